From an optimization exercise on the open Yosys and OpenROAD flow, aimed at small area; shortcuts taken in it are not production practice. The RTL was checked by simulation tests, not by an equivalence proof against the original design. The runs stand in the order in which they began. Some may have run side by side, so a run need not build on the results above it, and the first need not be the original design. Not every run is shown, and edits may drop behaviour that the tests do not exercise. Power is estimated from default activity; no workload was simulated.

[config.mk]
export PLATFORM = sky130hd
export DESIGN_NAME = action_processor
export DESIGN_NICKNAME = action_processor
export VERILOG_FILES = /design/flow/design.v
export SDC_FILE = /design/flow/constraint.sdc
export NUM_CORES = 4
export LEC_CHECK = 0
export CAP_MARGIN = 20
export CORE_MARGIN = 2
export CORE_UTILIZATION = 30
export PLACE_DENSITY = 0.5
export SLEW_MARGIN = 20
[design.v]
`timescale 1ns/1ps
  module small_fifo
    #(parameter WIDTH = 72,
      parameter MAX_DEPTH_BITS = 3,
      parameter PROG_FULL_THRESHOLD = 2**MAX_DEPTH_BITS - 1
      )
    (
     input [WIDTH-1:0] din,      
     input          wr_en,    
     input          rd_en,    
     output reg [WIDTH-1:0]  dout,     
     output         full,
     output         nearly_full,
     output         prog_full,
     output         empty,
     input          reset,
     input          clk
     );
parameter MAX_DEPTH        = 2 ** MAX_DEPTH_BITS;
reg [WIDTH-1:0] queue [MAX_DEPTH - 1 : 0];
reg [MAX_DEPTH_BITS - 1 : 0] rd_ptr;
reg [MAX_DEPTH_BITS - 1 : 0] wr_ptr;
reg [MAX_DEPTH_BITS : 0] depth;
always @(posedge clk)
begin
   if (wr_en)
      queue[wr_ptr] <= din;
   if (rd_en)
      dout <=
	      queue[rd_ptr];
end
always @(posedge clk)
begin
   if (reset) begin
      rd_ptr <= 'h0;
      wr_ptr <= 'h0;
      depth  <= 'h0;
   end
   else begin
      if (wr_en) wr_ptr <= wr_ptr + 'h1;
      if (rd_en) rd_ptr <= rd_ptr + 'h1;
      if (wr_en & ~rd_en) depth <=
				   depth + 'h1;
      else if (~wr_en & rd_en) depth <=
				   depth - 'h1;
   end
end
assign full = depth == MAX_DEPTH;
assign prog_full = (depth >= PROG_FULL_THRESHOLD);
assign nearly_full = depth >= MAX_DEPTH-1;
assign empty = depth == 'h0;
endmodule  
`timescale 1ns/1ps
module fallthrough_small_fifo
  #(parameter WIDTH = 72,
    parameter MAX_DEPTH_BITS = 4,
    parameter CAPACITY = 16,
    parameter PTR_BITS = 4)
   (
    input  [WIDTH-1:0] din,      
    input              wr_en,    
    input              rd_en,    
    output [WIDTH-1:0] dout,     
    output             nearly_full,
    output reg         empty,
    input              reset,
    input              clk
    );
   localparam MAX_DEPTH = 2 ** MAX_DEPTH_BITS;
   reg [WIDTH-1:0] ring [0:CAPACITY-1];
   reg [PTR_BITS-1:0] wr_ptr;
   reg [PTR_BITS-1:0] rd_ptr;
   reg [MAX_DEPTH_BITS:0] depth;
   wire q_empty = (depth == 0);
   wire q_rd = empty ? ~q_empty : (rd_en & ~q_empty);
   wire pop = rd_en & ~empty;
   always @(posedge clk) begin
      if (wr_en)
         ring[wr_ptr] <= din;
   end
   always @(posedge clk) begin
      if (reset) begin
         wr_ptr <= 0;
         rd_ptr <= 0;
         depth <= 0;
         empty <= 1'b1;
      end
      else begin
         if (wr_en)
            wr_ptr <= (wr_ptr == CAPACITY-1) ? 0 : wr_ptr + 1'b1;
         if (pop)
            rd_ptr <= (rd_ptr == CAPACITY-1) ? 0 : rd_ptr + 1'b1;
         if (wr_en & ~q_rd)
            depth <= depth + 1'b1;
         else if (~wr_en & q_rd)
            depth <= depth - 1'b1;
         if (empty)
            empty <= q_empty;
         else if (rd_en)
            empty <= q_empty;
      end
   end
   assign dout = ring[rd_ptr];
   assign nearly_full = depth >= MAX_DEPTH-1;
endmodule
`timescale 1ns/1ps
module action_processor
#(
   parameter C_AXIS_DATA_WIDTH = 64,
   parameter C_AXIS_TUSER_WIDTH=128,
   parameter C_AXIS_LEN_DATA_WIDTH=16,
   parameter C_AXIS_SPT_DATA_WIDTH=8,
   parameter C_AXIS_DPT_DATA_WIDTH=8,
   parameter OPENFLOW_ACTION_SIZE = 320
)
(
   input asclk,
   input aresetn,
   input [C_AXIS_DATA_WIDTH-1:0] s_axis_tdata,
   input [(C_AXIS_DATA_WIDTH/8)-1:0] s_axis_tstrb,
   input [C_AXIS_TUSER_WIDTH-1:0] s_axis_tuser,
   input  s_axis_tvalid,
   input  s_axis_tlast,
   output s_axis_tready,
   input [OPENFLOW_ACTION_SIZE -1: 0] lu_action,
   input lu_req,
   input lu_done,
   output [C_AXIS_DATA_WIDTH-1:0] m_axis_tdata,
   output [(C_AXIS_DATA_WIDTH/8)-1:0] m_axis_tstrb,
   output [C_AXIS_TUSER_WIDTH-1:0] m_axis_tuser,
   output m_axis_tvalid,
   output reg  m_axis_tlast,
   input  m_axis_tready,
   output reg [31:0] num_pkts_processed
);
   localparam FIFO_CTRL_WIDTH = 2;
   localparam FIFO_DATA_WIDTH = C_AXIS_DATA_WIDTH +
                                C_AXIS_DATA_WIDTH/8 +
                                FIFO_CTRL_WIDTH;
   localparam TUSER_LEN_POS = 0;
   localparam TUSER_SPT_POS = TUSER_LEN_POS
                            + C_AXIS_LEN_DATA_WIDTH;
   localparam TUSER_DPT_POS = TUSER_SPT_POS
                            + C_AXIS_SPT_DATA_WIDTH;
   localparam FLAG_START_MSB = 2'b10,
              FLAG_START_LSB = 2'b01;
   localparam NUM_DT_RD_STATES = 3;
   localparam DT_RD_1ST = 1,
              DT_RD_REST = 2,
              DT_RD_WAIT = 4;
   localparam NUM_DL_STATES = 8;
   localparam DL_HDR_1ST = 1,
              DL_HDR_2ND = 2,
              DL_THRU_CHK = 4,
              DL_THRU = 8,
              DL_HDR_3RD_POP = 16,
              DL_SFT_CHK = 32,
              DL_SFT = 64,
              DL_SFT_LAST = 128;
   localparam NUM_NW_STATES = 12;
   localparam NW_HDR_1ST = 1,
              NW_HDR_2ND_PTN1 = 2,
              NW_HDR_2ND_PTN2 = 4,
              NW_HDR_3RD_PTN1 = 8,
              NW_HDR_3RD_PTN2 = 16,
              NW_HDR_4TH_PTN1 = 32,
              NW_OPT_PASS = 64,
              TP_HDR_2ND_PTN1 = 128,
              TP_HDR_2ND_PTN2 = 256,
              TP_HDR_3RD_PTN1 = 512,
              TP_HDR_3RD_PTN2 = 1024,
              NW_THRU = 2048;
   localparam NUM_NWCS_STATES = 17;
   localparam NWCS_1ST = 1,
              NWCS_2ND = 2,
              NWCS_3RD = 4,
              NWCS_4TH = 8,
              NWCS_4TH_A = 16,
              NWCS_5TH = 32,
              NWCS_5TH_A = 64,
              NWCS_5TH_B = 128,
              NWCS_6TH = 256,
              NWCS_6TH_A = 512,
              NWCS_6TH_B = 1024,
              NWCS_6TH_C = 2048,
              NWCS_7TH = 4096,
              NWCS_7TH_A = 8192,
              NWCS_7TH_B = 16384,
              NWCS_7TH_C = 32768,
              NWCS_7TH_D = 65536;
   localparam NUM_TPCS_STATES = 13;
   localparam TPCS_1ST = 1,
              TPCS_2ND = 2,
              TPCS_3RD = 4,
              TPCS_3RD_A = 8,
              TPCS_4TH = 16,
              TPCS_4TH_A = 32,
              TPCS_4TH_B = 64,
              TPCS_5TH = 128,
              TPCS_5TH_A = 256,
              TPCS_5TH_B = 512,
              TPCS_6TH = 1024,
              TPCS_6TH_A = 2048,
              TPCS_6TH_B = 4096;
   localparam NUM_SHIFT_STATES = 2;
   localparam PKT_EXIST = 1,
              PKT_PUSH = 2;
   localparam NUM_TU_STATES = 2;
   localparam TU_WAIT_TVALID = 1,
              TU_WAIT_TLAST = 2;
   wire [C_AXIS_DATA_WIDTH-1:0] be_tx_data_infifo;
   reg [C_AXIS_DATA_WIDTH-1:0] be_tx_data;
   wire [(C_AXIS_DATA_WIDTH/8)-1:0] be_tx_strb_infifo;
   reg [(C_AXIS_DATA_WIDTH/8)-1:0] be_tx_strb;
   reg [OPENFLOW_ACTION_SIZE-1:0] result_reg;
   reg lu_done_d;
   reg lu_done_int;
   wire [16-1:0] forward_bitmask;
   wire [16-1:0] nf2_action_flag;
   wire [16-1:0] set_vlan_vid;
   wire [8-1:0] set_vlan_pcp;
   wire [48-1:0] set_dl_src;
   wire [48-1:0] set_dl_dst;
   wire [32-1:0] set_nw_src;
   wire [32-1:0] set_nw_dst;
   wire [6-1:0] set_nw_tos;
   wire [16-1:0] set_tp_src;
   wire [16-1:0] set_tp_dst;
   wire [2-1:0] set_nw_ecn;
   wire [15:0] set_vlan_type;
   wire [7:0] set_nw_ttl;
   reg fifo_rd_en;
   wire fifo_nearly_full;
   wire fifo_empty;
   reg tready_int;
   wire tx_valid_infifo;
   reg tx_valid, tx_valid_nxt;
   wire tx_last_infifo;
   reg tx_last, tx_last_nxt;
   wire [C_AXIS_DATA_WIDTH-1:0] tx_data;
   wire [C_AXIS_DATA_WIDTH/8-1:0] tx_strb;
   reg vlan_msb, vlan_lsb, vlan_lsb_or_msb, vlan_lsb_msb, vlan_lsb_not_msb;
   wire vlan_msb_nxt, vlan_lsb_nxt;
   reg [NUM_DT_RD_STATES-1:0] dt_rd_state, dt_rd_state_nxt;
   reg dt_rd_onemore, dt_rd_onemore_nxt;
   reg [NUM_DL_STATES-1:0]  dl_state, dl_state_nxt;
   reg dl_out_wr, dl_out_wr_nxt;
   reg [C_AXIS_DATA_WIDTH-1:0] dl_out_data, dl_out_data_nxt;
   reg [C_AXIS_DATA_WIDTH/2-1:0] dl_out_data_buf, dl_out_data_buf_nxt;
   reg [C_AXIS_DATA_WIDTH/8-1:0] dl_out_strb, dl_out_strb_nxt;
   reg [C_AXIS_DATA_WIDTH/16-1:0] dl_out_strb_buf, dl_out_strb_buf_nxt;
   reg dl_out_last, dl_out_last_nxt;
   reg dl_proc_start, dl_proc_start_nxt;
   reg [1:0] dl_proc_done, dl_proc_done_nxt;
   reg dl_out_wr_sft;
   reg dl_proc_done_sft;
   reg [C_AXIS_DATA_WIDTH-1:0] dl_out_data_sft;
   reg [NUM_NW_STATES-1:0] nw_diff_state;
   reg is_ip, is_ip_nxt, is_ip_1st, is_ip_2nd;
   reg is_udp, is_udp_nxt, is_udp_1st, is_udp_2nd;
   reg is_tcp, is_tcp_nxt, is_tcp_1st, is_tcp_2nd;
   reg is_sctp, is_sctp_nxt, is_sctp_1st, is_sctp_2nd;
   reg [4:0] ip_hlen, ip_hlen_nxt, ip_hlen_1st, ip_hlen_2nd;
   reg [NUM_NW_STATES-1:0]  nw_state, nw_state_nxt;
   reg nw_out_wr, nw_out_wr_nxt, nw_out_wr_1st, nw_out_wr_2nd;
   reg [C_AXIS_DATA_WIDTH-1:0] nw_out_data, nw_out_data_nxt, nw_out_data_1st, nw_out_data_2nd;
   reg [C_AXIS_DATA_WIDTH/8-1:0] nw_out_strb, nw_out_strb_nxt, nw_out_strb_1st, nw_out_strb_2nd;
   reg nw_out_last, nw_out_last_nxt, nw_out_last_1st, nw_out_last_2nd;
   reg [1:0] nw_dl_proc_done, nw_dl_proc_done_nxt, nw_dl_proc_done_1st, nw_dl_proc_done_2nd;
   reg [1:0] nw_proc_done, nw_proc_done_nxt, nw_proc_done_1st, nw_proc_done_2nd;
   reg [16:0] nw_tos_diff, nw_tos_diff_nxt, nw_tos_diff_2nd;
   reg [16:0] nw_ttl_diff, nw_ttl_diff_nxt, nw_ttl_diff_2nd;
   reg [16:0] nw_src_h_diff, nw_src_h_diff_nxt, nw_src_h_diff_2nd;
   reg [16:0] nw_src_l_diff, nw_src_l_diff_nxt, nw_src_l_diff_2nd;
   reg [16:0] nw_dst_h_diff, nw_dst_h_diff_nxt, nw_dst_h_diff_2nd;
   reg [16:0] nw_dst_l_diff, nw_dst_l_diff_nxt, nw_dst_l_diff_2nd;
   reg [16:0] nw_cs_inv, nw_cs_inv_nxt, nw_cs_inv_2nd;
   reg [16:0] tp_src_diff, tp_src_diff_nxt, tp_src_diff_2nd;
   reg [16:0] tp_dst_diff, tp_dst_diff_nxt, tp_dst_diff_2nd;
   reg [16:0] tp_cs_inv, tp_cs_inv_nxt, tp_cs_inv_2nd;
   reg [16:0] nw_diff1, nw_diff1_nxt;
   reg [16:0] nw_diff2, nw_diff2_nxt;
   reg [16:0] nw_pseudo_diff, nw_pseudo_diff_nxt;
   reg nw_cs_done, nw_cs_done_nxt;
   reg [NUM_NWCS_STATES-1:0] nwcs_state, nwcs_state_nxt;
   reg [1:0] nw_proc_flag, nw_proc_flag_nxt;
   reg [1:0] nw_nxt_proc_flag, nw_nxt_proc_flag_nxt;
   reg tp_proto, tp_proto_nxt;
   reg [16:0] tp_diff, tp_diff_nxt;
   reg tp_cs_done, tp_cs_done_nxt;
   reg [NUM_TPCS_STATES-1:0] tpcs_state, tpcs_state_nxt;
   reg [1:0] tp_proc_flag, tp_proc_flag_nxt;
   reg [C_AXIS_DATA_WIDTH-1:0] nw_out_data_1, nw_out_data_1_nxt;
   reg [C_AXIS_DATA_WIDTH/8-1:0] nw_out_strb_1, nw_out_strb_1_nxt;
   reg nw_out_last_1, nw_out_last_1_nxt;
   reg nw_out_wr_1, nw_out_wr_1_nxt;
   reg [C_AXIS_DATA_WIDTH-1:0] nw_out_data_2, nw_out_data_2_nxt;
   reg [C_AXIS_DATA_WIDTH/8-1:0] nw_out_strb_2, nw_out_strb_2_nxt;
   reg nw_out_last_2, nw_out_last_2_nxt;
   reg nw_out_wr_2, nw_out_wr_2_nxt;
   reg [C_AXIS_DATA_WIDTH-1:0] nw_out_data_3, nw_out_data_3_nxt;
   reg [C_AXIS_DATA_WIDTH/8-1:0] nw_out_strb_3, nw_out_strb_3_nxt;
   reg nw_out_last_3, nw_out_last_3_nxt;
   reg nw_out_wr_3, nw_out_wr_3_nxt;
   reg [C_AXIS_DATA_WIDTH-1:0] nw_out_data_4, nw_out_data_4_nxt;
   reg [C_AXIS_DATA_WIDTH/8-1:0] nw_out_strb_4, nw_out_strb_4_nxt;
   reg nw_out_last_4, nw_out_last_4_nxt;
   reg nw_out_wr_4, nw_out_wr_4_nxt;
   reg [C_AXIS_DATA_WIDTH-1:0] nw_out_data_5, nw_out_data_5_nxt;
   reg [C_AXIS_DATA_WIDTH/8-1:0] nw_out_strb_5, nw_out_strb_5_nxt;
   reg nw_out_last_5, nw_out_last_5_nxt;
   reg nw_out_wr_5, nw_out_wr_5_nxt;
   reg [C_AXIS_DATA_WIDTH-1:0] tp_out_data, tp_out_data_nxt;
   reg [C_AXIS_DATA_WIDTH/8-1:0] tp_out_strb, tp_out_strb_nxt;
   reg tp_out_last, tp_out_last_nxt;
   reg tp_out_wr, tp_out_wr_nxt;
   reg [2:0] shift_cnt, shift_cnt_nxt;
   reg [NUM_SHIFT_STATES-1:0] shift_state, shift_state_nxt;
   wire [C_AXIS_DATA_WIDTH-1:0] le_tp_out_data;
   wire [C_AXIS_DATA_WIDTH/8-1:0] le_tp_out_strb;
   wire m_axis_tlast_int;
   wire m_axis_tvalid_dummy;
   wire pkt_buf_empty;
   reg m_tdata_rd_en;
   reg s_tuser_valid, s_tuser_valid_nxt;
   wire s_tuser_wr_en;
   reg [C_AXIS_TUSER_WIDTH-1:TUSER_DPT_POS+C_AXIS_DPT_DATA_WIDTH] tx_user_hi;
   reg [C_AXIS_SPT_DATA_WIDTH-1:0] tx_user_spt;
   reg [C_AXIS_LEN_DATA_WIDTH-1:0] tx_user_len;
   reg [C_AXIS_LEN_DATA_WIDTH-1:0] tx_user_1, tx_user_1_nxt;
   reg [C_AXIS_LEN_DATA_WIDTH-1:0] m_tuser_len;
   reg tx_user_rd_en;
   reg [NUM_TU_STATES-1:0] s_tuser_state, s_tuser_state_nxt;
   reg mi_tuser_valid, mi_tuser_valid_nxt;
   wire m_tuser_wr_en;
   reg m_tuser_rd_en;
   reg [NUM_TU_STATES-1:0] mi_tuser_state, mi_tuser_state_nxt;
   reg [NUM_DT_RD_STATES-1:0] out_dt_rd_state, out_dt_rd_state_nxt;
   reg [31:0] num_pkts_processed_nxt;
   always @(*) begin
      s_tuser_valid_nxt = s_tuser_valid;
      s_tuser_state_nxt = s_tuser_state;
      case (s_tuser_state)
         TU_WAIT_TVALID: begin
            if (s_axis_tvalid) begin
               s_tuser_valid_nxt = 0;
               s_tuser_state_nxt = TU_WAIT_TLAST;
            end
         end
         TU_WAIT_TLAST: begin
            if (s_axis_tlast) begin
               s_tuser_valid_nxt = 1;
               s_tuser_state_nxt = TU_WAIT_TVALID;
            end
         end
      endcase
   end
   always @(posedge asclk) begin
      if (~aresetn) begin
         s_tuser_valid <= 1;
         s_tuser_state <= TU_WAIT_TVALID;
      end
      else begin
         s_tuser_valid <= s_tuser_valid_nxt;
         s_tuser_state <= s_tuser_state_nxt;
      end
   end
   assign s_tuser_wr_en = s_axis_tvalid && s_tuser_valid;
   always @(posedge asclk) begin
      if (s_tuser_wr_en) begin
         tx_user_hi <= s_axis_tuser[C_AXIS_TUSER_WIDTH-1:TUSER_DPT_POS+C_AXIS_DPT_DATA_WIDTH];
         tx_user_spt <= s_axis_tuser[TUSER_SPT_POS +: C_AXIS_SPT_DATA_WIDTH];
         tx_user_len <= s_axis_tuser[TUSER_LEN_POS +: C_AXIS_LEN_DATA_WIDTH];
      end
   end
   fallthrough_small_fifo
     #(.WIDTH(FIFO_DATA_WIDTH-1), .MAX_DEPTH_BITS(4),
       .CAPACITY(16), .PTR_BITS(4))
     input_buf
       (.din           ({s_axis_tlast,
                         s_axis_tstrb,
                         s_axis_tdata}),   
        .wr_en         ((s_axis_tvalid && s_axis_tready)),    
        .rd_en         (fifo_rd_en),       
        .dout          ({tx_last_infifo,
                        tx_strb,
                        tx_data}),
        .nearly_full   (fifo_nearly_full),
        .empty         (fifo_empty),
        .reset         (~aresetn),
        .clk           (asclk)
        );
   assign tx_valid_infifo = 1'b1;
   generate
      genvar i;
      for (i=0; i<8; i=i+1) begin:gen_network_order_data
         assign be_tx_strb_infifo[7-i] = tx_strb[i];
         assign be_tx_data_infifo[((56-i*8)+7):(56-i*8)]  = tx_data[(i*8+7):(i*8)];
      end
   endgenerate
   always @(posedge asclk) begin
      if (~aresetn) begin
         tready_int <= 0;
      end
      else begin
         if (lu_req) begin
            tready_int <= 1;
         end
         else if (s_axis_tlast) begin
            tready_int <= 0;
         end
      end
   end
   assign s_axis_tready = (~fifo_nearly_full) && tready_int;
   always @(posedge asclk) begin
      if (~aresetn) begin
         lu_done_d <= 0;
      end
      else begin
         lu_done_d <= lu_done;
      end
   end
   always @(posedge asclk) begin
      if (~aresetn) begin
         lu_done_int <= 0;
      end
      else begin
         if (lu_done_d) begin
            lu_done_int <= 1;
         end
         else if (dl_proc_start) begin
            lu_done_int <= 0;
         end
      end
   end
   always @(posedge asclk) begin
      if (~aresetn) begin
         result_reg <= 0;
      end
      else begin
         if (lu_done) begin
            result_reg <= lu_action;
         end
      end
   end
   assign forward_bitmask = (result_reg[0 +:
                             16]);
   assign nf2_action_flag = (result_reg[(0
                                         + 16) +:
                             16]);
   assign set_vlan_vid = (result_reg[((0
                                         + 16)
                                         + 16) +:
                          16]);
   assign set_vlan_pcp = (result_reg[(((0
                                         + 16)
                                         + 16)
                                        + 16) +:
                          8]);
   assign set_dl_src   = (result_reg[((((0
                                         + 16)
                                         + 16)
                                        + 16)
                                        + 8) +:
                          48]);
   assign set_dl_dst   = (result_reg[(((((0
                                         + 16)
                                         + 16)
                                        + 16)
                                        + 8)
                                        + 48) +:
                          48]);
   assign set_nw_src   = (result_reg[((((((0
                                         + 16)
                                         + 16)
                                        + 16)
                                        + 8)
                                        + 48)
                                        + 48) +:
                          32]);
   assign set_nw_dst   = (result_reg[(((((((0
                                         + 16)
                                         + 16)
                                        + 16)
                                        + 8)
                                        + 48)
                                        + 48)
                                        + 32) +:
                          32]);
   assign set_nw_tos   = (result_reg[((((((((0
                                         + 16)
                                         + 16)
                                        + 16)
                                        + 8)
                                        + 48)
                                        + 48)
                                        + 32)
                                        + 32) +:
                          6]);
   assign set_tp_src   = (result_reg[((((((((((0
                                         + 16)
                                         + 16)
                                        + 16)
                                        + 8)
                                        + 48)
                                        + 48)
                                        + 32)
                                        + 32)
                                        + 6)
                                        + 2) +:
                          16]);
   assign set_tp_dst   = (result_reg[(((((((((((0
                                         + 16)
                                         + 16)
                                        + 16)
                                        + 8)
                                        + 48)
                                        + 48)
                                        + 32)
                                        + 32)
                                        + 6)
                                        + 2)
                                        + 16) +:
                          16]);
   assign set_nw_ecn   = (result_reg[(((((((((0
                                         + 16)
                                         + 16)
                                        + 16)
                                        + 8)
                                        + 48)
                                        + 48)
                                        + 32)
                                        + 32)
                                        + 6) +:
                          2]);
   assign set_vlan_type = 16'h8100;
   assign set_nw_ttl = 8'h0;
   always @(*) begin
      fifo_rd_en = 0;
      tx_valid_nxt = 0;
      tx_last_nxt = 0;
      dt_rd_onemore_nxt = 0;
      dt_rd_state_nxt = dt_rd_state;
      case (dt_rd_state)
         DT_RD_1ST: begin
            if (lu_done_int) begin
               if (~fifo_empty) begin
                  fifo_rd_en = 1;
                  tx_valid_nxt = tx_valid_infifo;
                  dt_rd_state_nxt = DT_RD_REST;
               end
            end
         end
         DT_RD_REST: begin
            if (~fifo_empty) begin
               fifo_rd_en = 1;
               tx_valid_nxt = tx_valid_infifo;
               tx_last_nxt = tx_last_infifo;
               if (tx_last_infifo) begin
                  if (|be_tx_strb_infifo[3:0]) begin
                     dt_rd_onemore_nxt = 1;
                     dt_rd_state_nxt = DT_RD_WAIT;
                  end
                  else begin
                     dt_rd_state_nxt = DT_RD_1ST;
                  end
               end
            end
         end
         DT_RD_WAIT: begin
            dt_rd_state_nxt = DT_RD_1ST;
         end
      endcase
   end
   always @(posedge asclk) begin
      if (~aresetn) begin
         tx_valid <= 0;
         tx_last <= 0;
         dt_rd_onemore <= 0;
         dt_rd_state <= DT_RD_1ST;
      end
      else begin
         tx_valid <= tx_valid_nxt;
         tx_last <= tx_last_nxt;
         dt_rd_onemore <= dt_rd_onemore_nxt;
         dt_rd_state <= dt_rd_state_nxt;
      end
   end
   assign vlan_msb_nxt = ((be_tx_data_infifo[63:48] == 16'h8100) || (be_tx_data_infifo[63:48] == 16'h88a8)) ? 1 : 0;
   assign vlan_lsb_nxt = ((be_tx_data_infifo[31:16] == 16'h8100) || (be_tx_data_infifo[31:16] == 16'h88a8)) ? 1 : 0;
   always @(posedge asclk) begin
      if (~aresetn) begin
         be_tx_data <= 0;
         be_tx_strb <= 0;
         vlan_msb <= 0;
         vlan_lsb <= 0;
         vlan_lsb_or_msb <= 0;
         vlan_lsb_msb <= 0;
         vlan_lsb_not_msb <= 0;
      end
      else begin
         be_tx_data <= be_tx_data_infifo;
         be_tx_strb <= be_tx_strb_infifo;
         vlan_lsb <= vlan_lsb_nxt;
         vlan_msb <= vlan_msb_nxt;
         vlan_lsb_or_msb <= (vlan_lsb_nxt || vlan_msb_nxt);
         vlan_lsb_msb <= (vlan_lsb_nxt && vlan_msb_nxt);
         vlan_lsb_not_msb <= (vlan_lsb_nxt && ~vlan_msb_nxt);
      end
   end
   always @(*) begin
      tx_user_rd_en = 0;
      dl_out_wr_nxt = 0;
      tx_user_1_nxt = tx_user_1;
      dl_out_data_nxt = be_tx_data;
      dl_out_strb_nxt = be_tx_strb;
      dl_out_data_buf_nxt = dl_out_data_buf;
      dl_out_strb_buf_nxt = dl_out_strb_buf;
      dl_out_last_nxt = tx_last;
      dl_proc_start_nxt = 0;
      dl_proc_done_nxt = 0;
      dl_state_nxt = dl_state;
      case (dl_state)
         DL_HDR_1ST: begin
            tx_user_1_nxt = tx_user_len;
            if (tx_valid) begin
               tx_user_rd_en = 1;
               dl_out_wr_nxt = 1;
               if (nf2_action_flag & 16'h0020) begin
                  dl_out_data_nxt[63:16] = set_dl_dst;
               end
               if (nf2_action_flag & 16'h0010) begin
                  dl_out_data_nxt[15:0] = set_dl_src[47:32];
               end
               dl_proc_start_nxt = 1;
               dl_state_nxt = DL_HDR_2ND;
            end
         end
         DL_HDR_2ND: begin
            if (tx_valid) begin
               if (nf2_action_flag & 16'h0010) begin
                  dl_out_data_nxt[63:32] = set_dl_src[31:0];
               end
               if (nf2_action_flag & 16'h0008) begin
                  if (vlan_lsb) begin
                     if (nf2_action_flag & 16'h0010) begin
                        dl_out_data_buf_nxt = set_dl_src[31:0];
                     end
                     else begin
                        dl_out_data_buf_nxt = be_tx_data[63:32];
                     end
                     dl_out_strb_buf_nxt = be_tx_strb[7:4];
                     tx_user_1_nxt = tx_user_1-4;
                     dl_state_nxt = DL_HDR_3RD_POP;
                  end
                  else begin
                     dl_out_wr_nxt = 1;
                     dl_proc_done_nxt = FLAG_START_LSB;
                     dl_state_nxt = DL_THRU;
                  end
               end
               else if (nf2_action_flag & 16'h1000) begin
                  dl_out_wr_nxt = 1;
                  dl_out_data_nxt[31:16] = set_vlan_type;
                  dl_out_data_nxt[12] = 0;
                  dl_out_strb_nxt[3:0] = 4'b1111;
                  dl_out_data_buf_nxt = be_tx_data[31:0];
                  dl_out_strb_buf_nxt = be_tx_strb[3:0];
                  tx_user_1_nxt = tx_user_1+4;
                  dl_state_nxt = DL_SFT_CHK;
                  if (vlan_lsb_or_msb) begin
                     if (nf2_action_flag & 16'h0002) begin
                        dl_out_data_nxt[11:0] = set_vlan_vid[11:0];
                     end
                     if (nf2_action_flag & 16'h0004) begin
                        dl_out_data_nxt[15:13] = set_vlan_pcp[2:0];
                     end
                  end
                  else begin
                     if (nf2_action_flag & 16'h0002) begin
                        dl_out_data_nxt[11:0] = set_vlan_vid[11:0];
                     end
                     else begin
                        dl_out_data_nxt[11:0] = 0;
                     end
                     if (nf2_action_flag & 16'h0004) begin
                        dl_out_data_nxt[15:13] = set_vlan_pcp[2:0];
                     end
                     else begin
                        dl_out_data_nxt[15:13] = 0;
                     end
                  end
               end
               else begin
                  dl_out_wr_nxt = 1;
                  if (vlan_lsb) begin
                     if (nf2_action_flag & 16'h0002) begin
                        dl_out_data_nxt[11:0] = set_vlan_vid[11:0];
                     end
                     if (nf2_action_flag & 16'h0004) begin
                        dl_out_data_nxt[15:13] = set_vlan_pcp[2:0];
                     end
                     dl_state_nxt = DL_THRU_CHK;
                  end
                  else begin
                     dl_proc_done_nxt = FLAG_START_LSB;
                     dl_state_nxt = DL_THRU;
                  end
               end
            end
         end
         DL_THRU_CHK: begin
            if (tx_valid) begin
               dl_out_wr_nxt = 1;
               if (vlan_lsb_msb) begin
                  dl_state_nxt = DL_THRU_CHK;
               end
               if (vlan_lsb_not_msb) begin
                  dl_proc_done_nxt = FLAG_START_LSB;
                  dl_state_nxt = DL_THRU;
               end
               if (~vlan_lsb) begin
                  dl_proc_done_nxt = FLAG_START_MSB;
                  dl_state_nxt = DL_THRU;
               end
            end
         end
         DL_THRU: begin
            if (tx_valid) begin
               dl_out_wr_nxt = 1;
               if (tx_last) begin
                  dl_state_nxt = DL_HDR_1ST;
               end
            end
         end
         DL_HDR_3RD_POP: begin
            if (tx_valid) begin
               dl_out_wr_nxt = 1;
               dl_out_data_nxt[63:32] = dl_out_data_buf;
               dl_out_data_nxt[31:0] = be_tx_data[63:32];
               dl_out_data_buf_nxt = be_tx_data[31:0];
               dl_out_strb_nxt[7:4] = dl_out_strb_buf;
               dl_out_strb_nxt[3:0] = be_tx_strb[7:4];
               dl_out_strb_buf_nxt = be_tx_strb[3:0];
               if (vlan_msb) begin
                  dl_state_nxt = DL_SFT_CHK;
               end
               else begin
                  dl_proc_done_nxt = FLAG_START_LSB;
                  dl_state_nxt = DL_SFT;
               end
            end
         end
         DL_SFT_CHK: begin
            if (tx_valid) begin
               dl_out_wr_nxt = 1;
               dl_out_data_nxt[63:32] = dl_out_data_buf;
               dl_out_data_nxt[31:0] = be_tx_data[63:32];
               dl_out_data_buf_nxt = be_tx_data[31:0];
               dl_out_strb_nxt[7:4] = dl_out_strb_buf;
               dl_out_strb_nxt[3:0] = be_tx_strb[7:4];
               dl_out_strb_buf_nxt = be_tx_strb[3:0];
               if (vlan_lsb_msb) begin
                  dl_state_nxt = DL_SFT_CHK;
               end
               if (vlan_lsb_not_msb) begin
                  dl_proc_done_nxt = FLAG_START_LSB;
                  dl_state_nxt = DL_SFT;
               end
               if (~vlan_lsb) begin
                  dl_proc_done_nxt = FLAG_START_MSB;
                  dl_state_nxt = DL_SFT;
               end
            end
         end
         DL_SFT: begin
            if (tx_valid) begin
               dl_out_wr_nxt = 1;
               dl_out_data_nxt[63:32] = dl_out_data_buf;
               dl_out_data_nxt[31:0] = be_tx_data[63:32];
               dl_out_data_buf_nxt = be_tx_data[31:0];
               dl_out_strb_nxt[7:4] = dl_out_strb_buf;
               dl_out_strb_nxt[3:0] = be_tx_strb[7:4];
               dl_out_strb_buf_nxt = be_tx_strb[3:0];
               if (tx_last) begin
                  if (dt_rd_onemore) begin
                     dl_out_last_nxt = 0;
                     dl_state_nxt = DL_SFT_LAST;
                  end
                  else begin
                     dl_state_nxt = DL_HDR_1ST;
                  end
               end
            end
         end
         DL_SFT_LAST: begin
            dl_out_wr_nxt = 1;
            dl_out_data_nxt[63:32] = dl_out_data_buf;
            dl_out_data_nxt[31:0] = 32'hCAFE_F00D;
            dl_out_strb_nxt[7:4] = dl_out_strb_buf;
            dl_out_strb_nxt[3:0] = 0;
            dl_out_last_nxt = 1;
            dl_state_nxt = DL_HDR_1ST;
         end
      endcase
   end
   always @(posedge asclk) begin
      if (~aresetn) begin
         tx_user_1 <= 0;
         dl_out_wr <= 0;
         dl_out_data <= 0;
         dl_out_data_buf <= 0;
         dl_out_strb <= 0;
         dl_out_strb_buf <= 0;
         dl_out_last <= 0;
         dl_proc_start <= 0;
         dl_proc_done <= 0;
         dl_state <= DL_HDR_1ST;
      end
      else begin
         tx_user_1 <= tx_user_1_nxt;
         dl_out_wr <= dl_out_wr_nxt;
         dl_out_data <= dl_out_data_nxt;
         dl_out_data_buf <= dl_out_data_buf_nxt;
         dl_out_strb <= dl_out_strb_nxt;
         dl_out_strb_buf <= dl_out_strb_buf_nxt;
         dl_out_last <= dl_out_last_nxt;
         dl_proc_start <= dl_proc_start_nxt;
         dl_proc_done <= dl_proc_done_nxt;
         dl_state <= dl_state_nxt;
      end
   end
   always @(*) begin
      nw_out_data_nxt = nw_out_data_1st;
      nw_out_strb_nxt = nw_out_strb_1st;
      nw_out_last_nxt = dl_out_last;
      nw_out_wr_nxt = dl_out_wr;
      nw_dl_proc_done_nxt = dl_proc_done;
      nw_proc_done_nxt = 0;
      is_ip_nxt = is_ip_1st;
      is_udp_nxt = is_udp_1st;
      is_tcp_nxt = is_tcp_1st;
      is_sctp_nxt = is_sctp_1st;
      ip_hlen_nxt = ip_hlen_1st;
      nw_state_nxt = nw_state;
      case (nw_state)
         NW_HDR_1ST: begin
            is_udp_nxt = 0;
            is_tcp_nxt = 0;
            is_sctp_nxt = 0;
            if (dl_out_wr) begin
               nw_out_data_nxt = dl_out_data;
               nw_out_strb_nxt = dl_out_strb;
               if (dl_proc_done == FLAG_START_MSB) begin
                  if (dl_out_data[63:48] == 16'h0800) begin
                     is_ip_nxt = 1;
                     ip_hlen_nxt = dl_out_data[43:40] *2-3;
                     if (nf2_action_flag & 16'h0100) begin
                        nw_out_data_nxt[39:34] = set_nw_tos;
                     end
                     if (nf2_action_flag & 16'h0800) begin
                        nw_out_data_nxt[33:32] = set_nw_ecn;
                     end
                     nw_state_nxt = NW_HDR_2ND_PTN2;
                  end
                  else begin
                     is_ip_nxt = 0;
                     nw_state_nxt = NW_THRU;
                  end
               end
               else if (dl_proc_done == FLAG_START_LSB) begin
                  if (dl_out_data[31:16] == 16'h0800) begin
                     is_ip_nxt = 1;
                     ip_hlen_nxt = dl_out_data[11:8] *2-1;
                     if (nf2_action_flag & 16'h0100) begin
                        nw_out_data_nxt[7:2] = set_nw_tos;
                     end
                     if (nf2_action_flag & 16'h0800) begin
                        nw_out_data_nxt[1:0] = set_nw_ecn;
                     end
                     nw_state_nxt = NW_HDR_2ND_PTN1;
                  end
                  else begin
                     is_ip_nxt = 0;
                     nw_state_nxt = NW_THRU;
                  end
               end
            end
         end
         NW_HDR_2ND_PTN1: begin
            if (dl_out_wr) begin
               nw_out_data_nxt = dl_out_data;
               nw_out_strb_nxt = dl_out_strb;
               ip_hlen_nxt = ip_hlen_1st-4;
               if (nf2_action_flag & 16'h2000) begin
                  nw_out_data_nxt[15:8] = set_nw_ttl;
               end
               else if (nf2_action_flag & 16'h4000) begin
                  nw_out_data_nxt[15:8] = dl_out_data[15:8] - 1;
               end
               if (dl_out_data[7:0] == 8'h06) begin
                  is_tcp_nxt = 1;
               end
               else if (dl_out_data[7:0] == 8'h11) begin
                  is_udp_nxt = 1;
               end
               else if (dl_out_data[7:0] == 8'h84) begin
                  is_sctp_nxt = 1;
               end
               nw_state_nxt = NW_HDR_3RD_PTN1;
            end
         end
         NW_HDR_2ND_PTN2: begin
            if (dl_out_wr) begin
               nw_out_data_nxt = dl_out_data;
               nw_out_strb_nxt = dl_out_strb;
               ip_hlen_nxt = ip_hlen_1st-4;
               if (nf2_action_flag & 16'h2000) begin
                  nw_out_data_nxt[47:40] = set_nw_ttl;
               end
               else if (nf2_action_flag & 16'h4000) begin
                  nw_out_data_nxt[47:40] = dl_out_data[47:40] - 1;
               end
               if (dl_out_data[39:32] == 8'h06) begin
                  is_tcp_nxt = 1;
               end
               else if (dl_out_data[39:32] == 8'h11) begin
                  is_udp_nxt = 1;
               end
               else if (dl_out_data[39:32] == 8'h84) begin
                  is_sctp_nxt = 1;
               end
               if (nf2_action_flag & 16'h0040) begin
                  nw_out_data_nxt[15:0] = set_nw_src[31:16];
               end
               nw_state_nxt = NW_HDR_3RD_PTN2;
            end
         end
         NW_HDR_3RD_PTN1: begin
            if (dl_out_wr) begin
               nw_out_data_nxt = dl_out_data;
               nw_out_strb_nxt = dl_out_strb;
               ip_hlen_nxt = ip_hlen_1st-4;
               if (nf2_action_flag & 16'h0040) begin
                  nw_out_data_nxt[47:16] = set_nw_src;
               end
               if (nf2_action_flag & 16'h0080) begin
                  nw_out_data_nxt[15:0] = set_nw_dst[31:16];
               end
               nw_state_nxt = NW_HDR_4TH_PTN1;
            end
         end
         NW_HDR_3RD_PTN2: begin
            if (dl_out_wr) begin
               nw_out_data_nxt = dl_out_data;
               nw_out_strb_nxt = dl_out_strb;
               if (nf2_action_flag & 16'h0040) begin
                  nw_out_data_nxt[63:48] = set_nw_src[15:0];
               end
               if (nf2_action_flag & 16'h0080) begin
                  nw_out_data_nxt[47:16] = set_nw_dst;
               end
               if (ip_hlen_1st == 3) begin
                  if (is_udp_1st || is_tcp_1st) begin
                     if (nf2_action_flag & 16'h0200) begin
                        nw_out_data_nxt[15:0] = set_tp_src;
                     end
                     nw_state_nxt = TP_HDR_2ND_PTN1;
                  end
                  else begin
                     nw_state_nxt = NW_THRU;
                  end
                  nw_proc_done_nxt = FLAG_START_LSB;
               end
               else begin
                  ip_hlen_nxt = ip_hlen_1st-4;
                  nw_state_nxt = NW_OPT_PASS;
               end
            end
         end
         NW_HDR_4TH_PTN1: begin
            if (dl_out_wr) begin
               nw_out_data_nxt = dl_out_data;
               nw_out_strb_nxt = dl_out_strb;
               if (nf2_action_flag & 16'h0080) begin
                  nw_out_data_nxt[63:48] = set_nw_dst[15:0];
               end
               if (ip_hlen_1st == 1) begin
                  if (is_udp_1st || is_tcp_1st) begin
                     if (nf2_action_flag & 16'h0200) begin
                        nw_out_data_nxt[47:32] = set_tp_src;
                     end
                     if (nf2_action_flag & 16'h0400) begin
                        nw_out_data_nxt[31:16] = set_tp_dst;
                     end
                     nw_state_nxt = TP_HDR_2ND_PTN2;
                  end
                  else begin
                     nw_state_nxt = NW_THRU;
                  end
                  nw_proc_done_nxt = FLAG_START_MSB;
               end
               else if (ip_hlen_1st == 3) begin
                  if (is_udp_1st || is_tcp_1st) begin
                     if (nf2_action_flag & 16'h0200) begin
                        nw_out_data_nxt[15:0] = set_tp_src;
                     end
                     nw_state_nxt = TP_HDR_2ND_PTN1;
                  end
                  else begin
                     nw_state_nxt = NW_THRU;
                  end
                  nw_proc_done_nxt = FLAG_START_LSB;
               end
               else begin
                  ip_hlen_nxt = ip_hlen_1st - 4;
                  nw_state_nxt = NW_OPT_PASS;
               end
            end
         end
         NW_OPT_PASS: begin
            if (dl_out_wr) begin
               nw_out_data_nxt = dl_out_data;
               nw_out_strb_nxt = dl_out_strb;
               if (ip_hlen_1st == 1) begin
                  if (is_udp_1st || is_tcp_1st) begin
                     if (nf2_action_flag & 16'h0200) begin
                        nw_out_data_nxt[48:32] = set_tp_src;
                     end
                     if (nf2_action_flag & 16'h0400) begin
                        nw_out_data_nxt[31:16] = set_tp_dst;
                     end
                     nw_state_nxt = TP_HDR_2ND_PTN2;
                  end
                  else begin
                     nw_state_nxt = NW_THRU;
                  end
                  nw_proc_done_nxt = FLAG_START_MSB;
               end
               else if (ip_hlen_1st == 3) begin
                  if (is_udp_1st || is_tcp_1st) begin
                     if (nf2_action_flag & 16'h0200) begin
                        nw_out_data_nxt[15:0] = set_tp_src;
                     end
                     nw_state_nxt = TP_HDR_2ND_PTN1;
                  end
                  else begin
                     nw_state_nxt = NW_THRU;
                  end
                  nw_proc_done_nxt = FLAG_START_LSB;
               end
               else begin
                  ip_hlen_nxt = ip_hlen_1st-4;
               end
            end
         end
         TP_HDR_2ND_PTN1: begin
            if (dl_out_wr) begin
               nw_out_data_nxt = dl_out_data;
               nw_out_strb_nxt = dl_out_strb;
               if (nf2_action_flag & 16'h0400) begin
                  nw_out_data_nxt[63:48] = set_tp_dst;
               end
               if (is_tcp_1st) begin
                  nw_state_nxt = TP_HDR_3RD_PTN1;
               end
               else begin
                  nw_state_nxt = NW_THRU;
               end
            end
         end
         TP_HDR_2ND_PTN2: begin
            if (dl_out_wr) begin
               nw_out_data_nxt = dl_out_data;
               nw_out_strb_nxt = dl_out_strb;
               if (is_tcp_1st) begin
                  nw_state_nxt = TP_HDR_3RD_PTN2;
               end
               else begin
                  nw_state_nxt = NW_THRU;
               end
            end
         end
         TP_HDR_3RD_PTN1: begin
            if (dl_out_wr) begin
               nw_out_data_nxt = dl_out_data;
               nw_out_strb_nxt = dl_out_strb;
               nw_state_nxt = NW_THRU;
            end
         end
         TP_HDR_3RD_PTN2: begin
            if (dl_out_wr) begin
               nw_out_data_nxt = dl_out_data;
               nw_out_strb_nxt = dl_out_strb;
               nw_state_nxt = NW_THRU;
            end
         end
         NW_THRU: begin
            if (dl_out_wr) begin
               nw_out_data_nxt = dl_out_data;
               nw_out_strb_nxt = dl_out_strb;
               if (dl_out_last) begin
                  nw_state_nxt = NW_HDR_1ST;
               end
            end
         end
      endcase
   end
   always @(*) begin
      nw_tos_diff_nxt = nw_tos_diff_2nd;
      nw_ttl_diff_nxt = nw_ttl_diff_2nd;
      nw_src_h_diff_nxt = nw_src_h_diff_2nd;
      nw_src_l_diff_nxt = nw_src_l_diff_2nd;
      nw_dst_h_diff_nxt = nw_dst_h_diff_2nd;
      nw_dst_l_diff_nxt = nw_dst_l_diff_2nd;
      nw_cs_inv_nxt = nw_cs_inv_2nd;
      tp_src_diff_nxt = tp_src_diff_2nd;
      tp_dst_diff_nxt = tp_dst_diff_2nd;
      tp_cs_inv_nxt = tp_cs_inv_2nd;
      case (nw_diff_state)
         NW_HDR_1ST: begin
            if (dl_out_wr_sft) begin
               if (dl_proc_done_sft == FLAG_START_MSB) begin
                  if (dl_out_data_sft[63:48] == 16'h0800) begin
                     nw_tos_diff_nxt = {9'h00, nw_out_data_1st[39:32]} +
                                       {9'hFF, ~dl_out_data_sft[39:32]};
                  end
                  else begin
                     nw_tos_diff_nxt = 0;
                     nw_ttl_diff_nxt = 0;
                     nw_src_h_diff_nxt = 0;
                     nw_src_l_diff_nxt = 0;
                     nw_dst_h_diff_nxt = 0;
                     nw_dst_l_diff_nxt = 0;
                     nw_cs_inv_nxt = 0;
                  end
               end
               else if (dl_proc_done_sft == FLAG_START_LSB) begin
                  if (dl_out_data_sft[31:16] == 16'h0800) begin
                     nw_tos_diff_nxt = {9'h00, nw_out_data_1st[7:0]} +
                                       {9'hFF, ~dl_out_data_sft[7:0]};
                  end
                  else begin
                     nw_tos_diff_nxt = 0;
                     nw_ttl_diff_nxt = 0;
                     nw_src_h_diff_nxt = 0;
                     nw_src_l_diff_nxt = 0;
                     nw_dst_h_diff_nxt = 0;
                     nw_dst_l_diff_nxt = 0;
                     nw_cs_inv_nxt = 0;
                  end
               end
            end
         end
         NW_HDR_2ND_PTN1: begin
            if (dl_out_wr_sft) begin
               nw_ttl_diff_nxt = {1'b0, nw_out_data_1st[15:8], 8'h00} +
                                 {1'b0, ~dl_out_data_sft[15:8], 8'hFF};
            end
         end
         NW_HDR_2ND_PTN2: begin
            if (dl_out_wr_sft) begin
               nw_ttl_diff_nxt = {1'b0, nw_out_data_1st[47:40], 8'h00} +
                                 {1'b0, ~dl_out_data_sft[47:40], 8'hFF};
               nw_src_h_diff_nxt = {1'b0, nw_out_data_1st[15:0]} +
                                   {1'b0, ~dl_out_data_sft[15:0]};
               nw_cs_inv_nxt = {1'b0, ~dl_out_data_sft[31:16]};
            end
         end
         NW_HDR_3RD_PTN1: begin
            if (dl_out_wr_sft) begin
               nw_src_h_diff_nxt = {1'b0, nw_out_data_1st[47:32]} +
                                   {1'b0, ~dl_out_data_sft[47:32]};
               nw_src_l_diff_nxt = {1'b0, nw_out_data_1st[31:16]} +
                                   {1'b0,~dl_out_data_sft[31:16]};
               nw_dst_h_diff_nxt = {1'b0, nw_out_data_1st[15:0]} +
                                   {1'b0, ~dl_out_data_sft[15:0]};
               nw_cs_inv_nxt = {1'b0, ~dl_out_data_sft[63:48]};
            end
         end
         NW_HDR_3RD_PTN2: begin
            if (dl_out_wr_sft) begin
               nw_src_l_diff_nxt = {1'b0, nw_out_data_1st[63:48]} +
                                   {1'b0,~dl_out_data_sft[63:48]};
               nw_dst_h_diff_nxt = {1'b0, nw_out_data_1st[47:32]} +
                                   {1'b0, ~dl_out_data_sft[47:32]};
               nw_dst_l_diff_nxt = {1'b0, nw_out_data_1st[31:16]} +
                                   {1'b0, ~dl_out_data_sft[31:16]};
               tp_src_diff_nxt = {1'b0, nw_out_data_1st[15:0]} +
                                 {1'b0, ~dl_out_data_sft[15:0]};
            end
         end
         NW_HDR_4TH_PTN1: begin
            if (dl_out_wr_sft) begin
               if (ip_hlen_2nd == 1) begin
                  if (is_udp_2nd || is_tcp_2nd) begin
                     tp_src_diff_nxt = {1'b0, nw_out_data_1st[47:32]} +
                                       {1'b0, ~dl_out_data_sft[47:32]};
                     tp_dst_diff_nxt = {1'b0, nw_out_data_1st[31:16]} +
                                       {1'b0, ~dl_out_data_sft[31:16]};
                  end
                  else begin
                     tp_src_diff_nxt = 0;
                     tp_dst_diff_nxt = 0;
                  end
               end
               else if (ip_hlen_2nd == 3) begin
                  if (is_udp_2nd || is_tcp_2nd) begin
                     tp_src_diff_nxt = {1'b0, nw_out_data_1st[15:0]} +
                                       {1'b0, ~dl_out_data_sft[15:0]};
                  end
                  else begin
                     tp_src_diff_nxt = 0;
                     tp_dst_diff_nxt = 0;
                  end
               end
               nw_dst_l_diff_nxt = {1'b0, nw_out_data_1st[63:48]} +
                                   {1'b0, ~dl_out_data_sft[63:48]};
            end
         end
         NW_OPT_PASS: begin
            if (dl_out_wr_sft) begin
               if (ip_hlen_2nd == 1) begin
                  if (is_udp_2nd || is_tcp_2nd) begin
                     tp_src_diff_nxt = {1'b0, nw_out_data_1st[47:32]} +
                                       {1'b0, ~dl_out_data_sft[47:32]};
                     tp_dst_diff_nxt = {1'b0, nw_out_data_1st[31:16]} +
                                       {1'b0, ~dl_out_data_sft[31:16]};
                  end
                  else begin
                     tp_src_diff_nxt = 0;
                     tp_dst_diff_nxt = 0;
                  end
               end
               else if (ip_hlen_2nd == 3) begin
                  if (is_udp_2nd || is_tcp_2nd) begin
                     tp_src_diff_nxt = {1'b0, nw_out_data_1st[15:0]} +
                                       {1'b0, ~dl_out_data_sft[15:0]};
                  end
                  else begin
                     tp_src_diff_nxt = 0;
                     tp_dst_diff_nxt = 0;
                  end
               end
            end
         end
         TP_HDR_2ND_PTN1: begin
            if (dl_out_wr_sft) begin
               tp_dst_diff_nxt = {1'b0, nw_out_data_1st[63:48]} +
                                 {1'b0, ~dl_out_data_sft[63:48]};
               if (is_udp_2nd) begin
                  tp_cs_inv_nxt = {1'b0, ~dl_out_data_sft[31:16]};
               end
            end
         end
         TP_HDR_2ND_PTN2: begin
            if (dl_out_wr_sft) begin
               if (is_udp_2nd) begin
                  tp_cs_inv_nxt = {1'b0, ~dl_out_data_sft[63:48]};
               end
            end
         end
         TP_HDR_3RD_PTN1: begin
            if (dl_out_wr_sft) begin
               if (is_tcp_2nd) begin
                  tp_cs_inv_nxt = {1'b0, ~dl_out_data_sft[15:0]};
               end
            end
         end
         TP_HDR_3RD_PTN2: begin
            if (dl_out_wr_sft) begin
               if (is_tcp_2nd) begin
                  tp_cs_inv_nxt = {1'b0, ~dl_out_data_sft[47:32]};
               end
            end
         end
      endcase
   end
   always @(posedge asclk) begin
      if (~aresetn) begin
         nw_tos_diff_2nd <= 0;
         nw_ttl_diff_2nd <= 0;
         nw_src_h_diff_2nd <= 0;
         nw_src_l_diff_2nd <= 0;
         nw_dst_h_diff_2nd <= 0;
         nw_dst_l_diff_2nd <= 0;
         nw_cs_inv_2nd <= 0;
         tp_src_diff_2nd <= 0;
         tp_dst_diff_2nd <= 0;
         tp_cs_inv_2nd <= 0;
      end
      else begin
         nw_tos_diff_2nd <= nw_tos_diff_nxt;
         nw_ttl_diff_2nd <= nw_ttl_diff_nxt;
         nw_src_h_diff_2nd <= nw_src_h_diff_nxt;
         nw_src_l_diff_2nd <= nw_src_l_diff_nxt;
         nw_dst_h_diff_2nd <= nw_dst_h_diff_nxt;
         nw_dst_l_diff_2nd <= nw_dst_l_diff_nxt;
         nw_cs_inv_2nd <= nw_cs_inv_nxt;
         tp_src_diff_2nd <= tp_src_diff_nxt;
         tp_dst_diff_2nd <= tp_dst_diff_nxt;
         tp_cs_inv_2nd <= tp_cs_inv_nxt;
      end
   end
   always @(posedge asclk) begin
      if (~aresetn) begin
         dl_out_wr_sft <= 0;
         dl_proc_done_sft <= 0;
         dl_out_data_sft <= 0;
         nw_diff_state <= NW_HDR_1ST;
      end
      else begin
         dl_out_wr_sft <= dl_out_wr;
         dl_proc_done_sft <= dl_proc_done;
         dl_out_data_sft <= dl_out_data;
         nw_diff_state <= nw_state;
      end
   end
   always @(posedge asclk) begin
      if (~aresetn) begin
         nw_out_data_1st <= 0;
         nw_out_strb_1st <= 0;
         nw_out_last_1st <= 0;
         nw_out_wr_1st <= 0;
         nw_dl_proc_done_1st <= 0;
         nw_proc_done_1st <= 0;
         is_ip_1st <= 0;
         is_udp_1st <= 0;
         is_tcp_1st <= 0;
         is_sctp_1st <= 0;
         ip_hlen_1st <= 0;
         nw_state <= NW_HDR_1ST;
      end
      else begin
         nw_out_data_1st <= nw_out_data_nxt;
         nw_out_strb_1st <= nw_out_strb_nxt;
         nw_out_last_1st <= nw_out_last_nxt;
         nw_out_wr_1st <= nw_out_wr_nxt;
         nw_dl_proc_done_1st <= nw_dl_proc_done_nxt;
         nw_proc_done_1st <= nw_proc_done_nxt;
         is_ip_1st <= is_ip_nxt;
         is_udp_1st <= is_udp_nxt;
         is_tcp_1st <= is_tcp_nxt;
         is_sctp_1st <= is_sctp_nxt;
         ip_hlen_1st <= ip_hlen_nxt;
         nw_state <= nw_state_nxt;
      end
   end
   always @(posedge asclk) begin
      if (~aresetn) begin
         nw_out_data_2nd <= 0;
         nw_out_strb_2nd <= 0;
         nw_out_last_2nd <= 0;
         nw_out_wr_2nd <= 0;
         nw_dl_proc_done_2nd <= 0;
         nw_proc_done_2nd <= 0;
         is_ip_2nd <= 0;
         is_udp_2nd <= 0;
         is_tcp_2nd <= 0;
         is_sctp_2nd <= 0;
         ip_hlen_2nd <= 0;
      end
      else begin
         nw_out_data_2nd <= nw_out_data_1st;
         nw_out_strb_2nd <= nw_out_strb_1st;
         nw_out_last_2nd <= nw_out_last_1st;
         nw_out_wr_2nd <= nw_out_wr_1st;
         nw_dl_proc_done_2nd <= nw_dl_proc_done_1st;
         nw_proc_done_2nd <= nw_proc_done_1st;
         is_ip_2nd <= is_ip_1st;
         is_udp_2nd <= is_udp_1st;
         is_tcp_2nd <= is_tcp_1st;
         is_sctp_2nd <= is_sctp_1st;
         ip_hlen_2nd <= ip_hlen_1st;
      end
   end
   always @(posedge asclk) begin
      if (~aresetn) begin
         nw_out_data <= 0;
         nw_out_strb <= 0;
         nw_out_last <= 0;
         nw_out_wr <= 0;
         nw_dl_proc_done <= 0;
         nw_proc_done <= 0;
         is_ip <= 0;
         is_udp <= 0;
         is_tcp <= 0;
         is_sctp <= 0;
         ip_hlen <= 0;
      end
      else begin
         nw_out_data <= nw_out_data_2nd;
         nw_out_strb <= nw_out_strb_2nd;
         nw_out_last <= nw_out_last_2nd;
         nw_out_wr <= nw_out_wr_2nd;
         nw_dl_proc_done <= nw_dl_proc_done_2nd;
         nw_proc_done <= nw_proc_done_2nd;
         is_ip <= is_ip_2nd;
         is_udp <= is_udp_2nd;
         is_tcp <= is_tcp_2nd;
         is_sctp <= is_sctp_2nd;
         ip_hlen <= ip_hlen_2nd;
      end
   end
   always @(posedge asclk) begin
      if (~aresetn) begin
         nw_tos_diff <= 0;
         nw_ttl_diff <= 0;
         nw_src_h_diff <= 0;
         nw_src_l_diff <= 0;
         nw_dst_h_diff <= 0;
         nw_dst_l_diff <= 0;
         nw_cs_inv <= 0;
         tp_src_diff <= 0;
         tp_dst_diff <= 0;
         tp_cs_inv <= 0;
      end
      else begin
         if (nw_tos_diff_2nd[16] == 1) begin
            nw_tos_diff <= nw_tos_diff_2nd[15:0] + 1;
         end
         else begin
            nw_tos_diff <= nw_tos_diff_2nd;
         end
         if (nw_ttl_diff_2nd[16] == 1) begin
            nw_ttl_diff <= nw_ttl_diff_2nd[15:0] + 1;
         end
         else begin
            nw_ttl_diff <= nw_ttl_diff_2nd;
         end
         if (nw_src_h_diff_2nd[16] == 1) begin
            nw_src_h_diff <= nw_src_h_diff_2nd[15:0] + 1;
         end
         else begin
            nw_src_h_diff <= nw_src_h_diff_2nd;
         end
         if (nw_src_l_diff_2nd[16] == 1) begin
            nw_src_l_diff <= nw_src_l_diff_2nd[15:0] + 1;
         end
         else begin
            nw_src_l_diff <= nw_src_l_diff_2nd;
         end
         if (nw_dst_h_diff_2nd[16] == 1) begin
            nw_dst_h_diff <= nw_dst_h_diff_2nd[15:0] + 1;
         end
         else begin
            nw_dst_h_diff <= nw_dst_h_diff_2nd;
         end
         if (nw_dst_l_diff_2nd[16] == 1) begin
            nw_dst_l_diff <= nw_dst_l_diff_2nd[15:0] + 1;
         end
         else begin
            nw_dst_l_diff <= nw_dst_l_diff_2nd;
         end
         nw_cs_inv <= nw_cs_inv_2nd;
         if (tp_src_diff_2nd[16] == 1) begin
            tp_src_diff <= tp_src_diff_2nd[15:0] + 1;
         end
         else begin
            tp_src_diff <= tp_src_diff_2nd;
         end
         if (tp_dst_diff_2nd[16] == 1) begin
            tp_dst_diff <= tp_dst_diff_2nd[15:0] + 1;
         end
         else begin
            tp_dst_diff <= tp_dst_diff_2nd;
         end
         tp_cs_inv <= tp_cs_inv_2nd;
      end
   end
   always @(*) begin
      nw_diff1_nxt = nw_diff1;
      nw_diff2_nxt = nw_diff2;
      nw_pseudo_diff_nxt = nw_pseudo_diff;
      nw_cs_done_nxt = 0;
      case (nwcs_state)
         NWCS_3RD: begin
            nw_diff1_nxt = nw_tos_diff + nw_ttl_diff;
            nw_diff1_nxt = {1'b0, nw_diff1_nxt[15:0]} +
                           {16'h0000, nw_diff1_nxt[16]};
         end
         NWCS_4TH, NWCS_4TH_A: begin
            nw_diff2_nxt = nw_src_h_diff + nw_src_l_diff;
            nw_diff2_nxt = {1'b0, nw_diff2_nxt[15:0]} +
                           {16'h0000, nw_diff2_nxt[16]};
            nw_diff1_nxt = nw_diff1 + nw_cs_inv;
            nw_diff1_nxt = {1'b0, nw_diff1_nxt[15:0]} +
                           {16'h0000, nw_diff1_nxt[16]};
         end
         NWCS_5TH, NWCS_5TH_A, NWCS_5TH_B: begin
            nw_diff1_nxt = nw_diff1 + nw_diff2;
            nw_diff1_nxt = {1'b0, nw_diff1_nxt[15:0]} +
                           {16'h0000, nw_diff1_nxt[16]};
            nw_diff2_nxt = nw_dst_h_diff + nw_dst_l_diff;
            nw_diff2_nxt = {1'b0, nw_diff2_nxt[15:0]} +
                           {16'h0000, nw_diff2_nxt[16]};
            nw_pseudo_diff_nxt = nw_diff2;
         end
         NWCS_6TH, NWCS_6TH_A, NWCS_6TH_B, NWCS_6TH_C: begin
            nw_diff1_nxt = nw_diff1 + nw_diff2;
            nw_diff1_nxt = {1'b0, nw_diff1_nxt[15:0]} +
                           {16'h0000, nw_diff1_nxt[16]};
            nw_pseudo_diff_nxt = nw_pseudo_diff + nw_diff2;
            nw_pseudo_diff_nxt = {1'b0, nw_pseudo_diff_nxt[15:0]} +
                           {16'h0000, nw_pseudo_diff_nxt[16]};
            nw_cs_done_nxt = 1;
         end
      endcase
   end
   always @(posedge asclk) begin
      if (~aresetn) begin
         nw_diff1 <= 0;
         nw_diff2 <= 0;
         nw_pseudo_diff <= 0;
         nw_cs_done <= 0;
      end
      else begin
         nw_diff1 <= nw_diff1_nxt;
         nw_diff2 <= nw_diff2_nxt;
         nw_pseudo_diff <= nw_pseudo_diff_nxt;
         nw_cs_done <= nw_cs_done_nxt;
      end
   end
   always @(*) begin
      nw_proc_flag_nxt = nw_proc_flag;
      nw_nxt_proc_flag_nxt = nw_nxt_proc_flag;
      nwcs_state_nxt = nwcs_state;
      case (nwcs_state)
         NWCS_1ST: begin
            if (nw_out_wr) begin
               if (((nw_dl_proc_done == FLAG_START_MSB) && is_ip)||
                  ((nw_dl_proc_done == FLAG_START_LSB) && is_ip)) begin
                  nw_proc_flag_nxt = nw_dl_proc_done;
                  nwcs_state_nxt = NWCS_2ND;
               end
               else begin
                  nw_proc_flag_nxt = 0;
               end
            end
         end
         NWCS_2ND: begin
            if (nw_out_wr) begin
               nwcs_state_nxt = NWCS_3RD;
            end
         end
         NWCS_3RD: begin
            if (nw_out_wr) begin
               if (nw_out_last) begin
                  nwcs_state_nxt = NWCS_4TH_A;
               end
               else begin
                  nwcs_state_nxt = NWCS_4TH;
               end
            end
         end
         NWCS_4TH: begin
            if (nw_out_wr) begin
               if (nw_out_last) begin
                  nwcs_state_nxt = NWCS_5TH_A;
               end
               else begin
                  nwcs_state_nxt = NWCS_5TH;
               end
            end
         end
         NWCS_4TH_A: begin
            if (nw_out_wr) begin
               nwcs_state_nxt = NWCS_5TH_B;
            end
            else begin
               nwcs_state_nxt = NWCS_5TH_A;
            end
         end
         NWCS_5TH: begin
            if (nw_out_wr) begin
               if (nw_out_last) begin
                  nwcs_state_nxt = NWCS_6TH_A;
               end
               else begin
                  nwcs_state_nxt = NWCS_6TH;
               end
            end
         end
         NWCS_5TH_A: begin
            if (nw_out_wr) begin
               nwcs_state_nxt = NWCS_6TH_B;
            end
            else begin
               nwcs_state_nxt = NWCS_6TH_A;
            end
         end
         NWCS_5TH_B: begin
            if (nw_out_wr) begin
               if ((nw_dl_proc_done == FLAG_START_MSB) ||
                  (nw_dl_proc_done == FLAG_START_LSB)) begin
                  nw_nxt_proc_flag_nxt = nw_dl_proc_done;
                  nwcs_state_nxt = NWCS_6TH_C;
               end
               else begin
                  nwcs_state_nxt = NWCS_6TH_B;
               end
            end
         end
         NWCS_6TH: begin
            if (nw_out_wr) begin
               if (nw_out_last) begin
                  nwcs_state_nxt = NWCS_7TH_A;
               end
               else begin
                  nwcs_state_nxt = NWCS_7TH;
               end
            end
         end
         NWCS_6TH_A: begin
            if (nw_out_wr) begin
               nwcs_state_nxt = NWCS_7TH_B;
            end
            else begin
               nwcs_state_nxt = NWCS_7TH_A;
            end
         end
         NWCS_6TH_B: begin
            if (nw_out_wr) begin
               if ((nw_dl_proc_done == FLAG_START_MSB) ||
                  (nw_dl_proc_done == FLAG_START_LSB)) begin
                  nw_nxt_proc_flag_nxt = nw_dl_proc_done;
                  nwcs_state_nxt = NWCS_7TH_C;
               end
               else begin
                  nwcs_state_nxt = NWCS_7TH_B;
               end
            end
         end
         NWCS_6TH_C: begin
            if (nw_out_wr) begin
               nwcs_state_nxt = NWCS_7TH_D;
            end
         end
         NWCS_7TH: begin
            if (nw_out_wr) begin
               nwcs_state_nxt = NWCS_1ST;
            end
         end
         NWCS_7TH_A: begin
            nwcs_state_nxt = NWCS_1ST;
         end
         NWCS_7TH_B: begin
            if (nw_out_wr) begin
               if ((nw_dl_proc_done == FLAG_START_MSB) ||
                  (nw_dl_proc_done == FLAG_START_LSB)) begin
                  nw_proc_flag_nxt = nw_dl_proc_done;
                  nw_nxt_proc_flag_nxt = 0;
                  nwcs_state_nxt = NWCS_2ND;
               end
               else begin
                  nw_proc_flag_nxt = 0;
                  nw_nxt_proc_flag_nxt = 0;
                  nwcs_state_nxt = NWCS_1ST;
               end
            end
         end
         NWCS_7TH_C: begin
            if (nw_out_wr) begin
               nw_proc_flag_nxt = nw_dl_proc_done;
               nw_nxt_proc_flag_nxt = 0;
               nwcs_state_nxt = NWCS_3RD;
            end
         end
         NWCS_7TH_D: begin
            if (nw_out_wr) begin
               nw_proc_flag_nxt = nw_dl_proc_done;
               nw_nxt_proc_flag_nxt = 0;
               if (nw_out_last) begin
                  nwcs_state_nxt = NWCS_4TH_A;
               end
               else begin
                  nwcs_state_nxt = NWCS_4TH;
               end
            end
         end
      endcase
   end
   always @(posedge asclk) begin
      if (~aresetn) begin
         nw_proc_flag <= 0;
         nw_nxt_proc_flag <= 0;
         nwcs_state <= NWCS_1ST;
      end
      else begin
         nw_proc_flag <= nw_proc_flag_nxt;
         nw_nxt_proc_flag <= nw_nxt_proc_flag_nxt;
         nwcs_state <= nwcs_state_nxt;
      end
   end
   always @(*) begin
      tp_diff_nxt = tp_diff;
      tp_cs_done_nxt = 0;
      case (tpcs_state)
         TPCS_3RD, TPCS_3RD_A: begin
            tp_diff_nxt = tp_src_diff + tp_dst_diff;
            tp_diff_nxt = {1'b0, tp_diff_nxt[15:0]} +
                           {16'h0000, tp_diff_nxt[16]};
         end
         TPCS_4TH, TPCS_4TH_A, TPCS_4TH_B: begin
            tp_diff_nxt = tp_diff + tp_cs_inv;
            tp_diff_nxt = {1'b0, tp_diff_nxt[15:0]} +
                           {16'h0000, tp_diff_nxt[16]};
         end
         TPCS_5TH, TPCS_5TH_A, TPCS_5TH_B: begin
            tp_diff_nxt = tp_diff + nw_pseudo_diff;
            tp_diff_nxt = {1'b0, tp_diff_nxt[15:0]} +
                           {16'h0000, tp_diff_nxt[16]};
            tp_cs_done_nxt = 1;
         end
      endcase
   end
   always @(posedge asclk) begin
      if (~aresetn) begin
         tp_diff <= 0;
         tp_cs_done <= 0;
      end
      else begin
         tp_diff <= tp_diff_nxt;
         tp_cs_done <= tp_cs_done_nxt;
      end
   end
   always @(*) begin
      tp_proto_nxt = tp_proto;
      tp_proc_flag_nxt = tp_proc_flag;
      tpcs_state_nxt = tpcs_state;
      case (tpcs_state)
         TPCS_1ST: begin
            if (nw_out_wr) begin
               if (((nw_proc_done == FLAG_START_MSB) ||
                  (nw_proc_done == FLAG_START_LSB)) &&
                  (is_tcp || is_udp)) begin
                  tp_proto_nxt = (is_tcp ? 0 : 1);
                  tp_proc_flag_nxt = nw_proc_done;
                  tpcs_state_nxt = TPCS_2ND;
               end
               else begin
                  tp_proc_flag_nxt = 0;
               end
            end
         end
         TPCS_2ND: begin
            if (nw_out_wr) begin
               if (nw_out_last) begin
                  tpcs_state_nxt = TPCS_3RD_A;
               end
               else begin
                  tpcs_state_nxt = TPCS_3RD;
               end
            end
         end
         TPCS_3RD: begin
            if (nw_out_wr) begin
               if (nw_out_last) begin
                  tpcs_state_nxt = TPCS_4TH_A;
               end
               else begin
                  tpcs_state_nxt = TPCS_4TH;
               end
            end
         end
         TPCS_3RD_A: begin
            if (nw_out_wr) begin
               tpcs_state_nxt = TPCS_4TH_B;
            end
            else begin
               tpcs_state_nxt = TPCS_4TH_A;
            end
         end
         TPCS_4TH: begin
            if (nw_out_wr) begin
               if (nw_out_last) begin
                  tpcs_state_nxt = TPCS_5TH_A;
               end
               else begin
                  tpcs_state_nxt = TPCS_5TH;
               end
            end
         end
         TPCS_4TH_A: begin
            if (nw_out_wr) begin
               tpcs_state_nxt = TPCS_5TH_B;
            end
            else begin
               tpcs_state_nxt = TPCS_5TH_A;
            end
         end
         TPCS_4TH_B: begin
            if (nw_out_wr) begin
               tpcs_state_nxt = TPCS_5TH_B;
            end
         end
         TPCS_5TH: begin
            if (nw_out_wr) begin
               if (nw_out_last) begin
                  tpcs_state_nxt = TPCS_6TH_A;
               end
               else begin
                  tpcs_state_nxt = TPCS_6TH;
               end
            end
         end
         TPCS_5TH_A: begin
            if (nw_out_wr) begin
               tpcs_state_nxt = TPCS_6TH;
            end
            else begin
               tpcs_state_nxt = TPCS_6TH_A;
            end
         end
         TPCS_5TH_B: begin
            if (nw_out_wr) begin
               tpcs_state_nxt = TPCS_6TH;
            end
         end
         TPCS_6TH: begin
            if (nw_out_wr) begin
               tpcs_state_nxt = TPCS_1ST;
            end
         end
         TPCS_6TH_A: begin
            tpcs_state_nxt = TPCS_1ST;
         end
      endcase
   end
   always @(posedge asclk) begin
      if (~aresetn) begin
         tp_proto <= 0;
         tp_proc_flag <= 0;
         tpcs_state <= TPCS_1ST;
      end
      else begin
         tp_proto <= tp_proto_nxt;
         tp_proc_flag <= tp_proc_flag_nxt;
         tpcs_state <= tpcs_state_nxt;
      end
   end
   always @(*) begin
      nw_out_data_1_nxt = nw_out_data_1;
      nw_out_strb_1_nxt = nw_out_strb_1;
      nw_out_last_1_nxt = nw_out_last_1;
      nw_out_wr_1_nxt = nw_out_wr_1;
      nw_out_data_2_nxt = nw_out_data_2;
      nw_out_strb_2_nxt = nw_out_strb_2;
      nw_out_last_2_nxt = nw_out_last_2;
      nw_out_wr_2_nxt = nw_out_wr_2;
      nw_out_data_3_nxt = nw_out_data_3;
      nw_out_strb_3_nxt = nw_out_strb_3;
      nw_out_last_3_nxt = nw_out_last_3;
      nw_out_wr_3_nxt = nw_out_wr_3;
      nw_out_data_4_nxt = nw_out_data_4;
      nw_out_strb_4_nxt = nw_out_strb_4;
      nw_out_last_4_nxt = nw_out_last_4;
      nw_out_wr_4_nxt = nw_out_wr_4;
      nw_out_data_5_nxt = nw_out_data_5;
      nw_out_strb_5_nxt = nw_out_strb_5;
      nw_out_last_5_nxt = nw_out_last_5;
      nw_out_wr_5_nxt = nw_out_wr_5;
      tp_out_data_nxt = tp_out_data;
      tp_out_strb_nxt = tp_out_strb;
      tp_out_last_nxt = tp_out_last;
      tp_out_wr_nxt = 0;
      shift_cnt_nxt = shift_cnt;
      shift_state_nxt = shift_state;
      case (shift_state)
         PKT_EXIST: begin
            if (nw_out_wr) begin
               nw_out_data_1_nxt = nw_out_data;
               nw_out_strb_1_nxt = nw_out_strb;
               nw_out_last_1_nxt = nw_out_last;
               nw_out_wr_1_nxt = nw_out_wr;
               nw_out_data_2_nxt = nw_out_data_1;
               nw_out_strb_2_nxt = nw_out_strb_1;
               nw_out_last_2_nxt = nw_out_last_1;
               nw_out_wr_2_nxt = nw_out_wr_1;
               nw_out_data_3_nxt = nw_out_data_2;
               nw_out_strb_3_nxt = nw_out_strb_2;
               nw_out_last_3_nxt = nw_out_last_2;
               nw_out_wr_3_nxt = nw_out_wr_2;
               nw_out_data_4_nxt = nw_out_data_3;
               if (tp_cs_done && (tp_proto == 0)) begin
                  if (tp_proc_flag == FLAG_START_MSB) begin
                     nw_out_data_4_nxt[47:32] = ~tp_diff;
                  end
                  else begin
                     nw_out_data_4_nxt[15:0] = ~tp_diff;
                  end
               end
               nw_out_strb_4_nxt = nw_out_strb_3;
               nw_out_last_4_nxt = nw_out_last_3;
               nw_out_wr_4_nxt = nw_out_wr_3;
               nw_out_data_5_nxt = nw_out_data_4;
               if (nw_cs_done && (nw_proc_flag == FLAG_START_LSB)) begin
                  nw_out_data_5_nxt[63:48] = ~nw_diff1;
               end
               else if (tp_cs_done && (tp_proto == 1)) begin
                  if (tp_proc_flag == FLAG_START_MSB) begin
                     nw_out_data_5_nxt[63:48] = ~tp_diff;
                  end
                  else begin
                     nw_out_data_5_nxt[31:16] = ~tp_diff;
                  end
               end
               nw_out_strb_5_nxt = nw_out_strb_4;
               nw_out_last_5_nxt = nw_out_last_4;
               nw_out_wr_5_nxt = nw_out_wr_4;
               tp_out_data_nxt = nw_out_data_5;
               if (nw_cs_done && (nw_proc_flag == FLAG_START_MSB)) begin
                  tp_out_data_nxt[31:16] = ~nw_diff1;
               end
               tp_out_strb_nxt = nw_out_strb_5;
               tp_out_last_nxt = nw_out_last_5;
               tp_out_wr_nxt = nw_out_wr_5;
               if (nw_out_last) begin
                  shift_cnt_nxt = 5;
                  shift_state_nxt = PKT_PUSH;
               end
            end
         end
         PKT_PUSH: begin
            nw_out_data_1_nxt = nw_out_data;
            nw_out_strb_1_nxt = nw_out_strb;
            nw_out_last_1_nxt = nw_out_last;
            nw_out_wr_1_nxt = nw_out_wr;
            nw_out_data_2_nxt = nw_out_data_1;
            nw_out_strb_2_nxt = nw_out_strb_1;
            nw_out_last_2_nxt = nw_out_last_1;
            nw_out_wr_2_nxt = nw_out_wr_1;
            nw_out_data_3_nxt = nw_out_data_2;
            nw_out_strb_3_nxt = nw_out_strb_2;
            nw_out_last_3_nxt = nw_out_last_2;
            nw_out_wr_3_nxt = nw_out_wr_2;
            nw_out_data_4_nxt = nw_out_data_3;
            if (tp_cs_done && (tp_proto == 0)) begin
               if (tp_proc_flag == FLAG_START_MSB) begin
                  nw_out_data_4_nxt[47:32] = ~tp_diff;
               end
               else begin
                  nw_out_data_4_nxt[15:0] = ~tp_diff;
               end
            end
            nw_out_strb_4_nxt = nw_out_strb_3;
            nw_out_last_4_nxt = nw_out_last_3;
            nw_out_wr_4_nxt = nw_out_wr_3;
            nw_out_data_5_nxt = nw_out_data_4;
            if (nw_cs_done && (nw_proc_flag == FLAG_START_LSB)) begin
               nw_out_data_5_nxt[63:48] = ~nw_diff1;
            end
            else if (tp_cs_done && (tp_proto == 1)) begin
               if (tp_proc_flag == FLAG_START_MSB) begin
                  nw_out_data_5_nxt[63:48] = ~tp_diff;
               end
               else begin
                  nw_out_data_5_nxt[31:16] = ~tp_diff;
               end
            end
            nw_out_strb_5_nxt = nw_out_strb_4;
            nw_out_last_5_nxt = nw_out_last_4;
            nw_out_wr_5_nxt = nw_out_wr_4;
            tp_out_data_nxt = nw_out_data_5;
            if (nw_cs_done && (nw_proc_flag == FLAG_START_MSB)) begin
               tp_out_data_nxt[31:16] = ~nw_diff1;
            end
            tp_out_strb_nxt = nw_out_strb_5;
            tp_out_last_nxt = nw_out_last_5;
            tp_out_wr_nxt = nw_out_wr_5;
            shift_cnt_nxt = shift_cnt -1;
            if (nw_out_wr || (shift_cnt == 0)) begin
               shift_state_nxt = PKT_EXIST;
            end
         end
      endcase
   end
   always @(posedge asclk) begin
      if (~aresetn) begin
         nw_out_data_1 <= 0;
         nw_out_strb_1 <= 0;
         nw_out_last_1 <= 0;
         nw_out_wr_1 <= 0;
         nw_out_data_2 <= 0;
         nw_out_strb_2 <= 0;
         nw_out_last_2 <= 0;
         nw_out_wr_2 <= 0;
         nw_out_data_3 <= 0;
         nw_out_strb_3 <= 0;
         nw_out_last_3 <= 0;
         nw_out_wr_3 <= 0;
         nw_out_data_4 <= 0;
         nw_out_strb_4 <= 0;
         nw_out_last_4 <= 0;
         nw_out_wr_4 <= 0;
         nw_out_data_5 <= 0;
         nw_out_strb_5 <= 0;
         nw_out_last_5 <= 0;
         nw_out_wr_5 <= 0;
         tp_out_data <= 0;
         tp_out_strb <= 0;
         tp_out_last <= 0;
         tp_out_wr <= 0;
         shift_cnt <= 0;
         shift_state <= PKT_EXIST;
      end
      else begin
         nw_out_data_1 <= nw_out_data_1_nxt;
         nw_out_strb_1 <= nw_out_strb_1_nxt;
         nw_out_last_1 <= nw_out_last_1_nxt;
         nw_out_wr_1 <= nw_out_wr_1_nxt;
         nw_out_data_2 <= nw_out_data_2_nxt;
         nw_out_strb_2 <= nw_out_strb_2_nxt;
         nw_out_last_2 <= nw_out_last_2_nxt;
         nw_out_wr_2 <= nw_out_wr_2_nxt;
         nw_out_data_3 <= nw_out_data_3_nxt;
         nw_out_strb_3 <= nw_out_strb_3_nxt;
         nw_out_last_3 <= nw_out_last_3_nxt;
         nw_out_wr_3 <= nw_out_wr_3_nxt;
         nw_out_data_4 <= nw_out_data_4_nxt;
         nw_out_strb_4 <= nw_out_strb_4_nxt;
         nw_out_last_4 <= nw_out_last_4_nxt;
         nw_out_wr_4 <= nw_out_wr_4_nxt;
         nw_out_data_5 <= nw_out_data_5_nxt;
         nw_out_strb_5 <= nw_out_strb_5_nxt;
         nw_out_last_5 <= nw_out_last_5_nxt;
         nw_out_wr_5 <= nw_out_wr_5_nxt;
         tp_out_data <= tp_out_data_nxt;
         tp_out_strb <= tp_out_strb_nxt;
         tp_out_last <= tp_out_last_nxt;
         tp_out_wr <= tp_out_wr_nxt;
         shift_cnt <= shift_cnt_nxt;
         shift_state <= shift_state_nxt;
      end
   end
   generate
      genvar j;
      for (j=0; j<8; j=j+1) begin:gen_little_endian_data
         assign le_tp_out_strb[7-j] = tp_out_strb[j];
         assign le_tp_out_data[((56-j*8)+7):(56-j*8)]  =
            tp_out_data[(j*8+7):(j*8)];
      end
   endgenerate
   fallthrough_small_fifo
     #(.WIDTH(FIFO_DATA_WIDTH-1), .MAX_DEPTH_BITS(4),
       .CAPACITY(14), .PTR_BITS(4))
     output_fifo
       (.din           ({tp_out_last,
                         le_tp_out_strb,
                         le_tp_out_data}),   
        .wr_en         (tp_out_wr),    
        .rd_en         (m_tdata_rd_en),
        .dout          ({m_axis_tlast_int,
                         m_axis_tstrb,
                         m_axis_tdata}),
        .nearly_full   (),
        .empty         (pkt_buf_empty),
        .reset         (~aresetn),
        .clk           (asclk)
        );
   assign m_axis_tvalid = ~pkt_buf_empty;
   always @(*) begin
      mi_tuser_valid_nxt = mi_tuser_valid;
      mi_tuser_state_nxt = mi_tuser_state;
      case (mi_tuser_state)
         TU_WAIT_TVALID: begin
            if (tp_out_wr) begin
               mi_tuser_valid_nxt = 0;
               mi_tuser_state_nxt = TU_WAIT_TLAST;
            end
         end
         TU_WAIT_TLAST: begin
            if (tp_out_wr && tp_out_last) begin
               mi_tuser_valid_nxt = 1;
               mi_tuser_state_nxt = TU_WAIT_TVALID;
            end
         end
      endcase
   end
   always @(posedge asclk) begin
      if (~aresetn) begin
         mi_tuser_valid <= 1;
         mi_tuser_state <= TU_WAIT_TVALID;
      end
      else begin
         mi_tuser_valid <= mi_tuser_valid_nxt;
         mi_tuser_state <= mi_tuser_state_nxt;
      end
   end
   assign m_tuser_wr_en = tp_out_wr && mi_tuser_valid;
   always @(posedge asclk) begin
      if (m_tuser_wr_en) begin
         m_tuser_len <= tx_user_1;
      end
   end
   assign m_axis_tuser = {tx_user_hi,
                          forward_bitmask[C_AXIS_DPT_DATA_WIDTH-1:0],
                          tx_user_spt,
                          m_tuser_len};
   always @(*) begin
      num_pkts_processed_nxt = num_pkts_processed;
      m_tdata_rd_en = 0;
      m_tuser_rd_en = 0;
      m_axis_tlast = 0;
      out_dt_rd_state_nxt = out_dt_rd_state;
      case (out_dt_rd_state)
         DT_RD_1ST: begin
            if (~pkt_buf_empty && m_axis_tready) begin
               m_tdata_rd_en = 1;
               m_tuser_rd_en = 1;
               out_dt_rd_state_nxt = DT_RD_REST;
            end
         end
         DT_RD_REST: begin
            if (~pkt_buf_empty && m_axis_tready) begin
               m_tdata_rd_en = 1;
               if (m_axis_tlast_int) begin
                  num_pkts_processed_nxt = num_pkts_processed+1;
                  m_axis_tlast = 1; 
                  out_dt_rd_state_nxt = DT_RD_1ST;
               end
            end
         end
      endcase
   end
   always @(posedge asclk) begin
      if (~aresetn) begin
         out_dt_rd_state <= DT_RD_1ST;
         num_pkts_processed <= 0;
      end
      else begin
         out_dt_rd_state <= out_dt_rd_state_nxt;
         num_pkts_processed <= num_pkts_processed_nxt;
      end
   end
endmodule
[run.sh]
#!/bin/bash
# synth_recipe.tcl (not shown) runs the flow's synth.tcl, then flattens the netlist and writes it again
# the make line also repeats each setting of config.mk as NAME=value (left out here)
make -C /OpenROAD-flow-scripts/flow DESIGN_CONFIG=/design/flow/config.mk WORK_HOME=/design/flow/orfs CLKGATE_MAP_FILE= SYNTH_SCRIPT=/design/flow/synth_recipe.tcl finish
[constraint.sdc]
create_clock -name core_clock -period 10.0 [get_ports {asclk}]
set_input_delay 2.0000 -clock core_clock [delete_from_list [all_inputs] [get_ports {asclk}]]
set_output_delay 2.0000 -clock core_clock [all_outputs]
set_load 0.01 [all_outputs]
==> qor.csv, run 1 <==
metric;value;unit
clock latency of the later-clocked register in the worst-skew pair;1.06;ns
status;complete, no violations;
final setup fails;0;
net count of the mapped netlist;14100;
post-CTS setup buffer count;0;
WP depth;5;
height of the die;756;µm
DR vias;111000;
critical path peak fanout;44;
Via-to-Cell Ratio;5.11;
maximum ir drop on the vdd rail;169;µV
number of enable-type register cells in the synthesized netlist;2326;
data required time at the worst endpoint;8.00;ns
clock tree from TritonCTS;built;
post-route minimum period;6.80;ns
fin. max-slew vios;0;
worst reg2reg path depth;22;
Hold WC Path Type;flop to flop;
cell family contributing the most delay on the critical path;buffers and inverters;
number of filler cells placed in the layout;55300;
CTS Buf Count;430;
initial standard-cell utilization of the core;0.301;
flip-flop count of the largest register after layout;1168;
cell area after layout;200000;µm²
die extent in x;756;µm
Hold Path Origin;nw_out_data_2[13];
wire length of the first global-routing pass;819;mm
number of buffers and inverters on the critical path;3;
average instance area after synthesis;12.7;µm²
reported leakage power;0.0668;µW
sort of element at the start of the critical path;flop;
count of nets after finishing;14600;
average routed wire per standard cell;26.9;µm
data arrival time of the critical path;4.80;ns
type of destination of the critical path;output port;
std cell rows;276;
Remaining Overflow, GRT;0;
area of the die;572000;µm²
delay of the slowest critical-path stage;0.75;ns
Relative slew margins;0.193;
slew at the pin closest to its max-slew limit;1.20;ns
area of the placeable core;564000;µm²
number of iterations in the first detailed-routing pass;6;
worst-case clock skew;0.0928;ns
total negative slack for setup checks;0;ns
total number of yosys warnings;3;
sequential fraction of the synthesis area;0.618;
antenna-violating nets left;0;
achievable frequency;147;MHz
largest buffer count on any clock path;4;
post-detailed-placement half-perimeter wirelength;408;mm
Yosys reg bits;4076;
worst reg2reg startpoint;tp_diff[0];
async set-or-reset flop fraction in the synthesized netlist;0;
CTS Sinks;4076;
hold buffer count at CTS;0;
overall routed net length;585;mm
Synth Flop Type;edfxtp_1;
worst hold stages;2;
number of global-route vias before repair;105000;
area post-placement;185000;µm²
cell chain of the critical path;buf_4 -> buf_4 -> mux4_2 -> mux4_2 -> clkdlybuf4s50_1;
GRT Total Usage;0.197;
clock input transition at the sequential cells of the worst setup and hold paths;0.07;ns
number of distinct library cells after synthesis;103;
DRC Markers;0;
Boundary Pins;762;
share of layout cells above drive strength 1;0.123;
PostCTS Resize Cnt;0;
synthesized cell area;170000;µm²
count of input and output buffers;670;
Area Overhead vs Synth;17.6;%
start-to-end type of the worst setup path;flop to output port;
instance count of the mapped netlist;13300;
pwr dens;190;nW/µm²
number of DRC markers after the initial detailed-route iteration;11100;
gpl congestion;1.02;
Clock H-tree levels;5;
total count of hold-check failures in the final report;0;
count of max-cap constraint violations;0;
maximum number of pins on one net before global-route repair;210;
CP max-delay cell;buf_4;
final worst-path cycle share;0.680;
setup repair after global routing missed its margin;no;
CTS Root Buffer Type;clkbuf_16;
number of antenna violations at the first check in global routing;139;
==> synth_stat cells (all sizes together) (94+ instances only) <==
master,number,area (µm²)
ha,278,3480
a221oi,95,832
nor3,256,1290
and3,94,588
and2,379,2370
xnor2,230,2010
a21oi,883,4430
dfxtp,1750,35000
clkbuf,662,2490
mux2i,489,4890
o22ai,128,801
buf,126,582
a211oi,169,1280
mux4,657,14800
nand3,165,826
o21ai,414,2070
nand2,1329,4990
nor2,1218,4570
xor2,218,1910
edfxtp,2326,69800
inv,219,822
o211ai,98,736
==> path summary, 6_finish.rpt <==
check	to	slack (ns)
worst min-delay path	nw_out_data_3[13]	0.41
worst min register to register	nw_out_data_3[13]	0.41
worst max register to register	tp_diff[14]	4.52
worst max-delay path	m_axis_tdata[61]	3.20
==> cell families after synthesis <==
group           after synthesis  synth area share
buf+inv                    1007            0.0229
simple gates               3900             0.105
flops                      4076             0.618
xor+xnor                    448            0.0231
fa+ha+maj                   297            0.0227
mux                        1222             0.121
compound gates             2368            0.0874
==> area by class of cell <==
class	count	area (µm²)	area share
Antenna cell	62	155	0.000777
Multi-Input combinational cell	8235	61300	0.307
Timing Repair Buffer	859	8380	0.0420
Inverter	219	830	0.00416
Clock inverter	227	2670	0.0134
Tap cell	7506	9390	0.0471
Clock buffer	572	11900	0.0598
Sequential cell	4076	105000	0.526
==> report_power, final <==
part | switching (µW) | internal (µW)
Combinational | 1630 | 1400
Sequential | 384 | 17900
Clock | 6950 | 9650
==> cells in the final DEF, fill, tap and decap left out, types with 76 or more instances in the layout <==
master / n
xnor2_1: 230
a31oi_1: 78
nand2_1: 1325
mux2_2: 76
nand3_1: 164
clkinv_2: 78
a211oi_1: 167
and2_1: 374
clkbuf_16: 437
a221oi_1: 95
clkdlybuf4s50_1: 668
mux2i_1: 489
o211ai_1: 98
a21o_1: 86
xor2_1: 218
nor2_1: 1194
buf_4: 167
edfxtp_1: 2326
o21ai_0: 403
inv_1: 218
dfxtp_1: 1739
nor3_1: 246
a21oi_1: 879
mux4_2: 657
clkbuf_1: 86
ha_1: 278
and3_1: 93
o22ai_1: 128
==> per-layer routing <==
metal  global-route usage  part of all wire
met3               0.0347             0.065
met5                    0           0.00043
met1                0.273              0.44
met2                0.307              0.45
met4               0.0787             0.045
==> per-stage QoR <==
| step | total power [µW] | setup WS, ns | utilization | std cells | hold slack, ns |
|---|---|---|---|---|---|
| floorplan | 20300 | 1.71 | - | 13300 | 0.408 |
| global placement | 21600 | 3.99 | 0.328 | 20900 | 0.414 |
| detailed placement | 21700 | 3.99 | 0.328 | 20900 | 0.422 |
| CTS | 38300 | 3.02 | 0.353 | 21700 | 0.403 |
| global route | 39100 | 2.89 | 0.354 | 21700 | 0.422 |
| finish | 37900 | 3.20 | 0.354 | 21800 | 0.413 |
==> worst min-delay path, stage by stage (launching register included) <==
cell and delay, ns:
dfxtp_1 0.31, nand2_1 0.05, a21oi_1 0.05
==> run 2: changes to the inputs <==
--- a/design.v
+++ b/design.v
@@ -374,15 +374,20 @@
       end
    end
+   wire [2:0] s_strb_code = s_axis_tstrb[7] ? 3'd7 : s_axis_tstrb[6] ? 3'd6 :
+                            s_axis_tstrb[5] ? 3'd5 : s_axis_tstrb[4] ? 3'd4 :
+                            s_axis_tstrb[3] ? 3'd3 : s_axis_tstrb[2] ? 3'd2 :
+                            s_axis_tstrb[1] ? 3'd1 : 3'd0;
+   wire [2:0] tx_strb_code;
    fallthrough_small_fifo
-     #(.WIDTH(FIFO_DATA_WIDTH-1), .MAX_DEPTH_BITS(4),
+     #(.WIDTH(C_AXIS_DATA_WIDTH+4), .MAX_DEPTH_BITS(4),
        .CAPACITY(16), .PTR_BITS(4))
      input_buf
        (.din           ({s_axis_tlast,
-                         s_axis_tstrb,
+                         s_strb_code,
                          s_axis_tdata}),   
         .wr_en         ((s_axis_tvalid && s_axis_tready)),    
         .rd_en         (fifo_rd_en),       
         .dout          ({tx_last_infifo,
-                        tx_strb,
+                        tx_strb_code,
                         tx_data}),
         .nearly_full   (fifo_nearly_full),
@@ -393,4 +398,10 @@
    assign tx_valid_infifo = 1'b1;
    generate
+      genvar k;
+      for (k=0; k<8; k=k+1) begin:gen_tx_strb
+         assign tx_strb[k] = (tx_strb_code >= k);
+      end
+   endgenerate
+   generate
       genvar i;
       for (i=0; i<8; i=i+1) begin:gen_network_order_data
@@ -2042,15 +2053,21 @@
       end
    endgenerate
+   wire [2:0] le_tp_out_strb_code =
+      le_tp_out_strb[7] ? 3'd7 : le_tp_out_strb[6] ? 3'd6 :
+      le_tp_out_strb[5] ? 3'd5 : le_tp_out_strb[4] ? 3'd4 :
+      le_tp_out_strb[3] ? 3'd3 : le_tp_out_strb[2] ? 3'd2 :
+      le_tp_out_strb[1] ? 3'd1 : 3'd0;
+   wire [2:0] m_strb_code;
    fallthrough_small_fifo
-     #(.WIDTH(FIFO_DATA_WIDTH-1), .MAX_DEPTH_BITS(4),
+     #(.WIDTH(C_AXIS_DATA_WIDTH+4), .MAX_DEPTH_BITS(4),
        .CAPACITY(14), .PTR_BITS(4))
      output_fifo
        (.din           ({tp_out_last,
-                         le_tp_out_strb,
+                         le_tp_out_strb_code,
                          le_tp_out_data}),   
         .wr_en         (tp_out_wr),    
         .rd_en         (m_tdata_rd_en),
         .dout          ({m_axis_tlast_int,
-                         m_axis_tstrb,
+                         m_strb_code,
                          m_axis_tdata}),
         .nearly_full   (),
@@ -2059,4 +2076,10 @@
         .clk           (asclk)
         );
+   generate
+      genvar m;
+      for (m=0; m<8; m=m+1) begin:gen_m_strb
+         assign m_axis_tstrb[m] = (m_strb_code >= m);
+      end
+   endgenerate
    assign m_axis_tvalid = ~pkt_buf_empty;
    always @(*) begin
==> qor.csv, run 2 <==
metric;value;unit;change
area of the placeable core;544000;µm²;-3.6%
area post-placement;178000;µm²;-3.6%
hold buffer count at CTS;0;;unchanged
setup repair after global routing missed its margin;no;;
ranking of synthesized cells by instance count;edfxtp_1, dfxtp_1, nand2_1;;
most frequent standard cell in the layout excluding fill and tap cells;edfxtp_1;;
number of DRC markers after the initial detailed-route iteration;9634;;-13%
Finished Core Util;0.353;;about the same
DR vias;107000;;-3.7%
sequential fraction of the synthesis area;0.612;;-0.00573
slew at the pin closest to its max-slew limit;1.19;ns;-0.0120 ns
total count of hold-check failures in the final report;0;;unchanged
maximum number of pins on one net before global-route repair;233;;+11%
net count of the mapped netlist;13800;;-2.4%
Area Overhead vs Synth;17.5;%;about the same
count of max-cap constraint violations;0;;unchanged
count of input and output buffers;668;;-0.30%
DRC Markers;0;;unchanged
CTS Root Buffer Type;clkbuf_16;;
number of iterations in the first detailed-routing pass;6;;unchanged
number of global-route vias before repair;102000;;-2.8%
sort of element at the start of the critical path;flop;;
data required time at the worst endpoint;8.00;ns;about the same
area share of the leading cell type in the synthesized netlist;0.399;;-0.0121
height of the die;743;µm;-1.8%
critical path peak fanout;40;;-9.1%
CTS Sinks;3915;;-3.9%
count of nets after finishing;14300;;-2.3%
synthesized cell area;164000;µm²;-3.6%
std cell rows;271;;-1.8%
cell taking the most area after synthesis;edfxtp_1;;
number of antenna violations at the first check in global routing;74;;-47%
achievable frequency;152;MHz;+3.4%
post-detailed-placement half-perimeter wirelength;360;mm;-12%
Clock H-tree levels;5;;unchanged
clock latency of the later-clocked register in the worst-skew pair;1.03;ns;-0.03 ns
overall routed net length;528;mm;-9.8%
share of layout cells above drive strength 1;0.120;;-0.00272
highest-count cells in the layout ignoring fill and taps;edfxtp_1, dfxtp_1, nand2_1;;
most frequently used cell type in the post-synthesis netlist;edfxtp_1;;
type of destination of the critical path;output port;;
start-to-end type of the worst setup path;flop to output port;;
CTS Buf Count;425;;-1.2%
clock input transition at the sequential cells of the worst setup and hold paths;0.06;ns;about the same
total number of yosys warnings;3;;unchanged
post-CTS setup buffer count;0;;unchanged
area of the die;551000;µm²;-3.6%
gpl congestion;0.952;;-6.3%
maximum ir drop on the vdd rail;149;µV;-12%
Boundary Pins;762;;unchanged
post-route minimum period;6.58;ns;-0.226 ns
instance count of the mapped netlist;13000;;-2.6%
worst reg2reg path depth;19;;-14%
async set-or-reset flop fraction in the synthesized netlist;0;;unchanged
total negative slack for setup checks;0;ns;unchanged
GRT Total Usage;0.184;;-0.0131
final worst-path cycle share;0.658;;-0.0226
final setup fails;0;;unchanged
Via-to-Cell Ratio;5.07;;-0.78%
antenna-violating nets left;0;;unchanged
Hold WC Path Type;flop to flop;;
Synth Flop Type;edfxtp_1;;
die extent in x;743;µm;-1.8%
initial standard-cell utilization of the core;0.301;;about the same
cell area after layout;192000;µm²;-3.7%
largest buffer count on any clock path;4;;unchanged
data arrival time of the critical path;4.58;ns;-0.22 ns
status;complete, no violations;;
average instance area after synthesis;12.6;µm²;-1.1%
number of distinct library cells after synthesis;109;;+5.8%
fin. max-slew vios;0;;unchanged
worst hold stages;1;;-1
pwr dens;187;nW/µm²;-1.3%
clock tree from TritonCTS;built;;
top cells by area, synth;edfxtp_1, dfxtp_1, mux4_2;;
number of enable-type register cells in the synthesized netlist;2176;;-6.4%
flip-flop count of the largest register after layout;1088;;-6.8%
reported leakage power;0.0645;µW;-3.4%
Remaining Overflow, GRT;0;;unchanged
Yosys reg bits;3915;;-3.9%
worst-case clock skew;0.0577;ns;-0.0351 ns
average routed wire per standard cell;25.0;µm;-7.0%
PostCTS Resize Cnt;0;;unchanged
Relative slew margins;0.204;;+0.0112
wire length of the first global-routing pass;750;mm;-8.4%
## run 2: cell types whose count changed after synthesis, sizes merged, moves of 23 or more
cell and change:
edfxtp -150, and3 -26, a21oi -51, o211ai +36
nor2 -57, inv +29, a221oi +27, mux4 -48
nand3 +23, nor3 -53
## run 2: worst paths after layout
| path | slack [ns] | to | from |
|---|---|---|---|
| worst max-delay path | 3.42 | m_axis_tstrb[3] | flop |
| worst min register to register | 0.43 | nw_out_data[30] | nw_out_data_2nd[30] |
| worst min-delay path | 0.43 | nw_out_data[30] | nw_out_data_2nd[30] |
| worst max register to register | 4.41 | tp_diff[15] | tp_diff[0] |
## run 2: per-layer routing
| metal | up-vias | share of wire | GRT usage |
|---|---|---|---|
| met5 | - | 0.00062 | 0 |
| met4 | 50 | 0.040 | 0.0651 |
| met3 | 920 | 0.064 | 0.0328 |
| met2 | 3294 | 0.47 | 0.300 |
| met1 | 53500 | 0.43 | 0.246 |
| li1 | 49300 | - | - |
## run 2: cell type report
class                   count  area, µm²
fillers                 53200     352000
flip-flops and latches   3915     100000
multi-input cells        8042      59800
clock buffers             601      11900
well taps                7234       9050
repair buffers            852       8240
clock inverters           193       2080
inverters                 248        938
diodes                     23       57.6
## run 2: cell families (layout without fill, tap and decap cells)
family / Yosys count / in the layout / synth area share
buffers and inverters: 1019 / 1894 / 0.0243
adders and majority gates: 297 / 297 / 0.0236
and+or+nand+nor: 3787 / 3787 / 0.106
xor gates and xnor gates: 459 / 459 / 0.0246
AOI/OAI and AO/OA: 2329 / 2329 / 0.0904
DFF: 3915 / 3915 / 0.612
muxes: 1169 / 1169 / 0.119
other: 1 / 24 / 0.0000229
## run 2: through the flow
stage / hold slack [ns] / setup slack, ns / power, µW / std cells
CTS: 0.416 / 3.21 / 36400 / 21100
floorplan: 0.408 / 1.58 / 19400 / 13000
detailed placement: 0.418 / 3.92 / 20700 / 20300
finish: 0.429 / 3.42 / 36000 / 21100
global route: 0.443 / 3.07 / 37200 / 21100
global placement: 0.419 / 3.93 / 20600 / 20300
## run 2: report_power, final
part | switching, µW | internal (µW) | leakage, µW
Sequential | 356 | 17100 | 0.0340
Clock | 6730 | 9010 | 0.00679
Combinational | 1480 | 1310 | 0.0237
## run 2: critical path, stage by stage (launching register included)
cell,delay (ns)
dfxtp_4,0.91
buf_4,0.90
mux2i_1,0.26
nor2_1,0.06
a21oi_1,0.58
or2_2,0.24
nand2_1,0.06
clkdlybuf4s50_1,0.52
==> run 3: changes to the inputs <==
--- a/design.v
+++ b/design.v
@@ -209,8 +209,6 @@
    localparam TU_WAIT_TVALID = 1,
               TU_WAIT_TLAST = 2;
-   wire [C_AXIS_DATA_WIDTH-1:0] be_tx_data_infifo;
-   reg [C_AXIS_DATA_WIDTH-1:0] be_tx_data;
-   wire [(C_AXIS_DATA_WIDTH/8)-1:0] be_tx_strb_infifo;
-   reg [(C_AXIS_DATA_WIDTH/8)-1:0] be_tx_strb;
+   wire [C_AXIS_DATA_WIDTH-1:0] be_tx_data;
+   wire [(C_AXIS_DATA_WIDTH/8)-1:0] be_tx_strb;
    reg [OPENFLOW_ACTION_SIZE-1:0] result_reg;
    reg lu_done_d;
@@ -240,6 +238,5 @@
    wire [C_AXIS_DATA_WIDTH-1:0] tx_data;
    wire [C_AXIS_DATA_WIDTH/8-1:0] tx_strb;
-   reg vlan_msb, vlan_lsb, vlan_lsb_or_msb, vlan_lsb_msb, vlan_lsb_not_msb;
-   wire vlan_msb_nxt, vlan_lsb_nxt;
+   wire vlan_msb, vlan_lsb, vlan_lsb_or_msb, vlan_lsb_msb, vlan_lsb_not_msb;
    reg [NUM_DT_RD_STATES-1:0] dt_rd_state, dt_rd_state_nxt;
    reg dt_rd_onemore, dt_rd_onemore_nxt;
@@ -253,8 +250,8 @@
    reg dl_proc_start, dl_proc_start_nxt;
    reg [1:0] dl_proc_done, dl_proc_done_nxt;
-   reg dl_out_wr_sft;
-   reg dl_proc_done_sft;
-   reg [C_AXIS_DATA_WIDTH-1:0] dl_out_data_sft;
-   reg [NUM_NW_STATES-1:0] nw_diff_state;
+   function [16:0] fold;
+      input [16:0] v;
+      fold = v[16] ? {1'b0, v[15:0] + 16'd1} : v;
+   endfunction
    reg is_ip, is_ip_nxt, is_ip_1st, is_ip_2nd;
    reg is_udp, is_udp_nxt, is_udp_1st, is_udp_2nd;
@@ -311,6 +308,6 @@
    reg nw_out_last_5, nw_out_last_5_nxt;
    reg nw_out_wr_5, nw_out_wr_5_nxt;
-   reg [C_AXIS_DATA_WIDTH-1:0] tp_out_data, tp_out_data_nxt;
-   reg [C_AXIS_DATA_WIDTH/8-1:0] tp_out_strb, tp_out_strb_nxt;
+   reg [C_AXIS_DATA_WIDTH-1:0] tp_out_data_nxt;
+   reg [C_AXIS_DATA_WIDTH/8-1:0] tp_out_strb_nxt;
    reg tp_out_last, tp_out_last_nxt;
    reg tp_out_wr, tp_out_wr_nxt;
@@ -328,6 +325,7 @@
    reg [C_AXIS_SPT_DATA_WIDTH-1:0] tx_user_spt;
    reg [C_AXIS_LEN_DATA_WIDTH-1:0] tx_user_len;
-   reg [C_AXIS_LEN_DATA_WIDTH-1:0] tx_user_1, tx_user_1_nxt;
-   reg [C_AXIS_LEN_DATA_WIDTH-1:0] m_tuser_len;
+   reg [2:0] tx_user_1, tx_user_1_nxt;
+   reg [2:0] m_tuser_adj;
+   wire [C_AXIS_LEN_DATA_WIDTH-1:0] m_tuser_len;
    reg tx_user_rd_en;
    reg [NUM_TU_STATES-1:0] s_tuser_state, s_tuser_state_nxt;
@@ -379,21 +377,49 @@
                             s_axis_tstrb[1] ? 3'd1 : 3'd0;
    wire [2:0] tx_strb_code;
-   fallthrough_small_fifo
-     #(.WIDTH(C_AXIS_DATA_WIDTH+4), .MAX_DEPTH_BITS(4),
-       .CAPACITY(16), .PTR_BITS(4))
-     input_buf
-       (.din           ({s_axis_tlast,
-                         s_strb_code,
-                         s_axis_tdata}),   
-        .wr_en         ((s_axis_tvalid && s_axis_tready)),    
-        .rd_en         (fifo_rd_en),       
-        .dout          ({tx_last_infifo,
-                        tx_strb_code,
-                        tx_data}),
-        .nearly_full   (fifo_nearly_full),
-        .empty         (fifo_empty),
-        .reset         (~aresetn),
-        .clk           (asclk)
-        );
+   localparam RING_WIDTH = C_AXIS_DATA_WIDTH + 4;
+   reg [RING_WIDTH-1:0] in_ring [0:15];
+   reg [3:0] in_wp, in_rp;
+   reg [4:0] in_depth;
+   reg in_empty;
+   wire in_wr = s_axis_tvalid && s_axis_tready;
+   wire [RING_WIDTH-1:0] in_din = {s_axis_tlast, s_strb_code, s_axis_tdata};
+   wire in_q_empty = (in_depth == 0);
+   wire in_q_rd = in_empty ? ~in_q_empty : (fifo_rd_en & ~in_q_empty);
+   wire in_pop = fifo_rd_en & ~in_empty;
+   assign fifo_empty = in_empty;
+   assign fifo_nearly_full = (in_depth >= 15);
+   reg [3:0] in_rp_d;
+   wire [RING_WIDTH-1:0] in_head = in_ring[in_rp];
+   assign tx_last_infifo = in_head[RING_WIDTH-1];
+   assign {tx_strb_code, tx_data} = in_ring[in_rp_d][RING_WIDTH-2:0];
+   wire tx_head_lsb_valid = (in_head[RING_WIDTH-2 -: 3] >= 3'd4);
+   always @(posedge asclk) begin
+      if (~aresetn) begin
+         in_wp <= 0;
+         in_rp <= 0;
+         in_rp_d <= 0;
+         in_depth <= 0;
+         in_empty <= 1'b1;
+      end
+      else begin
+         in_rp_d <= in_rp;
+         if (lu_req) begin
+            in_wp <= 0;
+            in_rp <= 0;
+         end
+         else begin
+            if (in_wr)
+               in_wp <= in_wp + 1'b1;
+            if (in_pop)
+               in_rp <= in_rp + 1'b1;
+         end
+         if (in_wr & ~in_q_rd)
+            in_depth <= in_depth + 1'b1;
+         else if (~in_wr & in_q_rd)
+            in_depth <= in_depth - 1'b1;
+         if (in_empty | fifo_rd_en)
+            in_empty <= in_q_empty;
+      end
+   end
    assign tx_valid_infifo = 1'b1;
    generate
@@ -406,6 +432,6 @@
       genvar i;
       for (i=0; i<8; i=i+1) begin:gen_network_order_data
-         assign be_tx_strb_infifo[7-i] = tx_strb[i];
-         assign be_tx_data_infifo[((56-i*8)+7):(56-i*8)]  = tx_data[(i*8+7):(i*8)];
+         assign be_tx_strb[7-i] = tx_strb[i];
+         assign be_tx_data[((56-i*8)+7):(56-i*8)]  = tx_data[(i*8+7):(i*8)];
       end
    endgenerate
@@ -569,5 +595,5 @@
                tx_last_nxt = tx_last_infifo;
                if (tx_last_infifo) begin
-                  if (|be_tx_strb_infifo[3:0]) begin
+                  if (tx_head_lsb_valid) begin
                      dt_rd_onemore_nxt = 1;
                      dt_rd_state_nxt = DT_RD_WAIT;
@@ -598,26 +624,9 @@
       end
    end
-   assign vlan_msb_nxt = ((be_tx_data_infifo[63:48] == 16'h8100) || (be_tx_data_infifo[63:48] == 16'h88a8)) ? 1 : 0;
-   assign vlan_lsb_nxt = ((be_tx_data_infifo[31:16] == 16'h8100) || (be_tx_data_infifo[31:16] == 16'h88a8)) ? 1 : 0;
-   always @(posedge asclk) begin
-      if (~aresetn) begin
-         be_tx_data <= 0;
-         be_tx_strb <= 0;
-         vlan_msb <= 0;
-         vlan_lsb <= 0;
-         vlan_lsb_or_msb <= 0;
-         vlan_lsb_msb <= 0;
-         vlan_lsb_not_msb <= 0;
-      end
-      else begin
-         be_tx_data <= be_tx_data_infifo;
-         be_tx_strb <= be_tx_strb_infifo;
-         vlan_lsb <= vlan_lsb_nxt;
-         vlan_msb <= vlan_msb_nxt;
-         vlan_lsb_or_msb <= (vlan_lsb_nxt || vlan_msb_nxt);
-         vlan_lsb_msb <= (vlan_lsb_nxt && vlan_msb_nxt);
-         vlan_lsb_not_msb <= (vlan_lsb_nxt && ~vlan_msb_nxt);
-      end
-   end
+   assign vlan_msb = ((be_tx_data[63:48] == 16'h8100) || (be_tx_data[63:48] == 16'h88a8)) ? 1 : 0;
+   assign vlan_lsb = ((be_tx_data[31:16] == 16'h8100) || (be_tx_data[31:16] == 16'h88a8)) ? 1 : 0;
+   assign vlan_lsb_or_msb = vlan_lsb || vlan_msb;
+   assign vlan_lsb_msb = vlan_lsb && vlan_msb;
+   assign vlan_lsb_not_msb = vlan_lsb && ~vlan_msb;
    always @(*) begin
       tx_user_rd_en = 0;
@@ -634,5 +643,5 @@
       case (dl_state)
          DL_HDR_1ST: begin
-            tx_user_1_nxt = tx_user_len;
+            tx_user_1_nxt = 0;
             if (tx_valid) begin
                tx_user_rd_en = 1;
@@ -662,5 +671,5 @@
                      end
                      dl_out_strb_buf_nxt = be_tx_strb[7:4];
-                     tx_user_1_nxt = tx_user_1-4;
+                     tx_user_1_nxt = tx_user_1-1;
                      dl_state_nxt = DL_HDR_3RD_POP;
                   end
@@ -678,5 +687,5 @@
                   dl_out_data_buf_nxt = be_tx_data[31:0];
                   dl_out_strb_buf_nxt = be_tx_strb[3:0];
-                  tx_user_1_nxt = tx_user_1+4;
+                  tx_user_1_nxt = tx_user_1+1;
                   dl_state_nxt = DL_SFT_CHK;
                   if (vlan_lsb_or_msb) begin
@@ -1129,11 +1138,11 @@
       tp_dst_diff_nxt = tp_dst_diff_2nd;
       tp_cs_inv_nxt = tp_cs_inv_2nd;
-      case (nw_diff_state)
+      case (nw_state)
          NW_HDR_1ST: begin
-            if (dl_out_wr_sft) begin
-               if (dl_proc_done_sft == FLAG_START_MSB) begin
-                  if (dl_out_data_sft[63:48] == 16'h0800) begin
-                     nw_tos_diff_nxt = {9'h00, nw_out_data_1st[39:32]} +
-                                       {9'hFF, ~dl_out_data_sft[39:32]};
+            if (dl_out_wr) begin
+               if (dl_proc_done[0] == FLAG_START_MSB) begin
+                  if (dl_out_data[63:48] == 16'h0800) begin
+                     nw_tos_diff_nxt = {9'h00, nw_out_data_nxt[39:32]} +
+                                       {9'hFF, ~dl_out_data[39:32]};
                   end
                   else begin
@@ -1147,8 +1156,8 @@
                   end
                end
-               else if (dl_proc_done_sft == FLAG_START_LSB) begin
-                  if (dl_out_data_sft[31:16] == 16'h0800) begin
-                     nw_tos_diff_nxt = {9'h00, nw_out_data_1st[7:0]} +
-                                       {9'hFF, ~dl_out_data_sft[7:0]};
+               else if (dl_proc_done[0] == FLAG_START_LSB) begin
+                  if (dl_out_data[31:16] == 16'h0800) begin
+                     nw_tos_diff_nxt = {9'h00, nw_out_data_nxt[7:0]} +
+                                       {9'hFF, ~dl_out_data[7:0]};
                   end
                   else begin
@@ -1165,49 +1174,49 @@
          end
          NW_HDR_2ND_PTN1: begin
-            if (dl_out_wr_sft) begin
-               nw_ttl_diff_nxt = {1'b0, nw_out_data_1st[15:8], 8'h00} +
-                                 {1'b0, ~dl_out_data_sft[15:8], 8'hFF};
+            if (dl_out_wr) begin
+               nw_ttl_diff_nxt = {1'b0, nw_out_data_nxt[15:8], 8'h00} +
+                                 {1'b0, ~dl_out_data[15:8], 8'hFF};
             end
          end
          NW_HDR_2ND_PTN2: begin
-            if (dl_out_wr_sft) begin
-               nw_ttl_diff_nxt = {1'b0, nw_out_data_1st[47:40], 8'h00} +
-                                 {1'b0, ~dl_out_data_sft[47:40], 8'hFF};
-               nw_src_h_diff_nxt = {1'b0, nw_out_data_1st[15:0]} +
-                                   {1'b0, ~dl_out_data_sft[15:0]};
-               nw_cs_inv_nxt = {1'b0, ~dl_out_data_sft[31:16]};
+            if (dl_out_wr) begin
+               nw_ttl_diff_nxt = {1'b0, nw_out_data_nxt[47:40], 8'h00} +
+                                 {1'b0, ~dl_out_data[47:40], 8'hFF};
+               nw_src_h_diff_nxt = {1'b0, nw_out_data_nxt[15:0]} +
+                                   {1'b0, ~dl_out_data[15:0]};
+               nw_cs_inv_nxt = {1'b0, ~dl_out_data[31:16]};
             end
          end
          NW_HDR_3RD_PTN1: begin
-            if (dl_out_wr_sft) begin
-               nw_src_h_diff_nxt = {1'b0, nw_out_data_1st[47:32]} +
-                                   {1'b0, ~dl_out_data_sft[47:32]};
-               nw_src_l_diff_nxt = {1'b0, nw_out_data_1st[31:16]} +
-                                   {1'b0,~dl_out_data_sft[31:16]};
-               nw_dst_h_diff_nxt = {1'b0, nw_out_data_1st[15:0]} +
-                                   {1'b0, ~dl_out_data_sft[15:0]};
-               nw_cs_inv_nxt = {1'b0, ~dl_out_data_sft[63:48]};
+            if (dl_out_wr) begin
+               nw_src_h_diff_nxt = {1'b0, nw_out_data_nxt[47:32]} +
+                                   {1'b0, ~dl_out_data[47:32]};
+               nw_src_l_diff_nxt = {1'b0, nw_out_data_nxt[31:16]} +
+                                   {1'b0,~dl_out_data[31:16]};
+               nw_dst_h_diff_nxt = {1'b0, nw_out_data_nxt[15:0]} +
+                                   {1'b0, ~dl_out_data[15:0]};
+               nw_cs_inv_nxt = {1'b0, ~dl_out_data[63:48]};
             end
          end
          NW_HDR_3RD_PTN2: begin
-            if (dl_out_wr_sft) begin
-               nw_src_l_diff_nxt = {1'b0, nw_out_data_1st[63:48]} +
-                                   {1'b0,~dl_out_data_sft[63:48]};
-               nw_dst_h_diff_nxt = {1'b0, nw_out_data_1st[47:32]} +
-                                   {1'b0, ~dl_out_data_sft[47:32]};
-               nw_dst_l_diff_nxt = {1'b0, nw_out_data_1st[31:16]} +
-                                   {1'b0, ~dl_out_data_sft[31:16]};
-               tp_src_diff_nxt = {1'b0, nw_out_data_1st[15:0]} +
-                                 {1'b0, ~dl_out_data_sft[15:0]};
+            if (dl_out_wr) begin
+               nw_src_l_diff_nxt = {1'b0, nw_out_data_nxt[63:48]} +
+                                   {1'b0,~dl_out_data[63:48]};
+               nw_dst_h_diff_nxt = {1'b0, nw_out_data_nxt[47:32]} +
+                                   {1'b0, ~dl_out_data[47:32]};
+               nw_dst_l_diff_nxt = {1'b0, nw_out_data_nxt[31:16]} +
+                                   {1'b0, ~dl_out_data[31:16]};
+               tp_src_diff_nxt = {1'b0, nw_out_data_nxt[15:0]} +
+                                 {1'b0, ~dl_out_data[15:0]};
             end
          end
          NW_HDR_4TH_PTN1: begin
-            if (dl_out_wr_sft) begin
-               if (ip_hlen_2nd == 1) begin
-                  if (is_udp_2nd || is_tcp_2nd) begin
-                     tp_src_diff_nxt = {1'b0, nw_out_data_1st[47:32]} +
-                                       {1'b0, ~dl_out_data_sft[47:32]};
-                     tp_dst_diff_nxt = {1'b0, nw_out_data_1st[31:16]} +
-                                       {1'b0, ~dl_out_data_sft[31:16]};
+            if (dl_out_wr) begin
+               if (ip_hlen_1st == 1) begin
+                  if (is_udp_1st || is_tcp_1st) begin
+                     tp_src_diff_nxt = {1'b0, nw_out_data_nxt[47:32]} +
+                                       {1'b0, ~dl_out_data[47:32]};
+                     tp_dst_diff_nxt = {1'b0, nw_out_data_nxt[31:16]} +
+                                       {1'b0, ~dl_out_data[31:16]};
                   end
                   else begin
@@ -1216,8 +1225,8 @@
                   end
                end
-               else if (ip_hlen_2nd == 3) begin
-                  if (is_udp_2nd || is_tcp_2nd) begin
-                     tp_src_diff_nxt = {1'b0, nw_out_data_1st[15:0]} +
-                                       {1'b0, ~dl_out_data_sft[15:0]};
+               else if (ip_hlen_1st == 3) begin
+                  if (is_udp_1st || is_tcp_1st) begin
+                     tp_src_diff_nxt = {1'b0, nw_out_data_nxt[15:0]} +
+                                       {1'b0, ~dl_out_data[15:0]};
                   end
                   else begin
@@ -1226,16 +1235,16 @@
                   end
                end
-               nw_dst_l_diff_nxt = {1'b0, nw_out_data_1st[63:48]} +
-                                   {1'b0, ~dl_out_data_sft[63:48]};
+               nw_dst_l_diff_nxt = {1'b0, nw_out_data_nxt[63:48]} +
+                                   {1'b0, ~dl_out_data[63:48]};
             end
          end
          NW_OPT_PASS: begin
-            if (dl_out_wr_sft) begin
-               if (ip_hlen_2nd == 1) begin
-                  if (is_udp_2nd || is_tcp_2nd) begin
-                     tp_src_diff_nxt = {1'b0, nw_out_data_1st[47:32]} +
-                                       {1'b0, ~dl_out_data_sft[47:32]};
-                     tp_dst_diff_nxt = {1'b0, nw_out_data_1st[31:16]} +
-                                       {1'b0, ~dl_out_data_sft[31:16]};
+            if (dl_out_wr) begin
+               if (ip_hlen_1st == 1) begin
+                  if (is_udp_1st || is_tcp_1st) begin
+                     tp_src_diff_nxt = {1'b0, nw_out_data_nxt[47:32]} +
+                                       {1'b0, ~dl_out_data[47:32]};
+                     tp_dst_diff_nxt = {1'b0, nw_out_data_nxt[31:16]} +
+                                       {1'b0, ~dl_out_data[31:16]};
                   end
                   else begin
@@ -1244,8 +1253,8 @@
                   end
                end
-               else if (ip_hlen_2nd == 3) begin
-                  if (is_udp_2nd || is_tcp_2nd) begin
-                     tp_src_diff_nxt = {1'b0, nw_out_data_1st[15:0]} +
-                                       {1'b0, ~dl_out_data_sft[15:0]};
+               else if (ip_hlen_1st == 3) begin
+                  if (is_udp_1st || is_tcp_1st) begin
+                     tp_src_diff_nxt = {1'b0, nw_out_data_nxt[15:0]} +
+                                       {1'b0, ~dl_out_data[15:0]};
                   end
                   else begin
@@ -1257,30 +1266,30 @@
          end
          TP_HDR_2ND_PTN1: begin
-            if (dl_out_wr_sft) begin
-               tp_dst_diff_nxt = {1'b0, nw_out_data_1st[63:48]} +
-                                 {1'b0, ~dl_out_data_sft[63:48]};
-               if (is_udp_2nd) begin
-                  tp_cs_inv_nxt = {1'b0, ~dl_out_data_sft[31:16]};
+            if (dl_out_wr) begin
+               tp_dst_diff_nxt = {1'b0, nw_out_data_nxt[63:48]} +
+                                 {1'b0, ~dl_out_data[63:48]};
+               if (is_udp_1st) begin
+                  tp_cs_inv_nxt = {1'b0, ~dl_out_data[31:16]};
                end
             end
          end
          TP_HDR_2ND_PTN2: begin
-            if (dl_out_wr_sft) begin
-               if (is_udp_2nd) begin
-                  tp_cs_inv_nxt = {1'b0, ~dl_out_data_sft[63:48]};
+            if (dl_out_wr) begin
+               if (is_udp_1st) begin
+                  tp_cs_inv_nxt = {1'b0, ~dl_out_data[63:48]};
                end
             end
          end
          TP_HDR_3RD_PTN1: begin
-            if (dl_out_wr_sft) begin
-               if (is_tcp_2nd) begin
-                  tp_cs_inv_nxt = {1'b0, ~dl_out_data_sft[15:0]};
+            if (dl_out_wr) begin
+               if (is_tcp_1st) begin
+                  tp_cs_inv_nxt = {1'b0, ~dl_out_data[15:0]};
                end
             end
          end
          TP_HDR_3RD_PTN2: begin
-            if (dl_out_wr_sft) begin
-               if (is_tcp_2nd) begin
-                  tp_cs_inv_nxt = {1'b0, ~dl_out_data_sft[47:32]};
+            if (dl_out_wr) begin
+               if (is_tcp_1st) begin
+                  tp_cs_inv_nxt = {1'b0, ~dl_out_data[47:32]};
                end
             end
@@ -1302,28 +1311,14 @@
       end
       else begin
-         nw_tos_diff_2nd <= nw_tos_diff_nxt;
-         nw_ttl_diff_2nd <= nw_ttl_diff_nxt;
-         nw_src_h_diff_2nd <= nw_src_h_diff_nxt;
-         nw_src_l_diff_2nd <= nw_src_l_diff_nxt;
-         nw_dst_h_diff_2nd <= nw_dst_h_diff_nxt;
-         nw_dst_l_diff_2nd <= nw_dst_l_diff_nxt;
-         nw_cs_inv_2nd <= nw_cs_inv_nxt;
-         tp_src_diff_2nd <= tp_src_diff_nxt;
-         tp_dst_diff_2nd <= tp_dst_diff_nxt;
-         tp_cs_inv_2nd <= tp_cs_inv_nxt;
-      end
-   end
-   always @(posedge asclk) begin
-      if (~aresetn) begin
-         dl_out_wr_sft <= 0;
-         dl_proc_done_sft <= 0;
-         dl_out_data_sft <= 0;
-         nw_diff_state <= NW_HDR_1ST;
-      end
-      else begin
-         dl_out_wr_sft <= dl_out_wr;
-         dl_proc_done_sft <= dl_proc_done;
-         dl_out_data_sft <= dl_out_data;
-         nw_diff_state <= nw_state;
+         nw_tos_diff_2nd <= fold(nw_tos_diff_nxt);
+         nw_ttl_diff_2nd <= fold(nw_ttl_diff_nxt);
+         nw_src_h_diff_2nd <= fold(nw_src_h_diff_nxt);
+         nw_src_l_diff_2nd <= fold(nw_src_l_diff_nxt);
+         nw_dst_h_diff_2nd <= fold(nw_dst_h_diff_nxt);
+         nw_dst_l_diff_2nd <= fold(nw_dst_l_diff_nxt);
+         nw_cs_inv_2nd <= {1'b0, nw_cs_inv_nxt[15:0]};
+         tp_src_diff_2nd <= fold(tp_src_diff_nxt);
+         tp_dst_diff_2nd <= fold(tp_dst_diff_nxt);
+         tp_cs_inv_2nd <= {1'b0, tp_cs_inv_nxt[15:0]};
       end
    end
@@ -1414,69 +1409,15 @@
       end
    end
-   always @(posedge asclk) begin
-      if (~aresetn) begin
-         nw_tos_diff <= 0;
-         nw_ttl_diff <= 0;
-         nw_src_h_diff <= 0;
-         nw_src_l_diff <= 0;
-         nw_dst_h_diff <= 0;
-         nw_dst_l_diff <= 0;
-         nw_cs_inv <= 0;
-         tp_src_diff <= 0;
-         tp_dst_diff <= 0;
-         tp_cs_inv <= 0;
-      end
-      else begin
-         if (nw_tos_diff_2nd[16] == 1) begin
-            nw_tos_diff <= nw_tos_diff_2nd[15:0] + 1;
-         end
-         else begin
-            nw_tos_diff <= nw_tos_diff_2nd;
-         end
-         if (nw_ttl_diff_2nd[16] == 1) begin
-            nw_ttl_diff <= nw_ttl_diff_2nd[15:0] + 1;
-         end
-         else begin
-            nw_ttl_diff <= nw_ttl_diff_2nd;
-         end
-         if (nw_src_h_diff_2nd[16] == 1) begin
-            nw_src_h_diff <= nw_src_h_diff_2nd[15:0] + 1;
-         end
-         else begin
-            nw_src_h_diff <= nw_src_h_diff_2nd;
-         end
-         if (nw_src_l_diff_2nd[16] == 1) begin
-            nw_src_l_diff <= nw_src_l_diff_2nd[15:0] + 1;
-         end
-         else begin
-            nw_src_l_diff <= nw_src_l_diff_2nd;
-         end
-         if (nw_dst_h_diff_2nd[16] == 1) begin
-            nw_dst_h_diff <= nw_dst_h_diff_2nd[15:0] + 1;
-         end
-         else begin
-            nw_dst_h_diff <= nw_dst_h_diff_2nd;
-         end
-         if (nw_dst_l_diff_2nd[16] == 1) begin
-            nw_dst_l_diff <= nw_dst_l_diff_2nd[15:0] + 1;
-         end
-         else begin
-            nw_dst_l_diff <= nw_dst_l_diff_2nd;
-         end
-         nw_cs_inv <= nw_cs_inv_2nd;
-         if (tp_src_diff_2nd[16] == 1) begin
-            tp_src_diff <= tp_src_diff_2nd[15:0] + 1;
-         end
-         else begin
-            tp_src_diff <= tp_src_diff_2nd;
-         end
-         if (tp_dst_diff_2nd[16] == 1) begin
-            tp_dst_diff <= tp_dst_diff_2nd[15:0] + 1;
-         end
-         else begin
-            tp_dst_diff <= tp_dst_diff_2nd;
-         end
-         tp_cs_inv <= tp_cs_inv_2nd;
-      end
+   always @(*) begin
+      nw_tos_diff = nw_tos_diff_2nd;
+      nw_ttl_diff = nw_ttl_diff_2nd;
+      nw_src_h_diff = nw_src_h_diff_2nd;
+      nw_src_l_diff = nw_src_l_diff_2nd;
+      nw_dst_h_diff = nw_dst_h_diff_2nd;
+      nw_dst_l_diff = nw_dst_l_diff_2nd;
+      nw_cs_inv = nw_cs_inv_2nd;
+      tp_src_diff = tp_src_diff_2nd;
+      tp_dst_diff = tp_dst_diff_2nd;
+      tp_cs_inv = tp_cs_inv_2nd;
    end
    always @(*) begin
@@ -1527,7 +1468,7 @@
       end
       else begin
-         nw_diff1 <= nw_diff1_nxt;
-         nw_diff2 <= nw_diff2_nxt;
-         nw_pseudo_diff <= nw_pseudo_diff_nxt;
+         nw_diff1 <= {1'b0, nw_diff1_nxt[15:0]};
+         nw_diff2 <= {1'b0, nw_diff2_nxt[15:0]};
+         nw_pseudo_diff <= {1'b0, nw_pseudo_diff_nxt[15:0]};
          nw_cs_done <= nw_cs_done_nxt;
       end
@@ -1732,5 +1673,5 @@
       end
       else begin
-         tp_diff <= tp_diff_nxt;
+         tp_diff <= {1'b0, tp_diff_nxt[15:0]};
          tp_cs_done <= tp_cs_done_nxt;
       end
@@ -1872,6 +1813,6 @@
       nw_out_last_5_nxt = nw_out_last_5;
       nw_out_wr_5_nxt = nw_out_wr_5;
-      tp_out_data_nxt = tp_out_data;
-      tp_out_strb_nxt = tp_out_strb;
+      tp_out_data_nxt = nw_out_data_5;
+      tp_out_strb_nxt = nw_out_strb_5;
       tp_out_last_nxt = tp_out_last;
       tp_out_wr_nxt = 0;
@@ -2009,6 +1950,4 @@
          nw_out_last_5 <= 0;
          nw_out_wr_5 <= 0;
-         tp_out_data <= 0;
-         tp_out_strb <= 0;
          tp_out_last <= 0;
          tp_out_wr <= 0;
@@ -2037,6 +1976,4 @@
          nw_out_last_5 <= nw_out_last_5_nxt;
          nw_out_wr_5 <= nw_out_wr_5_nxt;
-         tp_out_data <= tp_out_data_nxt;
-         tp_out_strb <= tp_out_strb_nxt;
          tp_out_last <= tp_out_last_nxt;
          tp_out_wr <= tp_out_wr_nxt;
@@ -2048,7 +1985,7 @@
       genvar j;
       for (j=0; j<8; j=j+1) begin:gen_little_endian_data
-         assign le_tp_out_strb[7-j] = tp_out_strb[j];
+         assign le_tp_out_strb[7-j] = tp_out_strb_nxt[j];
          assign le_tp_out_data[((56-j*8)+7):(56-j*8)]  =
-            tp_out_data[(j*8+7):(j*8)];
+            tp_out_data_nxt[(j*8+7):(j*8)];
       end
    endgenerate
@@ -2059,21 +1996,96 @@
       le_tp_out_strb[1] ? 3'd1 : 3'd0;
    wire [2:0] m_strb_code;
-   fallthrough_small_fifo
-     #(.WIDTH(C_AXIS_DATA_WIDTH+4), .MAX_DEPTH_BITS(4),
-       .CAPACITY(14), .PTR_BITS(4))
-     output_fifo
-       (.din           ({tp_out_last,
-                         le_tp_out_strb_code,
-                         le_tp_out_data}),   
-        .wr_en         (tp_out_wr),    
-        .rd_en         (m_tdata_rd_en),
-        .dout          ({m_axis_tlast_int,
-                         m_strb_code,
-                         m_axis_tdata}),
-        .nearly_full   (),
-        .empty         (pkt_buf_empty),
-        .reset         (~aresetn),
-        .clk           (asclk)
-        );
+   reg [4:0] o_depth;
+   reg o_empty;
+   reg [RING_WIDTH-1:0] o_ring [0:2];
+   reg [1:0] o_wp, o_rp, o_cnt;
+   reg [3:0] o_wj, o_rj;
+   reg [15:0] o_loc;
+   wire o_we = tp_out_wr_nxt;
+   wire [RING_WIDTH-1:0] o_din = {tp_out_last_nxt, le_tp_out_strb_code, le_tp_out_data};
+   reg [RING_WIDTH-1:0] o_spill_word;
+   wire o_q_empty = (o_depth == 0);
+   wire o_q_rd = o_empty ? ~o_q_empty : (m_tdata_rd_en & ~o_q_empty);
+   wire o_pop = m_tdata_rd_en & ~o_empty;
+   wire o_rd_loc = o_loc[o_rj];
+   wire o_ring_pop = o_pop & ~o_rd_loc;
+   wire o_spill = o_we & (o_cnt == 2'd3) & ~o_ring_pop;
+   wire o_ring_wr = o_we & ~o_spill;
+   wire o_spill_own = o_spill & (o_wj >= 3) & (o_wj <= 6);
+   wire [RING_WIDTH-1:0] in_bus = (o_spill & ~o_spill_own) ? o_din : in_din;
+   assign pkt_buf_empty = o_empty;
+   assign {m_axis_tlast_int, m_strb_code, m_axis_tdata} =
+      o_rd_loc ? o_spill_word : o_ring[o_rp];
+   always @(*) begin
+      case (o_rj)
+         4'd4: o_spill_word = in_ring[4];
+         4'd5: o_spill_word = in_ring[5];
+         4'd6: o_spill_word = in_ring[6];
+         4'd7: o_spill_word = in_ring[7];
+         4'd8: o_spill_word = in_ring[8];
+         4'd9: o_spill_word = in_ring[9];
+         4'd10: o_spill_word = in_ring[10];
+         4'd11: o_spill_word = in_ring[11];
+         4'd12: o_spill_word = in_ring[12];
+         4'd13: o_spill_word = in_ring[13];
+         default: o_spill_word = in_ring[3];
+      endcase
+   end
+   integer r;
+   always @(posedge asclk) begin
+      for (r=0; r<16; r=r+1) begin
+         if (r >= 3 && r <= 6) begin
+            if (o_spill_own && o_wj == r)
+               in_ring[r] <= o_din;
+            else if (in_wr && in_wp == r)
+               in_ring[r] <= in_din;
+         end
+         else begin
+            if ((o_spill && o_wj == r) || (in_wr && in_wp == r))
+               in_ring[r] <= in_bus;
+         end
+      end
+      if (o_ring_wr)
+         o_ring[o_wp] <= o_din;
+      if (o_we)
+         o_loc[o_wj] <= o_spill;
+   end
+   always @(posedge asclk) begin
+      if (~aresetn) begin
+         o_depth <= 0;
+         o_empty <= 1'b1;
+         o_wp <= 0;
+         o_rp <= 0;
+         o_cnt <= 0;
+         o_wj <= 0;
+         o_rj <= 0;
+      end
+      else begin
+         if (tp_out_wr & ~o_q_rd)
+            o_depth <= o_depth + 1'b1;
+         else if (~tp_out_wr & o_q_rd)
+            o_depth <= o_depth - 1'b1;
+         if (o_empty | m_tdata_rd_en)
+            o_empty <= o_q_empty;
+         if (o_ring_wr)
+            o_wp <= (o_wp == 2'd2) ? 2'd0 : o_wp + 1'b1;
+         if (o_ring_pop)
+            o_rp <= (o_rp == 2'd2) ? 2'd0 : o_rp + 1'b1;
+         if (o_ring_wr & ~o_ring_pop)
+            o_cnt <= o_cnt + 1'b1;
+         else if (~o_ring_wr & o_ring_pop)
+            o_cnt <= o_cnt - 1'b1;
+         if (lu_req) begin
+            o_wj <= 0;
+            o_rj <= 0;
+         end
+         else begin
+            if (o_we)
+               o_wj <= o_wj + 1'b1;
+            if (o_pop)
+               o_rj <= o_rj + 1'b1;
+         end
+      end
+   end
    generate
       genvar m;
@@ -2114,7 +2126,8 @@
    always @(posedge asclk) begin
       if (m_tuser_wr_en) begin
-         m_tuser_len <= tx_user_1;
+         m_tuser_adj <= tx_user_1;
       end
    end
+   assign m_tuser_len = tx_user_len + {{(C_AXIS_LEN_DATA_WIDTH-5){m_tuser_adj[2]}}, m_tuser_adj, 2'b00};
    assign m_axis_tuser = {tx_user_hi,
                           forward_bitmask[C_AXIS_DPT_DATA_WIDTH-1:0],
==> qor.csv, run 3 <==
metric;value;unit;change
instance count of the mapped netlist;14000;;+7.5%
number of distinct library cells after synthesis;117;;+7.3%
std cell rows;249;;-8.1%
CTS Sinks;2766;;-29%
PostCTS Resize Cnt;0;;unchanged
gpl congestion;0.987;;+3.8%
worst-case clock skew;0.108;ns;+0.0499 ns
clock input transition at the sequential cells of the worst setup and hold paths;0.06;ns;about the same
height of the die;683;µm;-8.0%
reported leakage power;0.0569;µW;-12%
GRT Total Usage;0.265;;+0.0804
average routed wire per standard cell;31.2;µm;+25%
setup repair after global routing missed its margin;no;;
fraction of met1 tracks used by global routing;0.348;;+0.102
DRC Markers;0;;unchanged
hold buffer count at CTS;0;;unchanged
clock latency of the later-clocked register in the worst-skew pair;1.04;ns;about the same
overall routed net length;649;mm;+23%
maximum number of pins on one net before global-route repair;212;;-9.0%
data required time at the worst endpoint;10.79;ns;+2.79 ns
flip-flop count of the largest register after layout;1088;;unchanged
layer carrying the most global-route usage;met2;;
number of global-route vias before repair;111000;;+8.4%
data arrival time of the critical path;9.13;ns;+4.55 ns
fin. max-slew vios;0;;unchanged
share of layout cells above drive strength 1;0.0957;;-0.0242
type of destination of the critical path;flop;;
Area Overhead vs Synth;18.0;%;
Yosys reg bits;2766;;-29%
met3 Track Usage GR;0.0650;;+0.0323
CTS Root Buffer Type;clkbuf_16;;
post-detailed-placement half-perimeter wirelength;443;mm;+23%
sequential fraction of the synthesis area;0.504;;-0.108
top cells by area, synth;edfxtp_1, dfxtp_1, nand2_1;;
Synth Flop Type;edfxtp_1;;
total number of yosys warnings;2;;-1
number of cells after detailed placement;20100;;-0.75%
total count of hold-check failures in the final report;0;;unchanged
count of input and output buffers;668;;unchanged
critical path peak fanout;6;;-85%
final setup fails;0;;unchanged
wire length of the first global-routing pass;888;mm;+18%
Finished Core Util;0.355;;+0.00186
Remaining Overflow, GRT;0;;unchanged
Via-to-Cell Ratio;5.80;;+14%
slew at the pin closest to its max-slew limit;1.25;ns;+0.0644 ns
die extent in x;683;µm;-8.0%
area of the placeable core;460000;µm²;-16%
status;complete, no violations;;
number of iterations in the first detailed-routing pass;8;;+2
clock tree from TritonCTS;built;;
post-route minimum period;8.34;ns;+1.76 ns
cell taking the most area after synthesis;edfxtp_1;;
initial standard-cell utilization of the core;0.301;;about the same
achievable frequency;120;MHz;-21%
highest-count cells in the layout ignoring fill and taps;nand2_1, edfxtp_1, dfxtp_1;;
post-CTS setup buffer count;0;;unchanged
CTS Buf Count;327;;-23%
async set-or-reset flop fraction in the synthesized netlist;0;;unchanged
most frequently used cell type in the post-synthesis netlist;nand2_1;;
final worst-path cycle share;0.834;;+0.176
start-to-end type of the worst setup path;flop to flop;;
ranking of synthesized cells by instance count;nand2_1, edfxtp_1, dfxtp_1;;
count of nets after finishing;15200;;+5.9%
sort of element at the start of the critical path;flop;;
count of placed standard cells in the final layout, fillers left out;20800;;-1.6%
area share of the leading cell type in the synthesized netlist;0.311;;-0.0888
antenna-violating nets left;0;;unchanged
largest buffer count on any clock path;4;;unchanged
most frequent standard cell in the layout excluding fill and tap cells;nand2_1;;
DR vias;120000;;+13%
met2 usage;0.398;;+0.0977
net count of the mapped netlist;14800;;+7.2%
Boundary Pins;762;;unchanged
maximum ir drop on the vdd rail;131;µV;-12%
number of DRC markers after the initial detailed-route iteration;15700;;+63%
Hold WC Path Type;flop to flop;;
Clock H-tree levels;5;;unchanged
number of antenna violations at the first check in global routing;83;;+12%
synthesized cell area;138000;µm²;-15%
total negative slack for setup checks;0;ns;unchanged
pwr dens;165;nW/µm²;-12%
number of enable-type register cells in the synthesized netlist;1431;;-34%
average instance area after synthesis;9.92;µm²;-21%
Relative slew margins;0.164;;-0.0400
count of max-cap constraint violations;0;;unchanged
area of the die;467000;µm²;-15%
==> run 3: logic make-up (layout without fill, tap and decap cells) <==
group | after synthesis | after routing | synth area share
compound gates | 3909 | 3909 | 0.191
buf+inv | 1244 | 1872 | 0.0357
simple gates | 4518 | 4518 | 0.153
flops | 2766 | 2766 | 0.504
mux | 812 | 812 | 0.0631
xor+xnor | 388 | 388 | 0.0249
fa+ha+maj | 314 | 314 | 0.0294
other cells | 1 | 39 | 0.0000271
==> run 3: routing by layer <==
layer | part of all wire | vias to the layer above
li1 | - | 52900
met1 | 0.40 | 59500
met2 | 0.43 | 6544
met3 | 0.11 | 1396
met4 | 0.065 | 32
met5 | 0.00031 | -
==> run 3: critical path, cell delays in order, from the launching register on <==
cell and delay [ns]:
dfxtp_1 0.29, buf_4 0.18, or4_1 0.81, or4_1 0.86, nor2_1 0.43, nand3_1 0.15
nor2_1 0.43, a221oi_1 0.15, a21oi_1 0.17, o32a_1 0.22, ha_1 0.32, o21a_1 0.23
a2111oi_2 0.76, nor2_1 0.12, o22a_1 0.25, fa_1 0.75, nand3_1 0.11, a21o_1 0.20
o2111ai_1 0.10, o22ai_1 0.14, nor3b_2 0.39, nand4_1 0.21, nor4_1 0.56, and4_1 0.27
nor3_1 0.05
==> run 3: through the flow <==
step                hold WS [ns]  area, µm²  total power (µW)  worst slack [ns]
detailed placement         0.417     152000             14800              1.95
finish                     0.421     163000             26900              1.66
global placement           0.413     152000             14800              1.96
global route               0.401     163000             27700              1.30
floorplan                  0.412     138000             13700              1.24
CTS                        0.404     163000             27100              1.90
==> run 3: cell type report <==
cell class / instances / area, µm²
clock buffer: 442 / 9100
antenna: 38 / 95.1
timing repair buffer: 1012 / 9530
fill: 46400 / 296000
sequential: 2766 / 69700
tap: 6149 / 7690
multi-input combinational: 9942 / 64400
inverter: 270 / 1030
clock inverter: 148 / 1680
==> run 3: worst paths after layout <==
kind | slack [ns] | start | to | cells past startpoint
min reg2reg | 0.42 | nw_out_strb_2nd[1] | nw_out_strb[1] | 1
max | 1.66 | dl_out_data[24] | tp_src_diff_2nd[15] | 24
max reg2reg | 1.66 | dl_out_data[24] | tp_src_diff_2nd[15] | 24
min | 0.42 | nw_out_strb_2nd[1] | nw_out_strb[1] | 1
==> run 3: report_power, final <==
group | total, µW | switching [µW] | internal [µW]
clock | 12300 | 5200 | 7090
combinational | 2320 | 1480 | 845
sequential | 12300 | 218 | 12100
total | 26900 | 6890 | 20000
==> run 4: changes to the inputs <==
==> flow/run.sh (new file) <==
#!/bin/bash
# The standard layout (standard.sh, unchanged synthesis) with two changes:
# ports are buffered with the smallest buffer, and clock tree synthesis adds
# no dummy loads. Each tool's output is in the ORFS logs under orfs/logs.
set -euo pipefail
export BUFFER_PORTS_ARGS="-buffer_cell sky130_fd_sc_hd__buf_1"
export CTS_ARGS="-sink_clustering_enable -repair_clock_nets -dont_use_dummy_load"
bash standard.sh > standard_flow.log 2>&1
==> standard.sh (new file) <==
#!/bin/bash
# synth_recipe.tcl (not shown) runs the flow's synth.tcl, then flattens the netlist and writes it again
# the make line also repeats each setting of config.mk as NAME=value (left out here)
make -C /OpenROAD-flow-scripts/flow DESIGN_CONFIG=/design/flow/config.mk WORK_HOME=/design/flow/orfs CLKGATE_MAP_FILE= SYNTH_SCRIPT=/design/flow/synth_recipe.tcl "${@:-finish}"
removed: run.sh
==> qor.csv, run 4 <==
metric;value;unit;change
status;complete, no violations;;
Via-to-Cell Ratio;5.85;;+0.99%
DRC Markers;0;;unchanged
async set-or-reset flop fraction in the synthesized netlist;0;;unchanged
area of combinational cells with multiple inputs;64400;µm²;about the same
most frequently used cell type in the post-synthesis netlist;nand2_1;;
total number of yosys warnings;2;;unchanged
CTS Sinks;2766;;unchanged
critical path peak fanout;68;;+62
clock input transition at the sequential cells of the worst setup and hold paths;0.06;ns;about the same
post-route minimum period;8.74;ns;+0.401 ns
number of enable-type register cells in the synthesized netlist;1431;;unchanged
CP max-delay cell;or4_1;;
height of the die;683;µm;unchanged
share of layout cells above drive strength 1;0.0869;;-0.00877
ranking of synthesized cells by instance count;nand2_1, edfxtp_1, dfxtp_1;;
sequential fraction of the synthesis area;0.504;;unchanged
cell area after layout;156000;µm²;-4.2%
Relative slew margins;0.132;;-0.0322
number of DRC markers after the initial detailed-route iteration;16200;;+3.3%
data arrival time of the critical path;9.57;ns;+0.44 ns
number of iterations in the first detailed-routing pass;8;;unchanged
area of all sequential standard cells;69700;µm²;unchanged
number of antenna violations at the first check in global routing;88;;+6.0%
Boundary Pins;762;;unchanged
std cell rows;249;;unchanged
area post-placement;148000;µm²;-2.8%
DR vias;120000;;-0.22%
start-to-end type of the worst setup path;flop to flop;;
slew at the pin closest to its max-slew limit;1.30;ns;+0.0484 ns
area of the placeable core;460000;µm²;unchanged
Synth Flop Type;edfxtp_1;;
antenna-violating nets left;0;;unchanged
delay of the slowest critical-path stage;0.93;ns;+0.07 ns
worst-case clock skew;0.161;ns;+0.0537 ns
pwr dens;158;nW/µm²;-4.3%
wire length of the first global-routing pass;878;mm;-1.1%
total count of hold-check failures in the final report;0;;unchanged
R2R Setup Slk;1.26;ns;-0.40 ns
count of input and output buffers;668;;unchanged
total negative slack for setup checks;0;ns;unchanged
flip-flop count of the largest register after layout;1088;;unchanged
net count of the mapped netlist;14800;;unchanged
Area Overhead vs Synth;13.1;%;
number of distinct library cells after synthesis;117;;unchanged
Tot Pwr;24700;µW;-8.3%
part of the power in combinational logic;0.086;;about the same
clock tree from TritonCTS;built;;
top cells by area, synth;edfxtp_1, dfxtp_1, nand2_1;;
area share of the leading cell type in the synthesized netlist;0.311;;unchanged
cell chain of the critical path;or4_1 -> nor2_1 -> nand3_1 -> nand2_1 -> nor2_1 -> buf_4 -> nor2_4 -> buf_12 -> nor2_1 -> a21oi_1 -> ha_1 -> a211oi_1 -> o21ai_0 -> nand3_1 -> nand2_1 -> o21ai_0 -> o21ai_0 -> a221oi_1 -> nand4b_1 -> or4b_1 -> a21oi_1;;
Hold WC Path Type;flop to flop;;
maximum number of pins on one net before global-route repair;218;;+2.8%
clock latency of the later-clocked register in the worst-skew pair;1.03;ns;about the same
most frequent standard cell in the layout excluding fill and tap cells;nand2_1;;
setup slack after placement;1.77;ns;-0.176 ns
largest buffer count on any clock path;4;;unchanged
reported leakage power;0.0539;µW;-5.4%
final worst-path cycle share;0.874;;+0.0401
CTS Root Buffer Type;clkbuf_16;;
Internal Dissipation;18400;µW;-7.9%
maximum ir drop on the vdd rail;128;µV;-2.1%
setup repair after global routing missed its margin;no;;
Worst Slack Setup Final;1.26;ns;-0.401 ns
count of nets after finishing;15200;;-0.026%
switching power of the nets;6240;µW;-9.5%
post-detailed-placement half-perimeter wirelength;447;mm;+0.87%
Clock H-tree levels;5;;unchanged
Switching Share;0.253;;-0.00328
highest-count cells in the layout ignoring fill and taps;nand2_1, edfxtp_1, dfxtp_1;;
sort of element at the start of the critical path;flop;;
instance count of the mapped netlist;14000;;unchanged
final setup fails;0;;unchanged
Yosys reg bits;2766;;unchanged
PostCTS Resize Cnt;0;;unchanged
Remaining Overflow, GRT;0;;unchanged
synthesized cell area;138000;µm²;unchanged
die extent in x;683;µm;unchanged
fin. max-slew vios;0;;unchanged
area of the die;467000;µm²;unchanged
achievable frequency;114;MHz;-4.6%
number of filler cells placed in the layout;47000;;+1.5%
type of destination of the critical path;flop;;
number of global-route vias before repair;110000;;-1.1%
CTS Buf Count;326;;-0.31%
GRT Total Usage;0.262;;-0.00287
cell taking the most area after synthesis;edfxtp_1;;
count of max-cap constraint violations;0;;unchanged
average routed wire per standard cell;31.3;µm;+0.31%
gpl congestion;0.991;;+0.31%
average instance area after synthesis;9.92;µm²;unchanged
overall routed net length;643;mm;-0.89%
data required time at the worst endpoint;10.83;ns;+0.04 ns
share of total power in sequential cells;0.499;;+0.042
initial standard-cell utilization of the core;0.301;;unchanged
share of total power in the clock network;0.415;;-0.041
hold buffer count at CTS;0;;unchanged
post-CTS setup buffer count;0;;unchanged
## run 4: logic make-up after synthesis
| group | share of synthesized area |
|---|---|
| AO/OA/AOI/OAI | 0.191 |
| XOR/XNOR | 0.0249 |
| buffers and inverters | 0.0357 |
| flip-flops | 0.504 |
| other | 0.0000271 |
| multiplexers | 0.0631 |
| adder cells (fa/ha/maj) | 0.0294 |
| AND/OR/NAND/NOR | 0.153 |
## run 4: worst paths after layout
check / start / to / cells after the start
setup / recovery: nw_state[8] / nw_src_l_diff_2nd[15] / 21
hold / removal: lu_done_d / lu_done_int / 2
setup reg to reg: nw_state[8] / nw_src_l_diff_2nd[15] / 21
hold reg to reg: lu_done_d / lu_done_int / 2
## run 4: power groups by stage
| stage | Combinational, µW | Clock, µW | Sequential [µW] |
|---|---|---|---|
| after detailed placement | 2050 | 0 | 12600 |
| after CTS | 2060 | 10400 | 12300 |
| after global routing | 2240 | 10800 | 12300 |
| after floorplan | 1210 | 0 | 12400 |
| after global placement | 2040 | 0 | 12600 |
| final | 2120 | 10200 | 12300 |
## run 4: routing by layer
layer,share of wire,global-route usage
met5,0.00049,0
met1,0.40,0.341
met3,0.10,0.0636
met2,0.43,0.394
met4,0.068,0.152
## run 4: final cells by class
class                   instances  share of cell area
diodes                         55            0.000880
clock buffers                 326              0.0521
inverters                     270             0.00654
multi-input cells            9942               0.412
flip-flops and latches       2766               0.446
well taps                    6149              0.0492
repair buffers               1009              0.0336
## run 4: worst max-delay path, delay by kind of cell (launching register included)
family / cells / cell delay (ns)
adder cells (fa/ha/maj): 1 / 0.30
buffers and inverters: 2 / 0.62
AND/OR/NAND/NOR: 11 / 4.00
flip-flops: 1 / 0.42
AO/OA/AOI/OAI: 7 / 3.21
## run 4: per-stage QoR
stage	cells	hold WS (ns)	util
2_1_floorplan	14000	0.412	-
3_3_place_gp	20100	0.413	0.322
3_5_place_dp	20100	0.418	0.322
4_1_cts	20500	0.398	0.340
5_1_grt	20500	0.408	0.340
6_report	20500	0.393	0.340
==> run 5: changes to the inputs <==
--- a/flow/run.sh
+++ b/flow/run.sh
@@ -5,4 +5,4 @@
 set -euo pipefail
 export BUFFER_PORTS_ARGS="-buffer_cell sky130_fd_sc_hd__buf_1"
-export CTS_ARGS="-sink_clustering_enable -repair_clock_nets -dont_use_dummy_load"
+export CTS_ARGS="-sink_clustering_enable -repair_clock_nets -dont_use_dummy_load -buf_list {sky130_fd_sc_hd__clkbuf_4 sky130_fd_sc_hd__clkbuf_8}"
 bash standard.sh > standard_flow.log 2>&1
==> qor.csv, run 5 <==
metric;value;unit;change
cell area after layout;155000;µm²;-0.95%
average instance area after synthesis;9.92;µm²;unchanged
critical path peak fanout;68;;unchanged
routed length on met1;256;mm;+0.53%
Relative slew margins;0.103;;-0.0287
area of the die;467000;µm²;unchanged
clock latency of the later-clocked register in the worst-skew pair;1.27;ns;+0.24 ns
DRC Markers;0;;unchanged
top cells by area, synth;edfxtp_1, dfxtp_1, nand2_1;;
number of antenna violations at the first check in global routing;83;;-5.7%
area of the placeable core;460000;µm²;unchanged
number of iterations in the first detailed-routing pass;9;;+1
number of global-route vias before repair;111000;;+1.1%
total count of hold-check failures in the final report;0;;unchanged
ranking of synthesized cells by instance count;nand2_1, edfxtp_1, dfxtp_1;;
post-CTS setup buffer count;0;;unchanged
largest buffer count on any clock path;4;;unchanged
slew at the pin closest to its max-slew limit;1.34;ns;+0.0403 ns
CTS Sinks;2766;;unchanged
sort of element at the start of the critical path;flop;;
count of input and output buffers;668;;unchanged
start-to-end type of the worst setup path;flop to flop;;
cell taking the most area after synthesis;edfxtp_1;;
pwr dens;150;nW/µm²;-5.3%
number of DRC markers after the initial detailed-route iteration;15900;;-1.8%
total number of yosys warnings;2;;unchanged
amount of wire on met3 after detailed routing;67.2;mm;-0.36%
clock tree from TritonCTS;built;;
CTS Root Buffer Type;clkbuf_8;;
Finished Core Util;0.337;;-0.00324
count of nets after finishing;15300;;+1.0%
GRT Total Usage;0.262;;+0.000714
total negative slack for setup checks;0;ns;unchanged
Boundary Pins;762;;unchanged
Synth Flop Type;edfxtp_1;;
worst reg2reg startpoint;nw_state[8];;
PostCTS Resize Cnt;0;;unchanged
setup repair after global routing missed its margin;no;;
worst reg2reg path depth;21;;unchanged
std cell rows;249;;unchanged
Hold WC Path Type;flop to flop;;
average routed wire per standard cell;31.2;µm;-0.42%
final setup fails;0;;unchanged
met2 wirelength from detailed routing;275;mm;-0.53%
post-detailed-placement half-perimeter wirelength;447;mm;unchanged
type of destination of the critical path;flop;;
Tot Pwr;23200;µW;-6.2%
final worst-path cycle share;0.872;;-0.00183
maximum number of pins on one net before global-route repair;218;;unchanged
Clock H-tree levels;5;;unchanged
area post-placement;148000;µm²;unchanged
gpl congestion;0.991;;unchanged
hold buffer count at CTS;0;;unchanged
status;complete, no violations;;
count of max-cap constraint violations;0;;unchanged
Yosys reg bits;2766;;unchanged
synthesized cell area;138000;µm²;unchanged
wire length of the first global-routing pass;881;mm;+0.28%
CP Launch Point;nw_state[8];;
maximum ir drop on the vdd rail;121;µV;-5.5%
worst-case clock skew;0.209;ns;+0.0479 ns
Remaining Overflow, GRT;0;;unchanged
most frequently used cell type in the post-synthesis netlist;nand2_1;;
overall routed net length;645;mm;+0.34%
most frequent standard cell in the layout excluding fill and tap cells;nand2_1;;
reported leakage power;0.0534;µW;-0.98%
post-route minimum period;8.72;ns;-0.0183 ns
antenna-violating nets left;0;;unchanged
flip-flop count of the largest register after layout;1088;;unchanged
share of layout cells above drive strength 1;0.0969;;+0.0100
net count of the mapped netlist;14800;;unchanged
Area Overhead vs Synth;12.0;%;
async set-or-reset flop fraction in the synthesized netlist;0;;unchanged
height of the die;683;µm;unchanged
initial standard-cell utilization of the core;0.301;;unchanged
area share of the leading cell type in the synthesized netlist;0.311;;unchanged
clock input transition at the sequential cells of the worst setup and hold paths;0.05;ns;about the same
instance count of the mapped netlist;14000;;unchanged
Reg2Reg Capture Point;nw_src_l_diff_2nd[15];;
number of distinct library cells after synthesis;117;;unchanged
number of enable-type register cells in the synthesized netlist;1431;;unchanged
data arrival time of the critical path;9.80;ns;+0.23 ns
max layer used;met5;;
data required time at the worst endpoint;11.08;ns;+0.25 ns
achievable frequency;115;MHz;+0.21%
Via-to-Cell Ratio;5.85;;-0.16%
CTS Buf Count;485;;+49%
DR vias;121000;;+0.60%
R2R Setup Slk;1.28;ns;+0.02 ns
highest-count cells in the layout ignoring fill and taps;nand2_1, edfxtp_1, dfxtp_1;;
worst setup path endpoint;nw_src_l_diff_2nd[15];;
die extent in x;683;µm;unchanged
fin. max-slew vios;0;;unchanged
sequential fraction of the synthesis area;0.504;;unchanged
run 5: cell counts after synthesis:
Identical to the previous run, type by type.
run 5: power breakdown:
part	internal, µW	total, µW	switching, µW	leakage (µW)
clock network	4210	8720	4500	0.00349
registers	12100	12300	226	0.0238
logic	668	2120	1450	0.0260
total	17000	23200	6180	0.0534
run 5: kinds of logic (layout without fill, tap and decap cells):
logic type / Yosys count / in the layout / synth area share
AND/OR/NAND/NOR: 4518 / 4518 / 0.153
AO/OA/AOI/OAI: 3909 / 3909 / 0.191
flip-flops: 2766 / 2766 / 0.504
buffers and inverters: 1244 / 1764 / 0.0357
multiplexers: 812 / 812 / 0.0631
XOR/XNOR: 388 / 388 / 0.0249
adder cells (fa/ha/maj): 314 / 314 / 0.0294
other: 1 / 54 / 0.0000271
run 5: layout make-up:
class	count	area (µm²)
Tap cell	6149	7690
Timing Repair Buffer	1009	5260
Fill cell	47300	305000
Antenna cell	53	133
Sequential cell	2766	69700
Clock buffer	485	6680
Inverter	270	1020
Multi-Input combinational cell	9942	64400
run 5: layer usage:
metal | up-vias | track usage
li1 | 52900 | -
met1 | 59300 | 0.341
met2 | 6941 | 0.392
met3 | 1634 | 0.0650
met4 | 44 | 0.160
met5 | - | 0
run 5: worst min path at each step:
stage / startpoint / to / slack (ns) / depth (start not counted)
global route: nw_out_last_2nd / nw_out_last / 0.36 / 1
floorplan: is_ip_2nd / is_ip / 0.41 / 1
global placement: nw_out_strb_2nd[2] / nw_out_strb[2] / 0.41 / 1
finish: nw_out_data[17] / nw_out_data_1[17] / 0.38 / 2
detailed placement: nw_out_data_2nd[17] / nw_out_data[17] / 0.42 / 1
CTS: nw_out_last_2nd / nw_out_last / 0.36 / 1
run 5: worst max-delay path, stage by stage, from the launching register on:
cell and delay, ns:
dfxtp_1 0.41, or4_1 0.93, nor2_1 0.88, nand3_1 0.27, nand2_1 0.36, nor2_1 0.12, buf_4 0.22, nor2_4 0.30
buf_12 0.40, nor2_1 0.09, a21oi_1 0.30, ha_1 0.31, a211oi_1 0.64, o21ai_0 0.33, nand3_1 0.16, nand2_1 0.06
o21ai_0 0.84, o21ai_0 0.24, a221oi_1 0.68, nand4b_1 0.29, or4b_1 0.57, a21oi_1 0.14
run 5: per-stage QoR:
step,hold slack [ns],std cells,setup WS [ns]
after floorplan,0.412,14000,1.24
after global placement,0.413,20100,1.77
after detailed placement,0.418,20100,1.77
after CTS,0.359,20600,1.69
after global routing,0.360,20600,0.845
final,0.381,20700,1.28
==> run 6: changes to the inputs <==
--- a/design.v
+++ b/design.v
@@ -52,56 +52,68 @@
 endmodule  
 `timescale 1ns/1ps
-module fallthrough_small_fifo
-  #(parameter WIDTH = 72,
-    parameter MAX_DEPTH_BITS = 4,
-    parameter CAPACITY = 16,
-    parameter PTR_BITS = 4)
-   (
-    input  [WIDTH-1:0] din,      
-    input              wr_en,    
-    input              rd_en,    
-    output [WIDTH-1:0] dout,     
-    output             nearly_full,
-    output reg         empty,
-    input              reset,
-    input              clk
-    );
-   localparam MAX_DEPTH = 2 ** MAX_DEPTH_BITS;
-   reg [WIDTH-1:0] ring [0:CAPACITY-1];
-   reg [PTR_BITS-1:0] wr_ptr;
-   reg [PTR_BITS-1:0] rd_ptr;
-   reg [MAX_DEPTH_BITS:0] depth;
-   wire q_empty = (depth == 0);
-   wire q_rd = empty ? ~q_empty : (rd_en & ~q_empty);
-   wire pop = rd_en & ~empty;
-   always @(posedge clk) begin
-      if (wr_en)
-         ring[wr_ptr] <= din;
-   end
+  module fallthrough_small_fifo
+    #(parameter WIDTH = 72,
+      parameter MAX_DEPTH_BITS = 3,
+      parameter PROG_FULL_THRESHOLD = 2**MAX_DEPTH_BITS - 1)
+    (
+     input [WIDTH-1:0] din,      
+     input          wr_en,    
+     input          rd_en,    
+     output [WIDTH-1:0]  dout,     
+     output         full,
+     output         nearly_full,
+     output         prog_full,
+     output reg     empty,
+     input          reset,
+     input          clk
+     );
+   reg  fifo_rd_en, empty_nxt;
+   small_fifo
+     #(.WIDTH (WIDTH),
+       .MAX_DEPTH_BITS (MAX_DEPTH_BITS),
+       .PROG_FULL_THRESHOLD (PROG_FULL_THRESHOLD))
+       fifo
+        (.din           (din),
+         .wr_en         (wr_en),
+         .rd_en         (fifo_rd_en),
+         .dout          (dout),
+         .full          (full),
+         .nearly_full   (nearly_full),
+         .prog_full     (prog_full),
+         .empty         (fifo_empty),
+         .reset         (reset),
+         .clk           (clk)
+         );
+   always @(*) begin
+      empty_nxt  = empty;
+      fifo_rd_en = 0;
+      case (empty)
+         1'b1: begin
+            if(!fifo_empty) begin
+               fifo_rd_en = 1;
+               empty_nxt  = 0;
+            end
+         end
+         1'b0: begin
+            if(rd_en) begin
+               if(fifo_empty) begin
+                  empty_nxt = 1;
+               end
+               else begin
+                  fifo_rd_en = 1;
+               end
+            end
+         end
+      endcase  
+   end  
    always @(posedge clk) begin
-      if (reset) begin
-         wr_ptr <= 0;
-         rd_ptr <= 0;
-         depth <= 0;
+      if(reset) begin
          empty <= 1'b1;
       end
       else begin
-         if (wr_en)
-            wr_ptr <= (wr_ptr == CAPACITY-1) ? 0 : wr_ptr + 1'b1;
-         if (pop)
-            rd_ptr <= (rd_ptr == CAPACITY-1) ? 0 : rd_ptr + 1'b1;
-         if (wr_en & ~q_rd)
-            depth <= depth + 1'b1;
-         else if (~wr_en & q_rd)
-            depth <= depth - 1'b1;
-         if (empty)
-            empty <= q_empty;
-         else if (rd_en)
-            empty <= q_empty;
+         empty <= empty_nxt;
       end
    end
-   assign dout = ring[rd_ptr];
-   assign nearly_full = depth >= MAX_DEPTH-1;
-endmodule
+endmodule  
 `timescale 1ns/1ps
 module action_processor
@@ -245,5 +257,6 @@
    reg [C_AXIS_DATA_WIDTH-1:0] dl_out_data, dl_out_data_nxt;
    reg [C_AXIS_DATA_WIDTH/2-1:0] dl_out_data_buf, dl_out_data_buf_nxt;
-   reg [C_AXIS_DATA_WIDTH/8-1:0] dl_out_strb, dl_out_strb_nxt;
+   reg [C_AXIS_DATA_WIDTH/8-1:0] dl_out_strb_nxt;
+   reg [2:0] dl_out_strb;
    reg [C_AXIS_DATA_WIDTH/16-1:0] dl_out_strb_buf, dl_out_strb_buf_nxt;
    reg dl_out_last, dl_out_last_nxt;
@@ -262,5 +275,5 @@
    reg nw_out_wr, nw_out_wr_nxt, nw_out_wr_1st, nw_out_wr_2nd;
    reg [C_AXIS_DATA_WIDTH-1:0] nw_out_data, nw_out_data_nxt, nw_out_data_1st, nw_out_data_2nd;
-   reg [C_AXIS_DATA_WIDTH/8-1:0] nw_out_strb, nw_out_strb_nxt, nw_out_strb_1st, nw_out_strb_2nd;
+   reg [2:0] nw_out_strb, nw_out_strb_nxt, nw_out_strb_1st, nw_out_strb_2nd;
    reg nw_out_last, nw_out_last_nxt, nw_out_last_1st, nw_out_last_2nd;
    reg [1:0] nw_dl_proc_done, nw_dl_proc_done_nxt, nw_dl_proc_done_1st, nw_dl_proc_done_2nd;
@@ -289,25 +302,25 @@
    reg [1:0] tp_proc_flag, tp_proc_flag_nxt;
    reg [C_AXIS_DATA_WIDTH-1:0] nw_out_data_1, nw_out_data_1_nxt;
-   reg [C_AXIS_DATA_WIDTH/8-1:0] nw_out_strb_1, nw_out_strb_1_nxt;
+   reg [2:0] nw_out_strb_1, nw_out_strb_1_nxt;
    reg nw_out_last_1, nw_out_last_1_nxt;
    reg nw_out_wr_1, nw_out_wr_1_nxt;
    reg [C_AXIS_DATA_WIDTH-1:0] nw_out_data_2, nw_out_data_2_nxt;
-   reg [C_AXIS_DATA_WIDTH/8-1:0] nw_out_strb_2, nw_out_strb_2_nxt;
+   reg [2:0] nw_out_strb_2, nw_out_strb_2_nxt;
    reg nw_out_last_2, nw_out_last_2_nxt;
    reg nw_out_wr_2, nw_out_wr_2_nxt;
    reg [C_AXIS_DATA_WIDTH-1:0] nw_out_data_3, nw_out_data_3_nxt;
-   reg [C_AXIS_DATA_WIDTH/8-1:0] nw_out_strb_3, nw_out_strb_3_nxt;
+   reg [2:0] nw_out_strb_3, nw_out_strb_3_nxt;
    reg nw_out_last_3, nw_out_last_3_nxt;
    reg nw_out_wr_3, nw_out_wr_3_nxt;
    reg [C_AXIS_DATA_WIDTH-1:0] nw_out_data_4, nw_out_data_4_nxt;
-   reg [C_AXIS_DATA_WIDTH/8-1:0] nw_out_strb_4, nw_out_strb_4_nxt;
+   reg [2:0] nw_out_strb_4, nw_out_strb_4_nxt;
    reg nw_out_last_4, nw_out_last_4_nxt;
    reg nw_out_wr_4, nw_out_wr_4_nxt;
    reg [C_AXIS_DATA_WIDTH-1:0] nw_out_data_5, nw_out_data_5_nxt;
-   reg [C_AXIS_DATA_WIDTH/8-1:0] nw_out_strb_5, nw_out_strb_5_nxt;
+   reg [2:0] nw_out_strb_5, nw_out_strb_5_nxt;
    reg nw_out_last_5, nw_out_last_5_nxt;
    reg nw_out_wr_5, nw_out_wr_5_nxt;
    reg [C_AXIS_DATA_WIDTH-1:0] tp_out_data_nxt;
-   reg [C_AXIS_DATA_WIDTH/8-1:0] tp_out_strb_nxt;
+   reg [2:0] tp_out_strb_nxt;
    reg tp_out_last, tp_out_last_nxt;
    reg tp_out_wr, tp_out_wr_nxt;
@@ -315,5 +328,4 @@
    reg [NUM_SHIFT_STATES-1:0] shift_state, shift_state_nxt;
    wire [C_AXIS_DATA_WIDTH-1:0] le_tp_out_data;
-   wire [C_AXIS_DATA_WIDTH/8-1:0] le_tp_out_strb;
    wire m_axis_tlast_int;
    wire m_axis_tvalid_dummy;
@@ -377,5 +389,5 @@
                             s_axis_tstrb[1] ? 3'd1 : 3'd0;
    wire [2:0] tx_strb_code;
-   localparam RING_WIDTH = C_AXIS_DATA_WIDTH + 4;
+   localparam RING_WIDTH = C_AXIS_DATA_WIDTH;
    reg [RING_WIDTH-1:0] in_ring [0:15];
    reg [3:0] in_wp, in_rp;
@@ -383,5 +395,8 @@
    reg in_empty;
    wire in_wr = s_axis_tvalid && s_axis_tready;
-   wire [RING_WIDTH-1:0] in_din = {s_axis_tlast, s_strb_code, s_axis_tdata};
+   wire [RING_WIDTH-1:0] in_din = s_axis_tdata;
+   reg in_last_vld;
+   reg [3:0] in_last_slot;
+   reg [2:0] in_last_code;
    wire in_q_empty = (in_depth == 0);
    wire in_q_rd = in_empty ? ~in_q_empty : (fifo_rd_en & ~in_q_empty);
@@ -390,8 +405,17 @@
    assign fifo_nearly_full = (in_depth >= 15);
    reg [3:0] in_rp_d;
-   wire [RING_WIDTH-1:0] in_head = in_ring[in_rp];
-   assign tx_last_infifo = in_head[RING_WIDTH-1];
-   assign {tx_strb_code, tx_data} = in_ring[in_rp_d][RING_WIDTH-2:0];
-   wire tx_head_lsb_valid = (in_head[RING_WIDTH-2 -: 3] >= 3'd4);
+   assign tx_last_infifo = in_last_vld && (in_last_slot == in_rp);
+   reg [15:0] in_rd_oh;
+   integer q;
+   reg [RING_WIDTH-1:0] tx_data_r;
+   always @(*) begin
+      tx_data_r = 0;
+      for (q=0; q<16; q=q+1)
+         tx_data_r = tx_data_r | ({RING_WIDTH{in_rd_oh[q]}} & in_ring[q]);
+   end
+   assign tx_data = tx_data_r;
+   assign tx_strb_code = (in_last_vld && (in_last_slot == in_rp_d)) ?
+                         in_last_code : 3'd7;
+   wire tx_head_lsb_valid = (in_last_code >= 3'd4);
    always @(posedge asclk) begin
       if (~aresetn) begin
@@ -399,16 +423,25 @@
          in_rp <= 0;
          in_rp_d <= 0;
+         in_rd_oh <= 16'h0001;
          in_depth <= 0;
+         in_last_vld <= 0;
          in_empty <= 1'b1;
       end
       else begin
          in_rp_d <= in_rp;
+         in_rd_oh <= 16'h0001 << in_rp;
          if (lu_req) begin
             in_wp <= 0;
             in_rp <= 0;
+            in_last_vld <= 0;
          end
          else begin
             if (in_wr)
                in_wp <= in_wp + 1'b1;
+            if (in_wr && s_axis_tlast) begin
+               in_last_vld <= 1'b1;
+               in_last_slot <= in_wp;
+               in_last_code <= s_strb_code;
+            end
             if (in_pop)
                in_rp <= in_rp + 1'b1;
@@ -472,11 +505,6 @@
    end
    always @(posedge asclk) begin
-      if (~aresetn) begin
-         result_reg <= 0;
-      end
-      else begin
-         if (lu_done) begin
-            result_reg <= lu_action;
-         end
+      if (lu_done) begin
+         result_reg <= lu_action;
       end
    end
@@ -629,4 +657,9 @@
    assign vlan_lsb_msb = vlan_lsb && vlan_msb;
    assign vlan_lsb_not_msb = vlan_lsb && ~vlan_msb;
+   wire [2:0] dl_strb_code =
+      dl_out_strb_nxt[0] ? 3'd7 : dl_out_strb_nxt[1] ? 3'd6 :
+      dl_out_strb_nxt[2] ? 3'd5 : dl_out_strb_nxt[3] ? 3'd4 :
+      dl_out_strb_nxt[4] ? 3'd3 : dl_out_strb_nxt[5] ? 3'd2 :
+      dl_out_strb_nxt[6] ? 3'd1 : 3'd0;
    always @(*) begin
       tx_user_rd_en = 0;
@@ -829,8 +862,4 @@
          tx_user_1 <= 0;
          dl_out_wr <= 0;
-         dl_out_data <= 0;
-         dl_out_data_buf <= 0;
-         dl_out_strb <= 0;
-         dl_out_strb_buf <= 0;
          dl_out_last <= 0;
          dl_proc_start <= 0;
@@ -841,8 +870,4 @@
          tx_user_1 <= tx_user_1_nxt;
          dl_out_wr <= dl_out_wr_nxt;
-         dl_out_data <= dl_out_data_nxt;
-         dl_out_data_buf <= dl_out_data_buf_nxt;
-         dl_out_strb <= dl_out_strb_nxt;
-         dl_out_strb_buf <= dl_out_strb_buf_nxt;
          dl_out_last <= dl_out_last_nxt;
          dl_proc_start <= dl_proc_start_nxt;
@@ -852,6 +877,6 @@
    end
    always @(*) begin
-      nw_out_data_nxt = nw_out_data_1st;
-      nw_out_strb_nxt = nw_out_strb_1st;
+      nw_out_data_nxt = dl_out_data;
+      nw_out_strb_nxt = dl_out_strb;
       nw_out_last_nxt = dl_out_last;
       nw_out_wr_nxt = dl_out_wr;
@@ -1127,4 +1152,34 @@
       endcase
    end
+   function [15:0] fdiff;
+      input f;
+      input [15:0] set;
+      input [15:0] old;
+      fdiff = f ? fold({1'b0, set} + {1'b0, ~old}) : 16'hFFFF;
+   endfunction
+   wire flag_nw_src = |(nf2_action_flag & 16'h0040);
+   wire flag_nw_dst = |(nf2_action_flag & 16'h0080);
+   wire flag_tp_src = |(nf2_action_flag & 16'h0200);
+   wire flag_tp_dst = |(nf2_action_flag & 16'h0400);
+   wire s_hdr1 = nw_state == NW_HDR_1ST;
+   wire s_2p1 = nw_state == NW_HDR_2ND_PTN1;
+   wire s_2p2 = nw_state == NW_HDR_2ND_PTN2;
+   wire s_3p1 = nw_state == NW_HDR_3RD_PTN1;
+   wire s_3p2 = nw_state == NW_HDR_3RD_PTN2;
+   wire s_4p1 = nw_state == NW_HDR_4TH_PTN1;
+   wire s_opt = nw_state == NW_OPT_PASS;
+   wire s_t2p1 = nw_state == TP_HDR_2ND_PTN1;
+   wire s_t2p2 = nw_state == TP_HDR_2ND_PTN2;
+   wire s_t3p1 = nw_state == TP_HDR_3RD_PTN1;
+   wire s_t3p2 = nw_state == TP_HDR_3RD_PTN2;
+   wire s_tpchk = s_4p1 | s_opt;
+   wire hl1 = (ip_hlen_1st == 1);
+   wire hl3 = (ip_hlen_1st == 3);
+   wire tcpudp = is_udp_1st | is_tcp_1st;
+   wire d_hdr_ip = dl_out_wr & s_hdr1 & dl_proc_done[0];
+   wire d_is_ip = (dl_out_data[31:16] == 16'h0800);
+   wire d_zero = d_hdr_ip & ~d_is_ip;
+   wire [7:0] ttl_new = s_2p1 ? nw_out_data_nxt[15:8] : nw_out_data_nxt[47:40];
+   wire [7:0] ttl_old = s_2p1 ? dl_out_data[15:8] : dl_out_data[47:40];
    always @(*) begin
       nw_tos_diff_nxt = nw_tos_diff_2nd;
@@ -1138,162 +1193,50 @@
       tp_dst_diff_nxt = tp_dst_diff_2nd;
       tp_cs_inv_nxt = tp_cs_inv_2nd;
-      case (nw_state)
-         NW_HDR_1ST: begin
-            if (dl_out_wr) begin
-               if (dl_proc_done[0] == FLAG_START_MSB) begin
-                  if (dl_out_data[63:48] == 16'h0800) begin
-                     nw_tos_diff_nxt = {9'h00, nw_out_data_nxt[39:32]} +
-                                       {9'hFF, ~dl_out_data[39:32]};
-                  end
-                  else begin
-                     nw_tos_diff_nxt = 0;
-                     nw_ttl_diff_nxt = 0;
-                     nw_src_h_diff_nxt = 0;
-                     nw_src_l_diff_nxt = 0;
-                     nw_dst_h_diff_nxt = 0;
-                     nw_dst_l_diff_nxt = 0;
-                     nw_cs_inv_nxt = 0;
-                  end
-               end
-               else if (dl_proc_done[0] == FLAG_START_LSB) begin
-                  if (dl_out_data[31:16] == 16'h0800) begin
-                     nw_tos_diff_nxt = {9'h00, nw_out_data_nxt[7:0]} +
-                                       {9'hFF, ~dl_out_data[7:0]};
-                  end
-                  else begin
-                     nw_tos_diff_nxt = 0;
-                     nw_ttl_diff_nxt = 0;
-                     nw_src_h_diff_nxt = 0;
-                     nw_src_l_diff_nxt = 0;
-                     nw_dst_h_diff_nxt = 0;
-                     nw_dst_l_diff_nxt = 0;
-                     nw_cs_inv_nxt = 0;
-                  end
-               end
-            end
-         end
-         NW_HDR_2ND_PTN1: begin
-            if (dl_out_wr) begin
-               nw_ttl_diff_nxt = {1'b0, nw_out_data_nxt[15:8], 8'h00} +
-                                 {1'b0, ~dl_out_data[15:8], 8'hFF};
-            end
-         end
-         NW_HDR_2ND_PTN2: begin
-            if (dl_out_wr) begin
-               nw_ttl_diff_nxt = {1'b0, nw_out_data_nxt[47:40], 8'h00} +
-                                 {1'b0, ~dl_out_data[47:40], 8'hFF};
-               nw_src_h_diff_nxt = {1'b0, nw_out_data_nxt[15:0]} +
-                                   {1'b0, ~dl_out_data[15:0]};
-               nw_cs_inv_nxt = {1'b0, ~dl_out_data[31:16]};
-            end
-         end
-         NW_HDR_3RD_PTN1: begin
-            if (dl_out_wr) begin
-               nw_src_h_diff_nxt = {1'b0, nw_out_data_nxt[47:32]} +
-                                   {1'b0, ~dl_out_data[47:32]};
-               nw_src_l_diff_nxt = {1'b0, nw_out_data_nxt[31:16]} +
-                                   {1'b0,~dl_out_data[31:16]};
-               nw_dst_h_diff_nxt = {1'b0, nw_out_data_nxt[15:0]} +
-                                   {1'b0, ~dl_out_data[15:0]};
-               nw_cs_inv_nxt = {1'b0, ~dl_out_data[63:48]};
-            end
-         end
-         NW_HDR_3RD_PTN2: begin
-            if (dl_out_wr) begin
-               nw_src_l_diff_nxt = {1'b0, nw_out_data_nxt[63:48]} +
-                                   {1'b0,~dl_out_data[63:48]};
-               nw_dst_h_diff_nxt = {1'b0, nw_out_data_nxt[47:32]} +
-                                   {1'b0, ~dl_out_data[47:32]};
-               nw_dst_l_diff_nxt = {1'b0, nw_out_data_nxt[31:16]} +
-                                   {1'b0, ~dl_out_data[31:16]};
-               tp_src_diff_nxt = {1'b0, nw_out_data_nxt[15:0]} +
-                                 {1'b0, ~dl_out_data[15:0]};
-            end
-         end
-         NW_HDR_4TH_PTN1: begin
-            if (dl_out_wr) begin
-               if (ip_hlen_1st == 1) begin
-                  if (is_udp_1st || is_tcp_1st) begin
-                     tp_src_diff_nxt = {1'b0, nw_out_data_nxt[47:32]} +
-                                       {1'b0, ~dl_out_data[47:32]};
-                     tp_dst_diff_nxt = {1'b0, nw_out_data_nxt[31:16]} +
-                                       {1'b0, ~dl_out_data[31:16]};
-                  end
-                  else begin
-                     tp_src_diff_nxt = 0;
-                     tp_dst_diff_nxt = 0;
-                  end
-               end
-               else if (ip_hlen_1st == 3) begin
-                  if (is_udp_1st || is_tcp_1st) begin
-                     tp_src_diff_nxt = {1'b0, nw_out_data_nxt[15:0]} +
-                                       {1'b0, ~dl_out_data[15:0]};
-                  end
-                  else begin
-                     tp_src_diff_nxt = 0;
-                     tp_dst_diff_nxt = 0;
-                  end
-               end
-               nw_dst_l_diff_nxt = {1'b0, nw_out_data_nxt[63:48]} +
-                                   {1'b0, ~dl_out_data[63:48]};
-            end
-         end
-         NW_OPT_PASS: begin
-            if (dl_out_wr) begin
-               if (ip_hlen_1st == 1) begin
-                  if (is_udp_1st || is_tcp_1st) begin
-                     tp_src_diff_nxt = {1'b0, nw_out_data_nxt[47:32]} +
-                                       {1'b0, ~dl_out_data[47:32]};
-                     tp_dst_diff_nxt = {1'b0, nw_out_data_nxt[31:16]} +
-                                       {1'b0, ~dl_out_data[31:16]};
-                  end
-                  else begin
-                     tp_src_diff_nxt = 0;
-                     tp_dst_diff_nxt = 0;
-                  end
-               end
-               else if (ip_hlen_1st == 3) begin
-                  if (is_udp_1st || is_tcp_1st) begin
-                     tp_src_diff_nxt = {1'b0, nw_out_data_nxt[15:0]} +
-                                       {1'b0, ~dl_out_data[15:0]};
-                  end
-                  else begin
-                     tp_src_diff_nxt = 0;
-                     tp_dst_diff_nxt = 0;
-                  end
-               end
-            end
-         end
-         TP_HDR_2ND_PTN1: begin
-            if (dl_out_wr) begin
-               tp_dst_diff_nxt = {1'b0, nw_out_data_nxt[63:48]} +
-                                 {1'b0, ~dl_out_data[63:48]};
-               if (is_udp_1st) begin
-                  tp_cs_inv_nxt = {1'b0, ~dl_out_data[31:16]};
-               end
-            end
-         end
-         TP_HDR_2ND_PTN2: begin
-            if (dl_out_wr) begin
-               if (is_udp_1st) begin
-                  tp_cs_inv_nxt = {1'b0, ~dl_out_data[63:48]};
-               end
-            end
-         end
-         TP_HDR_3RD_PTN1: begin
-            if (dl_out_wr) begin
-               if (is_tcp_1st) begin
-                  tp_cs_inv_nxt = {1'b0, ~dl_out_data[15:0]};
-               end
-            end
-         end
-         TP_HDR_3RD_PTN2: begin
-            if (dl_out_wr) begin
-               if (is_tcp_1st) begin
-                  tp_cs_inv_nxt = {1'b0, ~dl_out_data[47:32]};
-               end
-            end
-         end
-      endcase
+      if (d_zero) begin
+         nw_tos_diff_nxt = 0;
+         nw_ttl_diff_nxt = 0;
+         nw_src_h_diff_nxt = 0;
+         nw_src_l_diff_nxt = 0;
+         nw_dst_h_diff_nxt = 0;
+         nw_dst_l_diff_nxt = 0;
+         nw_cs_inv_nxt = 0;
+      end
+      if (d_hdr_ip & d_is_ip)
+         nw_tos_diff_nxt = {9'h00, nw_out_data_nxt[7:0]} +
+                           {9'hFF, ~dl_out_data[7:0]};
+      if (dl_out_wr & (s_2p1 | s_2p2))
+         nw_ttl_diff_nxt = {1'b0, ttl_new, 8'h00} + {1'b0, ~ttl_old, 8'hFF};
+      if (dl_out_wr & (s_2p2 | s_3p1)) begin
+         nw_src_h_diff_nxt = fdiff(flag_nw_src, set_nw_src[31:16],
+                                   s_2p2 ? dl_out_data[15:0] : dl_out_data[47:32]);
+         nw_cs_inv_nxt = {1'b0, ~(s_2p2 ? dl_out_data[31:16] : dl_out_data[63:48])};
+      end
+      if (dl_out_wr & (s_3p1 | s_3p2)) begin
+         nw_src_l_diff_nxt = fdiff(flag_nw_src, set_nw_src[15:0],
+                                   s_3p1 ? dl_out_data[31:16] : dl_out_data[63:48]);
+         nw_dst_h_diff_nxt = fdiff(flag_nw_dst, set_nw_dst[31:16],
+                                   s_3p1 ? dl_out_data[15:0] : dl_out_data[47:32]);
+      end
+      if (dl_out_wr & (s_3p2 | s_4p1))
+         nw_dst_l_diff_nxt = fdiff(flag_nw_dst, set_nw_dst[15:0],
+                                   s_3p2 ? dl_out_data[31:16] : dl_out_data[63:48]);
+      if (dl_out_wr & (s_3p2 | (s_tpchk & (hl1 | hl3)))) begin
+         if (s_tpchk & ~tcpudp)
+            tp_src_diff_nxt = 0;
+         else
+            tp_src_diff_nxt = fdiff(flag_tp_src & (s_tpchk | (hl3 & tcpudp)), set_tp_src,
+                                    (s_3p2 | hl3) ? dl_out_data[15:0] : dl_out_data[47:32]);
+      end
+      if (dl_out_wr & (s_t2p1 | (s_tpchk & (hl1 | (hl3 & ~tcpudp))))) begin
+         if (s_tpchk & ~tcpudp)
+            tp_dst_diff_nxt = 0;
+         else
+            tp_dst_diff_nxt = fdiff(flag_tp_dst, set_tp_dst,
+                                    s_t2p1 ? dl_out_data[63:48] : dl_out_data[31:16]);
+      end
+      if (dl_out_wr & ((is_udp_1st & (s_t2p1 | s_t2p2)) | (is_tcp_1st & (s_t3p1 | s_t3p2))))
+         tp_cs_inv_nxt = {1'b0, ~(s_t2p1 ? dl_out_data[31:16] :
+                                  s_t2p2 ? dl_out_data[63:48] :
+                                  s_t3p1 ? dl_out_data[15:0] : dl_out_data[47:32])};
    end
    always @(posedge asclk) begin
@@ -1325,6 +1268,4 @@
    always @(posedge asclk) begin
       if (~aresetn) begin
-         nw_out_data_1st <= 0;
-         nw_out_strb_1st <= 0;
          nw_out_last_1st <= 0;
          nw_out_wr_1st <= 0;
@@ -1339,6 +1280,4 @@
       end
       else begin
-         nw_out_data_1st <= nw_out_data_nxt;
-         nw_out_strb_1st <= nw_out_strb_nxt;
          nw_out_last_1st <= nw_out_last_nxt;
          nw_out_wr_1st <= nw_out_wr_nxt;
@@ -1355,6 +1294,4 @@
    always @(posedge asclk) begin
       if (~aresetn) begin
-         nw_out_data_2nd <= 0;
-         nw_out_strb_2nd <= 0;
          nw_out_last_2nd <= 0;
          nw_out_wr_2nd <= 0;
@@ -1368,6 +1305,4 @@
       end
       else begin
-         nw_out_data_2nd <= nw_out_data_1st;
-         nw_out_strb_2nd <= nw_out_strb_1st;
          nw_out_last_2nd <= nw_out_last_1st;
          nw_out_wr_2nd <= nw_out_wr_1st;
@@ -1383,6 +1318,4 @@
    always @(posedge asclk) begin
       if (~aresetn) begin
-         nw_out_data <= 0;
-         nw_out_strb <= 0;
          nw_out_last <= 0;
          nw_out_wr <= 0;
@@ -1396,6 +1329,4 @@
       end
       else begin
-         nw_out_data <= nw_out_data_2nd;
-         nw_out_strb <= nw_out_strb_2nd;
          nw_out_last <= nw_out_last_2nd;
          nw_out_wr <= nw_out_wr_2nd;
@@ -1930,22 +1861,12 @@
    always @(posedge asclk) begin
       if (~aresetn) begin
-         nw_out_data_1 <= 0;
-         nw_out_strb_1 <= 0;
          nw_out_last_1 <= 0;
          nw_out_wr_1 <= 0;
-         nw_out_data_2 <= 0;
-         nw_out_strb_2 <= 0;
          nw_out_last_2 <= 0;
          nw_out_wr_2 <= 0;
-         nw_out_data_3 <= 0;
-         nw_out_strb_3 <= 0;
          nw_out_last_3 <= 0;
          nw_out_wr_3 <= 0;
-         nw_out_data_4 <= 0;
-         nw_out_strb_4 <= 0;
          nw_out_last_4 <= 0;
          nw_out_wr_4 <= 0;
-         nw_out_data_5 <= 0;
-         nw_out_strb_5 <= 0;
          nw_out_last_5 <= 0;
          nw_out_wr_5 <= 0;
@@ -1956,22 +1877,12 @@
       end
       else begin
-         nw_out_data_1 <= nw_out_data_1_nxt;
-         nw_out_strb_1 <= nw_out_strb_1_nxt;
          nw_out_last_1 <= nw_out_last_1_nxt;
          nw_out_wr_1 <= nw_out_wr_1_nxt;
-         nw_out_data_2 <= nw_out_data_2_nxt;
-         nw_out_strb_2 <= nw_out_strb_2_nxt;
          nw_out_last_2 <= nw_out_last_2_nxt;
          nw_out_wr_2 <= nw_out_wr_2_nxt;
-         nw_out_data_3 <= nw_out_data_3_nxt;
-         nw_out_strb_3 <= nw_out_strb_3_nxt;
          nw_out_last_3 <= nw_out_last_3_nxt;
          nw_out_wr_3 <= nw_out_wr_3_nxt;
-         nw_out_data_4 <= nw_out_data_4_nxt;
-         nw_out_strb_4 <= nw_out_strb_4_nxt;
          nw_out_last_4 <= nw_out_last_4_nxt;
          nw_out_wr_4 <= nw_out_wr_4_nxt;
-         nw_out_data_5 <= nw_out_data_5_nxt;
-         nw_out_strb_5 <= nw_out_strb_5_nxt;
          nw_out_last_5 <= nw_out_last_5_nxt;
          nw_out_wr_5 <= nw_out_wr_5_nxt;
@@ -1985,14 +1896,9 @@
       genvar j;
       for (j=0; j<8; j=j+1) begin:gen_little_endian_data
-         assign le_tp_out_strb[7-j] = tp_out_strb_nxt[j];
          assign le_tp_out_data[((56-j*8)+7):(56-j*8)]  =
             tp_out_data_nxt[(j*8+7):(j*8)];
       end
    endgenerate
-   wire [2:0] le_tp_out_strb_code =
-      le_tp_out_strb[7] ? 3'd7 : le_tp_out_strb[6] ? 3'd6 :
-      le_tp_out_strb[5] ? 3'd5 : le_tp_out_strb[4] ? 3'd4 :
-      le_tp_out_strb[3] ? 3'd3 : le_tp_out_strb[2] ? 3'd2 :
-      le_tp_out_strb[1] ? 3'd1 : 3'd0;
+   wire [2:0] le_tp_out_strb_code = tp_out_strb_nxt;
    wire [2:0] m_strb_code;
    reg [4:0] o_depth;
@@ -2003,5 +1909,8 @@
    reg [15:0] o_loc;
    wire o_we = tp_out_wr_nxt;
-   wire [RING_WIDTH-1:0] o_din = {tp_out_last_nxt, le_tp_out_strb_code, le_tp_out_data};
+   wire [RING_WIDTH-1:0] o_din = le_tp_out_data;
+   reg o_last_vld;
+   reg [3:0] o_last_j;
+   reg [2:0] o_last_code;
    reg [RING_WIDTH-1:0] o_spill_word;
    wire o_q_empty = (o_depth == 0);
@@ -2015,20 +1924,16 @@
    wire [RING_WIDTH-1:0] in_bus = (o_spill & ~o_spill_own) ? o_din : in_din;
    assign pkt_buf_empty = o_empty;
-   assign {m_axis_tlast_int, m_strb_code, m_axis_tdata} =
-      o_rd_loc ? o_spill_word : o_ring[o_rp];
+   assign m_axis_tlast_int = o_last_vld && (o_last_j == o_rj);
+   assign m_strb_code = m_axis_tlast_int ? o_last_code : 3'd7;
+   assign m_axis_tdata =
+      o_rd_loc ? o_spill_word :
+      (({RING_WIDTH{o_rp == 2'd0}} & o_ring[0]) |
+       ({RING_WIDTH{o_rp == 2'd1}} & o_ring[1]) |
+       ({RING_WIDTH{o_rp == 2'd2}} & o_ring[2]));
+   reg [13:3] o_rj_oh;
    always @(*) begin
-      case (o_rj)
-         4'd4: o_spill_word = in_ring[4];
-         4'd5: o_spill_word = in_ring[5];
-         4'd6: o_spill_word = in_ring[6];
-         4'd7: o_spill_word = in_ring[7];
-         4'd8: o_spill_word = in_ring[8];
-         4'd9: o_spill_word = in_ring[9];
-         4'd10: o_spill_word = in_ring[10];
-         4'd11: o_spill_word = in_ring[11];
-         4'd12: o_spill_word = in_ring[12];
-         4'd13: o_spill_word = in_ring[13];
-         default: o_spill_word = in_ring[3];
-      endcase
+      o_spill_word = 0;
+      for (q=3; q<14; q=q+1)
+         o_spill_word = o_spill_word | ({RING_WIDTH{o_rj_oh[q]}} & in_ring[q]);
    end
    integer r;
@@ -2060,4 +1965,6 @@
          o_wj <= 0;
          o_rj <= 0;
+         o_rj_oh <= 0;
+         o_last_vld <= 0;
       end
       else begin
@@ -2079,10 +1986,19 @@
             o_wj <= 0;
             o_rj <= 0;
+            o_rj_oh <= 0;
+            o_last_vld <= 0;
          end
          else begin
             if (o_we)
                o_wj <= o_wj + 1'b1;
-            if (o_pop)
+            if (o_we && tp_out_last_nxt) begin
+               o_last_vld <= 1'b1;
+               o_last_j <= o_wj;
+               o_last_code <= le_tp_out_strb_code;
+            end
+            if (o_pop) begin
                o_rj <= o_rj + 1'b1;
+               o_rj_oh <= {o_rj_oh[12:3], o_rj == 4'd2};
+            end
          end
       end
@@ -2170,3 +2086,25 @@
       end
    end
+   always @(posedge asclk) begin
+      dl_out_data <= dl_out_data_nxt;
+      dl_out_data_buf <= dl_out_data_buf_nxt;
+      dl_out_strb <= dl_strb_code;
+      dl_out_strb_buf <= dl_out_strb_buf_nxt;
+      nw_out_data_1st <= nw_out_data_nxt;
+      nw_out_strb_1st <= nw_out_strb_nxt;
+      nw_out_data_2nd <= nw_out_data_1st;
+      nw_out_strb_2nd <= nw_out_strb_1st;
+      nw_out_data <= nw_out_data_2nd;
+      nw_out_strb <= nw_out_strb_2nd;
+      nw_out_data_1 <= nw_out_data_1_nxt;
+      nw_out_strb_1 <= nw_out_strb_1_nxt;
+      nw_out_data_2 <= nw_out_data_2_nxt;
+      nw_out_strb_2 <= nw_out_strb_2_nxt;
+      nw_out_data_3 <= nw_out_data_3_nxt;
+      nw_out_strb_3 <= nw_out_strb_3_nxt;
+      nw_out_data_4 <= nw_out_data_4_nxt;
+      nw_out_strb_4 <= nw_out_strb_4_nxt;
+      nw_out_data_5 <= nw_out_data_5_nxt;
+      nw_out_strb_5 <= nw_out_strb_5_nxt;
+   end
 endmodule
==> qor.csv, run 6 <==
metric;value;unit;change
worst-case clock skew;0.203;ns;-0.00651 ns
clock tree from TritonCTS;built;;
highest-count cells in the layout ignoring fill and taps;edfxtp_1, nand2_1, dfxtp_1;;
CTS Buf Count;456;;-6.0%
CTS Root Buffer Type;clkbuf_8;;
post-detailed-placement half-perimeter wirelength;370;mm;-17%
flip-flop count of the largest register after layout;1024;;-5.9%
std cell rows;238;;-4.4%
type of destination of the critical path;output port;;
CP max-delay cell;mux4_4;;
hold buffer count at CTS;0;;unchanged
fin. max-slew vios;0;;unchanged
Tot Pwr;25200;µW;+8.6%
area of combinational cells with multiple inputs;49700;µm²;-23%
Clock H-tree levels;5;;unchanged
net count of the mapped netlist;11400;;-23%
post-CTS setup buffer count;0;;unchanged
worst hold slack;0.258;ns;-0.123 ns
CTS Sinks;2695;;-2.6%
post-route minimum period;6.85;ns;-1.87 ns
final worst-path cycle share;0.685;;-0.187
area of the placeable core;420000;µm²;-8.6%
setup repair after global routing missed its margin;no;;
start-to-end type of the worst setup path;flop to output port;;
number of iterations in the first detailed-routing pass;10;;+1
cell family contributing the most delay on the critical path;multiplexers;;
Remaining Overflow, GRT;0;;unchanged
data arrival time of the critical path;4.85;ns;-4.95 ns
share of total power in sequential cells;0.510;;-0.022
share of total power in the clock network;0.322;;-0.054
pwr dens;177;nW/µm²;+18%
maximum number of pins on one net before global-route repair;177;;-19%
Area Overhead vs Synth;12.3;%;
number of antenna violations at the first check in global routing;90;;+8.4%
cell taking the most area after synthesis;edfxtp_1;;
number of filler cells placed in the layout;41500;;-12%
final setup fails;0;;unchanged
gpl congestion;0.952;;-3.9%
initial standard-cell utilization of the core;0.301;;about the same
number of enable-type register cells in the synthesized netlist;1976;;+38%
Yosys reg bits;2695;;-2.6%
status;complete, no violations;;
share of layout cells above drive strength 1;0.103;;+0.00609
die extent in x;654;µm;-4.3%
DRC Markers;0;;unchanged
count of nets after finishing;12100;;-21%
total negative slack for setup checks;0;ns;unchanged
number of global-route vias before repair;95700;;-14%
largest buffer count on any clock path;4;;unchanged
PostCTS Resize Cnt;0;;unchanged
part of the power in combinational logic;0.167;;+0.075
reported leakage power;0.0483;µW;-9.4%
DR vias;99800;;-17%
clock input transition at the sequential cells of the worst setup and hold paths;0.06;ns;about the same
count of max-cap constraint violations;0;;unchanged
total number of yosys warnings;2;;unchanged
average instance area after synthesis;12.0;µm²;+21%
overall routed net length;551;mm;-15%
maximum ir drop on the vdd rail;121;µV;-0.45%
total count of hold-check failures in the final report;0;;unchanged
wire length of the first global-routing pass;748;mm;-15%
Boundary Pins;762;;unchanged
most frequent standard cell in the layout excluding fill and tap cells;edfxtp_1;;
Via-to-Cell Ratio;5.90;;+0.94%
ranking of synthesized cells by instance count;edfxtp_1, nand2_1, dfxtp_1;;
Relative slew margins;0.212;;+0.109
slew at the pin closest to its max-slew limit;1.17;ns;-0.170 ns
most frequently used cell type in the post-synthesis netlist;edfxtp_1;;
critical path peak fanout;46;;-32%
async set-or-reset flop fraction in the synthesized netlist;0;;unchanged
setup slack after placement;3.09;ns;+1.32 ns
count of input and output buffers;668;;unchanged
achievable frequency;146;MHz;+27%
Switching Share;0.294;;+0.0275
height of the die;654;µm;-4.3%
instance count of the mapped netlist;10500;;-24%
top cells by area, synth;edfxtp_1, dfxtp_1, ha_1;;
Finished Core Util;0.338;;+0.00105
clock latency of the later-clocked register in the worst-skew pair;1.19;ns;-0.08 ns
Hold WC Path Type;flop to flop;;
synthesized cell area;127000;µm²;-8.5%
number of DRC markers after the initial detailed-route iteration;13700;;-14%
number of buffers and inverters on the critical path;2;;unchanged
area share of the leading cell type in the synthesized netlist;0.469;;+0.158
switching power of the nets;7410;µW;+20%
sort of element at the start of the critical path;flop;;
delay of the slowest critical-path stage;0.97;ns;+0.04 ns
GRT Total Usage;0.247;;-0.0157
Worst Slack Setup Final;3.15;ns;+1.87 ns
Synth Flop Type;edfxtp_1;;
sequential fraction of the synthesis area;0.583;;+0.0788
area of all sequential standard cells;73800;µm²;+5.9%
antenna-violating nets left;0;;unchanged
Internal Dissipation;17800;µW;+4.6%
data required time at the worst endpoint;8.00;ns;-3.08 ns
average routed wire per standard cell;32.6;µm;+4.5%
number of distinct library cells after synthesis;117;;unchanged
cell chain of the critical path;mux4_2 -> mux4_4 -> buf_4 -> a211oi_1 -> a41oi_1 -> buf_1;;
area of the die;427000;µm²;-8.5%
run 6: cell count changes after synthesis, sizes merged, moves of 105 or more:
cell / change
a22oi: -396
a22o: +262
a221oi: +252
clkbuf: -310
o211ai: -105
mux2i: -149
and2: -252
dfxtp: -616
a31oi: -108
edfxtp: +545
a21oi: -551
nor2: -475
nand2: -974
run 6: kinds of logic after synthesis:
logic type               synth area share
AO/OA/AOI/OAI                       0.175
flip-flops                          0.583
AND/OR/NAND/NOR                    0.0945
buffers and inverters              0.0271
multiplexers                       0.0519
XOR/XNOR                           0.0322
adder cells (fa/ha/maj)            0.0370
other                           0.0000296
run 6: power groups by stage:
stage	logic, µW	clock network, µW	registers (µW)
after detailed placement	4100	0	13100
after floorplan	2470	0	12800
after CTS	4120	8280	12800
after global routing	4450	8700	12900
final	4210	8120	12800
after global placement	4080	0	13100
run 6: final timing paths:
| path | startpoint | endpoint | slack [ns] | cells after the start |
|---|---|---|---|---|
| max reg2reg | nw_state[9] | nw_tos_diff_2nd[8] | 3.35 | 22 |
| min reg2reg | nw_out_strb_1st[1] | nw_out_strb_2nd[1] | 0.26 | 0 |
| max | o_rj[0] | m_axis_tdata[25] | 3.15 | 6 |
| min | nw_out_strb_1st[1] | nw_out_strb_2nd[1] | 0.26 | 0 |
run 6: worst register-to-register path, cell delays in order (launching register included):
cell and delay [ns]:
dfxtp_1 0.52, nor4_4 0.11, and3_1 0.25, and3_1 0.43, nor2_1 0.60, nand4_1 0.39
nand2_1 0.69, nor2_1 0.10, o21ai_0 0.17, o221ai_1 0.40, ha_1 0.46, a21o_1 0.17
a21oi_1 0.23, o21bai_1 0.10, a21oi_1 0.25, nor2b_1 0.08, o21ai_0 0.17, nand2b_1 0.12
fa_1 0.51, and3_1 0.16, a21oi_1 0.06, or3_1 0.41, a31oi_1 0.16
run 6: cell type report:
| class | instances | share of cell area |
|---|---|---|
| repair buffers | 911 | 0.0309 |
| clock buffers | 456 | 0.0442 |
| well taps | 5640 | 0.0497 |
| multi-input cells | 6981 | 0.350 |
| diodes | 45 | 0.000792 |
| flip-flops and latches | 2695 | 0.520 |
| inverters | 186 | 0.00511 |
run 6: through the flow:
stage                     instance area [µm²]  std cells
after global placement                 136000      16400
after detailed placement               136000      16400
after floorplan                        127000      10500
after CTS                              142000      16900
after global routing                   142000      16900
final                                  142000      16900
run 6: per-layer routing:
| metal | wire length (µm) | global-route usage | vias to the layer above |
|---|---|---|---|
| met5 | 124 | 0 | - |
| met4 | 34400 | 0.137 | 20 |
| met3 | 52800 | 0.0548 | 1515 |
| met2 | 253000 | 0.396 | 6268 |
| met1 | 212000 | 0.307 | 49700 |
| li1 | - | - | 42300 |
==> run 7: changes to the inputs <==
--- a/design.v
+++ b/design.v
@@ -258,9 +258,17 @@
    reg [C_AXIS_DATA_WIDTH/2-1:0] dl_out_data_buf, dl_out_data_buf_nxt;
    reg [C_AXIS_DATA_WIDTH/8-1:0] dl_out_strb_nxt;
-   reg [2:0] dl_out_strb;
+   reg [2:0] dl_last_code;
    reg [C_AXIS_DATA_WIDTH/16-1:0] dl_out_strb_buf, dl_out_strb_buf_nxt;
    reg dl_out_last, dl_out_last_nxt;
    reg dl_proc_start, dl_proc_start_nxt;
    reg [1:0] dl_proc_done, dl_proc_done_nxt;
+   function [16:0] dfold;
+      input [17:0] v;
+      reg [16:0] t;
+      begin
+         t = v[15:0] + v[17:16];
+         dfold = {1'b0, t[15:0] + t[16]};
+      end
+   endfunction
    function [16:0] fold;
       input [16:0] v;
@@ -275,5 +283,4 @@
    reg nw_out_wr, nw_out_wr_nxt, nw_out_wr_1st, nw_out_wr_2nd;
    reg [C_AXIS_DATA_WIDTH-1:0] nw_out_data, nw_out_data_nxt, nw_out_data_1st, nw_out_data_2nd;
-   reg [2:0] nw_out_strb, nw_out_strb_nxt, nw_out_strb_1st, nw_out_strb_2nd;
    reg nw_out_last, nw_out_last_nxt, nw_out_last_1st, nw_out_last_2nd;
    reg [1:0] nw_dl_proc_done, nw_dl_proc_done_nxt, nw_dl_proc_done_1st, nw_dl_proc_done_2nd;
@@ -302,25 +309,19 @@
    reg [1:0] tp_proc_flag, tp_proc_flag_nxt;
    reg [C_AXIS_DATA_WIDTH-1:0] nw_out_data_1, nw_out_data_1_nxt;
-   reg [2:0] nw_out_strb_1, nw_out_strb_1_nxt;
    reg nw_out_last_1, nw_out_last_1_nxt;
    reg nw_out_wr_1, nw_out_wr_1_nxt;
    reg [C_AXIS_DATA_WIDTH-1:0] nw_out_data_2, nw_out_data_2_nxt;
-   reg [2:0] nw_out_strb_2, nw_out_strb_2_nxt;
    reg nw_out_last_2, nw_out_last_2_nxt;
    reg nw_out_wr_2, nw_out_wr_2_nxt;
    reg [C_AXIS_DATA_WIDTH-1:0] nw_out_data_3, nw_out_data_3_nxt;
-   reg [2:0] nw_out_strb_3, nw_out_strb_3_nxt;
    reg nw_out_last_3, nw_out_last_3_nxt;
    reg nw_out_wr_3, nw_out_wr_3_nxt;
    reg [C_AXIS_DATA_WIDTH-1:0] nw_out_data_4, nw_out_data_4_nxt;
-   reg [2:0] nw_out_strb_4, nw_out_strb_4_nxt;
    reg nw_out_last_4, nw_out_last_4_nxt;
    reg nw_out_wr_4, nw_out_wr_4_nxt;
    reg [C_AXIS_DATA_WIDTH-1:0] nw_out_data_5, nw_out_data_5_nxt;
-   reg [2:0] nw_out_strb_5, nw_out_strb_5_nxt;
    reg nw_out_last_5, nw_out_last_5_nxt;
    reg nw_out_wr_5, nw_out_wr_5_nxt;
    reg [C_AXIS_DATA_WIDTH-1:0] tp_out_data_nxt;
-   reg [2:0] tp_out_strb_nxt;
    reg tp_out_last, tp_out_last_nxt;
    reg tp_out_wr, tp_out_wr_nxt;
@@ -404,5 +405,4 @@
    assign fifo_empty = in_empty;
    assign fifo_nearly_full = (in_depth >= 15);
-   reg [3:0] in_rp_d;
    assign tx_last_infifo = in_last_vld && (in_last_slot == in_rp);
    reg [15:0] in_rd_oh;
@@ -415,5 +415,5 @@
    end
    assign tx_data = tx_data_r;
-   assign tx_strb_code = (in_last_vld && (in_last_slot == in_rp_d)) ?
+   assign tx_strb_code = (in_last_vld && in_rd_oh[in_last_slot]) ?
                          in_last_code : 3'd7;
    wire tx_head_lsb_valid = (in_last_code >= 3'd4);
@@ -422,5 +422,4 @@
          in_wp <= 0;
          in_rp <= 0;
-         in_rp_d <= 0;
          in_rd_oh <= 16'h0001;
          in_depth <= 0;
@@ -429,5 +428,4 @@
       end
       else begin
-         in_rp_d <= in_rp;
          in_rd_oh <= 16'h0001 << in_rp;
          if (lu_req) begin
@@ -662,4 +660,8 @@
       dl_out_strb_nxt[4] ? 3'd3 : dl_out_strb_nxt[5] ? 3'd2 :
       dl_out_strb_nxt[6] ? 3'd1 : 3'd0;
+   always @(posedge asclk) begin
+      if (dl_out_wr_nxt && dl_out_last_nxt)
+         dl_last_code <= dl_strb_code;
+   end
    always @(*) begin
       tx_user_rd_en = 0;
@@ -876,7 +878,8 @@
       end
    end
+   wire [7:0] ttl_old = (nw_state == NW_HDR_2ND_PTN1) ? dl_out_data[15:8] :
+                                                        dl_out_data[47:40];
    always @(*) begin
       nw_out_data_nxt = dl_out_data;
-      nw_out_strb_nxt = dl_out_strb;
       nw_out_last_nxt = dl_out_last;
       nw_out_wr_nxt = dl_out_wr;
@@ -896,5 +899,4 @@
             if (dl_out_wr) begin
                nw_out_data_nxt = dl_out_data;
-               nw_out_strb_nxt = dl_out_strb;
                if (dl_proc_done == FLAG_START_MSB) begin
                   if (dl_out_data[63:48] == 16'h0800) begin
@@ -936,5 +938,4 @@
             if (dl_out_wr) begin
                nw_out_data_nxt = dl_out_data;
-               nw_out_strb_nxt = dl_out_strb;
                ip_hlen_nxt = ip_hlen_1st-4;
                if (nf2_action_flag & 16'h2000) begin
@@ -942,5 +943,5 @@
                end
                else if (nf2_action_flag & 16'h4000) begin
-                  nw_out_data_nxt[15:8] = dl_out_data[15:8] - 1;
+                  nw_out_data_nxt[15:8] = ttl_old - 1;
                end
                if (dl_out_data[7:0] == 8'h06) begin
@@ -959,5 +960,4 @@
             if (dl_out_wr) begin
                nw_out_data_nxt = dl_out_data;
-               nw_out_strb_nxt = dl_out_strb;
                ip_hlen_nxt = ip_hlen_1st-4;
                if (nf2_action_flag & 16'h2000) begin
@@ -965,5 +965,5 @@
                end
                else if (nf2_action_flag & 16'h4000) begin
-                  nw_out_data_nxt[47:40] = dl_out_data[47:40] - 1;
+                  nw_out_data_nxt[47:40] = ttl_old - 1;
                end
                if (dl_out_data[39:32] == 8'h06) begin
@@ -985,5 +985,4 @@
             if (dl_out_wr) begin
                nw_out_data_nxt = dl_out_data;
-               nw_out_strb_nxt = dl_out_strb;
                ip_hlen_nxt = ip_hlen_1st-4;
                if (nf2_action_flag & 16'h0040) begin
@@ -999,5 +998,4 @@
             if (dl_out_wr) begin
                nw_out_data_nxt = dl_out_data;
-               nw_out_strb_nxt = dl_out_strb;
                if (nf2_action_flag & 16'h0040) begin
                   nw_out_data_nxt[63:48] = set_nw_src[15:0];
@@ -1027,5 +1025,4 @@
             if (dl_out_wr) begin
                nw_out_data_nxt = dl_out_data;
-               nw_out_strb_nxt = dl_out_strb;
                if (nf2_action_flag & 16'h0080) begin
                   nw_out_data_nxt[63:48] = set_nw_dst[15:0];
@@ -1067,5 +1064,4 @@
             if (dl_out_wr) begin
                nw_out_data_nxt = dl_out_data;
-               nw_out_strb_nxt = dl_out_strb;
                if (ip_hlen_1st == 1) begin
                   if (is_udp_1st || is_tcp_1st) begin
@@ -1103,5 +1099,4 @@
             if (dl_out_wr) begin
                nw_out_data_nxt = dl_out_data;
-               nw_out_strb_nxt = dl_out_strb;
                if (nf2_action_flag & 16'h0400) begin
                   nw_out_data_nxt[63:48] = set_tp_dst;
@@ -1118,5 +1113,4 @@
             if (dl_out_wr) begin
                nw_out_data_nxt = dl_out_data;
-               nw_out_strb_nxt = dl_out_strb;
                if (is_tcp_1st) begin
                   nw_state_nxt = TP_HDR_3RD_PTN2;
@@ -1130,5 +1124,4 @@
             if (dl_out_wr) begin
                nw_out_data_nxt = dl_out_data;
-               nw_out_strb_nxt = dl_out_strb;
                nw_state_nxt = NW_THRU;
             end
@@ -1137,5 +1130,4 @@
             if (dl_out_wr) begin
                nw_out_data_nxt = dl_out_data;
-               nw_out_strb_nxt = dl_out_strb;
                nw_state_nxt = NW_THRU;
             end
@@ -1144,5 +1136,4 @@
             if (dl_out_wr) begin
                nw_out_data_nxt = dl_out_data;
-               nw_out_strb_nxt = dl_out_strb;
                if (dl_out_last) begin
                   nw_state_nxt = NW_HDR_1ST;
@@ -1152,9 +1143,9 @@
       endcase
    end
-   function [15:0] fdiff;
+   function [16:0] fdiff;
       input f;
       input [15:0] set;
       input [15:0] old;
-      fdiff = f ? fold({1'b0, set} + {1'b0, ~old}) : 16'hFFFF;
+      fdiff = f ? ({1'b0, set} + {1'b0, ~old}) : 17'h0FFFF;
    endfunction
    wire flag_nw_src = |(nf2_action_flag & 16'h0040);
@@ -1181,5 +1172,4 @@
    wire d_zero = d_hdr_ip & ~d_is_ip;
    wire [7:0] ttl_new = s_2p1 ? nw_out_data_nxt[15:8] : nw_out_data_nxt[47:40];
-   wire [7:0] ttl_old = s_2p1 ? dl_out_data[15:8] : dl_out_data[47:40];
    always @(*) begin
       nw_tos_diff_nxt = nw_tos_diff_2nd;
@@ -1254,13 +1244,13 @@
       end
       else begin
-         nw_tos_diff_2nd <= fold(nw_tos_diff_nxt);
-         nw_ttl_diff_2nd <= fold(nw_ttl_diff_nxt);
-         nw_src_h_diff_2nd <= fold(nw_src_h_diff_nxt);
-         nw_src_l_diff_2nd <= fold(nw_src_l_diff_nxt);
-         nw_dst_h_diff_2nd <= fold(nw_dst_h_diff_nxt);
-         nw_dst_l_diff_2nd <= fold(nw_dst_l_diff_nxt);
+         nw_tos_diff_2nd <= nw_tos_diff_nxt;
+         nw_ttl_diff_2nd <= nw_ttl_diff_nxt;
+         nw_src_h_diff_2nd <= nw_src_h_diff_nxt;
+         nw_src_l_diff_2nd <= nw_src_l_diff_nxt;
+         nw_dst_h_diff_2nd <= nw_dst_h_diff_nxt;
+         nw_dst_l_diff_2nd <= nw_dst_l_diff_nxt;
          nw_cs_inv_2nd <= {1'b0, nw_cs_inv_nxt[15:0]};
-         tp_src_diff_2nd <= fold(tp_src_diff_nxt);
-         tp_dst_diff_2nd <= fold(tp_dst_diff_nxt);
+         tp_src_diff_2nd <= tp_src_diff_nxt;
+         tp_dst_diff_2nd <= tp_dst_diff_nxt;
          tp_cs_inv_2nd <= {1'b0, tp_cs_inv_nxt[15:0]};
       end
@@ -1352,4 +1342,17 @@
       tp_cs_inv = tp_cs_inv_2nd;
    end
+   wire nwcs_3 = (nwcs_state == NWCS_3RD);
+   wire nwcs_4 = (nwcs_state == NWCS_4TH) || (nwcs_state == NWCS_4TH_A);
+   wire nwcs_5 = (nwcs_state == NWCS_5TH) || (nwcs_state == NWCS_5TH_A) ||
+                 (nwcs_state == NWCS_5TH_B);
+   wire nwcs_6 = (nwcs_state == NWCS_6TH) || (nwcs_state == NWCS_6TH_A) ||
+                 (nwcs_state == NWCS_6TH_B) || (nwcs_state == NWCS_6TH_C);
+   wire [16:0] nw_d1_a = nwcs_3 ? nw_tos_diff : nw_diff1;
+   wire [16:0] nw_d1_b = nwcs_3 ? nw_ttl_diff : nwcs_4 ? nw_cs_inv : nw_diff2;
+   wire [16:0] nw_d1_sum = dfold({1'b0, nw_d1_a} + {1'b0, nw_d1_b});
+   wire [16:0] nw_d2_a = nwcs_4 ? nw_src_h_diff : nw_dst_h_diff;
+   wire [16:0] nw_d2_b = nwcs_4 ? nw_src_l_diff : nw_dst_l_diff;
+   wire [16:0] nw_d2_sum = dfold({1'b0, nw_d2_a} + {1'b0, nw_d2_b});
+   wire [16:0] nw_ps_sum = dfold({1'b0, nw_pseudo_diff} + {1'b0, nw_diff2});
    always @(*) begin
       nw_diff1_nxt = nw_diff1;
@@ -1357,37 +1360,14 @@
       nw_pseudo_diff_nxt = nw_pseudo_diff;
       nw_cs_done_nxt = 0;
-      case (nwcs_state)
-         NWCS_3RD: begin
-            nw_diff1_nxt = nw_tos_diff + nw_ttl_diff;
-            nw_diff1_nxt = {1'b0, nw_diff1_nxt[15:0]} +
-                           {16'h0000, nw_diff1_nxt[16]};
-         end
-         NWCS_4TH, NWCS_4TH_A: begin
-            nw_diff2_nxt = nw_src_h_diff + nw_src_l_diff;
-            nw_diff2_nxt = {1'b0, nw_diff2_nxt[15:0]} +
-                           {16'h0000, nw_diff2_nxt[16]};
-            nw_diff1_nxt = nw_diff1 + nw_cs_inv;
-            nw_diff1_nxt = {1'b0, nw_diff1_nxt[15:0]} +
-                           {16'h0000, nw_diff1_nxt[16]};
-         end
-         NWCS_5TH, NWCS_5TH_A, NWCS_5TH_B: begin
-            nw_diff1_nxt = nw_diff1 + nw_diff2;
-            nw_diff1_nxt = {1'b0, nw_diff1_nxt[15:0]} +
-                           {16'h0000, nw_diff1_nxt[16]};
-            nw_diff2_nxt = nw_dst_h_diff + nw_dst_l_diff;
-            nw_diff2_nxt = {1'b0, nw_diff2_nxt[15:0]} +
-                           {16'h0000, nw_diff2_nxt[16]};
-            nw_pseudo_diff_nxt = nw_diff2;
-         end
-         NWCS_6TH, NWCS_6TH_A, NWCS_6TH_B, NWCS_6TH_C: begin
-            nw_diff1_nxt = nw_diff1 + nw_diff2;
-            nw_diff1_nxt = {1'b0, nw_diff1_nxt[15:0]} +
-                           {16'h0000, nw_diff1_nxt[16]};
-            nw_pseudo_diff_nxt = nw_pseudo_diff + nw_diff2;
-            nw_pseudo_diff_nxt = {1'b0, nw_pseudo_diff_nxt[15:0]} +
-                           {16'h0000, nw_pseudo_diff_nxt[16]};
-            nw_cs_done_nxt = 1;
-         end
-      endcase
+      if (nwcs_3 | nwcs_4 | nwcs_5 | nwcs_6)
+         nw_diff1_nxt = nw_d1_sum;
+      if (nwcs_4 | nwcs_5)
+         nw_diff2_nxt = nw_d2_sum;
+      if (nwcs_5)
+         nw_pseudo_diff_nxt = nw_diff2;
+      if (nwcs_6) begin
+         nw_pseudo_diff_nxt = nw_ps_sum;
+         nw_cs_done_nxt = 1;
+      end
    end
    always @(posedge asclk) begin
@@ -1576,25 +1556,19 @@
       end
    end
+   wire tpcs_3 = (tpcs_state == TPCS_3RD) || (tpcs_state == TPCS_3RD_A);
+   wire tpcs_4 = (tpcs_state == TPCS_4TH) || (tpcs_state == TPCS_4TH_A) ||
+                 (tpcs_state == TPCS_4TH_B);
+   wire tpcs_5 = (tpcs_state == TPCS_5TH) || (tpcs_state == TPCS_5TH_A) ||
+                 (tpcs_state == TPCS_5TH_B);
+   wire [16:0] tp_a = tpcs_3 ? tp_src_diff : tp_diff;
+   wire [16:0] tp_b = tpcs_3 ? tp_dst_diff : tpcs_4 ? tp_cs_inv : nw_pseudo_diff;
+   wire [16:0] tp_sum = dfold({1'b0, tp_a} + {1'b0, tp_b});
    always @(*) begin
       tp_diff_nxt = tp_diff;
       tp_cs_done_nxt = 0;
-      case (tpcs_state)
-         TPCS_3RD, TPCS_3RD_A: begin
-            tp_diff_nxt = tp_src_diff + tp_dst_diff;
-            tp_diff_nxt = {1'b0, tp_diff_nxt[15:0]} +
-                           {16'h0000, tp_diff_nxt[16]};
-         end
-         TPCS_4TH, TPCS_4TH_A, TPCS_4TH_B: begin
-            tp_diff_nxt = tp_diff + tp_cs_inv;
-            tp_diff_nxt = {1'b0, tp_diff_nxt[15:0]} +
-                           {16'h0000, tp_diff_nxt[16]};
-         end
-         TPCS_5TH, TPCS_5TH_A, TPCS_5TH_B: begin
-            tp_diff_nxt = tp_diff + nw_pseudo_diff;
-            tp_diff_nxt = {1'b0, tp_diff_nxt[15:0]} +
-                           {16'h0000, tp_diff_nxt[16]};
-            tp_cs_done_nxt = 1;
-         end
-      endcase
+      if (tpcs_3 | tpcs_4 | tpcs_5)
+         tp_diff_nxt = tp_sum;
+      if (tpcs_5)
+         tp_cs_done_nxt = 1;
    end
    always @(posedge asclk) begin
@@ -1725,25 +1699,19 @@
    always @(*) begin
       nw_out_data_1_nxt = nw_out_data_1;
-      nw_out_strb_1_nxt = nw_out_strb_1;
       nw_out_last_1_nxt = nw_out_last_1;
       nw_out_wr_1_nxt = nw_out_wr_1;
       nw_out_data_2_nxt = nw_out_data_2;
-      nw_out_strb_2_nxt = nw_out_strb_2;
       nw_out_last_2_nxt = nw_out_last_2;
       nw_out_wr_2_nxt = nw_out_wr_2;
       nw_out_data_3_nxt = nw_out_data_3;
-      nw_out_strb_3_nxt = nw_out_strb_3;
       nw_out_last_3_nxt = nw_out_last_3;
       nw_out_wr_3_nxt = nw_out_wr_3;
       nw_out_data_4_nxt = nw_out_data_4;
-      nw_out_strb_4_nxt = nw_out_strb_4;
       nw_out_last_4_nxt = nw_out_last_4;
       nw_out_wr_4_nxt = nw_out_wr_4;
       nw_out_data_5_nxt = nw_out_data_5;
-      nw_out_strb_5_nxt = nw_out_strb_5;
       nw_out_last_5_nxt = nw_out_last_5;
       nw_out_wr_5_nxt = nw_out_wr_5;
       tp_out_data_nxt = nw_out_data_5;
-      tp_out_strb_nxt = nw_out_strb_5;
       tp_out_last_nxt = tp_out_last;
       tp_out_wr_nxt = 0;
@@ -1754,13 +1722,10 @@
             if (nw_out_wr) begin
                nw_out_data_1_nxt = nw_out_data;
-               nw_out_strb_1_nxt = nw_out_strb;
                nw_out_last_1_nxt = nw_out_last;
                nw_out_wr_1_nxt = nw_out_wr;
                nw_out_data_2_nxt = nw_out_data_1;
-               nw_out_strb_2_nxt = nw_out_strb_1;
                nw_out_last_2_nxt = nw_out_last_1;
                nw_out_wr_2_nxt = nw_out_wr_1;
                nw_out_data_3_nxt = nw_out_data_2;
-               nw_out_strb_3_nxt = nw_out_strb_2;
                nw_out_last_3_nxt = nw_out_last_2;
                nw_out_wr_3_nxt = nw_out_wr_2;
@@ -1774,5 +1739,4 @@
                   end
                end
-               nw_out_strb_4_nxt = nw_out_strb_3;
                nw_out_last_4_nxt = nw_out_last_3;
                nw_out_wr_4_nxt = nw_out_wr_3;
@@ -1789,5 +1753,4 @@
                   end
                end
-               nw_out_strb_5_nxt = nw_out_strb_4;
                nw_out_last_5_nxt = nw_out_last_4;
                nw_out_wr_5_nxt = nw_out_wr_4;
@@ -1796,5 +1759,4 @@
                   tp_out_data_nxt[31:16] = ~nw_diff1;
                end
-               tp_out_strb_nxt = nw_out_strb_5;
                tp_out_last_nxt = nw_out_last_5;
                tp_out_wr_nxt = nw_out_wr_5;
@@ -1807,13 +1769,10 @@
          PKT_PUSH: begin
             nw_out_data_1_nxt = nw_out_data;
-            nw_out_strb_1_nxt = nw_out_strb;
             nw_out_last_1_nxt = nw_out_last;
             nw_out_wr_1_nxt = nw_out_wr;
             nw_out_data_2_nxt = nw_out_data_1;
-            nw_out_strb_2_nxt = nw_out_strb_1;
             nw_out_last_2_nxt = nw_out_last_1;
             nw_out_wr_2_nxt = nw_out_wr_1;
             nw_out_data_3_nxt = nw_out_data_2;
-            nw_out_strb_3_nxt = nw_out_strb_2;
             nw_out_last_3_nxt = nw_out_last_2;
             nw_out_wr_3_nxt = nw_out_wr_2;
@@ -1827,5 +1786,4 @@
                end
             end
-            nw_out_strb_4_nxt = nw_out_strb_3;
             nw_out_last_4_nxt = nw_out_last_3;
             nw_out_wr_4_nxt = nw_out_wr_3;
@@ -1842,5 +1800,4 @@
                end
             end
-            nw_out_strb_5_nxt = nw_out_strb_4;
             nw_out_last_5_nxt = nw_out_last_4;
             nw_out_wr_5_nxt = nw_out_wr_4;
@@ -1849,5 +1806,4 @@
                tp_out_data_nxt[31:16] = ~nw_diff1;
             end
-            tp_out_strb_nxt = nw_out_strb_5;
             tp_out_last_nxt = nw_out_last_5;
             tp_out_wr_nxt = nw_out_wr_5;
@@ -1900,5 +1856,4 @@
       end
    endgenerate
-   wire [2:0] le_tp_out_strb_code = tp_out_strb_nxt;
    wire [2:0] m_strb_code;
    reg [4:0] o_depth;
@@ -1907,15 +1862,15 @@
    reg [1:0] o_wp, o_rp, o_cnt;
    reg [3:0] o_wj, o_rj;
-   reg [15:0] o_loc;
+   reg [13:3] o_loc;
+   reg [13:3] o_rj_oh;
    wire o_we = tp_out_wr_nxt;
    wire [RING_WIDTH-1:0] o_din = le_tp_out_data;
    reg o_last_vld;
    reg [3:0] o_last_j;
-   reg [2:0] o_last_code;
    reg [RING_WIDTH-1:0] o_spill_word;
    wire o_q_empty = (o_depth == 0);
    wire o_q_rd = o_empty ? ~o_q_empty : (m_tdata_rd_en & ~o_q_empty);
    wire o_pop = m_tdata_rd_en & ~o_empty;
-   wire o_rd_loc = o_loc[o_rj];
+   wire o_rd_loc = |(o_rj_oh & o_loc);
    wire o_ring_pop = o_pop & ~o_rd_loc;
    wire o_spill = o_we & (o_cnt == 2'd3) & ~o_ring_pop;
@@ -1925,5 +1880,5 @@
    assign pkt_buf_empty = o_empty;
    assign m_axis_tlast_int = o_last_vld && (o_last_j == o_rj);
-   assign m_strb_code = m_axis_tlast_int ? o_last_code : 3'd7;
+   assign m_strb_code = m_axis_tlast_int ? dl_last_code : 3'd7;
    assign m_axis_tdata =
       o_rd_loc ? o_spill_word :
@@ -1931,5 +1886,4 @@
        ({RING_WIDTH{o_rp == 2'd1}} & o_ring[1]) |
        ({RING_WIDTH{o_rp == 2'd2}} & o_ring[2]));
-   reg [13:3] o_rj_oh;
    always @(*) begin
       o_spill_word = 0;
@@ -1953,5 +1907,5 @@
       if (o_ring_wr)
          o_ring[o_wp] <= o_din;
-      if (o_we)
+      if (o_we && o_wj >= 3 && o_wj <= 13)
          o_loc[o_wj] <= o_spill;
    end
@@ -1995,5 +1949,4 @@
                o_last_vld <= 1'b1;
                o_last_j <= o_wj;
-               o_last_code <= le_tp_out_strb_code;
             end
             if (o_pop) begin
@@ -2089,22 +2042,13 @@
       dl_out_data <= dl_out_data_nxt;
       dl_out_data_buf <= dl_out_data_buf_nxt;
-      dl_out_strb <= dl_strb_code;
       dl_out_strb_buf <= dl_out_strb_buf_nxt;
       nw_out_data_1st <= nw_out_data_nxt;
-      nw_out_strb_1st <= nw_out_strb_nxt;
       nw_out_data_2nd <= nw_out_data_1st;
-      nw_out_strb_2nd <= nw_out_strb_1st;
       nw_out_data <= nw_out_data_2nd;
-      nw_out_strb <= nw_out_strb_2nd;
       nw_out_data_1 <= nw_out_data_1_nxt;
-      nw_out_strb_1 <= nw_out_strb_1_nxt;
       nw_out_data_2 <= nw_out_data_2_nxt;
-      nw_out_strb_2 <= nw_out_strb_2_nxt;
       nw_out_data_3 <= nw_out_data_3_nxt;
-      nw_out_strb_3 <= nw_out_strb_3_nxt;
       nw_out_data_4 <= nw_out_data_4_nxt;
-      nw_out_strb_4 <= nw_out_strb_4_nxt;
       nw_out_data_5 <= nw_out_data_5_nxt;
-      nw_out_strb_5 <= nw_out_strb_5_nxt;
    end
 endmodule
==> flow/run.sh (replaced) <==
#!/bin/bash
# The standard layout (standard.sh, unchanged synthesis) with two changes:
# ports are buffered with the smallest buffer, and clock tree synthesis adds
# no dummy loads and uses sink clusters of up to 15 flip-flops, with small
# buffers. Each tool's output is in the ORFS logs under orfs/logs, and
# standard.sh's own output in standard_flow.log.
set -euo pipefail
export BUFFER_PORTS_ARGS="-buffer_cell sky130_fd_sc_hd__buf_1"
export CTS_ARGS="-sink_clustering_enable -repair_clock_nets -dont_use_dummy_load -sink_clustering_size 15 -sink_clustering_max_diameter 60 -buf_list {sky130_fd_sc_hd__clkbuf_4 sky130_fd_sc_hd__clkbuf_8}"
bash standard.sh > standard_flow.log 2>&1
--- a/config.mk
+++ b/config.mk
@@ -8,5 +8,5 @@
 export CAP_MARGIN = 20
 export CORE_MARGIN = 2
-export CORE_UTILIZATION = 30
-export PLACE_DENSITY = 0.5
+export CORE_UTILIZATION = 50
+export PLACE_DENSITY = 0.6
 export SLEW_MARGIN = 20
==> qor.csv, run 7 <==
metric;value;unit;change
status;complete, no violations;;
number of filler cells placed in the layout;20400;;-51%
sort of element at the start of the critical path;flop;;
Relative slew margins;0.168;;-0.0438
Reg2Reg Capture Point;nw_diff2[15];;
data required time at the worst endpoint;10.92;ns;+2.92 ns
antenna-violating nets left;0;;unchanged
number of enable-type register cells in the synthesized netlist;1956;;-1.0%
average instance area after synthesis;12.1;µm²;+1.1%
Hold WC Path Type;flop to flop;;
die extent in x;494;µm;-24%
type of destination of the critical path;flop;;
worst hold stages;0;;unchanged
number of distinct library cells after synthesis;115;;-1.7%
clock input transition at the sequential cells of the worst setup and hold paths;0.10;ns;+0.04 ns
ranking of synthesized cells by instance count;edfxtp_1, nand2_1, dfxtp_1;;
overall routed net length;466;mm;-15%
count of input and output buffers;668;;unchanged
CTS Sinks;2659;;-1.3%
Synth Flop Type;edfxtp_1;;
worst reg2reg startpoint;nwcs_state[8];;
area of all sequential standard cells;72900;µm²;-1.3%
top cells by area, synth;edfxtp_1, dfxtp_1, mux2_2;;
fin. max-slew vios;0;;unchanged
highest-count cells in the layout ignoring fill and taps;edfxtp_1, nand2_1, dfxtp_1;;
maximum ir drop on the vdd rail;123;µV;+2.2%
start-to-end type of the worst setup path;flop to flop;;
final setup fails;0;;unchanged
clock tree from TritonCTS;built;;
total negative slack for setup checks;0;ns;unchanged
final worst-path cycle share;0.899;;+0.215
most frequently used cell type in the post-synthesis netlist;edfxtp_1;;
DR vias;91800;;-8.0%
maximum number of pins on one net before global-route repair;175;;-1.1%
Most common cell on crit path;ha_1;;
delay of the slowest critical-path stage;0.59;ns;-0.38 ns
Remaining Overflow, GRT;0;;unchanged
setup slack after placement;0.767;ns;-2.32 ns
flip-flop count of the largest register after layout;1024;;unchanged
Worst Slack Setup Final;1.01;ns;-2.15 ns
wire length of the first global-routing pass;647;mm;-14%
Clock H-tree levels;4;;-1
post-route minimum period;8.99;ns;+2.15 ns
worst setup path endpoint;nw_diff2[15];;
total number of yosys warnings;2;;unchanged
R2R Setup Slk;1.01;ns;-2.34 ns
DRC Markers;0;;unchanged
area of the placeable core;238000;µm²;-43%
gpl congestion;0.950;;-0.22%
Area Overhead vs Synth;7.80;%;
post-detailed-placement half-perimeter wirelength;309;mm;-17%
std cell rows;179;;-25%
clock latency of the later-clocked register in the worst-skew pair;1.09;ns;-0.10 ns
net count of the mapped netlist;10700;;-6.4%
most frequent standard cell in the layout excluding fill and tap cells;edfxtp_1;;
CP max-delay cell;nor4_1;;
number of iterations in the first detailed-routing pass;13;;+3
area of the die;244000;µm²;-43%
count of nets after finishing;11200;;-7.8%
height of the die;494;µm;-24%
achievable frequency;111;MHz;-24%
sequential fraction of the synthesis area;0.606;;+0.0236
async set-or-reset flop fraction in the synthesized netlist;0;;unchanged
count of max-cap constraint violations;0;;unchanged
setup repair after global routing missed its margin;no;;
initial standard-cell utilization of the core;0.504;;+0.203
cell taking the most area after synthesis;edfxtp_1;;
average routed wire per standard cell;34.4;µm;+5.5%
total count of hold-check failures in the final report;0;;unchanged
Boundary Pins;762;;unchanged
worst reg2reg path depth;32;;+45%
synthesized cell area;120000;µm²;-5.1%
number of DRC markers after the initial detailed-route iteration;13200;;-3.5%
number of antenna violations at the first check in global routing;48;;-47%
critical path peak fanout;17;;-63%
Yosys reg bits;2659;;-1.3%
GRT Total Usage;0.371;;+0.124
CTS Root Buffer Type;clkbuf_8;;
share of layout cells above drive strength 1;0.0929;;-0.0101
reported leakage power;0.0445;µW;-7.8%
pwr dens;155;nW/µm²;-12%
CP Launch Point;nwcs_state[8];;
Via-to-Cell Ratio;6.77;;+15%
instance count of the mapped netlist;9892;;-6.2%
worst-case clock skew;0.126;ns;-0.0764 ns
area share of the leading cell type in the synthesized netlist;0.489;;+0.0201
CTS Buf Count;219;;-52%
largest buffer count on any clock path;3;;-1
area of combinational cells with multiple inputs;44300;µm²;-11%
number of global-route vias before repair;86900;;-9.2%
data arrival time of the critical path;9.91;ns;+5.06 ns
slew at the pin closest to its max-slew limit;1.23;ns;+0.0616 ns
## run 7: changes by cell type after synthesis, sizes merged, moves of 51 or more
cell / previous run / this run
a22o: 375 / 270
mux2: 280 / 348
a21oi: 523 / 596
ha: 339 / 258
a22oi: 162 / 308
xnor2: 272 / 161
a221oi: 430 / 280
xor2: 186 / 125
a21o: 130 / 79
buf: 178 / 119
o21ai: 531 / 478
## run 7: per-stage QoR
step	util	total power, µW	area [µm²]	hold WS [ns]	std cells
floorplan	-	13800	120000	0.310	9892
global placement	0.530	14800	126000	0.311	13300
detailed placement	0.530	14900	126000	0.312	13300
CTS	0.543	20100	129000	0.240	13500
global route	0.543	20700	129000	0.258	13500
finish	0.543	20100	130000	0.252	13600
## run 7: worst max-delay path, delay by kind of cell (launching register included)
kind	cells	cell delay, ns
flops	1	0.39
buf+inv	2	0.50
mux	1	0.38
xor+xnor	1	0.16
simple gates	12	3.20
fa+ha+maj	4	1.13
compound gates	12	3.08
## run 7: where the power goes
group	switching [µW]	total, µW	internal (µW)
logic	1500	2270	774
registers	326	12400	12100
clock network	3480	5420	1940
total	5310	20100	14800
## run 7: logic make-up after synthesis
kind of cell	share of synthesized area
and+or+nand+nor	0.0900
muxes	0.0618
buffers and inverters	0.0281
xor gates and xnor gates	0.0214
DFF	0.606
AOI/OAI and AO/OA	0.162
other	0.0000312
adders and majority gates	0.0304
## run 7: repair_timing
item                       in CTS  in global routing
hold buffers                    0                  0
setup endpoints to repair       0                  4
buffers inserted                0                  0
resized for setup               0                  2
## run 7: cell type report
cell class,instances,share of cell area
Sequential cell,2659,0.563
Multi-Input combinational cell,6359,0.342
Timing Repair Buffer,906,0.0337
Tap cell,3167,0.0306
Clock buffer,219,0.0233
Inverter,219,0.00650
Antenna cell,33,0.000638
## run 7: how the worst min path moves through the flow
| stage | from | to |
|---|---|---|
| 2_1_floorplan | nw_out_data_2nd[0] | nw_out_data[0] |
| 3_3_place_gp | nw_out_data_2nd[42] | nw_out_data[42] |
| 3_5_place_dp | nw_out_data_2nd[43] | nw_out_data[43] |
| 4_1_cts | nw_out_data_2nd[1] | nw_out_data[1] |
| 5_1_grt | nw_out_data_1st[49] | nw_out_data_2nd[49] |
| 6_report | nw_out_data_2nd[1] | nw_out_data[1] |
## run 7: routing by layer
layer	share of wire	global-route usage	routed length (µm)	up-vias
met5	0.00043	0	202	-
met2	0.44	0.566	207000	6260
met4	0.074	0.232	34500	26
met1	0.37	0.480	173000	45200
met3	0.11	0.0837	52200	1492
li1	-	-	-	38900
==> run 8: changes to the inputs <==
==> flow/run.sh (replaced) <==
#!/bin/bash
# The standard layout (standard.sh, unchanged synthesis) with two changes:
# ports are buffered with the smallest buffer, and clock tree synthesis adds
# no dummy loads and uses small buffers. Each tool's output is in the ORFS
# logs under orfs/logs, and standard.sh's own output in standard_flow.log.
set -euo pipefail
export BUFFER_PORTS_ARGS="-buffer_cell sky130_fd_sc_hd__buf_1"
export CTS_ARGS="-sink_clustering_enable -repair_clock_nets -dont_use_dummy_load -buf_list {sky130_fd_sc_hd__clkbuf_4 sky130_fd_sc_hd__clkbuf_8}"
bash standard.sh > standard_flow.log 2>&1
==> qor.csv, run 8 <==
metric;value;unit;change
top cells by area, synth;edfxtp_1, dfxtp_1, mux2_2;;
std cell rows;179;;unchanged
worst-case clock skew;0.176;ns;+0.0497 ns
delay of the slowest critical-path stage;0.50;ns;-0.09 ns
final setup fails;0;;unchanged
fin. max-slew vios;0;;unchanged
largest buffer count on any clock path;4;;+1
clock latency of the later-clocked register in the worst-skew pair;1.18;ns;+0.09 ns
met2 usage;0.570;;+0.00358
number of antenna violations at the first check in global routing;50;;+4.2%
fraction of met1 tracks used by global routing;0.478;;-0.00247
area of the placeable core;238000;µm²;unchanged
Synth Flop Type;edfxtp_1;;
clock tree from TritonCTS;built;;
clock input transition at the sequential cells of the worst setup and hold paths;0.06;ns;-0.04 ns
Most common cell on crit path;ha_1;;
data required time at the worst endpoint;10.97;ns;+0.05 ns
Area Overhead vs Synth;10.4;%;
Boundary Pins;762;;unchanged
maximum ir drop on the vdd rail;132;µV;+6.7%
Via-to-Cell Ratio;6.74;;-0.38%
synthesized cell area;120000;µm²;unchanged
achievable frequency;111;MHz;about the same
total count of hold-check failures in the final report;0;;unchanged
slew at the pin closest to its max-slew limit;1.18;ns;-0.0521 ns
data arrival time of the critical path;9.97;ns;+0.06 ns
net count of the mapped netlist;10700;;unchanged
count of max-cap constraint violations;0;;unchanged
gpl congestion;0.950;;unchanged
most frequently used cell type in the post-synthesis netlist;edfxtp_1;;
instance count of the mapped netlist;9892;;unchanged
Remaining Overflow, GRT;0;;unchanged
type of destination of the critical path;flop;;
post-detailed-placement half-perimeter wirelength;309;mm;unchanged
initial standard-cell utilization of the core;0.504;;unchanged
height of the die;494;µm;unchanged
critical path peak fanout;17;;unchanged
maximum number of pins on one net before global-route repair;175;;unchanged
share of layout cells above drive strength 1;0.112;;+0.0194
die extent in x;494;µm;unchanged
number of DRC markers after the initial detailed-route iteration;13000;;-1.9%
final worst-path cycle share;0.900;;about the same
average routed wire per standard cell;34.1;µm;-0.91%
Yosys reg bits;2659;;unchanged
total negative slack for setup checks;0;ns;unchanged
Tot Pwr;22600;µW;+12%
area share of the leading cell type in the synthesized netlist;0.489;;unchanged
number of buffers and inverters on the critical path;2;;unchanged
start-to-end type of the worst setup path;flop to flop;;
flip-flop count of the largest register after layout;1024;;unchanged
reported leakage power;0.0462;µW;+3.6%
DRC Markers;0;;unchanged
number of distinct library cells after synthesis;115;;unchanged
DR vias;93000;;+1.3%
Relative slew margins;0.209;;+0.0405
most frequent standard cell in the layout excluding fill and tap cells;edfxtp_1;;
CTS Buf Count;445;;+100%
number of global-route vias before repair;88700;;+2.1%
status;complete, no violations;;
count of nets after finishing;11400;;+2.0%
cell family contributing the most delay on the critical path;simple AND/OR/NAND/NOR gates;;
met3 Track Usage GR;0.0906;;+0.00687
number of filler cells placed in the layout;20200;;-1.0%
Clock H-tree levels;5;;+1
GRT Total Usage;0.373;;+0.00238
sequential fraction of the synthesis area;0.606;;unchanged
cell taking the most area after synthesis;edfxtp_1;;
sort of element at the start of the critical path;flop;;
CP max-delay cell;nor4_1;;
highest-count cells in the layout ignoring fill and taps;edfxtp_1, nand2_1, dfxtp_1;;
count of input and output buffers;668;;unchanged
hold buffer count at CTS;0;;unchanged
ranking of synthesized cells by instance count;edfxtp_1, nand2_1, dfxtp_1;;
CTS Root Buffer Type;clkbuf_8;;
average instance area after synthesis;12.1;µm²;unchanged
Hold WC Path Type;flop to flop;;
async set-or-reset flop fraction in the synthesized netlist;0;;unchanged
total number of yosys warnings;2;;unchanged
layer carrying the most global-route usage;met2;;
pwr dens;170;nW/µm²;+9.5%
number of iterations in the first detailed-routing pass;9;;-4
overall routed net length;470;mm;+0.72%
post-route minimum period;9.00;ns;+0.00846 ns
antenna-violating nets left;0;;unchanged
area of the die;244000;µm²;unchanged
wire length of the first global-routing pass;652;mm;+0.78%
number of enable-type register cells in the synthesized netlist;1956;;unchanged
CTS Sinks;2659;;unchanged
setup repair after global routing missed its margin;no;;
==> run 8: cell counts after synthesis <==
No cell type changed its count.
==> run 8: worst paths after layout <==
| kind | startpoint | end | slack (ns) | cells past startpoint |
|---|---|---|---|---|
| setup / recovery | nwcs_state[13] | nw_diff2[15] | 1.0 | 32 |
| hold / removal | nw_out_data_2nd[7] | nw_out_data[7] | 0.27 | 0 |
| setup reg to reg | nwcs_state[13] | nw_diff2[15] | 1.0 | 32 |
| hold reg to reg | nw_out_data_2nd[7] | nw_out_data[7] | 0.27 | 0 |
==> run 8: final cells by class <==
cell class,instances,area (µm²),area share
sequential,2659,72900,0.550
multi-input combinational,6359,44300,0.334
clock buffer,445,6120,0.0462
timing repair buffer,906,4360,0.0329
tap,3167,3960,0.0299
inverter,219,842,0.00635
antenna,31,77.6,0.000585
==> run 8: metal layers <==
metal,wire (µm),up-vias
met5,127,-
met4,35700,20
met3,53300,1626
met1,174000,45600
li1,-,39300
met2,207000,6464
==> run 8: kinds of logic (layout without fill, tap and decap cells) <==
kind of cell	after synthesis	in the layout	synth area share
AO/OA/AOI/OAI	2777	2777	0.162
XOR/XNOR	289	289	0.0214
adder cells (fa/ha/maj)	280	280	0.0304
buffers and inverters	874	1570	0.0281
flip-flops	2659	2659	0.606
multiplexers	691	691	0.0618
other	1	32	0.0000312
AND/OR/NAND/NOR	2321	2321	0.0900
==> run 8: what timing repair did <==
item                                    4_1_cts  5_1_grt
buffers inserted                              0        0
endpoints found under the setup margin        0        4
resized for setup                             0        2
==> run 8: stage by stage <==
stage	worst slack [ns]	instance area (µm²)	utilization	hold slack [ns]	std cells
6_report	0.998	133000	0.557	0.267	13800
5_1_grt	0.172	133000	0.556	0.259	13800
3_5_place_dp	0.767	126000	0.530	0.312	13300
3_3_place_gp	0.881	126000	0.530	0.311	13300
4_1_cts	0.663	132000	0.556	0.257	13800
2_1_floorplan	0.247	120000	-	0.310	9892
==> run 8: where the power goes <==
| part | total (µW) | switching [µW] | internal (µW) |
|---|---|---|---|
| sequential | 12500 | 325 | 12100 |
| clock | 7840 | 3950 | 3890 |
| combinational | 2270 | 1500 | 774 |
| total | 22600 | 5770 | 16800 |
==> run 9: changes to the inputs <==
==> flow/run.sh (replaced) <==
#!/bin/bash
# The standard layout (standard.sh, unchanged synthesis) with two changes:
# ports are buffered with the smallest buffer, and clock tree synthesis adds
# no dummy loads and uses sink clusters of up to 15 flip-flops, with small
# buffers. Each tool's output is in the ORFS logs under orfs/logs, and
# standard.sh's own output in standard_flow.log.
set -euo pipefail
export BUFFER_PORTS_ARGS="-buffer_cell sky130_fd_sc_hd__buf_1"
export CTS_ARGS="-sink_clustering_enable -repair_clock_nets -dont_use_dummy_load -sink_clustering_size 15 -sink_clustering_max_diameter 60 -buf_list {sky130_fd_sc_hd__clkbuf_4 sky130_fd_sc_hd__clkbuf_8}"
bash standard.sh > standard_flow.log 2>&1
--- a/config.mk
+++ b/config.mk
@@ -8,5 +8,5 @@
 export CAP_MARGIN = 20
 export CORE_MARGIN = 2
-export CORE_UTILIZATION = 50
-export PLACE_DENSITY = 0.6
+export CORE_UTILIZATION = 60
+export PLACE_DENSITY = 0.7
 export SLEW_MARGIN = 20
==> qor.csv, run 9 <==
metric;value;unit;change
start-to-end type of the worst setup path;flop to flop;;
instance count of the mapped netlist;9892;;unchanged
critical path peak fanout;20;;+3
clock input transition at the sequential cells of the worst setup and hold paths;0.09;ns;+0.03 ns
CTS Buf Count;210;;-53%
most frequently used cell type in the post-synthesis netlist;edfxtp_1;;
Clock H-tree levels;4;;-1
number of enable-type register cells in the synthesized netlist;1956;;unchanged
highest-count cells in the layout ignoring fill and taps;edfxtp_1, nand2_1, dfxtp_1;;
CTS Root Buffer Type;clkbuf_8;;
maximum ir drop on the vdd rail;138;µV;+4.7%
Hold WC Path Type;flop to flop;;
sequential fraction of the synthesis area;0.606;;unchanged
Boundary Pins;762;;unchanged
total number of yosys warnings;2;;unchanged
CTS Sinks;2659;;unchanged
worst-case clock skew;0.0921;ns;-0.0839 ns
number of iterations in the first detailed-routing pass;13;;+4
R2R Setup Slk;0.91;ns;-0.09 ns
antenna-violating nets left;0;;unchanged
overall routed net length;446;mm;-5.2%
area of the die;204000;µm²;-17%
clock latency of the later-clocked register in the worst-skew pair;1.05;ns;-0.13 ns
wire length of the first global-routing pass;623;mm;-4.4%
DRC Markers;0;;unchanged
delay of the slowest critical-path stage;0.49;ns;about the same
data required time at the worst endpoint;10.93;ns;-0.04 ns
post-route minimum period;9.09;ns;+0.0857 ns
GRT Total Usage;0.426;;+0.0525
number of DRC markers after the initial detailed-route iteration;15100;;+16%
std cell rows;164;;-8.4%
cell family contributing the most delay on the critical path;simple AND/OR/NAND/NOR gates;;
cell taking the most area after synthesis;edfxtp_1;;
Synth Flop Type;edfxtp_1;;
final setup fails;0;;unchanged
height of the die;451;µm;-8.6%
total count of hold-check failures in the final report;0;;unchanged
synthesized cell area;120000;µm²;unchanged
share of layout cells above drive strength 1;0.0914;;-0.0209
Yosys reg bits;2659;;unchanged
async set-or-reset flop fraction in the synthesized netlist;0;;unchanged
count of placed standard cells in the final layout, fillers left out;13000;;-5.4%
reported leakage power;0.0444;µW;-3.7%
count of input and output buffers;668;;unchanged
slew at the pin closest to its max-slew limit;1.34;ns;+0.155 ns
achievable frequency;110;MHz;-0.94%
Area Overhead vs Synth;7.15;%;
die extent in x;451;µm;-8.6%
clock tree from TritonCTS;built;;
most frequent standard cell in the layout excluding fill and tap cells;edfxtp_1;;
gpl congestion;0.980;;+3.2%
fin. max-slew vios;0;;unchanged
average instance area after synthesis;12.1;µm²;unchanged
count of max-cap constraint violations;0;;unchanged
setup slack after placement;0.760;ns;-0.00666 ns
post-detailed-placement half-perimeter wirelength;294;mm;-4.8%
net count of the mapped netlist;10700;;unchanged
worst hold slack;0.271;ns;+0.00406 ns
Tot Pwr;19900;µW;-12%
flip-flop count of the largest register after layout;1024;;unchanged
CP max-delay cell;nor4_1;;
sort of element at the start of the critical path;flop;;
data arrival time of the critical path;10.02;ns;+0.05 ns
ranking of synthesized cells by instance count;edfxtp_1, nand2_1, dfxtp_1;;
pwr dens;155;nW/µm²;-9.1%
final worst-path cycle share;0.909;;+0.00857
Most common cell on crit path;ha_1;;
total negative slack for setup checks;0;ns;unchanged
number of buffers and inverters on the critical path;1;;-1
type of destination of the critical path;flop;;
count of nets after finishing;11200;;-2.1%
Remaining Overflow, GRT;0;;unchanged
top cells by area, synth;edfxtp_1, dfxtp_1, mux2_2;;
number of global-route vias before repair;87900;;-0.93%
number of cells after detailed placement;12800;;-3.9%
DR vias;92600;;-0.44%
average routed wire per standard cell;34.2;µm;+0.23%
area share of the leading cell type in the synthesized netlist;0.489;;unchanged
area of the placeable core;199000;µm²;-16%
number of filler cells placed in the layout;15400;;-24%
status;complete, no violations;;
number of distinct library cells after synthesis;115;;unchanged
Via-to-Cell Ratio;7.10;;+5.2%
initial standard-cell utilization of the core;0.602;;+0.0982
largest buffer count on any clock path;3;;-1
Worst Slack Setup Final;0.912;ns;-0.0857 ns
number of antenna violations at the first check in global routing;48;;-4.0%
setup repair after global routing missed its margin;no;;
Relative slew margins;0.0992;;-0.110
maximum number of pins on one net before global-route repair;154;;-12%
run 9: cell type report:
cell class / count / area [µm²] / share of cell area
inverter: 219 / 842 / 0.00654
clock buffer: 210 / 2890 / 0.0225
timing repair buffer: 897 / 4320 / 0.0336
sequential: 2659 / 72900 / 0.566
antenna: 42 / 105 / 0.000816
tap: 2656 / 3320 / 0.0258
multi-input combinational: 6359 / 44300 / 0.344
run 9: what timing repair did:
action | 4_1_cts | 5_1_grt
resized for setup | 0 | 2
hold buffers | 0 | 0
endpoints found under the setup margin | 0 | 5
buffers inserted | 0 | 0
run 9: logic make-up (layout without fill, tap and decap cells):
group                    count (synthesis)  in the layout  synth area share
AND/OR/NAND/NOR                       2321           2321            0.0900
multiplexers                           691            691            0.0618
flip-flops                            2659           2659             0.606
XOR/XNOR                               289            289            0.0214
adder cells (fa/ha/maj)                280            280            0.0304
AO/OA/AOI/OAI                         2777           2777             0.162
buffers and inverters                  874           1326            0.0281
other                                    1             43         0.0000312
run 9: power by group:
part | switching, µW | internal (µW) | leakage (µW)
clock network | 3390 | 1860 | 0.00151
registers | 304 | 12100 | 0.0236
logic | 1480 | 773 | 0.0193
total | 5170 | 14700 | 0.0444
run 9: per-stage QoR:
stage | util | cell area (µm²)
after global placement | 0.630 | 126000
after global routing | 0.645 | 129000
final | 0.645 | 129000
after floorplan | - | 120000
after CTS | 0.644 | 129000
after detailed placement | 0.630 | 126000
run 9: final timing paths:
check / start / endpoint / depth (start not counted)
worst max-delay path: nwcs_state[12] / nw_diff2[14] / 31
worst min-delay path: nw_out_data_2nd[11] / nw_out_data[11] / 0
worst max register to register: nwcs_state[12] / nw_diff2[14] / 31
worst min register to register: nw_out_data_2nd[11] / nw_out_data[11] / 0
run 9: layer usage:
| metal | GRT usage | share of wire | vias up |
|---|---|---|---|
| met5 | 0 | 0.00023 | - |
| met4 | 0.311 | 0.089 | 18 |
| met3 | 0.121 | 0.13 | 1903 |
| met2 | 0.642 | 0.44 | 7203 |
| met1 | 0.528 | 0.35 | 44600 |
| li1 | - | - | 38900 |

==> separate check: timing with driven ports <==
In the flow no input, the clock included, has a driving cell. The finished layouts below were timed again as built, in two steps. Step 1 (the two cells are an assumption about what drives the block):
set clk [get_ports {asclk}]
set_driving_cell -lib_cell sky130_fd_sc_hd__clkbuf_16 $clk
set_driving_cell -lib_cell sky130_fd_sc_hd__buf_2 [delete_from_list [all_inputs] $clk]
Step 2 moves the port delays by t, midway between the first and last clock arrival at a register: inputs arrive t later, outputs are due t later. That takes back most of the time a late clock gives input paths. a / b / c = ideal / step 1 / step 2; a / b = the first two.
| run | t (ns) | setup WS [ns] | worst data-port slew with drivers (ns) |
|---|---|---|---|
| run 1 | 1.143 | 3.199 / 3.068 / 4.011 | 0.50 |
| run 2 | 1.135 | 3.425 / 3.293 / 3.992 | 0.29 |
| run 3 | 1.097 | 1.664 / 1.664 / 1.664 | 0.28 |
| run 4 | 1.065 | 1.264 / 1.264 / 1.264 | 0.33 |
| run 5 | 1.302 | 1.282 / 1.282 / 1.282 | 0.33 |
| run 6 | 1.192 | 3.153 / 3.049 / 2.957 | 0.31 |
| run 7 | 1.107 | 1.006 / 1.006 / 1.006 | 0.22 |
| run 8 | 1.193 | 0.998 / 0.998 / 0.998 | 0.22 |
| run 9 | 1.094 | 0.912 / 0.912 / 0.912 | 0.19 |
After both steps every run listed still meets setup and hold. The setup slack of run 6, which loses most, moves by -0.104 ns with the drivers and by -0.196 ns with both steps.
